Source: an optimization exercise on an open RTL-to-GDS flow (aim: small area). Production flows keep margins and buffers that such runs may drop. RTL that was checked went through simulation tests only; none was proved equivalent to the original. Runs are listed by start time; runs that overlapped did not see each other's results, and the first one shown may already differ from the original design. The series may have gaps, and a smaller design here may also do less where the tests do not look. No functional check of the RTL was part of runs 1 and 17. In runs 13 to 17 the design's own scripts or RTL, not TritonCTS, make the clock network. The flow treats the clock pin as an ideal source. Dropping or thinning the clock tree relies on that and would not hold on a real chip.

==> flow/design.v <==
module clock_dividers(
	input clk_in,
	input rst,
	output clk_1hz,
	output clk_2hz,
	output clk_blink,
	output scan_tick,    
	output [1:0] scan_idx  
);
reg [7:0] c0;
reg scan;
reg [4:0] j;
reg [2:0] wave;
wire w0 = (c0 == 8'hec);
wire c0_zero = (c0 == 8'h00);
wire e1 = w0 & scan;
wire jw = (j == 5'd24);
always @(posedge clk_in) begin
	if (rst | w0)
		c0 <= 8'd0;
	else
		c0 <= {c0[6:0], ~(c0[7] ^ c0[5] ^ c0[4] ^ c0[3])};
end
always @(posedge clk_in) begin
	if (rst) begin
		scan <= 1'b0;
		j <= 5'd0;
		wave <= 3'd0;
	end
	else begin
		scan <= scan ^ w0;
		if (e1) begin
			j <= jw ? 5'd0 : j + 5'd1;
			if (jw)
				wave <= wave + 3'd1;
		end
	end
end
assign clk_blink = wave[0];
assign clk_2hz = wave[1];
assign clk_1hz = wave[2];
assign scan_tick = scan & c0_zero;
assign scan_idx = j[1:0] + wave[1:0] + {1'b0, scan & ~c0_zero};
endmodule
module debouncer(
	input clk,
	input btn,
	output reg btn_out,
	output btn_rise
);
reg [15:0] lfsr;
wire z = ~|lfsr[14:0];
wire fb = btn_out | (lfsr[15] ^ lfsr[14] ^ lfsr[12] ^ lfsr[3] ^ z);
always @(posedge clk) begin
	if (!btn) begin
		lfsr <= 16'd0;
		btn_out <= 1'b0;
	end
	else begin
		lfsr <= {lfsr[14:0], fb};
		if (lfsr[15] & z)
			btn_out <= 1'b1;
	end
end
assign btn_rise = btn_out & z & ~lfsr[15];
endmodule
module display(
	input [3:0] number,
	output reg [6:0] seg
);
always @* begin
	case (number)
		0: seg = 7'b1000000;
		1: seg = 7'b1111001;
		2: seg = 7'b0100100;
		3: seg = 7'b0110000;
		4: seg = 7'b0011001;
		5: seg = 7'b0010010;
		6: seg = 7'b0000010;
		7: seg = 7'b1111000;
		8: seg = 7'b0000000;
		9: seg = 7'b0010000;
		default: seg = 7'b1111111;
	endcase
end
endmodule
module counter(
	input rst,
	input pause,
	input adj,
	input sel,
	input clk_sys,
	input clk,
	input clk_adj,
	output reg [3:0] sec_1s,
	output reg [2:0] sec_10s,
	output reg [3:0] min_1s,
	output reg [2:0] min_10s
);
wire clk_sel = adj ? clk_adj : clk;
reg clk_sel_d;
always @(posedge clk_sys)
	clk_sel_d <= clk_sel;
wire tick = clk_sel & ~clk_sel_d & ~pause;
wire sec_wrap = (sec_10s == 3'd5) & (sec_1s == 4'd9);
wire inc_sec = tick & (~adj | sel);
wire inc_min = tick & (adj ? ~sel : sec_wrap);
always @(posedge clk_sys) begin
	if (rst) begin
		sec_1s <= 0;
		sec_10s <= 0;
		min_1s <= 0;
		min_10s <= 0;
	end
	else begin
		if (inc_sec) begin
			sec_1s <= (sec_1s == 4'd9) ? 4'd0 : sec_1s + 4'd1;
			if (sec_1s == 4'd9)
				sec_10s <= (sec_10s == 3'd5) ? 3'd0 : sec_10s + 3'd1;
		end
		if (inc_min) begin
			min_1s <= (min_1s == 4'd9) ? 4'd0 : min_1s + 4'd1;
			if (min_1s == 4'd9)
				min_10s <= (min_10s == 3'd5) ? 3'd0 : min_10s + 3'd1;
		end
	end
end
endmodule
module stopwatch(
	input clk,
	input rst,
	input pause,
	input sel,
	input adj,
	output [6:0] seg,
	output [3:0] an
);
wire rst_out;
wire pause_out;
wire pause_rise;
debouncer rst_btn(
	.clk(clk),
	.btn(rst),
	.btn_out(rst_out),
	.btn_rise()
);
debouncer pause_btn(
	.clk(clk),
	.btn(pause),
	.btn_out(pause_out),
	.btn_rise(pause_rise)
);
reg is_paused;
always @(posedge clk) begin
	if (rst_out)
		is_paused <= 1'b0;
	else if (pause_rise)
		is_paused <= ~is_paused;
end
wire clk_1hz, clk_2hz, clk_blink, scan_tick;
wire [1:0] scan_idx;
clock_dividers divs(
	.clk_in(clk),
	.rst(rst_out),
	.clk_1hz(clk_1hz),
	.clk_2hz(clk_2hz),
	.clk_blink(clk_blink),
	.scan_tick(scan_tick),
	.scan_idx(scan_idx)
);
wire [3:0] sec_1s, min_1s;
wire [2:0] sec_10s, min_10s;
counter count(
	.rst(rst_out),
	.pause(is_paused),
	.adj(adj),
	.sel(sel),
	.clk_sys(clk),
	.clk(clk_1hz),
	.clk_adj(clk_2hz),
	.sec_1s(sec_1s),
	.sec_10s(sec_10s),
	.min_1s(min_1s),
	.min_10s(min_10s)
);
reg [3:0] shown;
reg [3:0] digit;
always @* begin
	case (scan_idx)
		2'd0: digit = {1'b0, min_10s};
		2'd1: digit = min_1s;
		2'd2: digit = {1'b0, sec_10s};
		default: digit = sec_1s;
	endcase
end
wire blank = adj & ~clk_blink & (sel == scan_idx[1]);
always @(posedge clk) begin
	if (rst_out)
		shown <= 4'd15;
	else if (scan_tick)
		shown <= blank ? 4'd10 : digit;
end
display dec(
	.number(shown),
	.seg(seg)
);
wire on = ~&shown;
assign an[3] = ~(on & (scan_idx == 2'd1));
assign an[2] = ~(on & (scan_idx == 2'd2));
assign an[1] = ~(on & (scan_idx == 2'd3));
assign an[0] = ~(on & (scan_idx == 2'd0));
endmodule
==> flow/run.sh <==
#!/bin/bash
# synth_recipe.tcl (not shown) runs the flow's synth.tcl, then flattens the netlist and writes it again
# the make line also repeats each setting of config.mk as NAME=value (left out here)
make -C /OpenROAD-flow-scripts/flow DESIGN_CONFIG=/design/flow/config.mk WORK_HOME=/design/flow/orfs CLKGATE_MAP_FILE= SYNTH_SCRIPT=/design/flow/synth_recipe.tcl finish
==> flow/config.mk <==
export PLATFORM = sky130hd
export DESIGN_NAME = stopwatch
export DESIGN_NICKNAME = stopwatch
export VERILOG_FILES = /design/flow/design.v
export SDC_FILE = /design/flow/constraint.sdc
export NUM_CORES = 4
export LEC_CHECK = 0
export CAP_MARGIN = 20
export CORE_MARGIN = 2
export CORE_UTILIZATION = 40
export SLEW_MARGIN = 20
==> flow/constraint.sdc <==
create_clock -name core_clock -period 10.0 [get_ports {clk}]
set_input_delay 2.0000 -clock core_clock [delete_from_list [all_inputs] [get_ports {clk}]]
set_output_delay 2.0000 -clock core_clock [all_outputs]
set_load 0.01 [all_outputs]
==> results.sh, run 1 <==
export IMPL_yosysTopAreaCellShare_pct=48.4
export IMPL_viasPerCell=4.81
export IMPL_insertion_delay_ns=0.34
export IMPL_setup_ws_ns=5.33
export IMPL_yosysWarningCount=5
export IMPL_rows=32
export IMPL_avgSynthCellArea_sq_um=10.1
export IMPL_max_freq_mhz=214
export IMPL_grt_antenna_before_repair=0
export IMPL_ff2ff_setup_slack_ns=6.28
export IMPL_ys_seq_area_share_pct=48.4
export IMPL_synth_async_reset_ratio_pct=0
export IMPL_post_route_period_util_pct=46.7
export IMPL_rsz0062_at_grt="false"
export IMPL_crit_cells=7
export IMPL_r2r_end="seg[4]"
export IMPL_max_stage_delay_ns=0.54
export IMPL_ctsResizeCount=0
export IMPL_dpl_cell_area_sq_um=3470
export IMPL_hp_start="pause_btn.lfsr[13]"
export IMPL_post_route_drc_count=0
export IMPL_synth_most_common_cell="dfxtp_1"
export IMPL_grt_overflow=0
export IMPL_routed_wl_um=5360
export IMPL_synthDistinctLibCells=47
export IMPL_numCtsBuffers=9
export IMPL_min_to="pause_btn.lfsr[14]"
export IMPL_grt_pass1_vias=1992
export IMPL_fillers=742
export IMPL_crit_arrival_ns=2.67
export IMPL_grt_max_degree=30
export IMPL_r2r_cells=14
export IMPL_cp_required_ns=8.00
export IMPL_wl_per_cell_um=12.0
export IMPL_crit_fanout=11
export IMPL_regArea_sq_um=1560
export IMPL_drv_slew=0
export IMPL_start_util_pct=41.5
export IMPL_stdcell_area_sq_um=3680
export IMPL_outcome="finished clean"
export IMPL_antennaDiodeCount=0
export IMPL_die_area_sq_um=8800
export IMPL_vias=2141
export IMPL_critical_path_class="register to primary output"
export IMPL_slew_headroom_pct=61.1
export IMPL_worstMarginPinSlew_ns=0.580
export IMPL_grt_pass1_wl_um=9140
export IMPL_dr_pass1_iters=4
export IMPL_setup_tns_ns=0
export IMPL_crit_family="simple AND/OR/NAND/NOR gates"
export IMPL_layout_drive_gt1_share_pct=8.45
export IMPL_place_congestion=0.775
export IMPL_core_area_sq_um=7770
export IMPL_syn_instance_count=320
export IMPL_fin_skew_ns=0.0154
export IMPL_synth_seq_cells=78
export IMPL_grt_usage_pct=13.4
export IMPL_yosysTopAreaCell="dfxtp_1"
export IMPL_start_kind="register"
export IMPL_ctsHoldBuffers=0
export IMPL_yosys_top_cells_area="dfxtp_1, and2_1, xnor2_1, ha_1, mux2i_1"
export IMPL_multi_input_area_sq_um=1580
export IMPL_postCtsSetupRepairBufs=0
export IMPL_hold_violations=0
export IMPL_clkSinkCount=78
export IMPL_synth_common_cells="dfxtp_1, and2_1, nor2_1, a21oi_1, xnor2_1"
export IMPL_die_w_um=93.8
export IMPL_fin_nets=354
export IMPL_period_minus_slack_ns=4.67
export IMPL_clk_pin_slew_worst_paths_ns=0.08
export IMPL_io_buffers=15
export IMPL_cts_buffer_depth=2
export IMPL_pre_cts_ws_ns=5.45
export IMPL_synth_enable_flop_cells=0
export IMPL_finalSetupViolCount=0
export IMPL_die_h_um=93.8
export IMPL_path_buf_inv=1
export IMPL_slowest_stage="clkdlybuf4s50_1"
export IMPL_drv_cap=0
export IMPL_io_pins=16
export IMPL_cp_end_kind="primary output"
export IMPL_cts_tree="done"
export IMPL_clock_root_buffer="clkbuf_8"
export IMPL_hold_depth=1
export IMPL_synthesis_area_sq_um=3230
export IMPL_ant_nets=0
export IMPL_h_tree_depth=3
export IMPL_hold_class="register to register"
export IMPL_drtIter0Drc=78
export IMPL_timing_rr_start="divs.c0[4]"
export IMPL_ys_flop_type="dfxtp_1"
export IMPL_synth_nets=336
export IMPL_area_delta_synth_final_pct=14.0
export IMPL_finish_utilization_pct=47.3
export IMPL_place_hpwl_um=3690
export IMPL_critical_path_cell_chain="nor3_1, nand3_1, nand2_1, fa_1, xnor3_1, nand3b_1, clkdlybuf4s50_1"
[metrics by stage]
stage	instances	hold slack, ns
after CTS	445	0.452
after global placement	429	0.438
final	445	0.453
after detailed placement	429	0.446
after global routing	445	0.470
after floorplan	320	0.430
[layout make-up]
type,instances,area share (%)
clock buffer,11,4.12
sequential,78,42.5
tap,102,3.47
inverter,12,1.29
multi-input combinational,221,42.8
clock inverter,5,1.53
timing repair buffer,16,4.29
[sequential cells by signal, indices dropped and copies added, names as in the netlist]
signal	count
count.min_10s	3
count.clk_sel_d	1
divs.j	5
divs.c0	8
divs.scan	1
rst_btn.btn_out	1
seg	7
is_paused	1
count.sec_10s	3
pause_btn.lfsr	16
shown	4
count.min_1s	4
count.sec_1s	4
divs.wave	3
rst_btn.lfsr	16
pause_btn.btn_out	1
[cell families after synthesis]
family	share of synthesized area, %
multiplexers	4.77
adder cells (fa/ha/maj)	4.50
buffers and inverters	2.79
XOR/XNOR	7.48
AO/OA/AOI/OAI	7.83
flip-flops	48.4
AND/OR/NAND/NOR	24.2
[worst max-delay path by stage]
| stage | from | end | slack (ns) |
|---|---|---|---|
| after CTS | divs.c0[4] | an[0] | 5.32 |
| after floorplan | sel | seg[4] | 6.15 |
| after global placement | adj | seg[4] | 5.51 |
| final | divs.c0[4] | an[0] | 5.33 |
| after detailed placement | adj | seg[4] | 5.45 |
| after global routing | divs.c0[4] | an[0] | 5.16 |
[layer usage]
metal | part of all wire [%] | GRT usage (%) | routed length, um | vias to the layer above
met5 | 0 | 0 | 0 | -
met2 | 42 | 19.9 | 2270 | 25
met3 | 3.4 | 4.25 | 182 | 10
met4 | 2.5 | 7.25 | 136 | 0
li1 | - | - | - | 1131
met1 | 52 | 17.2 | 2770 | 975
[cells in the final DEF (no fill, tap or decap), types with 7 or more instances in the layout]
| cell | synthesis | layout |
|---|---|---|
| inv_1 | 9 | 9 |
| clkbuf_8 | 0 | 11 |
| clkdlybuf4s50_1 | 0 | 15 |
| ha_1 | 10 | 10 |
| a21oi_1 | 19 | 19 |
| and2_1 | 34 | 34 |
| nor3_1 | 7 | 7 |
| nor2b_1 | 14 | 14 |
| dfxtp_1 | 78 | 78 |
| xor2_1 | 8 | 8 |
| nor2_1 | 22 | 22 |
| xnor2_1 | 17 | 17 |
| mux2i_1 | 12 | 12 |
| nand2_1 | 12 | 12 |
Power of run 1 is not shown: the default activity estimate is doubtful for this run.
==> inputs of run 2 (changes only) <==
--- a/flow/design.v
+++ b/flow/design.v
@@ -66,23 +66,17 @@
 endmodule
 module display(
 	input [3:0] number,
-	output reg [6:0] seg
-);
-always @* begin
-	case (number)
-		0: seg = 7'b1000000;
-		1: seg = 7'b1111001;
-		2: seg = 7'b0100100;
-		3: seg = 7'b0110000;
-		4: seg = 7'b0011001;
-		5: seg = 7'b0010010;
-		6: seg = 7'b0000010;
-		7: seg = 7'b1111000;
-		8: seg = 7'b0000000;
-		9: seg = 7'b0010000;
-		default: seg = 7'b1111111;
-	endcase
-end
+	output [6:0] seg
+);
+localparam [15:0] SEG_A = 16'hfc12;
+localparam [15:0] SEG_B = 16'hfc60;
+localparam [15:0] SEG_C = 16'hfc04;
+localparam [15:0] SEG_D = 16'hfc92;
+localparam [15:0] SEG_E = 16'hfeba;
+localparam [15:0] SEG_F = 16'hfc8e;
+localparam [15:0] SEG_G = 16'hfc83;
+assign seg = {SEG_G[number], SEG_F[number], SEG_E[number], SEG_D[number],
+	SEG_C[number], SEG_B[number], SEG_A[number]};
 endmodule
 module counter(
 	input rst,
==> results.sh, run 2 <==
export IMPL_max_stage_delay_ns=0.57
export IMPL_reg_top3="pause_btn.lfsr (16), rst_btn.lfsr (16), divs.c0 (8)"
export IMPL_io_buffers=15
export IMPL_place_congestion=0.713
export IMPL_numCtsBuffers=9
export IMPL_outcome="finished clean"
export IMPL_wl_met3_um=149
export IMPL_setup_ws_ns=5.27
export IMPL_cts_buffer_depth=2
export IMPL_period_minus_slack_ns=4.73
export IMPL_area_delta_synth_final_pct=12.5
export IMPL_post_route_drc_count=0
export IMPL_finalSetupViolCount=0
export IMPL_wl_per_cell_um=12.6
export IMPL_instances_no_fill=433
export IMPL_grt_max_degree=29
export IMPL_ctsResizeCount=0
export IMPL_r2r_end="shown[2]"
export IMPL_drv_slew=0
export IMPL_max_freq_mhz=212
export IMPL_ys_flop_type="dfxtp_1"
export IMPL_crit_family="adder cells"
export IMPL_yosys_top_cells_area="dfxtp_1, and2_1, xnor2_1, ha_1, o21ai_0"
export IMPL_grt_pass1_vias=2082
export IMPL_syn_instance_count=316
export IMPL_crit_arrival_ns=2.73
export IMPL_die_w_um=91.0
export IMPL_yosysWarningCount=4
export IMPL_r2r_cells=7
export IMPL_synth_common_cells="dfxtp_1, and2_1, nor2_1, o21ai_0, nand2_1"
export IMPL_synth_most_common_cell="dfxtp_1"
export IMPL_synth_enable_flop_cells=0
export IMPL_crit_fanout=7
export IMPL_synth_async_reset_ratio_pct=0
export IMPL_cp_end_kind="primary output"
export IMPL_clkSinkCount=71
export IMPL_final_cell_mix="dfxtp_1, and2_1, nor2_1, o21ai_0, nand2_1"
export IMPL_rsz0062_at_grt="false"
export IMPL_routed_wl_um=5440
export IMPL_dr_pass1_iters=4
export IMPL_topRoutingLayerUsed="met4"
export IMPL_synthesis_area_sq_um=3030
export IMPL_pre_cts_ws_ns=5.65
export IMPL_wl_met1_um=2670
export IMPL_grt_pass1_wl_um=9470
export IMPL_path_buf_inv=1
export IMPL_cts_tree="done"
export IMPL_avgSynthCellArea_sq_um=9.59
export IMPL_place_hpwl_um=3880
export IMPL_start_kind="register"
export IMPL_worstMarginPinSlew_ns=0.978
export IMPL_yosysTopAreaCell="dfxtp_1"
export IMPL_post_route_period_util_pct=47.3
export IMPL_die_h_um=91.0
export IMPL_viasPerCell=4.99
export IMPL_synth_seq_cells=71
export IMPL_postCtsSetupRepairBufs=0
export IMPL_grt_antenna_before_repair=0
export IMPL_io_pins=16
export IMPL_drv_cap=0
export IMPL_hold_depth=1
export IMPL_vias=2161
export IMPL_clock_root_buffer="clkbuf_8"
export IMPL_clk_pin_slew_worst_paths_ns=0.07
export IMPL_fin_nets=346
export IMPL_ys_seq_area_share_pct=46.9
export IMPL_hold_violations=0
export IMPL_hp_start="pause_btn.lfsr[1]"
export IMPL_critical_path_cell_chain="nor4_1, nand2_1, o21ai_0, fa_1, a31oi_1, nand2_1, clkdlybuf4s50_1"
export IMPL_wl_met2_um=2530
export IMPL_h_tree_depth=3
export IMPL_die_area_sq_um=8280
export IMPL_ff2ff_setup_slack_ns=7.32
export IMPL_setup_tns_ns=0
export IMPL_critical_path_class="register to primary output"
export IMPL_grt_usage_pct=14.2
export IMPL_rows=31
export IMPL_layout_drive_gt1_share_pct=5.39
export IMPL_hold_class="register to register"
export IMPL_ctsHoldBuffers=0
export IMPL_antennaDiodeCount=0
export IMPL_cpMostUsedCell="nand2_1"
export IMPL_grt_overflow=0
export IMPL_fillers=737
export IMPL_slowest_stage="fa_1"
export IMPL_yosysTopAreaCellShare_pct=46.9
export IMPL_layout_commonest_cell="dfxtp_1"
export IMPL_slew_headroom_pct=34.7
export IMPL_ant_nets=0
export IMPL_min_to="pause_btn.lfsr[2]"
export IMPL_start_util_pct=41.5
export IMPL_cp_required_ns=8.00
export IMPL_synthDistinctLibCells=47
export IMPL_core_area_sq_um=7290
export IMPL_timing_rr_start="divs.c0[3]"
export IMPL_drtIter0Drc=103
export IMPL_synth_nets=331
export IMPL_insertion_delay_ns=0.33
export IMPL_fin_skew_ns=0.00970
export IMPL_dp_cells=419
[run 2: changes by cell type in the layout (fill, tap and decap cells not counted), sizes merged, moves of 5 or more]
cell | before | now
a21oi | 19 | 14
dfxtp | 78 | 71
mux2i | 12 | 6
nand2 | 12 | 17
o21ai | 5 | 18
[run 2: layout make-up]
| class | instances | area (sq um) | share of cell area, % |
|---|---|---|---|
| repair buffers | 15 | 150 | 4.41 |
| flip-flops and latches | 71 | 1420 | 41.7 |
| well taps | 99 | 124 | 3.64 |
| clock inverters | 4 | 25.0 | 0.734 |
| inverters | 11 | 41.3 | 1.21 |
| clock buffers | 10 | 128 | 3.75 |
| multi-input cells | 223 | 1520 | 44.5 |
[run 2: how the worst max path moves through the flow]
stage | to | depth (start not counted) | start | slack, ns
after floorplan | an[3] | 7 | divs.c0[3] | 6.21
after global placement | an[1] | 7 | divs.c0[3] | 5.65
after detailed placement | an[1] | 7 | divs.c0[3] | 5.65
after CTS | an[1] | 7 | divs.c0[3] | 5.26
after global routing | an[3] | 7 | divs.c0[3] | 5.08
final | an[1] | 7 | divs.c0[3] | 5.27
[run 2: metrics by stage]
stage | hold slack, ns | area, sq um | util [%]
2_1_floorplan | 0.430 | 3030 | -
3_3_place_gp | 0.435 | 3250 | 44.6
3_5_place_dp | 0.440 | 3250 | 44.6
4_1_cts | 0.458 | 3410 | 46.7
5_1_grt | 0.477 | 3410 | 46.7
6_report | 0.454 | 3410 | 46.7
[run 2: kinds of logic (layout without fill, tap and decap cells)]
kind of cell	Yosys count	after routing	share of synthesized area [%]
multiplexers	10	10	4.34
AND/OR/NAND/NOR	129	129	24.0
AO/OA/AOI/OAI	52	52	10.5
XOR/XNOR	22	22	6.82
adder cells (fa/ha/maj)	10	10	4.38
flip-flops	71	71	46.9
buffers and inverters	22	40	2.97
[run 2: per-layer routing]
metal,vias up,GRT usage (%)
met3,7,2.99
met1,1005,17.8
met2,24,23.0
li1,1125,-
met4,0,7.58
met5,-,0
Power of run 2 is not shown: the default activity estimate is doubtful for this run.
==> inputs of run 3 (changes only) <==
--- a/flow/config.mk
+++ b/flow/config.mk
@@ -8,4 +8,7 @@
 export CAP_MARGIN = 20
 export CORE_MARGIN = 2
 export CORE_UTILIZATION = 40
+export CTS_BUF_LIST = sky130_fd_sc_hd__clkbuf_4 sky130_fd_sc_hd__clkbuf_8
+export CTS_CLUSTER_DIAMETER = 500
+export CTS_CLUSTER_SIZE = 100
 export SLEW_MARGIN = 20
==> results.sh, run 3 <==
export IMPL_synth_async_reset_ratio_pct=0
export IMPL_yosys_top_cells_area="dfxtp_1, and2_1, xnor2_1, ha_1, o21ai_0"
export IMPL_multi_input_area_sq_um=1520
export IMPL_grt_pass1_wl_um=9470
export IMPL_crit_fanout=7
export IMPL_cp_end_kind="primary output"
export IMPL_synthDistinctLibCells=47
export IMPL_vias=2161
export IMPL_ctsResizeCount=0
export IMPL_wl_per_cell_um=12.6
export IMPL_synth_common_cells="dfxtp_1, and2_1, nor2_1, o21ai_0, nand2_1"
export IMPL_yosysTopAreaCellShare_pct=46.9
export IMPL_clock_root_buffer="clkbuf_8"
export IMPL_regArea_sq_um=1420
export IMPL_critPathLaunch="divs.c0[3]"
export IMPL_avgSynthCellArea_sq_um=9.59
export IMPL_clk_pin_slew_worst_paths_ns=0.07
export IMPL_start_util_pct=41.5
export IMPL_synth_most_common_cell="dfxtp_1"
export IMPL_yosysWarningCount=4
export IMPL_cp_required_ns=8.00
export IMPL_yosysTopAreaCell="dfxtp_1"
export IMPL_topRoutingLayerUsed="met4"
export IMPL_start_kind="register"
export IMPL_post_route_drc_count=0
export IMPL_fin_skew_ns=0.00970
export IMPL_hp_start="pause_btn.lfsr[1]"
export IMPL_post_route_period_util_pct=47.3
export IMPL_fin_nets=346
export IMPL_wl_met1_um=2670
export IMPL_timing_rr_start="divs.c0[3]"
export IMPL_wl_met3_um=149
export IMPL_synth_nets=331
export IMPL_drv_cap=0
export IMPL_final_cell_mix="dfxtp_1, and2_1, nor2_1, o21ai_0, nand2_1"
export IMPL_cts_buffer_depth=2
export IMPL_crit_family="adder cells"
export IMPL_numCtsBuffers=9
export IMPL_setup_tns_ns=0
export IMPL_grt_max_degree=29
export IMPL_dr_pass1_iters=4
export IMPL_synth_enable_flop_cells=0
export IMPL_synth_seq_cells=71
export IMPL_crit_arrival_ns=2.73
export IMPL_reg_top3="pause_btn.lfsr (16), rst_btn.lfsr (16), divs.c0 (8)"
export IMPL_h_tree_depth=3
export IMPL_postCtsSetupRepairBufs=0
export IMPL_die_area_sq_um=8280
export IMPL_ant_nets=0
export IMPL_insertion_delay_ns=0.33
export IMPL_grt_overflow=0
export IMPL_synthesis_area_sq_um=3030
export IMPL_critical_path_cell_chain="nor4_1, nand2_1, o21ai_0, fa_1, a31oi_1, nand2_1, clkdlybuf4s50_1"
export IMPL_die_w_um=91.0
export IMPL_hold_class="register to register"
export IMPL_worstMarginPinSlew_ns=0.978
export IMPL_ys_seq_area_share_pct=46.9
export IMPL_syn_instance_count=316
export IMPL_cpMostUsedCell="nand2_1"
export IMPL_period_minus_slack_ns=4.73
export IMPL_max_freq_mhz=212
export IMPL_clkSinkCount=71
export IMPL_place_congestion=0.713
export IMPL_slowest_stage="fa_1"
export IMPL_area_delta_synth_final_pct=12.6
export IMPL_max_stage_delay_ns=0.57
export IMPL_io_pins=16
export IMPL_grt_antenna_before_repair=0
export IMPL_grt_usage_pct=14.2
export IMPL_ctsHoldBuffers=0
export IMPL_routed_wl_um=5440
export IMPL_layout_commonest_cell="dfxtp_1"
export IMPL_antennaDiodeCount=0
export IMPL_die_h_um=91.0
export IMPL_rows=31
export IMPL_rsz0062_at_grt="false"
export IMPL_fillers=737
export IMPL_finalSetupViolCount=0
export IMPL_wl_met2_um=2530
export IMPL_critical_path_class="register to primary output"
export IMPL_ys_flop_type="dfxtp_1"
export IMPL_outcome="finished clean"
export IMPL_io_buffers=15
export IMPL_slew_headroom_pct=34.7
export IMPL_grt_pass1_vias=2082
export IMPL_layout_drive_gt1_share_pct=5.69
export IMPL_drv_slew=0
export IMPL_drtIter0Drc=103
export IMPL_place_hpwl_um=3880
export IMPL_path_buf_inv=1
export IMPL_core_area_sq_um=7290
export IMPL_viasPerCell=4.99
export IMPL_cts_tree="done"
export IMPL_hold_violations=0
-- run 3: changes by cell type in the layout (fill, tap and decap cells not counted) --
| cell | before | now |
|---|---|---|
| clkbuf_1 | 1 | 0 |
| clkbuf_4 | 0 | 1 |
-- run 3: final cells by class --
cell class                      instances  area share, %
Clock inverter                          4          0.734
Sequential cell                        71           41.7
Multi-Input combinational cell        223           44.5
Inverter                               11           1.21
Tap cell                               99           3.63
Clock buffer                           10           3.85
Timing Repair Buffer                   15           4.40
-- run 3: cells by family after synthesis --
| logic type | after synthesis | share of synthesized area, % |
|---|---|---|
| flops | 71 | 46.9 |
| compound gates | 52 | 10.5 |
| simple gates | 129 | 24.0 |
| buf+inv | 22 | 2.97 |
| mux | 10 | 4.34 |
| xor+xnor | 22 | 6.82 |
| fa+ha+maj | 10 | 4.38 |
-- run 3: per-layer routing --
layer	GRT usage, %	up-vias
li1	-	1125
met1	17.8	1005
met2	23.0	24
met3	2.99	7
met4	7.58	0
met5	0	-
-- run 3: through the flow --
stage               instances  util [%]  area, sq um  setup WS, ns  hold slack [ns]
floorplan                 316         -         3030          6.21            0.430
global placement          419      44.6         3250          5.65            0.435
detailed placement        419      44.6         3250          5.65            0.440
CTS                       433      46.8         3410          5.26            0.458
global route              433      46.8         3410          5.08            0.477
finish                    433      46.8         3410          5.27            0.454
-- run 3: worst paths after layout --
path | end | slack [ns] | depth (start not counted)
setup / recovery | an[1] | 5.27 | 7
setup reg to reg | shown[2] | 7.32 | 7
hold / removal | pause_btn.lfsr[2] | 0.45 | 1
hold reg to reg | pause_btn.lfsr[2] | 0.45 | 1
Power of run 3 is not shown: the default activity estimate is doubtful for this run.
==> inputs of run 4 (changes only) <==
--- a/flow/design.v
+++ b/flow/design.v
@@ -14,13 +14,15 @@
 wire w0 = (c0 == 8'hec);
 wire c0_zero = (c0 == 8'h00);
 wire e1 = w0 & scan;
-wire jw = (j == 5'd24);
+wire jw = j[4] & j[3];
 always @(posedge clk_in) begin
 	if (rst | w0)
 		c0 <= 8'd0;
 	else
 		c0 <= {c0[6:0], ~(c0[7] ^ c0[5] ^ c0[4] ^ c0[3])};
 end
+wire e2 = e1 & jw;
+wire j3c = e1 & j[2] & j[1] & j[0];
 always @(posedge clk_in) begin
 	if (rst) begin
 		scan <= 1'b0;
@@ -29,11 +31,14 @@
 	end
 	else begin
 		scan <= scan ^ w0;
-		if (e1) begin
-			j <= jw ? 5'd0 : j + 5'd1;
-			if (jw)
-				wave <= wave + 3'd1;
-		end
+		j[0] <= j[0] ^ (e1 & ~jw);
+		j[1] <= j[1] ^ (e1 & j[0]);
+		j[2] <= j[2] ^ (e1 & j[1] & j[0]);
+		j[3] <= j[3] ^ (e2 | j3c);
+		j[4] <= j[4] ^ (e2 | (j3c & j[3]));
+		wave[0] <= wave[0] ^ e2;
+		wave[1] <= wave[1] ^ (e2 & wave[0]);
+		wave[2] <= wave[2] ^ (e2 & wave[1] & wave[0]);
 	end
 end
 assign clk_blink = wave[0];
@@ -48,16 +53,18 @@
 	output reg btn_out,
 	output btn_rise
 );
-reg [15:0] lfsr;
+localparam [15:0] INV = 16'haaaa;
+reg [15:0] sr;
+wire [15:0] lfsr = sr ^ INV;
 wire z = ~|lfsr[14:0];
 wire fb = btn_out | (lfsr[15] ^ lfsr[14] ^ lfsr[12] ^ lfsr[3] ^ z);
 always @(posedge clk) begin
 	if (!btn) begin
-		lfsr <= 16'd0;
+		sr <= INV;
 		btn_out <= 1'b0;
 	end
 	else begin
-		lfsr <= {lfsr[14:0], fb};
+		sr <= {lfsr[14:0], fb} ^ INV;
 		if (lfsr[15] & z)
 			btn_out <= 1'b1;
 	end
@@ -86,37 +93,44 @@
 	input clk_sys,
 	input clk,
 	input clk_adj,
-	output reg [3:0] sec_1s,
-	output reg [2:0] sec_10s,
-	output reg [3:0] min_1s,
-	output reg [2:0] min_10s
+	output [3:0] sec_1s,
+	output [2:0] sec_10s,
+	output [3:0] min_1s,
+	output [2:0] min_10s
 );
 wire clk_sel = adj ? clk_adj : clk;
 reg clk_sel_d;
 always @(posedge clk_sys)
 	clk_sel_d <= clk_sel;
 wire tick = clk_sel & ~clk_sel_d & ~pause;
-wire sec_wrap = (sec_10s == 3'd5) & (sec_1s == 4'd9);
+wire sec_wrap = sec_10s[2] & sec_10s[0] & sec_1s[3] & sec_1s[0];
 wire inc_sec = tick & (~adj | sel);
 wire inc_min = tick & (adj ? ~sel : sec_wrap);
-always @(posedge clk_sys) begin
+bcd60 sec(.clk(clk_sys), .rst(rst), .inc(inc_sec), .ones(sec_1s), .tens(sec_10s));
+bcd60 min(.clk(clk_sys), .rst(rst), .inc(inc_min), .ones(min_1s), .tens(min_10s));
+endmodule
+module bcd60(
+	input clk,
+	input rst,
+	input inc,
+	output reg [3:0] ones,
+	output reg [2:0] tens
+);
+wire e1 = inc & ones[0];
+wire e10 = e1 & ones[3];
+always @(posedge clk) begin
 	if (rst) begin
-		sec_1s <= 0;
-		sec_10s <= 0;
-		min_1s <= 0;
-		min_10s <= 0;
+		ones <= 4'd0;
+		tens <= 3'd0;
 	end
 	else begin
-		if (inc_sec) begin
-			sec_1s <= (sec_1s == 4'd9) ? 4'd0 : sec_1s + 4'd1;
-			if (sec_1s == 4'd9)
-				sec_10s <= (sec_10s == 3'd5) ? 3'd0 : sec_10s + 3'd1;
-		end
-		if (inc_min) begin
-			min_1s <= (min_1s == 4'd9) ? 4'd0 : min_1s + 4'd1;
-			if (min_1s == 4'd9)
-				min_10s <= (min_10s == 3'd5) ? 3'd0 : min_10s + 3'd1;
-		end
+		ones[0] <= ones[0] ^ inc;
+		ones[1] <= ones[1] ^ (e1 & ~ones[3]);
+		ones[2] <= ones[2] ^ (e1 & ones[1]);
+		ones[3] <= ones[3] ^ (e1 & (ones[3] | (ones[2] & ones[1])));
+		tens[0] <= tens[0] ^ e10;
+		tens[1] <= tens[1] ^ (e10 & tens[0] & ~tens[2]);
+		tens[2] <= tens[2] ^ (e10 & tens[0] & (tens[2] | tens[1]));
 	end
 end
 endmodule
--- a/flow/config.mk
+++ b/flow/config.mk
@@ -8,7 +8,5 @@
 export CAP_MARGIN = 20
 export CORE_MARGIN = 2
 export CORE_UTILIZATION = 40
-export CTS_BUF_LIST = sky130_fd_sc_hd__clkbuf_4 sky130_fd_sc_hd__clkbuf_8
-export CTS_CLUSTER_DIAMETER = 500
-export CTS_CLUSTER_SIZE = 100
+export CTS_BUF_LIST = sky130_fd_sc_hd__clkbuf_2 sky130_fd_sc_hd__clkbuf_8
 export SLEW_MARGIN = 20
==> results.sh, run 4 <==
export IMPL_dr_pass1_iters=4
export IMPL_multi_input_area_sq_um=1470
export IMPL_wl_per_cell_um=11.2
export IMPL_io_buffers=15
export IMPL_ctsHoldBuffers=0
export IMPL_routed_wl_um=4870
export IMPL_layout_drive_gt1_share_pct=7.14
export IMPL_crit_fanout=5
export IMPL_post_route_drc_count=0
export IMPL_h_tree_depth=3
export IMPL_grt_pass1_wl_um=8460
export IMPL_numCtsBuffers=9
export IMPL_muxShareOfSynthArea_pct=4.73
export IMPL_crit_arrival_ns=2.65
export IMPL_synth_enable_flop_cells=0
export IMPL_drtIter0Drc=73
export IMPL_die_w_um=90.1
export IMPL_place_congestion=0.771
export IMPL_grt_pass1_vias=1922
export IMPL_cts_buffer_depth=2
export IMPL_period_minus_slack_ns=4.65
export IMPL_synth_nets=332
export IMPL_yosys_area_share_adder_pct=5.32
export IMPL_drv_cap=0
export IMPL_layout_commonest_cell="dfxtp_1"
export IMPL_die_h_um=90.1
export IMPL_fin_skew_ns=0.0108
export IMPL_hold_class="register to register"
export IMPL_yosysWarningCount=5
export IMPL_io_pins=16
export IMPL_synth_compound_area_share_pct=6.29
export IMPL_clk_pin_slew_worst_paths_ns=0.07
export IMPL_yosys_top_cells_area="dfxtp_1, nor2b_1, xnor2_1, nand2_1, ha_1"
export IMPL_vias=2068
export IMPL_cp_end_kind="primary output"
export IMPL_slew_headroom_pct=59.3
export IMPL_synth_async_reset_ratio_pct=0
export IMPL_ys_seq_area_share_pct=48.0
export IMPL_grtUsageMet2_pct=20.8
export IMPL_ctsResizeCount=0
export IMPL_hold_ws_ns=0.374
export IMPL_synth_seq_cells=71
export IMPL_antennaDiodeCount=0
export IMPL_cts_tree="done"
export IMPL_clkSinkCount=71
export IMPL_viasPerCell=4.75
export IMPL_postCtsSetupRepairBufs=0
export IMPL_grt_overflow=0
export IMPL_grt_usage_pct=13.0
export IMPL_start_util_pct=41.1
export IMPL_rows=31
export IMPL_yosysTopAreaCellShare_pct=48.0
export IMPL_critical_path_class="register to primary output"
export IMPL_avgSynthCellArea_sq_um=9.41
export IMPL_synth_most_common_cell="dfxtp_1"
export IMPL_synth_top_family_by_area="simple AND/OR/NAND/NOR gates"
export IMPL_area_delta_synth_final_pct=16.4
export IMPL_synthSimpleGateAreaFrac_pct=25.0
export IMPL_use_met1_pct=16.0
export IMPL_core_area_sq_um=7210
export IMPL_grt_antenna_before_repair=0
export IMPL_worstMarginPinSlew_ns=0.609
export IMPL_r2r_cells=7
export IMPL_post_route_period_util_pct=46.5
export IMPL_ys_flop_type="dfxtp_1"
export IMPL_clock_root_buffer="clkbuf_8"
export IMPL_hold_violations=0
export IMPL_finalSetupViolCount=0
export IMPL_syn_instance_count=315
export IMPL_drv_slew=0
export IMPL_synthXorXnorAreaFrac_pct=8.19
export IMPL_grt_max_degree=36
export IMPL_outcome="finished clean"
export IMPL_start_kind="register"
export IMPL_top_usage_layer="met2"
export IMPL_cp_required_ns=8.00
export IMPL_insertion_delay_ns=0.34
export IMPL_hold_depth=1
export IMPL_synth_common_cells="dfxtp_1, nand2_1, nor2b_1, nor2_1, xnor2_1"
export IMPL_regArea_sq_um=1420
export IMPL_place_hpwl_um=3540
export IMPL_final_cell_mix="dfxtp_1, nand2_1, nor2b_1, nor2_1, xnor2_1"
export IMPL_use_met3_pct=3.77
export IMPL_fillers=717
export IMPL_fin_nets=348
export IMPL_synthDistinctLibCells=38
export IMPL_rsz0062_at_grt="false"
export IMPL_ant_nets=0
export IMPL_die_area_sq_um=8110
export IMPL_setup_tns_ns=0
export IMPL_max_freq_mhz=215
export IMPL_reg_top3="pause_btn.sr (16), rst_btn.sr (16), divs.c0 (8)"
export IMPL_synthesis_area_sq_um=2960
export IMPL_yosysTopAreaCell="dfxtp_1"
## run 4: cell count changes after synthesis, sizes merged, moves of 3 or more
cell / change
xnor2: +6
nor2b: +24
nand3: +4
or4: -3
nand2b: +5
o21ai: -13
nor4: -3
nor2: +8
inv: -3
and2: -30
nand2: +21
o211ai: -3
## run 4: worst max-delay path, stage by stage (launching register included)
cell and delay, ns:
dfxtp_1 0.38, nor4_1 0.08, nand2_1 0.07, nand2_1 0.08, fa_1 0.44, xnor2_1 0.45
xnor2_1 0.16, nand3_1 0.12, clkdlybuf4s50_1 0.54
## run 4: worst paths after layout
check / from / endpoint / slack (ns)
worst min register to register: rst_btn.sr[2] / rst_btn.sr[3] / 0.37
worst max-delay path: divs.c0[4] / an[0] / 5.35
worst min-delay path: rst_btn.sr[2] / rst_btn.sr[3] / 0.37
worst max register to register: divs.c0[4] / shown[0] / 7.54
## run 4: final cells by class
type,instances,share of cell area (%)
Clock inverter,5,3.05
Tap cell,99,3.59
Inverter,8,0.871
Timing Repair Buffer,16,4.57
Sequential cell,71,41.2
Clock buffer,11,4.13
Multi-Input combinational cell,225,42.6
## run 4: logic make-up (layout without fill, tap and decap cells)
logic type	Yosys count	in the layout
muxes	10	10
AOI/OAI and AO/OA	30	30
DFF	71	71
adders and majority gates	12	12
and+or+nand+nor	147	147
xor gates and xnor gates	26	26
buffers and inverters	19	40
## run 4: per-layer routing
| layer | routed length (um) | vias up | share of wire [%] |
|---|---|---|---|
| met5 | 0 | - | 0 |
| met4 | 80 | 0 | 1.6 |
| met3 | 141 | 6 | 2.9 |
| met2 | 2210 | 16 | 45 |
| met1 | 2430 | 963 | 50 |
| li1 | - | 1083 | - |
## run 4: per-stage QoR
| step | setup slack [ns] | instances | utilization [%] | cell area (sq um) |
|---|---|---|---|---|
| 6_report | 5.35 | 435 | 47.8 | 3450 |
| 5_1_grt | 5.13 | 435 | 47.8 | 3450 |
| 4_1_cts | 5.29 | 435 | 47.8 | 3450 |
| 3_5_place_dp | 5.67 | 419 | 44.4 | 3200 |
| 3_3_place_gp | 5.74 | 419 | 44.4 | 3200 |
| 2_1_floorplan | 6.28 | 315 | - | 2960 |
Power of run 4 is not shown: the default activity estimate is doubtful for this run.
==> inputs of run 5 (changes only) <==
--- a/flow/config.mk
+++ b/flow/config.mk
@@ -8,5 +8,5 @@
 export CAP_MARGIN = 20
 export CORE_MARGIN = 2
 export CORE_UTILIZATION = 40
-export CTS_BUF_LIST = sky130_fd_sc_hd__clkbuf_2 sky130_fd_sc_hd__clkbuf_8
+export CTS_BUF_LIST = sky130_fd_sc_hd__clkbuf_4
 export SLEW_MARGIN = 20
==> results.sh, run 5 <==
export IMPL_rsz0062_at_grt="false"
export IMPL_drv_slew=0
export IMPL_synth_nets=332
export IMPL_hold_class="register to register"
export IMPL_layout_drive_gt1_share_pct=6.85
export IMPL_cts_tree="done"
export IMPL_min_to="rst_btn.sr[3]"
export IMPL_yosysTopAreaCell="dfxtp_1"
export IMPL_grt_pass1_wl_um=8540
export IMPL_slew_headroom_pct=59.9
export IMPL_final_cell_mix="dfxtp_1, nand2_1, nor2b_1, nor2_1, xnor2_1"
export IMPL_ctsHoldBuffers=0
export IMPL_dp_cells=419
export IMPL_r2r_end="shown[0]"
export IMPL_postCtsSetupRepairBufs=0
export IMPL_reg_top3="pause_btn.sr (16), rst_btn.sr (16), divs.c0 (8)"
export IMPL_numCtsBuffers=9
export IMPL_clkSinkCount=71
export IMPL_fillers=721
export IMPL_die_h_um=90.1
export IMPL_cp_end_kind="primary output"
export IMPL_io_buffers=15
export IMPL_post_route_drc_count=0
export IMPL_viasPerCell=4.80
export IMPL_synth_common_cells="dfxtp_1, nand2_1, nor2b_1, nor2_1, xnor2_1"
export IMPL_clock_root_buffer="clkbuf_4"
export IMPL_ys_flop_type="dfxtp_1"
export IMPL_crit_fanout=5
export IMPL_ys_seq_area_share_pct=48.0
export IMPL_place_hpwl_um=3540
export IMPL_synth_enable_flop_cells=0
export IMPL_finalSetupViolCount=0
export IMPL_synth_seq_cells=71
export IMPL_start_kind="register"
export IMPL_max_freq_mhz=211
export IMPL_cp_required_ns=8.00
export IMPL_synthesis_area_sq_um=2960
export IMPL_grt_antenna_before_repair=0
export IMPL_routed_wl_um=4860
export IMPL_drtIter0Drc=65
export IMPL_ctsResizeCount=0
export IMPL_wl_per_cell_um=11.2
export IMPL_die_w_um=90.1
export IMPL_grt_pass1_vias=1927
export IMPL_hp_start="rst_btn.sr[2]"
export IMPL_clk_pin_slew_worst_paths_ns=0.12
export IMPL_antennaDiodeCount=0
export IMPL_avgSynthCellArea_sq_um=9.41
export IMPL_vias=2088
export IMPL_synth_async_reset_ratio_pct=0
export IMPL_timing_rr_start="divs.c0[4]"
export IMPL_cts_buffer_depth=2
export IMPL_h_tree_depth=3
export IMPL_dr_pass1_iters=4
export IMPL_finish_utilization_pct=46.9
export IMPL_fin_nets=348
export IMPL_ant_nets=0
export IMPL_synth_most_common_cell="dfxtp_1"
export IMPL_insertion_delay_ns=0.42
export IMPL_io_pins=16
export IMPL_yosysWarningCount=5
export IMPL_rows=31
export IMPL_fin_skew_ns=0.0141
export IMPL_instances_no_fill=435
export IMPL_yosysTopAreaCellShare_pct=48.0
export IMPL_grt_overflow=0
export IMPL_grt_max_degree=36
export IMPL_worstMarginPinSlew_ns=0.601
export IMPL_core_area_sq_um=7210
export IMPL_post_route_period_util_pct=47.5
export IMPL_hold_violations=0
export IMPL_critical_path_class="register to primary output"
export IMPL_outcome="finished clean"
export IMPL_grt_usage_pct=13.2
export IMPL_period_minus_slack_ns=4.75
export IMPL_syn_instance_count=315
export IMPL_start_util_pct=41.1
export IMPL_ff2ff_setup_slack_ns=7.53
export IMPL_place_congestion=0.771
export IMPL_drv_cap=0
export IMPL_synthDistinctLibCells=38
export IMPL_layout_commonest_cell="dfxtp_1"
export IMPL_area_delta_synth_final_pct=14.2
export IMPL_r2r_cells=7
export IMPL_crit_arrival_ns=2.75
export IMPL_die_area_sq_um=8110
export IMPL_yosys_top_cells_area="dfxtp_1, nor2b_1, xnor2_1, nand2_1, ha_1"
export IMPL_setup_tns_ns=0
export IMPL_hold_depth=1
run 5: kinds of logic after synthesis:
| group | count (synthesis) | share of synthesized area [%] |
|---|---|---|
| XOR/XNOR | 26 | 8.19 |
| buffers and inverters | 19 | 2.49 |
| flip-flops | 71 | 48.0 |
| multiplexers | 10 | 4.73 |
| AND/OR/NAND/NOR | 147 | 25.0 |
| adder cells (fa/ha/maj) | 12 | 5.32 |
| AO/OA/AOI/OAI | 30 | 6.29 |
run 5: cell type report:
cell class | instances | area, sq um | share of cell area (%)
Clock inverter | 6 | 109 | 3.22
Sequential cell | 71 | 1420 | 42.0
Multi-Input combinational cell | 225 | 1470 | 43.4
Tap cell | 99 | 124 | 3.66
Clock buffer | 10 | 75.1 | 2.22
Timing Repair Buffer | 16 | 158 | 4.66
Inverter | 8 | 30.0 | 0.887
run 5: critical path, stage by stage, from the launching register on:
cell and delay [ns]:
dfxtp_1 0.40, nor4_1 0.08, nand2_1 0.07, nand2_1 0.08, fa_1 0.44, xnor2_1 0.45
xnor2_1 0.16, nand3_1 0.12, clkdlybuf4s50_1 0.54
run 5: how the worst max path moves through the flow:
stage	startpoint	to	slack, ns	cells after the start
final	divs.c0[4]	an[0]	5.25	8
after global placement	divs.c0[3]	an[0]	5.74	8
after global routing	divs.c0[4]	an[0]	5.03	8
after floorplan	divs.c0[3]	an[1]	6.28	7
after detailed placement	divs.c0[3]	an[0]	5.67	8
after CTS	divs.c0[4]	an[0]	5.18	8
run 5: per-layer routing:
| layer | up-vias | GRT usage [%] | share of wire (%) |
|---|---|---|---|
| met5 | - | 0 | 0 |
| met4 | 0 | 8.46 | 2.8 |
| met3 | 11 | 3.02 | 2.4 |
| met2 | 20 | 21.0 | 45 |
| met1 | 965 | 16.1 | 50 |
| li1 | 1092 | - | - |
run 5: through the flow:
step / hold WS [ns] / area (sq um) / setup WS [ns]
detailed placement: 0.363 / 3200 / 5.67
finish: 0.372 / 3390 / 5.25
CTS: 0.383 / 3390 / 5.18
global route: 0.393 / 3390 / 5.03
floorplan: 0.352 / 2960 / 6.28
global placement: 0.365 / 3200 / 5.74
Power of run 5 is not shown: the default activity estimate is doubtful for this run.
==> inputs of run 6 (changes only) <==
==> flow/flow/run.sh (new file) <==
#!/bin/bash
# Own layout flow: the standard synthesis, then the combinational logic
# re-mapped for area with an area-oriented ABC script (every register instance
# of the standard synthesis is kept as it is), then the standard layout
# steps with a leaner clock tree (no dummy loads, clkbuf_4 only).
# Each tool's output goes to a log file of its own in the work folder.
set -euo pipefail
WORK=$(pwd)
FLOWDIR=$WORK/flow
RES=$WORK/orfs/results/${FLOW_PLATFORM:-sky130hd}/stopwatch/base
YOSYS=${FLOW_HOME:-/OpenROAD-flow-scripts/flow}/../tools/install/yosys/bin/yosys
[ -x "$YOSYS" ] || YOSYS=yosys

bash standard.sh synth > "$WORK/run_synth.log" 2>&1
cp "$RES/1_2_yosys.v" "$WORK/standard_synth.v"
(cd "$WORK" && "$YOSYS" -c "$FLOWDIR/remap.tcl") > "$WORK/run_remap.log" 2>&1
cp "$WORK/remapped.v" "$RES/1_2_yosys.v"
rm -f "$RES/1_synth.odb" "$RES/1_synth.sdc"
bash standard.sh \
	"CTS_ARGS=-sink_clustering_enable -repair_clock_nets -dont_use_dummy_load -buf_list {sky130_fd_sc_hd__clkbuf_4 sky130_fd_sc_hd__clkbuf_8}" \
	"BUFFER_PORTS_ARGS=-buffer_cell sky130_fd_sc_hd__buf_1" \
	finish > "$WORK/run_layout.log" 2>&1
==> flow/flow/area.abc (new file) <==
strash
&get -n
&st
&syn2
&dch -f
&nf -R 1000
&put
strash
&get -n
&st
&syn2
&dch -f
&nf -R 1000
&put
==> flow/flow/remap.tcl (new file) <==
# Re-map the combinational cells of the standard synthesis for area. The
# flip-flop cells are black boxes, so they and their instance names stay.
set lib $::env(FLOW_HOME)/platforms/sky130hd/lib/sky130_fd_sc_hd__tt_025C_1v80.lib
set dont_use {}
foreach c {sky130_fd_sc_hd__lpflow_bleeder_1 sky130_fd_sc_hd__lpflow_clkbufkapwr_1 sky130_fd_sc_hd__lpflow_clkbufkapwr_16 sky130_fd_sc_hd__lpflow_clkbufkapwr_2 sky130_fd_sc_hd__lpflow_clkbufkapwr_4 sky130_fd_sc_hd__lpflow_clkbufkapwr_8 sky130_fd_sc_hd__lpflow_clkinvkapwr_1 sky130_fd_sc_hd__lpflow_clkinvkapwr_16 sky130_fd_sc_hd__lpflow_clkinvkapwr_2 sky130_fd_sc_hd__lpflow_clkinvkapwr_4 sky130_fd_sc_hd__lpflow_clkinvkapwr_8 sky130_fd_sc_hd__lpflow_decapkapwr_12 sky130_fd_sc_hd__lpflow_decapkapwr_3 sky130_fd_sc_hd__lpflow_decapkapwr_4 sky130_fd_sc_hd__lpflow_decapkapwr_6 sky130_fd_sc_hd__lpflow_decapkapwr_8 sky130_fd_sc_hd__lpflow_inputiso0n_1 sky130_fd_sc_hd__lpflow_inputiso0p_1 sky130_fd_sc_hd__lpflow_inputiso1n_1 sky130_fd_sc_hd__lpflow_inputiso1p_1 sky130_fd_sc_hd__lpflow_inputisolatch_1 sky130_fd_sc_hd__lpflow_isobufsrc_1 sky130_fd_sc_hd__lpflow_isobufsrc_16 sky130_fd_sc_hd__lpflow_isobufsrc_2 sky130_fd_sc_hd__lpflow_isobufsrc_4 sky130_fd_sc_hd__lpflow_isobufsrc_8 sky130_fd_sc_hd__lpflow_isobufsrckapwr_16 sky130_fd_sc_hd__lpflow_lsbuf_lh_hl_isowell_tap_1 sky130_fd_sc_hd__lpflow_lsbuf_lh_hl_isowell_tap_2 sky130_fd_sc_hd__lpflow_lsbuf_lh_hl_isowell_tap_4 sky130_fd_sc_hd__lpflow_lsbuf_lh_isowell_4 sky130_fd_sc_hd__lpflow_lsbuf_lh_isowell_tap_1 sky130_fd_sc_hd__lpflow_lsbuf_lh_isowell_tap_2 sky130_fd_sc_hd__lpflow_lsbuf_lh_isowell_tap_4 sky130_fd_sc_hd__probe_p_8 sky130_fd_sc_hd__probec_p_8} { lappend dont_use -dont_use $c }
yosys read_liberty -ignore_miss_func $lib
yosys read_verilog standard_synth.v
yosys blackbox sky130_fd_sc_hd__df* sky130_fd_sc_hd__edf* sky130_fd_sc_hd__sdf* sky130_fd_sc_hd__dl*
yosys hierarchy -top stopwatch
yosys flatten
yosys opt_clean -purge
yosys abc -script flow/area.abc -liberty $lib {*}$dont_use
yosys opt_clean -purge
yosys read_liberty -lib -overwrite $lib
yosys hilomap -singleton -hicell sky130_fd_sc_hd__conb_1 HI -locell sky130_fd_sc_hd__conb_1 LO
yosys insbuf -buf sky130_fd_sc_hd__buf_4 A X
yosys check -assert
yosys tee -o remap_stat.txt stat -liberty $lib
yosys write_verilog -noattr -nohex -nodec remapped.v
==> flow/standard.sh (new file) <==
#!/bin/bash
# synth_recipe.tcl (not shown) runs the flow's synth.tcl, then flattens the netlist and writes it again
# the make line also repeats each setting of config.mk as NAME=value (left out here)
make -C /OpenROAD-flow-scripts/flow DESIGN_CONFIG=/design/flow/config.mk WORK_HOME=/design/flow/orfs CLKGATE_MAP_FILE= SYNTH_SCRIPT=/design/flow/synth_recipe.tcl "${@:-finish}"
--- a/flow/config.mk
+++ b/flow/config.mk
@@ -8,5 +8,4 @@
 export CAP_MARGIN = 20
 export CORE_MARGIN = 2
 export CORE_UTILIZATION = 40
-export CTS_BUF_LIST = sky130_fd_sc_hd__clkbuf_4
 export SLEW_MARGIN = 20
removed: flow/run.sh
==> results.sh, run 6 <==
export IMPL_grt_overflow=0
export IMPL_critPathLaunch="divs.c0[4]"
export IMPL_max_freq_mhz=198
export IMPL_drtIter0Drc=70
export IMPL_ctsHoldBuffers=0
export IMPL_clk_pin_slew_worst_paths_ns=0.07
export IMPL_hold_depth=1
export IMPL_die_w_um=85.6
export IMPL_crit_fanout=12
export IMPL_fillers=619
export IMPL_setup_tns_ns=0
export IMPL_grt_pass1_wl_um=7680
export IMPL_antennaDiodeCount=0
export IMPL_start_kind="register"
export IMPL_max_stage_delay_ns=0.76
export IMPL_drv_cap=0
export IMPL_io_buffers=15
export IMPL_cp_end_kind="primary output"
export IMPL_rsz0062_at_grt="false"
export IMPL_ant_nets=0
export IMPL_final_cell_mix="dfxtp_1, nand2_1, nor2_1, xnor2_1, nor2b_1"
export IMPL_insertion_delay_ns=0.33
export IMPL_routed_wl_um=4550
export IMPL_r2r_cells=8
export IMPL_fin_nets=316
export IMPL_ctsResizeCount=0
export IMPL_period_minus_slack_ns=5.05
export IMPL_syn_instance_count=284
export IMPL_slew_headroom_pct=36.7
export IMPL_grt_usage_pct=13.5
export IMPL_hold_violations=0
export IMPL_worstMarginPinSlew_ns=0.942
export IMPL_core_area_sq_um=6390
export IMPL_fin_skew_ns=0.0215
export IMPL_die_h_um=85.6
export IMPL_hp_start="pause_btn.sr[8]"
export IMPL_place_hpwl_um=3250
export IMPL_min_to="pause_btn.sr[9]"
export IMPL_die_area_sq_um=7340
export IMPL_cp_required_ns=8.00
export IMPL_critical_path_class="register to primary output"
export IMPL_outcome="finished clean"
export IMPL_area_delta_synth_final_pct=10.7
export IMPL_io_pins=16
export IMPL_post_route_period_util_pct=50.5
export IMPL_hold_class="register to register"
export IMPL_ff2ff_setup_slack_ns=6.59
export IMPL_numCtsBuffers=9
export IMPL_synthesis_area_sq_um=2670
export IMPL_viasPerCell=5.01
export IMPL_layout_commonest_cell="dfxtp_1"
export IMPL_h_tree_depth=3
export IMPL_grt_pass1_vias=1766
export IMPL_grt_max_degree=23
export IMPL_postCtsSetupRepairBufs=0
export IMPL_yosysWarningCount=5
export IMPL_r2r_end="shown[2]"
export IMPL_dr_pass1_iters=4
export IMPL_post_route_drc_count=0
export IMPL_cts_tree="done"
export IMPL_vias=1933
export IMPL_finalSetupViolCount=0
export IMPL_cpMostUsedCell="nand2b_1"
export IMPL_clock_root_buffer="clkbuf_8"
export IMPL_avgSynthCellArea_sq_um=9.39
export IMPL_grt_antenna_before_repair=0
export IMPL_wl_per_cell_um=11.8
export IMPL_timing_rr_start="divs.c0[4]"
export IMPL_place_congestion=0.775
export IMPL_layout_drive_gt1_share_pct=3.88
export IMPL_crit_arrival_ns=3.05
export IMPL_cts_buffer_depth=2
export IMPL_drv_slew=0
export IMPL_start_util_pct=41.8
export IMPL_rows=29
export IMPL_synth_nets=289
export IMPL_critical_path_cell_chain="or3_1, or4_1, nor3_1, nand2b_1, a21oi_1, xnor2_1, nand2b_1, buf_1"
export IMPL_slowest_stage="xnor2_1"
export IMPL_reg_top3="pause_btn.sr (16), rst_btn.sr (16), divs.c0 (8)"
export IMPL_clkSinkCount=71
-- run 6: final cells by class --
type | count | area [sq um] | area share (%)
clock buffer | 9 | 124 | 4.20
inverter | 4 | 15.0 | 0.509
multi-input combinational | 209 | 1230 | 41.7
sequential | 71 | 1420 | 48.2
tap | 77 | 96.3 | 3.27
timing repair buffer | 16 | 63.8 | 2.16
-- run 6: worst max path at each step --
| stage | cells past startpoint | endpoint |
|---|---|---|
| 2_1_floorplan | 7 | an[1] |
| 5_1_grt | 8 | an[1] |
| 3_5_place_dp | 8 | an[1] |
| 6_report | 8 | an[2] |
| 4_1_cts | 8 | an[1] |
| 3_3_place_gp | 8 | an[1] |
-- run 6: per-layer routing --
metal | track usage (%) | vias up | wire length (um)
met2 | 21.8 | 32 | 2100
met5 | 0 | - | 0
met4 | 8.08 | 0 | 98
li1 | - | 1019 | -
met1 | 16.0 | 870 | 2210
met3 | 3.56 | 12 | 147
-- run 6: through the flow --
| step | cell area, sq um | setup WS, ns | hold WS, ns | instances | util [%] |
|---|---|---|---|---|---|
| after floorplan | 2670 | 5.64 | 0.365 | 284 | - |
| after global placement | 2830 | 5.33 | 0.373 | 377 | 44.3 |
| after detailed placement | 2830 | 5.29 | 0.374 | 377 | 44.3 |
| after CTS | 2950 | 4.90 | 0.383 | 386 | 46.2 |
| after global routing | 2950 | 4.72 | 0.406 | 386 | 46.2 |
| final | 2950 | 4.95 | 0.381 | 386 | 46.2 |
-- run 6: critical path, delay by kind of cell (launching register included) --
family,cells,cell delay (ns)
AOI/OAI and AO/OA,1,0.09
xor gates and xnor gates,1,0.76
buffers and inverters,1,0.15
DFF,1,0.32
and+or+nand+nor,5,1.40
Power of run 6 is not shown: the default activity estimate is doubtful for this run.
==> inputs of run 7 (changes only) <==
--- a/flow/flow/run.sh
+++ b/flow/flow/run.sh
@@ -17,6 +17,6 @@
 cp "$WORK/remapped.v" "$RES/1_2_yosys.v"
 rm -f "$RES/1_synth.odb" "$RES/1_synth.sdc"
 bash standard.sh \
-	"CTS_ARGS=-sink_clustering_enable -repair_clock_nets -dont_use_dummy_load -buf_list {sky130_fd_sc_hd__clkbuf_4 sky130_fd_sc_hd__clkbuf_8}" \
+	"CTS_ARGS=-sink_clustering_enable -sink_clustering_size 10 -sink_clustering_max_diameter 50 -repair_clock_nets -dont_use_dummy_load -buf_list sky130_fd_sc_hd__clkbuf_4" \
 	"BUFFER_PORTS_ARGS=-buffer_cell sky130_fd_sc_hd__buf_1" \
 	finish > "$WORK/run_layout.log" 2>&1
==> results.sh, run 7 <==
export IMPL_grt_overflow=0
export IMPL_place_hpwl_um=3250
export IMPL_grt_pass1_wl_um=7630
export IMPL_ctsResizeCount=0
export IMPL_grt_pass1_vias=1741
export IMPL_viasPerCell=5.00
export IMPL_die_h_um=85.6
export IMPL_grt_antenna_before_repair=0
export IMPL_start_kind="register"
export IMPL_insertion_delay_ns=0.39
export IMPL_ctsHoldBuffers=0
export IMPL_h_tree_depth=3
export IMPL_period_minus_slack_ns=5.13
export IMPL_dr_pass1_iters=4
export IMPL_io_buffers=15
export IMPL_final_cell_mix="dfxtp_1, nand2_1, nor2_1, xnor2_1, nor2b_1"
export IMPL_post_route_period_util_pct=51.3
export IMPL_avgSynthCellArea_sq_um=9.39
export IMPL_cp_end_kind="primary output"
export IMPL_slowest_stage="xnor2_1"
export IMPL_layout_commonest_cell="dfxtp_1"
export IMPL_clkSinkCount=71
export IMPL_antennaDiodeCount=0
export IMPL_drv_slew=0
export IMPL_hold_class="register to register"
export IMPL_reg_top3="pause_btn.sr (16), rst_btn.sr (16), divs.c0 (8)"
export IMPL_synthesis_area_sq_um=2670
export IMPL_synth_nets=289
export IMPL_rows=29
export IMPL_ant_nets=0
export IMPL_max_stage_delay_ns=0.77
export IMPL_area_delta_synth_final_pct=8.54
export IMPL_routed_wl_um=4530
export IMPL_grt_max_degree=23
export IMPL_vias=1929
export IMPL_die_area_sq_um=7340
export IMPL_max_freq_mhz=195
export IMPL_slew_headroom_pct=35.9
export IMPL_worstMarginPinSlew_ns=0.955
export IMPL_critical_path_class="register to primary output"
export IMPL_rsz0062_at_grt="false"
export IMPL_fillers=627
export IMPL_cpMostUsedCell="nand2b_1"
export IMPL_dp_cells=377
export IMPL_core_area_sq_um=6390
export IMPL_critical_path_cell_chain="or3_1, or4_1, nor3_1, nand2b_1, a21oi_1, xnor2_1, nand2b_1, buf_1"
export IMPL_yosysWarningCount=5
export IMPL_instances_no_fill=386
export IMPL_fin_skew_ns=0.0316
export IMPL_io_pins=16
export IMPL_setup_tns_ns=0
export IMPL_hold_violations=0
export IMPL_post_route_drc_count=0
export IMPL_fin_nets=316
export IMPL_clk_pin_slew_worst_paths_ns=0.10
export IMPL_cp_required_ns=8.00
export IMPL_cts_buffer_depth=2
export IMPL_path_buf_inv=1
export IMPL_drv_cap=0
export IMPL_crit_arrival_ns=3.13
export IMPL_clock_root_buffer="clkbuf_4"
export IMPL_crit_family="simple AND/OR/NAND/NOR gates"
export IMPL_postCtsSetupRepairBufs=0
export IMPL_numCtsBuffers=9
export IMPL_syn_instance_count=284
export IMPL_crit_fanout=12
export IMPL_start_util_pct=41.8
export IMPL_grt_usage_pct=13.2
export IMPL_cts_tree="done"
export IMPL_die_w_um=85.6
export IMPL_drtIter0Drc=49
export IMPL_layout_drive_gt1_share_pct=3.88
export IMPL_finalSetupViolCount=0
export IMPL_wl_per_cell_um=11.7
export IMPL_outcome="finished clean"
export IMPL_place_congestion=0.775
[run 7: cell types whose count changed in the layout (fill, tap and decap cells not counted)]
cell,before,now
clkbuf_4,0,9
clkbuf_8,9,0
[run 7: area by class of cell]
class                   count  area [sq um]  area share (%)
flip-flops and latches     71          1420            49.1
multi-input cells         209          1230            42.5
inverters                   4          15.0           0.519
repair buffers             16          63.8            2.20
well taps                  77          96.3            3.33
clock buffers               9          67.6            2.33
[run 7: path summary, 6_finish.rpt]
check                  start         endpoint  slack, ns  cells past startpoint
min reg2reg  pause_btn.sr[8]  pause_btn.sr[9]       0.38                      1
max reg2reg       divs.c0[4]         shown[2]       6.57                      8
max               divs.c0[4]            an[2]       4.87                      8
min          pause_btn.sr[8]  pause_btn.sr[9]       0.38                      1
[run 7: routing by layer]
layer | vias to the layer above | part of all wire [%] | track usage, %
li1 | 1023 | - | -
met1 | 871 | 49 | 16.3
met2 | 30 | 47 | 21.5
met3 | 5 | 3.3 | 2.89
met4 | 0 | 1.4 | 7.36
met5 | - | 0 | 0
[run 7: per-stage QoR]
stage          hold WS (ns)  util [%]  instance area [sq um]  worst slack (ns)
4_1_cts               0.378      45.3                   2890              4.82
2_1_floorplan         0.365         -                   2670              5.64
5_1_grt               0.399      45.3                   2890              4.64
3_3_place_gp          0.373      44.3                   2830              5.33
6_report              0.377      45.3                   2890              4.87
3_5_place_dp          0.374      44.3                   2830              5.29
Power of run 7 is not shown: the default activity estimate is doubtful for this run.
==> inputs of run 8 (changes only) <==
--- a/flow/design.v
+++ b/flow/design.v
@@ -11,7 +11,7 @@
 reg scan;
 reg [4:0] j;
 reg [2:0] wave;
-wire w0 = (c0 == 8'hec);
+wire w0 = (c0 == 8'h24);
 wire c0_zero = (c0 == 8'h00);
 wire e1 = w0 & scan;
 wire jw = j[4] & j[3];
@@ -19,7 +19,7 @@
 	if (rst | w0)
 		c0 <= 8'd0;
 	else
-		c0 <= {c0[6:0], ~(c0[7] ^ c0[5] ^ c0[4] ^ c0[3])};
+		c0 <= {c0[6:0], ~(c0[7] ^ c0[6] ^ c0[5] ^ c0[0])};
 end
 wire e2 = e1 & jw;
 wire j3c = e1 & j[2] & j[1] & j[0];
@@ -75,13 +75,13 @@
 	input [3:0] number,
 	output [6:0] seg
 );
-localparam [15:0] SEG_A = 16'hfc12;
-localparam [15:0] SEG_B = 16'hfc60;
-localparam [15:0] SEG_C = 16'hfc04;
-localparam [15:0] SEG_D = 16'hfc92;
-localparam [15:0] SEG_E = 16'hfeba;
-localparam [15:0] SEG_F = 16'hfc8e;
-localparam [15:0] SEG_G = 16'hfc83;
+localparam [15:0] SEG_A = 16'hcc12;
+localparam [15:0] SEG_B = 16'hec60;
+localparam [15:0] SEG_C = 16'hcc04;
+localparam [15:0] SEG_D = 16'h8892;
+localparam [15:0] SEG_E = 16'hbaba;
+localparam [15:0] SEG_F = 16'h888e;
+localparam [15:0] SEG_G = 16'h8883;
 assign seg = {SEG_G[number], SEG_F[number], SEG_E[number], SEG_D[number],
 	SEG_C[number], SEG_B[number], SEG_A[number]};
 endmodule
@@ -206,7 +206,7 @@
 	if (rst_out)
 		shown <= 4'd15;
 	else if (scan_tick)
-		shown <= blank ? 4'd10 : digit;
+		shown <= blank ? 4'd11 : digit;
 end
 display dec(
 	.number(shown),
==> flow/flow/run.sh (replaced) <==
#!/bin/bash
# Own layout flow: the standard synthesis, then the combinational logic
# re-mapped for area with area-oriented ABC scripts (every register instance
# of the standard synthesis is kept as it is; the smallest of the mappings is
# used), then the standard layout steps with a leaner clock tree (no dummy
# loads, clkbuf_4 leaves in small clusters) and buf_1 port buffers.
# Each tool's output goes to a log file of its own in the work folder.
set -euo pipefail
WORK=$(pwd)
FLOWDIR=$WORK/flow
RES=$WORK/orfs/results/${FLOW_PLATFORM:-sky130hd}/stopwatch/base
YOSYS=${FLOW_HOME:-/OpenROAD-flow-scripts/flow}/../tools/install/yosys/bin/yosys
[ -x "$YOSYS" ] || YOSYS=yosys

bash standard.sh synth > "$WORK/run_synth.log" 2>&1
cp "$RES/1_2_yosys.v" "$WORK/standard_synth.v"

best=""
best_area=""
for script in "$FLOWDIR"/abc*.script; do
	n=$(basename "$script" .script)
	REMAP_SCRIPT=$script REMAP_OUT=remap_$n "$YOSYS" -c "$FLOWDIR/remap.tcl" > "$WORK/run_remap_$n.log" 2>&1 || continue
	a=$(awk '/Chip area/ {print $NF}' "$WORK/remap_$n.stat")
	echo "$n $a" >> "$WORK/remap_areas.txt"
	if [ -z "$best" ] || awk -v a="$a" -v b="$best_area" 'BEGIN {exit !(a < b)}'; then
		best=$n
		best_area=$a
	fi
done
echo "using $best $best_area" >> "$WORK/remap_areas.txt"
cp "$WORK/remap_$best.v" "$RES/1_2_yosys.v"
rm -f "$RES/1_synth.odb" "$RES/1_synth.sdc"
bash standard.sh \
	"CTS_ARGS=$(cat "$FLOWDIR/cts_args.txt")" \
	"BUFFER_PORTS_ARGS=-buffer_cell sky130_fd_sc_hd__buf_1" \
	finish > "$WORK/run_layout.log" 2>&1
==> flow/flow/abc1.script (new file) <==
strash
&get -n
&st
&syn2
&dch -f
&nf -R 1000
&put
strash
&get -n
&st
&syn2
&dch -f
&nf -R 1000
&put
==> flow/flow/abc2.script (new file) <==
strash
&get -n
&st
&syn2
&dch -f
&nf -R 1000
&put
strash
&get -n
&st
&syn2
&dch -f
&nf -R 1000
&put
strash
&get -n
&st
&syn2
&dch -f
&nf -R 1000
&put
strash
&get -n
&st
&syn2
&dch -f
&nf -R 1000
&put
==> flow/flow/abc3.script (new file) <==
strash
&get -n
&st
&syn2
&syn3
&dch -f
&nf -a -R 1000
&put
strash
&get -n
&st
&syn2
&dch -f
&nf -a -R 1000
&put
==> flow/flow/abc4.script (new file) <==
strash
ifraig
dc2
dch -f
amap
strash
dc2
dch -f
amap
==> flow/flow/cts_args.txt (new file) <==
-sink_clustering_enable -sink_clustering_size 10 -sink_clustering_max_diameter 50 -repair_clock_nets -dont_use_dummy_load -buf_list sky130_fd_sc_hd__clkbuf_4
==> flow/flow/remap.tcl (replaced) <==
# Re-map the combinational cells of the standard synthesis for area. The
# flip-flop cells are black boxes, so they and their instance names stay.
# REMAP_SCRIPT names the ABC script, REMAP_OUT the output files' stem.
set lib $::env(FLOW_HOME)/platforms/sky130hd/lib/sky130_fd_sc_hd__tt_025C_1v80.lib
set dont_use {}
foreach c {sky130_fd_sc_hd__lpflow_bleeder_1 sky130_fd_sc_hd__lpflow_clkbufkapwr_1 sky130_fd_sc_hd__lpflow_clkbufkapwr_16 sky130_fd_sc_hd__lpflow_clkbufkapwr_2 sky130_fd_sc_hd__lpflow_clkbufkapwr_4 sky130_fd_sc_hd__lpflow_clkbufkapwr_8 sky130_fd_sc_hd__lpflow_clkinvkapwr_1 sky130_fd_sc_hd__lpflow_clkinvkapwr_16 sky130_fd_sc_hd__lpflow_clkinvkapwr_2 sky130_fd_sc_hd__lpflow_clkinvkapwr_4 sky130_fd_sc_hd__lpflow_clkinvkapwr_8 sky130_fd_sc_hd__lpflow_decapkapwr_12 sky130_fd_sc_hd__lpflow_decapkapwr_3 sky130_fd_sc_hd__lpflow_decapkapwr_4 sky130_fd_sc_hd__lpflow_decapkapwr_6 sky130_fd_sc_hd__lpflow_decapkapwr_8 sky130_fd_sc_hd__lpflow_inputiso0n_1 sky130_fd_sc_hd__lpflow_inputiso0p_1 sky130_fd_sc_hd__lpflow_inputiso1n_1 sky130_fd_sc_hd__lpflow_inputiso1p_1 sky130_fd_sc_hd__lpflow_inputisolatch_1 sky130_fd_sc_hd__lpflow_isobufsrc_1 sky130_fd_sc_hd__lpflow_isobufsrc_16 sky130_fd_sc_hd__lpflow_isobufsrc_2 sky130_fd_sc_hd__lpflow_isobufsrc_4 sky130_fd_sc_hd__lpflow_isobufsrc_8 sky130_fd_sc_hd__lpflow_isobufsrckapwr_16 sky130_fd_sc_hd__lpflow_lsbuf_lh_hl_isowell_tap_1 sky130_fd_sc_hd__lpflow_lsbuf_lh_hl_isowell_tap_2 sky130_fd_sc_hd__lpflow_lsbuf_lh_hl_isowell_tap_4 sky130_fd_sc_hd__lpflow_lsbuf_lh_isowell_4 sky130_fd_sc_hd__lpflow_lsbuf_lh_isowell_tap_1 sky130_fd_sc_hd__lpflow_lsbuf_lh_isowell_tap_2 sky130_fd_sc_hd__lpflow_lsbuf_lh_isowell_tap_4 sky130_fd_sc_hd__probe_p_8 sky130_fd_sc_hd__probec_p_8} { lappend dont_use -dont_use $c }
yosys read_liberty -ignore_miss_func $lib
yosys read_verilog standard_synth.v
yosys blackbox sky130_fd_sc_hd__df* sky130_fd_sc_hd__edf* sky130_fd_sc_hd__sdf* sky130_fd_sc_hd__dl*
yosys hierarchy -top stopwatch
yosys flatten
yosys opt_clean -purge
yosys abc -script $::env(REMAP_SCRIPT) -liberty $lib {*}$dont_use
yosys opt_clean -purge
yosys read_liberty -lib -overwrite $lib
yosys hilomap -singleton -hicell sky130_fd_sc_hd__conb_1 HI -locell sky130_fd_sc_hd__conb_1 LO
yosys insbuf -buf sky130_fd_sc_hd__buf_4 A X
yosys check -assert
yosys tee -o $::env(REMAP_OUT).stat stat -liberty $lib
yosys write_verilog -noattr -nohex -nodec $::env(REMAP_OUT).v
removed: flow/flow/area.abc
==> results.sh, run 8 <==
export IMPL_drv_slew=0
export IMPL_io_buffers=15
export IMPL_min_to="pause_btn.sr[10]"
export IMPL_fin_nets=352
export IMPL_reg_top3="pause_btn.sr (16), rst_btn.sr (16), divs.c0 (8)"
export IMPL_cp_required_ns=8.00
export IMPL_drv_cap=0
export IMPL_post_route_period_util_pct=48.8
export IMPL_r2r_end="shown[2]"
export IMPL_viasPerCell=5.05
export IMPL_hold_depth=1
export IMPL_r2r_cells=14
export IMPL_synth_nets=324
export IMPL_vias=2133
export IMPL_fillers=650
export IMPL_ant_nets=0
export IMPL_finalSetupViolCount=0
export IMPL_setup_tns_ns=0
export IMPL_routed_wl_um=4780
export IMPL_grt_overflow=0
export IMPL_fin_skew_ns=0.0381
export IMPL_grt_max_degree=28
export IMPL_clock_root_buffer="clkbuf_4"
export IMPL_h_tree_depth=3
export IMPL_hp_start="pause_btn.sr[9]"
export IMPL_rows=29
export IMPL_hold_class="register to register"
export IMPL_timing_rr_start="divs.c0[6]"
export IMPL_ctsHoldBuffers=0
export IMPL_outcome="finished clean"
export IMPL_layout_drive_gt1_share_pct=3.19
export IMPL_postCtsSetupRepairBufs=0
export IMPL_antennaDiodeCount=0
export IMPL_max_freq_mhz=205
export IMPL_final_cell_mix="dfxtp_1, nor2_1, nand2_1, clkinv_1, o21ai_0"
export IMPL_die_w_um=84.6
export IMPL_ff2ff_setup_slack_ns=7.36
export IMPL_cts_buffer_depth=2
export IMPL_worstMarginPinSlew_ns=0.602
export IMPL_critical_path_cell_chain="clkinv_1, nand2_1, nor3_1, nand3_1, nor3_1, nor2_1, or3_1, a22oi_1, clkinv_1, o21ai_0, or2_0, buf_1"
export IMPL_stdcell_area_sq_um=2830
export IMPL_die_area_sq_um=7160
export IMPL_period_minus_slack_ns=4.88
export IMPL_dpl_cell_area_sq_um=2770
export IMPL_clk_pin_slew_worst_paths_ns=0.12
export IMPL_io_pins=16
export IMPL_post_route_drc_count=0
export IMPL_grt_pass1_vias=1895
export IMPL_crit_fanout=8
export IMPL_ctsResizeCount=0
export IMPL_wl_per_cell_um=11.3
export IMPL_start_util_pct=41.2
export IMPL_layout_commonest_cell="dfxtp_1"
export IMPL_drtIter0Drc=81
export IMPL_synthesis_area_sq_um=2600
export IMPL_rsz0062_at_grt="false"
export IMPL_slew_headroom_pct=59.9
export IMPL_insertion_delay_ns=0.41
export IMPL_dr_pass1_iters=4
export IMPL_die_h_um=84.6
export IMPL_avgSynthCellArea_sq_um=8.15
export IMPL_place_hpwl_um=3470
export IMPL_place_congestion=0.791
export IMPL_numCtsBuffers=9
export IMPL_max_stage_delay_ns=0.49
export IMPL_cts_tree="done"
export IMPL_cp_end_kind="primary output"
export IMPL_grt_usage_pct=14.9
export IMPL_hold_ws_ns=0.384
export IMPL_syn_instance_count=319
export IMPL_crit_arrival_ns=2.88
export IMPL_slowest_stage="a22oi_1"
export IMPL_clkSinkCount=71
export IMPL_core_area_sq_um=6310
export IMPL_start_kind="register"
export IMPL_critical_path_class="register to primary output"
export IMPL_hold_violations=0
export IMPL_area_delta_synth_final_pct=9.05
export IMPL_yosysWarningCount=5
export IMPL_grt_pass1_wl_um=8510
export IMPL_grt_antenna_before_repair=0
export IMPL_finish_utilization_pct=44.9
run 8: routing by layer:
metal | up-vias | global-route usage [%] | wire length [um]
met3 | 10 | 3.24 | 160
met2 | 31 | 22.8 | 2180
met5 | - | 0 | 0
met1 | 947 | 19.5 | 2320
li1 | 1145 | - | -
met4 | 0 | 8.66 | 125
run 8: area by class of cell:
type | count | area [sq um] | area share [%]
Sequential cell | 71 | 1420 | 50.2
Multi-Input combinational cell | 212 | 1040 | 36.8
Inverter | 36 | 135 | 4.77
Tap cell | 77 | 96.3 | 3.40
Timing Repair Buffer | 17 | 71.3 | 2.52
Clock buffer | 9 | 67.6 | 2.38
run 8: metrics by stage:
step	setup WS [ns]	cells
6_report	5.12	422
5_1_grt	4.76	422
4_1_cts	5.11	422
3_5_place_dp	5.57	413
3_3_place_gp	5.64	413
2_1_floorplan	5.65	319
run 8: critical path, delay by kind of cell (launching register included):
| kind | cells | cell delay [ns] |
|---|---|---|
| simple gates | 7 | 1.20 |
| buf+inv | 3 | 0.38 |
| compound gates | 2 | 0.62 |
| flops | 1 | 0.30 |
run 8: worst max path at each step:
| stage | startpoint | to | slack [ns] | cells past startpoint |
|---|---|---|---|---|
| after floorplan | divs.c0[6] | an[0] | 5.65 | 10 |
| after global placement | divs.c0[6] | an[1] | 5.64 | 12 |
| after detailed placement | divs.c0[6] | an[3] | 5.57 | 12 |
| after CTS | divs.c0[6] | an[3] | 5.11 | 12 |
| after global routing | divs.c0[6] | an[1] | 4.76 | 12 |
| final | divs.c0[6] | an[3] | 5.12 | 12 |
Power of run 8 is not shown: the default activity estimate is doubtful for this run.
==> inputs of run 9 (changes only) <==
==> flow/flow/cts_args.txt (replaced) <==
-sink_clustering_enable -sink_clustering_size 20 -sink_clustering_max_diameter 60 -repair_clock_nets -dont_use_dummy_load -buf_list sky130_fd_sc_hd__clkbuf_8
==> results.sh, run 9 <==
export IMPL_fin_nets=352
export IMPL_dr_pass1_iters=4
export IMPL_core_area_sq_um=6310
export IMPL_h_tree_depth=3
export IMPL_pre_cts_ws_ns=5.57
export IMPL_synth_nets=324
export IMPL_dpl_cell_area_sq_um=2770
export IMPL_clkSinkCount=71
export IMPL_rsz0062_at_grt="false"
export IMPL_period_minus_slack_ns=4.80
export IMPL_ctsHoldBuffers=0
export IMPL_drv_slew=0
export IMPL_setup_tns_ns=0
export IMPL_finalSetupViolCount=0
export IMPL_drtIter0Drc=62
export IMPL_reg_top3="pause_btn.sr (16), rst_btn.sr (16), divs.c0 (8)"
export IMPL_worstMarginPinSlew_ns=0.591
export IMPL_stdcell_area_sq_um=2890
export IMPL_setup_ws_ns=5.20
export IMPL_routed_wl_um=4780
export IMPL_die_h_um=84.6
export IMPL_grt_overflow=0
export IMPL_rows=29
export IMPL_post_route_period_util_pct=48.0
export IMPL_cts_tree="done"
export IMPL_critical_path_class="register to primary output"
export IMPL_grt_pass1_vias=1898
export IMPL_crit_fanout=8
export IMPL_grt_max_degree=28
export IMPL_place_congestion=0.791
export IMPL_grt_antenna_before_repair=0
export IMPL_antennaDiodeCount=0
export IMPL_fillers=642
export IMPL_layout_commonest_cell="dfxtp_1"
export IMPL_io_buffers=15
export IMPL_io_pins=16
export IMPL_yosysWarningCount=5
export IMPL_die_w_um=84.6
export IMPL_postCtsSetupRepairBufs=0
export IMPL_crit_arrival_ns=2.80
export IMPL_ant_nets=0
export IMPL_viasPerCell=5.02
export IMPL_die_area_sq_um=7160
export IMPL_outcome="finished clean"
export IMPL_final_cell_mix="dfxtp_1, nor2_1, nand2_1, clkinv_1, o21ai_0"
export IMPL_wl_per_cell_um=11.3
export IMPL_post_route_drc_count=0
export IMPL_hold_class="register to register"
export IMPL_syn_instance_count=319
export IMPL_grt_pass1_wl_um=8540
export IMPL_max_freq_mhz=208
export IMPL_clk_pin_slew_worst_paths_ns=0.06
export IMPL_ctsResizeCount=0
export IMPL_layout_drive_gt1_share_pct=3.19
export IMPL_start_util_pct=41.2
export IMPL_place_hpwl_um=3470
export IMPL_cts_buffer_depth=2
export IMPL_slew_headroom_pct=60.6
export IMPL_hold_violations=0
export IMPL_vias=2119
export IMPL_grt_usage_pct=15.1
export IMPL_avgSynthCellArea_sq_um=8.15
export IMPL_cp_required_ns=8.00
export IMPL_cp_end_kind="primary output"
export IMPL_drv_cap=0
export IMPL_fin_skew_ns=0.0232
export IMPL_start_kind="register"
export IMPL_synthesis_area_sq_um=2600
export IMPL_numCtsBuffers=9
export IMPL_insertion_delay_ns=0.34
export IMPL_area_delta_synth_final_pct=11.2
export IMPL_clock_root_buffer="clkbuf_8"
==> run 9: cell types whose count changed in the layout (fill, tap and decap cells not counted) <==
cell      before  now
clkbuf_4       9    0
clkbuf_8       0    9
==> run 9: worst paths after layout <==
kind | endpoint | cells after the start | slack, ns | start
worst max-delay path | an[3] | 12 | 5.20 | divs.c0[6]
worst min-delay path | pause_btn.sr[7] | 1 | 0.38 | pause_btn.sr[6]
worst min register to register | pause_btn.sr[7] | 1 | 0.38 | pause_btn.sr[6]
worst max register to register | shown[2] | 14 | 7.35 | divs.c0[6]
==> run 9: area by class of cell <==
type,instances,area [sq um],share of cell area (%)
Sequential cell,71,1420,49.2
Multi-Input combinational cell,212,1040,36.1
Inverter,36,135,4.68
Clock buffer,9,124,4.29
Tap cell,77,96.3,3.33
Timing Repair Buffer,17,71.3,2.47
==> run 9: critical path: stages (launching register included) <==
cell and delay [ns]:
dfxtp_1 0.30, clkinv_1 0.05, nand2_1 0.06, nor3_1 0.14, nand3_1 0.12, nor3_1 0.30
nor2_1 0.09, or3_1 0.35, a22oi_1 0.49, clkinv_1 0.18, o21ai_0 0.13, or2_0 0.13
buf_1 0.15
==> run 9: through the flow <==
step	util, %	hold WS (ns)	instances
after global placement	43.8	0.370	413
final	45.8	0.385	422
after detailed placement	43.8	0.373	413
after global routing	45.8	0.402	422
after CTS	45.8	0.389	422
after floorplan	-	0.359	319
==> run 9: metal layers <==
metal  vias up  part of all wire, %  global-route usage [%]
met3         8                  3.6                    4.72
li1       1145                    -                       -
met1       932                   49                    19.3
met2        34                   46                    23.0
met4         0                  1.9                    7.79
met5         -                    0                       0
Power of run 9 is not shown: the default activity estimate is doubtful for this run.
==> inputs of run 10 (changes only) <==
==> flow/flow/abc5.script (new file) <==
strash
&get -n
&st
&deepsyn -T 60
&dch -f
&nf -R 1000
&put
==> flow/flow/cts_args.txt (replaced) <==
-sink_clustering_enable -sink_clustering_size 10 -sink_clustering_max_diameter 50 -repair_clock_nets -dont_use_dummy_load -buf_list sky130_fd_sc_hd__clkbuf_4
--- a/flow/config.mk
+++ b/flow/config.mk
@@ -5,7 +5,8 @@
 export SDC_FILE = /design/flow/constraint.sdc
 export NUM_CORES = 4
 export LEC_CHECK = 0
-export CAP_MARGIN = 20
+export CAP_MARGIN = 0
 export CORE_MARGIN = 2
 export CORE_UTILIZATION = 40
-export SLEW_MARGIN = 20
+export GPL_TIMING_DRIVEN = 0
+export SLEW_MARGIN = 0
==> results.sh, run 10 <==
export IMPL_max_freq_mhz=205
export IMPL_place_hpwl_um=3100
export IMPL_critPathLaunch="divs.c0[0]"
export IMPL_setup_tns_ns=0
export IMPL_ant_nets=0
export IMPL_vias=1916
export IMPL_synth_nets=288
export IMPL_hold_class="register to register"
export IMPL_crit_fanout=5
export IMPL_insertion_delay_ns=0.41
export IMPL_grt_pass1_vias=1789
export IMPL_cp_required_ns=8.00
export IMPL_outcome="finished clean"
export IMPL_drv_slew=0
export IMPL_ctsResizeCount=0
export IMPL_clock_root_buffer="clkbuf_4"
export IMPL_start_util_pct=41.0
export IMPL_grt_pass1_wl_um=7940
export IMPL_post_route_period_util_pct=48.8
export IMPL_grt_max_degree=22
export IMPL_syn_instance_count=283
export IMPL_routed_wl_um=4490
export IMPL_rsz0062_at_grt="false"
export IMPL_postCtsSetupRepairBufs=0
export IMPL_cts_tree="done"
export IMPL_wl_per_cell_um=11.7
export IMPL_ctsHoldBuffers=0
export IMPL_slew_headroom_pct=45.9
export IMPL_fillers=630
export IMPL_period_minus_slack_ns=4.88
export IMPL_grt_overflow=0
export IMPL_core_area_sq_um=6280
export IMPL_io_buffers=15
export IMPL_slowest_stage="maj3_1"
export IMPL_dr_pass1_iters=6
export IMPL_drtIter0Drc=77
export IMPL_cts_buffer_depth=2
export IMPL_final_cell_mix="dfxtp_1, nand2_1, nor2_1, nor2b_1, a21oi_1"
export IMPL_crit_arrival_ns=2.88
export IMPL_clkSinkCount=71
export IMPL_die_w_um=84.3
export IMPL_area_delta_synth_final_pct=8.55
export IMPL_grt_antenna_before_repair=0
export IMPL_critical_path_cell_chain="nor4_1, nand2_1, nor3_1, nor2b_1, maj3_1, xnor2_1, and2_0, nand2_1, buf_1"
export IMPL_yosysWarningCount=5
export IMPL_grt_usage_pct=13.8
export IMPL_synthesis_area_sq_um=2580
export IMPL_rows=29
export IMPL_place_congestion=0.764
export IMPL_critical_path_class="register to primary output"
export IMPL_pre_cts_ws_ns=5.58
export IMPL_fin_skew_ns=0.0348
export IMPL_crit_family="simple AND/OR/NAND/NOR gates"
export IMPL_layout_drive_gt1_share_pct=2.93
export IMPL_reg_top3="pause_btn.sr (16), rst_btn.sr (16), divs.c0 (8)"
export IMPL_worstMarginPinSlew_ns=0.811
export IMPL_fin_nets=314
export IMPL_drv_cap=0
export IMPL_cpMostUsedCell="nand2_1"
export IMPL_viasPerCell=4.99
export IMPL_max_stage_delay_ns=0.38
export IMPL_setup_ws_ns=5.12
export IMPL_avgSynthCellArea_sq_um=9.10
export IMPL_path_buf_inv=1
export IMPL_antennaDiodeCount=0
export IMPL_die_h_um=84.3
export IMPL_start_kind="register"
export IMPL_post_route_drc_count=0
export IMPL_die_area_sq_um=7100
export IMPL_cp_end_kind="primary output"
export IMPL_layout_commonest_cell="dfxtp_1"
export IMPL_clk_pin_slew_worst_paths_ns=0.09
export IMPL_timing_rr_start="divs.c0[0]"
export IMPL_io_pins=16
export IMPL_h_tree_depth=3
export IMPL_numCtsBuffers=9
export IMPL_hold_violations=0
export IMPL_finalSetupViolCount=0
export IMPL_hp_start="pause_btn.sr[8]"
run 10: per-stage QoR:
step	instances	hold WS (ns)	utilization [%]	area [sq um]
after floorplan	283	0.360	-	2580
after global placement	375	0.370	43.5	2730
after detailed placement	375	0.374	43.5	2730
after CTS	384	0.379	44.5	2800
after global routing	384	0.405	44.5	2800
final	384	0.372	44.5	2800
run 10: area by class of cell:
class,count,area [sq um],share of cell area [%]
tap,77,96.3,3.45
clock buffer,9,67.6,2.42
multi-input combinational,208,1140,40.8
sequential,71,1420,50.8
inverter,4,15.0,0.537
timing repair buffer,15,56.3,2.01
run 10: per-layer routing:
layer	global-route usage (%)	wire length, um	share of wire (%)
met4	8.36	116	2.6
met1	17.5	2380	53
met2	20.9	1830	41
met3	3.83	163	3.6
met5	0	0	0
run 10: worst register-to-register path, cell delays in order, from the launching register on:
cell and delay (ns):
dfxtp_1 0.34, nor4_1 0.30, nand2_1 0.12, nor3_1 0.23, nor2b_1 0.15, maj3_1 0.38
xnor2_1 0.37, nor2_1 0.18, a222oi_1 0.41, nand2_1 0.09, a221o_1 0.31
run 10: worst paths after layout:
path / endpoint / slack [ns] / cells after the start
max: an[3] / 5.12 / 9
min: pause_btn.sr[9] / 0.37 / 1
max reg2reg: shown[2] / 7.02 / 10
min reg2reg: pause_btn.sr[9] / 0.37 / 1
Power of run 10 is not shown: the default activity estimate is doubtful for this run.
==> inputs of run 11 (changes only) <==
==> flow/config.mk (replaced) <==
export PLATFORM = sky130hd
export DESIGN_NAME = stopwatch
export DESIGN_NICKNAME = stopwatch
export VERILOG_FILES = /design/flow/design.v
export SDC_FILE = /design/flow/constraint.sdc
export NUM_CORES = 4
export LEC_CHECK = 0
export CAP_MARGIN = 20
export CORE_MARGIN = 2
export CORE_UTILIZATION = 40
export SLEW_MARGIN = 20
==> results.sh, run 11 <==
export IMPL_clock_root_buffer="clkbuf_4"
export IMPL_crit_arrival_ns=2.74
export IMPL_ctsResizeCount=0
export IMPL_place_hpwl_um=3180
export IMPL_die_area_sq_um=7100
export IMPL_hp_start="pause_btn.sr[8]"
export IMPL_critical_path_class="register to primary output"
export IMPL_multi_input_area_sq_um=1140
export IMPL_ant_nets=0
export IMPL_dr_pass1_iters=4
export IMPL_insertion_delay_ns=0.39
export IMPL_start_util_pct=41.0
export IMPL_ctsHoldBuffers=0
export IMPL_viasPerCell=5.04
export IMPL_reg_top3="pause_btn.sr (16), rst_btn.sr (16), divs.c0 (8)"
export IMPL_worstMarginPinSlew_ns=0.804
export IMPL_clkSinkCount=71
export IMPL_slowest_stage="maj3_1"
export IMPL_die_w_um=84.3
export IMPL_drv_slew=0
export IMPL_syn_instance_count=283
export IMPL_rows=29
export IMPL_start_kind="register"
export IMPL_synthesis_area_sq_um=2580
export IMPL_slew_headroom_pct=46.3
export IMPL_rsz0062_at_grt="false"
export IMPL_core_area_sq_um=6280
export IMPL_grt_antenna_before_repair=0
export IMPL_critical_path_cell_chain="nor4_1, nand2_1, nor3_1, nor2b_1, maj3_1, xnor2_1, and2_0, nand2_1, buf_1"
export IMPL_drv_cap=0
export IMPL_fillers=634
export IMPL_drtIter0Drc=92
export IMPL_postCtsSetupRepairBufs=0
export IMPL_place_congestion=0.822
export IMPL_wl_per_cell_um=11.7
export IMPL_fin_nets=314
export IMPL_h_tree_depth=3
export IMPL_cp_end_kind="primary output"
export IMPL_min_to="pause_btn.sr[9]"
export IMPL_period_minus_slack_ns=4.74
export IMPL_setup_tns_ns=0
export IMPL_fin_skew_ns=0.0292
export IMPL_clk_pin_slew_worst_paths_ns=0.12
export IMPL_hold_violations=0
export IMPL_vias=1936
export IMPL_area_delta_synth_final_pct=8.55
export IMPL_yosysWarningCount=5
export IMPL_max_freq_mhz=211
export IMPL_max_stage_delay_ns=0.38
export IMPL_synth_nets=288
export IMPL_post_route_period_util_pct=47.4
export IMPL_io_buffers=15
export IMPL_grt_pass1_vias=1812
export IMPL_grt_overflow=0
export IMPL_layout_commonest_cell="dfxtp_1"
export IMPL_layout_drive_gt1_share_pct=2.93
export IMPL_grt_usage_pct=14.0
export IMPL_antennaDiodeCount=0
export IMPL_io_pins=16
export IMPL_post_route_drc_count=0
export IMPL_r2r_end="shown[2]"
export IMPL_final_cell_mix="dfxtp_1, nand2_1, nor2_1, nor2b_1, a21oi_1"
export IMPL_numCtsBuffers=9
export IMPL_hold_class="register to register"
export IMPL_hold_depth=1
export IMPL_outcome="finished clean"
export IMPL_timing_rr_start="divs.c0[0]"
export IMPL_die_h_um=84.3
export IMPL_cpMostUsedCell="nand2_1"
export IMPL_finalSetupViolCount=0
export IMPL_cts_tree="done"
export IMPL_regArea_sq_um=1420
export IMPL_grt_max_degree=22
export IMPL_crit_fanout=5
export IMPL_cp_required_ns=8.00
export IMPL_routed_wl_um=4500
export IMPL_grt_pass1_wl_um=7880
export IMPL_ff2ff_setup_slack_ns=7.11
export IMPL_cts_buffer_depth=2
export IMPL_avgSynthCellArea_sq_um=9.10
export IMPL_r2r_cells=10
-- run 11: cell counts in the layout (fill, tap and decap cells not counted) --
Identical to the previous run, type by type.
-- run 11: how the worst max path moves through the flow --
stage	from	endpoint	cells after the start
finish	divs.c0[0]	an[3]	9
global route	divs.c0[0]	an[3]	9
CTS	divs.c0[0]	an[3]	9
detailed placement	divs.c0[0]	an[3]	9
global placement	divs.c0[0]	an[3]	9
floorplan	divs.c0[0]	an[3]	8
-- run 11: per-stage QoR --
stage,std cells,hold WS (ns),cell area [sq um],worst slack (ns),utilization (%)
global placement,375,0.372,2730,5.72,43.5
CTS,384,0.387,2800,5.23,44.5
global route,384,0.402,2800,5.01,44.5
detailed placement,375,0.371,2730,5.67,43.5
finish,384,0.377,2800,5.26,44.5
floorplan,283,0.360,2580,6.00,-
-- run 11: final cells by class --
class	count	share of cell area (%)
Sequential cell	71	50.8
Multi-Input combinational cell	208	40.8
Tap cell	77	3.45
Clock buffer	9	2.42
Timing Repair Buffer	15	2.01
Inverter	4	0.537
-- run 11: critical path: cells and delay by family, from the launching register on --
family	cells	cell delay (ns)
and+or+nand+nor	6	1.19
buffers and inverters	1	0.14
xor gates and xnor gates	1	0.34
DFF	1	0.33
adders and majority gates	1	0.38
-- run 11: metal layers --
layer / global-route usage, % / share of wire [%] / routed length [um] / up-vias
li1: - / - / - / 1027
met1: 18.2 / 52 / 2320 / 879
met2: 21.0 / 44 / 1990 / 28
met3: 5.60 / 3.8 / 169 / 2
met4: 5.28 / 0.51 / 23 / 0
met5: 0 / 0 / 0 / -
Power of run 11 is not shown: the default activity estimate is doubtful for this run.
==> inputs of run 12 (changes only) <==
--- a/flow/design.v
+++ b/flow/design.v
@@ -9,33 +9,41 @@
 );
 reg [7:0] c0;
 reg scan;
-reg [4:0] j;
+reg [2:0] jh;
+reg [1:0] r;
 reg [2:0] wave;
-wire w0 = (c0 == 8'h24);
-wire c0_zero = (c0 == 8'h00);
+wire c0_low = ~(c0[6] | c0[4] | c0[3] | c0[1] | c0[0]);
+wire w0 = c0_low & c0[5] & ~c0[7];
+wire c0_zero = c0_low & ~c0[5] & ~c0[2];
 wire e1 = w0 & scan;
-wire jw = j[4] & j[3];
+wire jw = jh[2] & jh[1];
+wire j_low3 = (r[0] ^ wave[0]) & ~(r[1] ^ r[0] ^ wave[1]);
+wire e2 = e1 & jw;
+wire ejh = e1 & j_low3;
 always @(posedge clk_in) begin
 	if (rst | w0)
 		c0 <= 8'd0;
 	else
 		c0 <= {c0[6:0], ~(c0[7] ^ c0[6] ^ c0[5] ^ c0[0])};
 end
-wire e2 = e1 & jw;
-wire j3c = e1 & j[2] & j[1] & j[0];
 always @(posedge clk_in) begin
 	if (rst) begin
 		scan <= 1'b0;
-		j <= 5'd0;
+		jh <= 3'd0;
+		r <= 2'd0;
 		wave <= 3'd0;
 	end
 	else begin
 		scan <= scan ^ w0;
-		j[0] <= j[0] ^ (e1 & ~jw);
-		j[1] <= j[1] ^ (e1 & j[0]);
-		j[2] <= j[2] ^ (e1 & j[1] & j[0]);
-		j[3] <= j[3] ^ (e2 | j3c);
-		j[4] <= j[4] ^ (e2 | (j3c & j[3]));
+		r[0] <= r[0] ^ e1;
+		r[1] <= r[1] ^ (e1 & r[0]);
+		if (e2)
+			jh <= 3'd0;
+		else begin
+			jh[0] <= jh[0] ^ ejh;
+			jh[1] <= jh[1] ^ (ejh & jh[0]);
+			jh[2] <= jh[2] ^ (ejh & jh[1] & jh[0]);
+		end
 		wave[0] <= wave[0] ^ e2;
 		wave[1] <= wave[1] ^ (e2 & wave[0]);
 		wave[2] <= wave[2] ^ (e2 & wave[1] & wave[0]);
@@ -45,7 +53,7 @@
 assign clk_2hz = wave[1];
 assign clk_1hz = wave[2];
 assign scan_tick = scan & c0_zero;
-assign scan_idx = j[1:0] + wave[1:0] + {1'b0, scan & ~c0_zero};
+assign scan_idx = r + {1'b0, scan & ~c0_zero};
 endmodule
 module debouncer(
 	input clk,
@@ -212,7 +220,7 @@
 	.number(shown),
 	.seg(seg)
 );
-wire on = ~&shown;
+wire on = ~(shown[3] & shown[2]);
 assign an[3] = ~(on & (scan_idx == 2'd1));
 assign an[2] = ~(on & (scan_idx == 2'd2));
 assign an[1] = ~(on & (scan_idx == 2'd3));
--- a/flow/flow/run.sh
+++ b/flow/flow/run.sh
@@ -19,7 +19,12 @@
 best_area=""
 for script in "$FLOWDIR"/abc*.script; do
 	n=$(basename "$script" .script)
-	REMAP_SCRIPT=$script REMAP_OUT=remap_$n "$YOSYS" -c "$FLOWDIR/remap.tcl" > "$WORK/run_remap_$n.log" 2>&1 || continue
+	REMAP_SCRIPT=$script REMAP_OUT=remap_$n "$YOSYS" -c "$FLOWDIR/remap.tcl" > "$WORK/run_remap_$n.log" 2>&1 &
+done
+wait
+for script in "$FLOWDIR"/abc*.script; do
+	n=$(basename "$script" .script)
+	[ -f "$WORK/remap_$n.stat" ] && [ -f "$WORK/remap_$n.v" ] || continue
 	a=$(awk '/Chip area/ {print $NF}' "$WORK/remap_$n.stat")
 	echo "$n $a" >> "$WORK/remap_areas.txt"
 	if [ -z "$best" ] || awk -v a="$a" -v b="$best_area" 'BEGIN {exit !(a < b)}'; then
==> flow/flow/abc_ds1.script (new file) <==
strash
&get -n
&st
&deepsyn -S 1 -T 90
&dch -f
&nf -R 1000
&put
==> flow/flow/abc_ds2.script (new file) <==
strash
&get -n
&st
&deepsyn -S 2 -T 90
&dch -f
&nf -R 1000
&put
==> flow/flow/abc_ds3.script (new file) <==
strash
&get -n
&st
&deepsyn -S 3 -T 90
&dch -f
&nf -R 1000
&put
removed: flow/flow/abc5.script
==> results.sh, run 12 <==
export IMPL_worstMarginPinSlew_ns=0.783
export IMPL_dr_pass1_iters=4
export IMPL_wl_per_cell_um=11.8
export IMPL_grt_overflow=0
export IMPL_synth_nets=277
export IMPL_outcome="finished clean"
export IMPL_routed_wl_um=4380
export IMPL_path_buf_inv=1
export IMPL_vias=1865
export IMPL_max_stage_delay_ns=0.32
export IMPL_antennaDiodeCount=0
export IMPL_post_route_period_util_pct=38.9
export IMPL_grt_usage_pct=13.4
export IMPL_critical_path_cell_chain="nor3_1, nand2_1, nor3_1, nor2b_1, xor2_1, a21boi_0, nand2_1, buf_1"
export IMPL_finish_utilization_pct=44.4
export IMPL_dpl_cell_area_sq_um=2720
export IMPL_setup_tns_ns=0
export IMPL_hold_ws_ns=0.384
export IMPL_clkSinkCount=71
export IMPL_hold_class="register to register"
export IMPL_h_tree_depth=3
export IMPL_numCtsBuffers=9
export IMPL_rows=29
export IMPL_die_w_um=84.1
export IMPL_drv_cap=0
export IMPL_grt_pass1_vias=1743
export IMPL_ant_nets=0
export IMPL_rsz0062_at_grt="false"
export IMPL_layout_commonest_cell="dfxtp_1"
export IMPL_max_freq_mhz=257
export IMPL_grt_antenna_before_repair=0
export IMPL_clk_pin_slew_worst_paths_ns=0.12
export IMPL_ctsHoldBuffers=0
export IMPL_grt_max_degree=23
export IMPL_clock_root_buffer="clkbuf_4"
export IMPL_slew_headroom_pct=47.7
export IMPL_crit_fanout=2
export IMPL_postCtsSetupRepairBufs=0
export IMPL_die_h_um=84.1
export IMPL_drv_slew=0
export IMPL_fin_nets=303
export IMPL_area_delta_synth_final_pct=8.57
export IMPL_insertion_delay_ns=0.41
export IMPL_synthesis_area_sq_um=2570
export IMPL_post_route_drc_count=0
export IMPL_start_kind="register"
export IMPL_yosysWarningCount=5
export IMPL_slowest_stage="dfxtp_1"
export IMPL_period_minus_slack_ns=3.89
export IMPL_crit_arrival_ns=1.89
export IMPL_fin_skew_ns=0.0230
export IMPL_finalSetupViolCount=0
export IMPL_hold_violations=0
export IMPL_cts_buffer_depth=2
export IMPL_final_cell_mix="dfxtp_1, nand2_1, nor2b_1, a21oi_1, nor2_1"
export IMPL_drtIter0Drc=76
export IMPL_fillers=630
export IMPL_layout_drive_gt1_share_pct=3.38
export IMPL_grt_pass1_wl_um=7570
export IMPL_cts_tree="done"
export IMPL_place_hpwl_um=3080
export IMPL_start_util_pct=40.9
export IMPL_ctsResizeCount=0
export IMPL_avgSynthCellArea_sq_um=9.44
export IMPL_ff2ff_setup_slack_ns=7.77
export IMPL_place_congestion=0.799
export IMPL_die_area_sq_um=7080
export IMPL_io_pins=16
export IMPL_cp_end_kind="primary output"
export IMPL_io_buffers=15
export IMPL_critical_path_class="register to primary output"
export IMPL_core_area_sq_um=6280
export IMPL_syn_instance_count=272
export IMPL_viasPerCell=5.00
export IMPL_reg_top3="pause_btn.sr (16), rst_btn.sr (16), divs.c0 (8)"
export IMPL_crit_family="simple AND/OR/NAND/NOR gates"
export IMPL_cp_required_ns=8.00
export IMPL_stdcell_area_sq_um=2790
run 12: changes by cell type in the layout (fill, tap and decap cells not counted), moves of 4 or more:
cell | before | now
nand2b_1 | 1 | 5
nand2_1 | 45 | 35
a22oi_1 | 4 | 0
a21oi_1 | 23 | 18
o21a_1 | 2 | 6
and3_1 | 12 | 8
nor2_1 | 25 | 18
run 12: path summary, 6_finish.rpt:
path / start / endpoint / cells after the start
hold reg to reg: pause_btn.sr[8] / pause_btn.sr[9] / 1
setup reg to reg: divs.c0[1] / divs.wave[2] / 7
setup / recovery: divs.c0[1] / an[1] / 8
hold / removal: pause_btn.sr[8] / pause_btn.sr[9] / 1
run 12: final cells by class:
| cell class | instances | area, sq um | share of cell area (%) |
|---|---|---|---|
| well taps | 77 | 96.3 | 3.45 |
| clock buffers | 9 | 67.6 | 2.42 |
| flip-flops and latches | 71 | 1420 | 51.0 |
| inverters | 4 | 15.0 | 0.538 |
| multi-input cells | 197 | 1130 | 40.6 |
| repair buffers | 15 | 56.3 | 2.02 |
run 12: metrics by stage:
step | setup slack [ns] | cells
finish | 6.11 | 373
global route | 5.81 | 373
CTS | 6.08 | 373
detailed placement | 6.52 | 364
global placement | 6.53 | 364
floorplan | 6.72 | 272
run 12: per-layer routing:
layer	track usage, %	up-vias	part of all wire, %
li1	-	1002	-
met1	16.5	821	50
met2	20.9	36	43
met3	6.00	6	5.7
met4	4.40	0	1.3
met5	0	-	0
Power of run 12 is not shown: the default activity estimate is doubtful for this run.
==> inputs of run 13 (changes only) <==
--- a/flow/flow/run.sh
+++ b/flow/flow/run.sh
@@ -2,8 +2,8 @@
 # Own layout flow: the standard synthesis, then the combinational logic
 # re-mapped for area with area-oriented ABC scripts (every register instance
 # of the standard synthesis is kept as it is; the smallest of the mappings is
-# used), then the standard layout steps with a leaner clock tree (no dummy
-# loads, clkbuf_4 leaves in small clusters) and buf_1 port buffers.
+# used), then the standard layout steps with a manual clock tree (see
+# pre_cts.tcl) and buf_1 port buffers.
 # Each tool's output goes to a log file of its own in the work folder.
 set -euo pipefail
 WORK=$(pwd)
@@ -36,6 +36,6 @@
 cp "$WORK/remap_$best.v" "$RES/1_2_yosys.v"
 rm -f "$RES/1_synth.odb" "$RES/1_synth.sdc"
 bash standard.sh \
-	"CTS_ARGS=$(cat "$FLOWDIR/cts_args.txt")" \
+	"PRE_CTS_TCL=$FLOWDIR/pre_cts.tcl" \
 	"BUFFER_PORTS_ARGS=-buffer_cell sky130_fd_sc_hd__buf_1" \
 	finish > "$WORK/run_layout.log" 2>&1
==> flow/flow/manual_cts.tcl (new file) <==
# Manual clock tree, used in place of TritonCTS: the clock port drives nbuf
# clock buffers of cell bufname, each placed at the centre of a cluster of the
# flip-flops (balanced k-means on their placed positions) and driving it.
proc manual_clock_tree { nbuf bufname } {
  set block [ord::get_db_block]
  set db [ord::get_db]
  set clknet [$block findNet clk]
  set sinks {}
  foreach it [$clknet getITerms] {
    set inst [$it getInst]
    set bb [$inst getBBox]
    lappend sinks [list $it [expr {([$bb xMin] + [$bb xMax]) / 2.0}] [expr {([$bb yMin] + [$bb yMax]) / 2.0}]]
  }
  set n [llength $sinks]
  # initial centres: sinks sorted by x, picked evenly
  set sorted [lsort -real -index 1 $sinks]
  set cx {}; set cy {}
  for {set k 0} {$k < $nbuf} {incr k} {
    set s [lindex $sorted [expr {int(($k + 0.5) * $n / $nbuf)}]]
    lappend cx [lindex $s 1]; lappend cy [lindex $s 2]
  }
  set cap [expr {int(ceil(double($n) / $nbuf))}]
  for {set iter 0} {$iter < 30} {incr iter} {
    # balanced assignment: nearest centre with room, sinks taken by increasing distance
    set pairs {}
    set i 0
    foreach s $sinks {
      for {set k 0} {$k < $nbuf} {incr k} {
        set d [expr {abs([lindex $s 1] - [lindex $cx $k]) + abs([lindex $s 2] - [lindex $cy $k])}]
        lappend pairs [list $d $i $k]
      }
      incr i
    }
    set pairs [lsort -real -index 0 $pairs]
    array unset asg; array unset cnt
    for {set k 0} {$k < $nbuf} {incr k} { set cnt($k) 0 }
    foreach p $pairs {
      lassign $p d i k
      if {[info exists asg($i)] || $cnt($k) >= $cap} continue
      set asg($i) $k; incr cnt($k)
    }
    set ncx {}; set ncy {}
    for {set k 0} {$k < $nbuf} {incr k} {
      set sx 0.0; set sy 0.0; set m 0
      for {set i 0} {$i < $n} {incr i} {
        if {$asg($i) == $k} { set s [lindex $sinks $i]; set sx [expr {$sx + [lindex $s 1]}]; set sy [expr {$sy + [lindex $s 2]}]; incr m }
      }
      if {$m > 0} { lappend ncx [expr {$sx / $m}]; lappend ncy [expr {$sy / $m}] } else { lappend ncx [lindex $cx $k]; lappend ncy [lindex $cy $k] }
    }
    set cx $ncx; set cy $ncy
  }
  set master [$db findMaster $bufname]
  for {set k 0} {$k < $nbuf} {incr k} {
    set inst [odb::dbInst_create $block $master "clkbuf_m_$k"]
    set net [odb::dbNet_create $block "clknet_m_$k"]
    $net setSigType CLOCK
    [$inst findITerm A] connect $clknet
    [$inst findITerm X] connect $net
    $inst setLocation [expr {int([lindex $cx $k] - [$master getWidth] / 2)}] [expr {int([lindex $cy $k])}]
    $inst setPlacementStatus PLACED
    for {set i 0} {$i < $n} {incr i} {
      if {$asg($i) == $k} {
        set it [lindex [lindex $sinks $i] 0]
        $it disconnect
        $it connect $net
      }
    }
    puts "manual clock tree: $bufname clkbuf_m_$k drives $cnt($k) flip-flops"
  }
  global_connect
  set_propagated_clock [all_clocks]
}
==> flow/flow/pre_cts.tcl (new file) <==
# Sourced by ORFS's cts.tcl before it runs clock_tree_synthesis: replaces
# TritonCTS with the manual clock tree of manual_cts.tcl (the clock port
# drives four clkbuf_8, each placed at the centre of a cluster of about 18
# flip-flops and driving it). The rest of the CTS step (legalisation, timing
# repair) runs as usual.
source [file join [file dirname [info script]] manual_cts.tcl]
rename clock_tree_synthesis triton_clock_tree_synthesis
proc clock_tree_synthesis { args } {
  manual_clock_tree 4 sky130_fd_sc_hd__clkbuf_8
}
removed: flow/flow/cts_args.txt
==> results.sh, run 13 <==
export IMPL_drtIter0Drc=109
export IMPL_grt_usage_pct=12.0
export IMPL_start_kind="register"
export IMPL_io_buffers=15
export IMPL_syn_instance_count=272
export IMPL_layout_commonest_cell="dfxtp_1"
export IMPL_place_hpwl_um=3080
export IMPL_hold_class="register to register"
export IMPL_ctsHoldBuffers=0
export IMPL_die_area_sq_um=7080
export IMPL_reg_top3="pause_btn.sr (16), rst_btn.sr (16), divs.c0 (8)"
export IMPL_vias=1846
export IMPL_final_cell_mix="dfxtp_1, nand2_1, nor2b_1, a21oi_1, nor2_1"
export IMPL_ctsResizeCount=0
export IMPL_post_route_period_util_pct=36.8
export IMPL_grt_pass1_vias=1678
export IMPL_avgSynthCellArea_sq_um=9.44
export IMPL_routed_wl_um=4330
export IMPL_cp_required_ns=8.00
export IMPL_cp_end_kind="primary output"
export IMPL_insertion_delay_ns=0.16
export IMPL_rsz0062_at_grt="false"
export IMPL_grt_max_degree=23
export IMPL_clk_pin_slew_worst_paths_ns=0.11
export IMPL_rows=29
export IMPL_core_area_sq_um=6280
export IMPL_wl_per_cell_um=11.8
export IMPL_outcome="finished clean"
export IMPL_grt_pass1_wl_um=7410
export IMPL_worstMarginPinSlew_ns=0.778
export IMPL_place_congestion=0.799
export IMPL_area_delta_synth_final_pct=8.09
export IMPL_finalSetupViolCount=0
export IMPL_io_pins=16
export IMPL_max_freq_mhz=272
export IMPL_drv_slew=0
export IMPL_fillers=629
export IMPL_dr_pass1_iters=4
export IMPL_crit_fanout=2
export IMPL_start_util_pct=40.9
export IMPL_synth_nets=277
export IMPL_fin_skew_ns=0.0107
export IMPL_die_w_um=84.1
export IMPL_layout_drive_gt1_share_pct=1.72
export IMPL_yosysWarningCount=5
export IMPL_viasPerCell=5.02
export IMPL_synthesis_area_sq_um=2570
export IMPL_ant_nets=0
export IMPL_post_route_drc_count=0
export IMPL_grt_antenna_before_repair=0
export IMPL_setup_tns_ns=0
export IMPL_period_minus_slack_ns=3.68
export IMPL_critical_path_class="register to primary output"
export IMPL_hold_violations=0
export IMPL_drv_cap=0
export IMPL_postCtsSetupRepairBufs=0
export IMPL_grt_overflow=0
export IMPL_fin_nets=298
export IMPL_slew_headroom_pct=48.1
export IMPL_die_h_um=84.1
export IMPL_crit_arrival_ns=1.68
export IMPL_antennaDiodeCount=0
-- run 13: critical path, stage by stage (launching register included) --
cell      delay, ns
dfxtp_1        0.33
nor3_1         0.17
nand2_1        0.09
nor3_1         0.21
nor2b_1        0.09
xor2_1         0.16
a21boi_0       0.25
nand2_1        0.08
buf_1          0.14
-- run 13: through the flow --
step	utilization [%]	worst slack, ns	area (sq um)	hold slack (ns)	cells
after floorplan	-	6.72	2570	0.360	272
after global placement	43.4	6.53	2720	0.371	364
after detailed placement	43.4	6.52	2720	0.372	364
after CTS	44.2	6.32	2780	0.398	368
after global routing	44.2	6.05	2780	0.407	368
final	44.2	6.32	2780	0.394	368
-- run 13: worst paths after layout --
kind	start	end	slack, ns	depth (start not counted)
max	divs.c0[1]	an[1]	6.32	8
min	pause_btn.sr[4]	pause_btn.sr[5]	0.39	1
max reg2reg	divs.c0[1]	divs.wave[2]	7.76	7
min reg2reg	pause_btn.sr[4]	pause_btn.sr[5]	0.39	1
-- run 13: cell type report --
class,instances,area (sq um),share of cell area [%]
multi-input combinational,197,1130,40.8
timing repair buffer,15,56.3,2.03
inverter,4,15.0,0.541
tap,77,96.3,3.47
sequential,71,1420,51.2
buffer,4,55.1,1.98
-- run 13: per-layer routing --
layer	up-vias	GRT usage (%)	wire length (um)
li1	994	-	-
met1	817	17.5	2240
met2	30	20.0	1860
met3	5	0.787	143
met4	0	1.91	92
met5	-	0	0
Power of run 13 is not shown: the default activity estimate is doubtful for this run.
==> inputs of run 14 (changes only) <==
--- a/flow/design.v
+++ b/flow/design.v
@@ -77,7 +77,7 @@
 			btn_out <= 1'b1;
 	end
 end
-assign btn_rise = btn_out & z & ~lfsr[15];
+assign btn_rise = btn_out & ~lfsr[0];
 endmodule
 module display(
 	input [3:0] number,
--- a/flow/flow/run.sh
+++ b/flow/flow/run.sh
@@ -2,7 +2,8 @@
 # Own layout flow: the standard synthesis, then the combinational logic
 # re-mapped for area with area-oriented ABC scripts (every register instance
 # of the standard synthesis is kept as it is; the smallest of the mappings is
-# used), then the standard layout steps with a manual clock tree (see
+# used, after share_inv.py gives inverted-input gates shared inverters), then
+# the standard layout steps with a manual clock tree (see
 # pre_cts.tcl) and buf_1 port buffers.
 # Each tool's output goes to a log file of its own in the work folder.
 set -euo pipefail
@@ -15,18 +16,30 @@
 bash standard.sh synth > "$WORK/run_synth.log" 2>&1
 cp "$RES/1_2_yosys.v" "$WORK/standard_synth.v"
 
-best=""
-best_area=""
+LIB=${FLOW_HOME:-/OpenROAD-flow-scripts/flow}/platforms/sky130hd/lib/sky130_fd_sc_hd__tt_025C_1v80.lib
 for script in "$FLOWDIR"/abc*.script; do
 	n=$(basename "$script" .script)
 	REMAP_SCRIPT=$script REMAP_OUT=remap_$n "$YOSYS" -c "$FLOWDIR/remap.tcl" > "$WORK/run_remap_$n.log" 2>&1 &
 done
 wait
+best=""
+best_area=""
 for script in "$FLOWDIR"/abc*.script; do
 	n=$(basename "$script" .script)
 	[ -f "$WORK/remap_$n.stat" ] && [ -f "$WORK/remap_$n.v" ] || continue
 	a=$(awk '/Chip area/ {print $NF}' "$WORK/remap_$n.stat")
-	echo "$n $a" >> "$WORK/remap_areas.txt"
+	# share the inverters of inverted-input gates, if that still proves equivalent
+	s=0
+	if saved=$(python3 "$FLOWDIR/share_inv.py" "$LIB" "$WORK/remap_$n.v" "$WORK/remap_${n}_inv.v" 2> "$WORK/run_share_inv_$n.log"); then
+		cp "$WORK/remap_$n.v" "$WORK/equiv_a.v"
+		cp "$WORK/remap_${n}_inv.v" "$WORK/equiv_b.v"
+		if LIB=$LIB "$YOSYS" -c "$FLOWDIR/equiv.tcl" > "$WORK/run_equiv_$n.log" 2>&1; then
+			cp "$WORK/remap_${n}_inv.v" "$WORK/remap_$n.v"
+			s=$saved
+		fi
+	fi
+	a=$(awk -v a="$a" -v s="$s" 'BEGIN {printf "%.4f", a - s}')
+	echo "$n $a (inverter sharing saved $s)" >> "$WORK/remap_areas.txt"
 	if [ -z "$best" ] || awk -v a="$a" -v b="$best_area" 'BEGIN {exit !(a < b)}'; then
 		best=$n
 		best_area=$a
==> flow/flow/equiv.tcl (new file) <==
# Combinational equivalence of two netlists with the same flip-flop
# instances (flip-flops are black boxes): equiv_a.v and equiv_b.v.
yosys read_liberty -ignore_miss_func $::env(LIB)
yosys blackbox sky130_fd_sc_hd__df*
yosys read_verilog equiv_a.v
yosys rename stopwatch gold
yosys read_verilog equiv_b.v
yosys rename stopwatch gate
yosys hierarchy -check
yosys flatten gold gate
yosys opt_clean
yosys equiv_make gold gate equiv
yosys hierarchy -top equiv
yosys equiv_simple -undef
yosys equiv_status -assert
==> flow/flow/share_inv.py (new file) <==
#!/usr/bin/env python3
"""Inverter sharing for a mapped sky130hd netlist (Yosys write_verilog form).

ABC maps a gate whose input is inverted to a cell with a built-in input
inverter (nor2b, nand2b, ...) even when many such gates invert the same net.
This pass gives each such net one shared inverter (or reuses an inverter that
already drives its complement) and swaps the gates for their plain versions,
where that saves area. Usage: share_inv.py LIB IN.v OUT.v; prints the area
saved in um2."""
import re, sys

lib_path, src, dst = sys.argv[1:4]
lib = open(lib_path).read()
area = {}
for m in re.finditer(r'\n\s*cell\s*\(\s*"?(sky130_fd_sc_hd__\w+)"?\s*\)', lib):
    a = re.search(r'area\s*:\s*([\d.]+)', lib[m.end():m.end() + 400000])
    if a:
        area[m.group(1)] = float(a.group(1))

P = 'sky130_fd_sc_hd__'
# cell with one inverted input -> (inverted pin, plain cell, plain pin)
SWAP = {
    'nor2b_1': ('B_N', 'nor2_1', 'B'), 'nand2b_1': ('A_N', 'nand2_1', 'A'),
    'nor3b_1': ('C_N', 'nor3_1', 'C'), 'nand3b_1': ('A_N', 'nand3_1', 'A'),
    'nor4b_1': ('D_N', 'nor4_1', 'D'), 'nand4b_1': ('A_N', 'nand4_1', 'A'),
    'and2b_1': ('A_N', 'and2_1', 'A'), 'or2b_1': ('B_N', 'or2_1', 'B'),
    'and3b_1': ('A_N', 'and3_1', 'A'), 'or3b_1': ('C_N', 'or3_1', 'C'),
    'and4b_1': ('A_N', 'and4_1', 'A'), 'or4b_1': ('D_N', 'or4_1', 'D'),
    'a21boi_0': ('B1_N', 'a21oi_1', 'B1'), 'o21bai_1': ('B1_N', 'o21ai_1', 'B1'),
    'a21bo_1': ('B1_N', 'a21o_1', 'B1'), 'o21ba_1': ('B1_N', 'o21a_1', 'B1'),
}
SWAP = {P + k: (v[0], P + v[1], v[2]) for k, v in SWAP.items()
        if P + k in area and P + v[1] in area and area[P + k] > area[P + v[1]]}
INV = P + 'inv_1'

text = open(src).read()
inst_re = re.compile(r'^(\s*)(sky130_fd_sc_hd__\w+)(\s+)(\S+)(\s*\()(.*?)(\);)', re.M | re.S)
pin_re = re.compile(r'\.(\w+)\(((?:\\\S+\s)|[^()]*?)\s*\)')

insts = []
for m in inst_re.finditer(text):
    pins = {p.group(1): p.group(2).strip() for p in pin_re.finditer(m.group(6))}
    insts.append((m, pins))

# nets whose complement an existing inverter already drives
inv_of = {}
for m, pins in insts:
    if m.group(2) in (P + 'inv_1', P + 'clkinv_1', P + 'inv_2') and 'A' in pins and 'Y' in pins:
        inv_of.setdefault(pins['A'], pins['Y'])

groups = {}
for idx, (m, pins) in enumerate(insts):
    t = m.group(2)
    if t in SWAP:
        n = pins.get(SWAP[t][0])
        if n and not n.startswith("1'b"):
            groups.setdefault(n, []).append(idx)

def esc(n):
    return n if n.startswith('\\') else n

saved = 0.0
new_cells = []
rewrite = {}
k = 0
for n, idxs in groups.items():
    gain = sum(area[insts[i][0].group(2)] - area[SWAP[insts[i][0].group(2)][1]] for i in idxs)
    if n in inv_of:
        y = inv_of[n]
    elif gain > area[INV] + 1e-9:
        y = '_shinv_%d_' % k
        new_cells.append((n, y, 'shinv_%d' % k))
        k += 1
        gain -= area[INV]
    else:
        continue
    saved += gain
    for i in idxs:
        rewrite[i] = y

out = []
last = 0
for idx, (m, pins) in enumerate(insts):
    if idx not in rewrite:
        continue
    t = m.group(2)
    pin, plain, ppin = SWAP[t]
    body = m.group(6)
    y = rewrite[idx]
    yref = y if y.startswith('\\') else y
    body = re.sub(r'\.' + pin + r'\(((?:\\\S+\s)|[^()]*?)\s*\)', '.' + ppin + '(' + (yref + ' ' if yref.startswith('\\') else yref) + ')', body, count=1)
    out.append(text[last:m.start()])
    out.append(m.group(1) + plain + m.group(3) + m.group(4) + m.group(5) + body + m.group(7))
    last = m.end()
out.append(text[last:])
text = ''.join(out)

if new_cells:
    decl = ''.join('  wire %s;\n' % y for _, y, _ in new_cells)
    cells = ''.join('  %s %s (\n    .A(%s),\n    .Y(%s)\n  );\n' % (INV, name, n + ' ' if n.startswith('\\') else n, y)
                    for n, y, name in new_cells)
    mod = text.index('module ')
    semi = text.index(');', mod) + 2
    text = text[:semi] + '\n' + decl + text[semi:]
    end = text.rindex('endmodule')
    text = text[:end] + cells + text[end:]

open(dst, 'w').write(text)
print('%.4f' % saved)
==> results.sh, run 14 <==
export IMPL_fillers=595
export IMPL_critical_path_cell_chain="nor3_1, nand2_1, nor3_1, nor2b_1, xor2_1, a21boi_0, nand2_1, buf_1"
export IMPL_grt_pass1_vias=1719
export IMPL_rows=28
export IMPL_io_pins=16
export IMPL_die_w_um=83.4
export IMPL_start_kind="register"
export IMPL_antennaDiodeCount=0
export IMPL_core_area_sq_um=5990
export IMPL_ctsResizeCount=0
export IMPL_max_stage_delay_ns=0.32
export IMPL_critical_path_class="register to primary output"
export IMPL_timing_rr_start="divs.c0[1]"
export IMPL_hold_depth=1
export IMPL_ctsHoldBuffers=0
export IMPL_post_route_period_util_pct=38.1
export IMPL_pre_cts_ws_ns=6.39
export IMPL_setup_tns_ns=0
export IMPL_io_buffers=15
export IMPL_setup_ws_ns=6.19
export IMPL_dr_pass1_iters=4
export IMPL_start_util_pct=42.1
export IMPL_outcome="finished clean"
export IMPL_syn_instance_count=276
export IMPL_place_congestion=0.788
export IMPL_layout_commonest_cell="dfxtp_1"
export IMPL_cp_end_kind="primary output"
export IMPL_die_h_um=83.4
export IMPL_r2r_cells=8
export IMPL_worstMarginPinSlew_ns=0.756
export IMPL_max_freq_mhz=263
export IMPL_grt_usage_pct=12.9
export IMPL_cp_required_ns=8.00
export IMPL_crit_family="simple AND/OR/NAND/NOR gates"
export IMPL_die_area_sq_um=6950
export IMPL_place_hpwl_um=3210
export IMPL_finalSetupViolCount=0
export IMPL_grt_overflow=0
export IMPL_yosysWarningCount=5
export IMPL_r2r_end="divs.wave[2]"
export IMPL_fin_nets=302
export IMPL_routed_wl_um=4470
export IMPL_postCtsSetupRepairBufs=0
export IMPL_layout_drive_gt1_share_pct=1.36
export IMPL_crit_fanout=3
export IMPL_vias=1857
export IMPL_post_route_drc_count=0
export IMPL_viasPerCell=5.02
export IMPL_drv_slew=0
export IMPL_min_to="rst_btn.sr[3]"
export IMPL_hold_class="register to register"
export IMPL_period_minus_slack_ns=3.81
export IMPL_hold_violations=0
export IMPL_insertion_delay_ns=0.16
export IMPL_ff2ff_setup_slack_ns=7.83
export IMPL_slew_headroom_pct=49.6
export IMPL_grt_antenna_before_repair=0
export IMPL_grt_max_degree=22
export IMPL_drv_cap=0
export IMPL_drtIter0Drc=93
export IMPL_slowest_stage="dfxtp_1"
export IMPL_reg_top3="pause_btn.sr (16), rst_btn.sr (16), divs.c0 (8)"
export IMPL_crit_arrival_ns=1.81
export IMPL_rsz0062_at_grt="false"
export IMPL_area_delta_synth_final_pct=8.14
export IMPL_synthesis_area_sq_um=2520
export IMPL_final_cell_mix="dfxtp_1, nor2_1, nand2_1, a21oi_1, o21ai_0"
export IMPL_avgSynthCellArea_sq_um=9.13
export IMPL_regArea_sq_um=1420
export IMPL_path_buf_inv=1
export IMPL_ant_nets=0
export IMPL_fin_skew_ns=0.0114
export IMPL_wl_per_cell_um=12.1
export IMPL_hp_start="rst_btn.sr[2]"
export IMPL_synth_nets=281
export IMPL_grt_pass1_wl_um=7860
export IMPL_multi_input_area_sq_um=1070
export IMPL_clk_pin_slew_worst_paths_ns=0.11
run 14: how the worst max path moves through the flow:
stage	start	to	slack (ns)	cells after the start
6_report	divs.c0[1]	an[1]	6.19	8
2_1_floorplan	divs.c0[1]	an[1]	6.67	7
3_5_place_dp	divs.c0[1]	an[1]	6.39	8
5_1_grt	divs.c0[3]	an[3]	6.00	8
3_3_place_gp	divs.c0[1]	an[1]	6.44	8
4_1_cts	divs.c0[1]	an[1]	6.18	8
run 14: area by class of cell:
cell class	count	area share, %
Inverter	7	0.964
Buffer	4	2.02
Tap cell	75	3.44
Multi-Input combinational cell	198	39.3
Timing Repair Buffer	15	2.07
Sequential cell	71	52.2
run 14: metrics by stage:
stage	hold WS (ns)	instance area, sq um	util, %	instances
2_1_floorplan	0.360	2520	-	276
3_3_place_gp	0.371	2670	44.6	366
3_5_place_dp	0.375	2670	44.6	366
4_1_cts	0.403	2730	45.5	370
5_1_grt	0.421	2730	45.5	370
6_report	0.400	2730	45.5	370
run 14: layer usage:
metal	up-vias	part of all wire (%)	GRT usage, %
met5	-	0	0
met4	0	1.3	1.34
met3	5	2.8	0.795
met2	22	43	22.1
met1	845	53	18.6
li1	985	-	-
Power of run 14 is not shown: the default activity estimate is doubtful for this run.
==> inputs of run 15 (changes only) <==
--- a/flow/flow/run.sh
+++ b/flow/flow/run.sh
@@ -17,9 +17,15 @@
 cp "$RES/1_2_yosys.v" "$WORK/standard_synth.v"
 
 LIB=${FLOW_HOME:-/OpenROAD-flow-scripts/flow}/platforms/sky130hd/lib/sky130_fd_sc_hd__tt_025C_1v80.lib
+running=0
 for script in "$FLOWDIR"/abc*.script; do
 	n=$(basename "$script" .script)
 	REMAP_SCRIPT=$script REMAP_OUT=remap_$n "$YOSYS" -c "$FLOWDIR/remap.tcl" > "$WORK/run_remap_$n.log" 2>&1 &
+	running=$((running + 1))
+	if [ $running -ge 4 ]; then
+		wait -n || true
+		running=$((running - 1))
+	fi
 done
 wait
 best=""
==> flow/flow/abc_ds1.script (replaced) <==
strash
&get -n
&st
&deepsyn -S 1 -T 120
&dch -f
&nf -R 1000
&put
==> flow/flow/abc_ds2.script (replaced) <==
strash
&get -n
&st
&deepsyn -S 2 -T 120
&dch -f
&nf -R 1000
&put
==> flow/flow/abc_ds3.script (replaced) <==
strash
&get -n
&st
&deepsyn -S 3 -T 120
&dch -f
&nf -R 1000
&put
==> flow/flow/abc_ds4.script (new file) <==
strash
&get -n
&st
&deepsyn -S 4 -T 120
&dch -f
&nf -R 1000
&put
==> flow/flow/abc_ds5.script (new file) <==
strash
&get -n
&st
&deepsyn -S 5 -T 120
&dch -f
&nf -R 1000
&put
==> flow/flow/abc_ds6.script (new file) <==
strash
&get -n
&st
&deepsyn -S 6 -T 120
&dch -f
&nf -R 1000
&put
==> results.sh, run 15 <==
export IMPL_outcome="finished clean"
export IMPL_vias=1857
export IMPL_crit_arrival_ns=1.81
export IMPL_r2r_cells=8
export IMPL_layout_drive_gt1_share_pct=1.36
export IMPL_worstMarginPinSlew_ns=0.756
export IMPL_io_pins=16
export IMPL_core_area_sq_um=5990
export IMPL_area_delta_synth_final_pct=8.14
export IMPL_crit_fanout=3
export IMPL_hold_violations=0
export IMPL_postCtsSetupRepairBufs=0
export IMPL_rsz0062_at_grt="false"
export IMPL_die_w_um=83.4
export IMPL_die_h_um=83.4
export IMPL_grt_antenna_before_repair=0
export IMPL_grt_max_degree=22
export IMPL_hold_depth=1
export IMPL_synth_nets=281
export IMPL_slowest_stage="dfxtp_1"
export IMPL_min_to="rst_btn.sr[3]"
export IMPL_wl_per_cell_um=12.1
export IMPL_final_cell_mix="dfxtp_1, nor2_1, nand2_1, a21oi_1, o21ai_0"
export IMPL_instances_no_fill=370
export IMPL_dr_pass1_iters=4
export IMPL_reg_top3="pause_btn.sr (16), rst_btn.sr (16), divs.c0 (8)"
export IMPL_grt_pass1_vias=1719
export IMPL_cp_required_ns=8.00
export IMPL_slew_headroom_pct=49.6
export IMPL_finalSetupViolCount=0
export IMPL_start_util_pct=42.1
export IMPL_clk_pin_slew_worst_paths_ns=0.11
export IMPL_insertion_delay_ns=0.16
export IMPL_fin_nets=302
export IMPL_critical_path_class="register to primary output"
export IMPL_setup_tns_ns=0
export IMPL_place_congestion=0.788
export IMPL_viasPerCell=5.02
export IMPL_drv_cap=0
export IMPL_syn_instance_count=276
export IMPL_period_minus_slack_ns=3.81
export IMPL_synthesis_area_sq_um=2520
export IMPL_routed_wl_um=4470
export IMPL_antennaDiodeCount=0
export IMPL_post_route_period_util_pct=38.1
export IMPL_ff2ff_setup_slack_ns=7.83
export IMPL_place_hpwl_um=3210
export IMPL_die_area_sq_um=6950
export IMPL_fin_skew_ns=0.0114
export IMPL_max_freq_mhz=263
export IMPL_timing_rr_start="divs.c0[1]"
export IMPL_drtIter0Drc=93
export IMPL_dp_cells=366
export IMPL_yosysWarningCount=5
export IMPL_hp_start="rst_btn.sr[2]"
export IMPL_rows=28
export IMPL_ctsHoldBuffers=0
export IMPL_io_buffers=15
export IMPL_grt_pass1_wl_um=7860
export IMPL_hold_class="register to register"
export IMPL_grt_overflow=0
export IMPL_ant_nets=0
export IMPL_grt_usage_pct=12.9
export IMPL_max_stage_delay_ns=0.32
export IMPL_avgSynthCellArea_sq_um=9.13
export IMPL_cp_end_kind="primary output"
export IMPL_layout_commonest_cell="dfxtp_1"
export IMPL_ctsResizeCount=0
export IMPL_critical_path_cell_chain="nor3_1, nand2_1, nor3_1, nor2b_1, xor2_1, a21boi_0, nand2_1, buf_1"
export IMPL_post_route_drc_count=0
export IMPL_r2r_end="divs.wave[2]"
export IMPL_drv_slew=0
export IMPL_start_kind="register"
[run 15: cell counts in the layout (fill, tap and decap cells not counted)]
No cell type changed its count.
[run 15: final cells by class]
cell class	count	area (sq um)
Buffer	4	55.1
Fill cell	595	3270
Inverter	7	26.3
Multi-Input combinational cell	198	1070
Sequential cell	71	1420
Tap cell	75	93.8
Timing Repair Buffer	15	56.3
[run 15: how the worst max path moves through the flow]
stage	from	to	slack [ns]	depth (start not counted)
3_3_place_gp	divs.c0[1]	an[1]	6.44	8
3_5_place_dp	divs.c0[1]	an[1]	6.39	8
5_1_grt	divs.c0[3]	an[3]	6.00	8
6_report	divs.c0[1]	an[1]	6.19	8
4_1_cts	divs.c0[1]	an[1]	6.18	8
2_1_floorplan	divs.c0[1]	an[1]	6.67	7
[run 15: worst max-delay path: cells and delay by family (launching register included)]
kind,cells,cell delay (ns)
compound gates,1,0.28
buf+inv,1,0.13
flops,1,0.32
simple gates,5,0.74
xor+xnor,1,0.17
[run 15: per-layer routing]
metal	vias up	part of all wire [%]	track usage (%)
li1	985	-	-
met1	845	53	18.6
met2	22	43	22.1
met3	5	2.8	0.795
met4	0	1.3	1.34
met5	-	0	0
[run 15: through the flow]
stage	util (%)	area, sq um	worst slack (ns)	hold WS [ns]
after global placement	44.6	2670	6.44	0.371
final	45.5	2730	6.19	0.400
after CTS	45.5	2730	6.18	0.403
after detailed placement	44.6	2670	6.39	0.375
after global routing	45.5	2730	6.00	0.421
after floorplan	-	2520	6.67	0.360
Power of run 15 is not shown: the default activity estimate is doubtful for this run.
==> inputs of run 16 (changes only) <==
--- a/flow/design.v
+++ b/flow/design.v
@@ -17,7 +17,7 @@
 wire c0_zero = c0_low & ~c0[5] & ~c0[2];
 wire e1 = w0 & scan;
 wire jw = jh[2] & jh[1];
-wire j_low3 = (r[0] ^ wave[0]) & ~(r[1] ^ r[0] ^ wave[1]);
+wire j_low3 = (r == wave[1:0]);
 wire e2 = e1 & jw;
 wire ejh = e1 & j_low3;
 always @(posedge clk_in) begin
@@ -35,8 +35,8 @@
 	end
 	else begin
 		scan <= scan ^ w0;
-		r[0] <= r[0] ^ e1;
-		r[1] <= r[1] ^ (e1 & r[0]);
+		if (scan_tick)
+			r <= r + 2'd1;
 		if (e2)
 			jh <= 3'd0;
 		else begin
@@ -53,7 +53,7 @@
 assign clk_2hz = wave[1];
 assign clk_1hz = wave[2];
 assign scan_tick = scan & c0_zero;
-assign scan_idx = r + {1'b0, scan & ~c0_zero};
+assign scan_idx = r;
 endmodule
 module debouncer(
 	input clk,
--- a/flow/flow/run.sh
+++ b/flow/flow/run.sh
@@ -17,15 +17,9 @@
 cp "$RES/1_2_yosys.v" "$WORK/standard_synth.v"
 
 LIB=${FLOW_HOME:-/OpenROAD-flow-scripts/flow}/platforms/sky130hd/lib/sky130_fd_sc_hd__tt_025C_1v80.lib
-running=0
 for script in "$FLOWDIR"/abc*.script; do
 	n=$(basename "$script" .script)
 	REMAP_SCRIPT=$script REMAP_OUT=remap_$n "$YOSYS" -c "$FLOWDIR/remap.tcl" > "$WORK/run_remap_$n.log" 2>&1 &
-	running=$((running + 1))
-	if [ $running -ge 4 ]; then
-		wait -n || true
-		running=$((running - 1))
-	fi
 done
 wait
 best=""
==> flow/flow/abc_ds1.script (replaced) <==
strash
&get -n
&st
&deepsyn -S 1 -T 90
&dch -f
&nf -R 1000
&put
==> flow/flow/abc_ds2.script (replaced) <==
strash
&get -n
&st
&deepsyn -S 2 -T 90
&dch -f
&nf -R 1000
&put
==> flow/flow/abc_ds3.script (replaced) <==
strash
&get -n
&st
&deepsyn -S 3 -T 90
&dch -f
&nf -R 1000
&put
removed: flow/flow/abc_ds4.script
removed: flow/flow/abc_ds5.script
removed: flow/flow/abc_ds6.script
==> results.sh, run 16 <==
export IMPL_grt_pass1_wl_um=7680
export IMPL_crit_family="flip-flops"
export IMPL_cp_end_kind="primary output"
export IMPL_timing_rr_start="divs.c0[6]"
export IMPL_area_delta_synth_final_pct=8.16
export IMPL_period_minus_slack_ns=3.42
export IMPL_final_cell_mix="dfxtp_1, nor2_1, nand2_1, a21oi_1, buf_1"
export IMPL_synthesis_area_sq_um=2510
export IMPL_grt_usage_pct=12.6
export IMPL_grt_antenna_before_repair=0
export IMPL_critical_path_cell_chain="clkinv_1, nor2_1, nand2_1, buf_1"
export IMPL_stdcell_area_sq_um=2720
export IMPL_core_area_sq_um=5990
export IMPL_hold_violations=0
export IMPL_critical_path_class="register to primary output"
export IMPL_die_h_um=83.3
export IMPL_grt_overflow=0
export IMPL_layout_commonest_cell="dfxtp_1"
export IMPL_max_freq_mhz=293
export IMPL_postCtsSetupRepairBufs=0
export IMPL_pre_cts_ws_ns=6.61
export IMPL_post_route_period_util_pct=34.2
export IMPL_slowest_stage="dfxtp_1"
export IMPL_grt_max_degree=24
export IMPL_vias=1810
export IMPL_layout_drive_gt1_share_pct=1.71
export IMPL_r2r_cells=8
export IMPL_post_route_drc_count=0
export IMPL_crit_cells=4
export IMPL_drv_cap=0
export IMPL_ctsHoldBuffers=0
export IMPL_drv_slew=0
export IMPL_crit_fanout=10
export IMPL_fillers=585
export IMPL_crit_arrival_ns=1.42
export IMPL_cp_required_ns=8.00
export IMPL_io_buffers=15
export IMPL_worstMarginPinSlew_ns=0.830
export IMPL_place_hpwl_um=3180
export IMPL_die_area_sq_um=6930
export IMPL_dr_pass1_iters=4
export IMPL_finalSetupViolCount=0
export IMPL_endpoint="an[3]"
export IMPL_clk_pin_slew_worst_paths_ns=0.11
export IMPL_max_stage_delay_ns=0.57
export IMPL_dpl_cell_area_sq_um=2660
export IMPL_setup_ws_ns=6.58
export IMPL_rows=28
export IMPL_routed_wl_um=4440
export IMPL_slew_headroom_pct=44.6
export IMPL_outcome="finished clean"
export IMPL_ant_nets=0
export IMPL_antennaDiodeCount=0
export IMPL_yosysWarningCount=5
export IMPL_reg_top3="pause_btn.sr (16), rst_btn.sr (16), divs.c0 (8)"
export IMPL_die_w_um=83.3
export IMPL_fin_skew_ns=0.00908
export IMPL_path_buf_inv=2
export IMPL_ff2ff_setup_slack_ns=7.70
export IMPL_ctsResizeCount=0
export IMPL_start_util_pct=42.0
export IMPL_hold_ws_ns=0.398
export IMPL_avgSynthCellArea_sq_um=9.21
export IMPL_wl_per_cell_um=12.1
export IMPL_rsz0062_at_grt="false"
export IMPL_syn_instance_count=273
export IMPL_synth_nets=278
export IMPL_insertion_delay_ns=0.16
export IMPL_grt_pass1_vias=1697
export IMPL_place_congestion=0.769
export IMPL_hold_depth=1
export IMPL_critPathLaunch="divs.r[0]"
export IMPL_start_kind="register"
export IMPL_viasPerCell=4.93
export IMPL_hold_class="register to register"
export IMPL_setup_tns_ns=0
export IMPL_io_pins=16
export IMPL_fin_nets=299
export IMPL_r2r_end="divs.wave[2]"
export IMPL_drtIter0Drc=95
run 16: stage by stage:
stage               std cells  utilization (%)
floorplan                 273                -
global placement          363             44.5
detailed placement        363             44.5
CTS                       367             45.4
global route              367             45.4
finish                    367             45.4
run 16: how the worst min path moves through the flow:
stage / start / end / slack [ns]
floorplan: rst_btn.sr[0] / rst_btn.sr[1] / 0.36
global placement: pause_btn.sr[8] / pause_btn.sr[9] / 0.37
detailed placement: pause_btn.sr[8] / pause_btn.sr[9] / 0.38
CTS: pause_btn.sr[8] / pause_btn.sr[9] / 0.40
global route: rst_btn.sr[4] / rst_btn.sr[5] / 0.42
finish: pause_btn.sr[2] / pause_btn.sr[3] / 0.40
run 16: per-layer routing:
| metal | global-route usage (%) | part of all wire, % | up-vias |
|---|---|---|---|
| met5 | 0 | 0 | - |
| met4 | 1.49 | 0.92 | 0 |
| met3 | 1.49 | 3.9 | 4 |
| met2 | 20.1 | 41 | 23 |
| met1 | 18.9 | 54 | 813 |
| li1 | - | - | 970 |
run 16: area by class of cell:
cell class / count / area (sq um) / area share, %
timing repair buffer: 15 / 56.3 / 2.07
tap: 75 / 93.8 / 3.45
inverter: 6 / 22.5 / 0.828
buffer: 4 / 55.1 / 2.02
sequential: 71 / 1420 / 52.3
multi-input combinational: 196 / 1070 / 39.3
Power of run 16 is not shown: the default activity estimate is doubtful for this run.
==> inputs of run 17 (changes only) <==
--- a/flow/design.v
+++ b/flow/design.v
@@ -55,7 +55,9 @@
 assign scan_tick = scan & c0_zero;
 assign scan_idx = r;
 endmodule
-module debouncer(
+module debouncer #(
+	parameter RISE = 1   
+) (
 	input clk,
 	input btn,
 	output reg btn_out,
@@ -65,7 +67,7 @@
 reg [15:0] sr;
 wire [15:0] lfsr = sr ^ INV;
 wire z = ~|lfsr[14:0];
-wire fb = btn_out | (lfsr[15] ^ lfsr[14] ^ lfsr[12] ^ lfsr[3] ^ z);
+wire fb = (RISE & btn_out) | (lfsr[15] ^ lfsr[14] ^ lfsr[12] ^ lfsr[3] ^ z);
 always @(posedge clk) begin
 	if (!btn) begin
 		sr <= INV;
@@ -154,7 +156,7 @@
 wire rst_out;
 wire pause_out;
 wire pause_rise;
-debouncer rst_btn(
+debouncer #(.RISE(0)) rst_btn(
 	.clk(clk),
 	.btn(rst),
 	.btn_out(rst_out),
==> results.sh, run 17 <==
export IMPL_syn_instance_count=279
export IMPL_clk_pin_slew_worst_paths_ns=0.11
export IMPL_rsz0062_at_grt="false"
export IMPL_dr_pass1_iters=5
export IMPL_critical_path_cell_chain="clkinv_1, nor2_1, nand2_1, buf_1"
export IMPL_place_hpwl_um=3110
export IMPL_drtIter0Drc=75
export IMPL_r2r_cells=7
export IMPL_crit_arrival_ns=1.40
export IMPL_period_minus_slack_ns=3.40
export IMPL_outcome="finished clean"
export IMPL_start_util_pct=42.0
export IMPL_grt_max_degree=29
export IMPL_path_buf_inv=2
export IMPL_grt_usage_pct=12.5
export IMPL_crit_cells=4
export IMPL_fillers=601
export IMPL_max_stage_delay_ns=0.57
export IMPL_core_area_sq_um=5990
export IMPL_yosysWarningCount=6
export IMPL_grt_pass1_vias=1688
export IMPL_antennaDiodeCount=0
export IMPL_ctsResizeCount=0
export IMPL_crit_family="flip-flops"
export IMPL_area_delta_synth_final_pct=8.46
export IMPL_place_congestion=0.807
export IMPL_layout_commonest_cell="dfxtp_1"
export IMPL_cp_end_kind="primary output"
export IMPL_drv_slew=0
export IMPL_timing_rr_start="divs.c0[1]"
export IMPL_critical_path_class="register to primary output"
export IMPL_worstMarginPinSlew_ns=0.502
export IMPL_post_route_period_util_pct=34.0
export IMPL_ant_nets=0
export IMPL_r2r_end="divs.wave[2]"
export IMPL_io_buffers=15
export IMPL_layout_drive_gt1_share_pct=1.67
export IMPL_synth_nets=284
export IMPL_drv_cap=0
export IMPL_grt_antenna_before_repair=0
export IMPL_grt_overflow=0
export IMPL_grt_pass1_wl_um=7690
export IMPL_io_pins=16
export IMPL_fin_nets=306
export IMPL_slew_headroom_pct=66.5
export IMPL_die_h_um=83.3
export IMPL_slowest_stage="dfxtp_1"
export IMPL_die_area_sq_um=6930
export IMPL_setup_tns_ns=0
export IMPL_wl_met1_um=2230
export IMPL_post_route_drc_count=0
export IMPL_rows=28
export IMPL_max_freq_mhz=294
export IMPL_wl_met2_um=1870
export IMPL_die_w_um=83.3
export IMPL_ctsHoldBuffers=0
export IMPL_hold_violations=0
export IMPL_hold_class="register to register"
export IMPL_finalSetupViolCount=0
export IMPL_final_cell_mix="dfxtp_1, nor2_1, nand2_1, a21oi_1, nor3_1"
export IMPL_wl_met3_um=160
export IMPL_multi_input_area_sq_um=1060
export IMPL_synthesis_area_sq_um=2510
export IMPL_ff2ff_setup_slack_ns=8.22
export IMPL_start_kind="register"
export IMPL_endpoint="an[3]"
export IMPL_postCtsSetupRepairBufs=0
export IMPL_routed_wl_um=4320
export IMPL_crit_fanout=11
export IMPL_cp_required_ns=8.00
export IMPL_reg_top3="pause_btn.sr (16), rst_btn.sr (16), divs.c0 (8)"
export IMPL_vias=1875
export IMPL_wl_per_cell_um=11.5
export IMPL_viasPerCell=5.01
export IMPL_insertion_delay_ns=0.16
export IMPL_regArea_sq_um=1420
export IMPL_avgSynthCellArea_sq_um=9.01
export IMPL_fin_skew_ns=0.00675
export IMPL_critPathLaunch="divs.r[0]"
export IMPL_topRoutingLayerUsed="met4"
run 17: area by class of cell:
cell class / instances / area share [%]
timing repair buffer: 16 / 2.34
sequential: 71 / 52.1
tap: 75 / 3.44
buffer: 4 / 2.02
multi-input combinational: 199 / 38.8
inverter: 9 / 1.24
run 17: worst min path at each step:
stage                               start              end  slack (ns)  cells after the start
after detailed placement    rst_btn.sr[2]    rst_btn.sr[3]        0.37                      1
after global routing       rst_btn.sr[10]   rst_btn.sr[11]        0.42                      1
after CTS                   rst_btn.sr[2]    rst_btn.sr[3]        0.40                      1
after global placement      rst_btn.sr[2]    rst_btn.sr[3]        0.37                      1
final                       rst_btn.sr[2]    rst_btn.sr[3]        0.40                      1
after floorplan           pause_btn.sr[4]  pause_btn.sr[5]        0.36                      1
run 17: layer usage:
layer	track usage (%)	vias to the layer above
met5	0	-
met4	1.79	0
met2	21.8	33
met1	17.5	836
li1	-	1001
met3	0.895	5
run 17: per-stage QoR:
step	cell area (sq um)	setup slack, ns	util [%]	std cells	hold slack, ns
after floorplan	2510	6.85	-	279	0.360
after detailed placement	2670	6.58	44.6	370	0.372
after global placement	2670	6.63	44.6	370	0.370
after global routing	2730	6.40	45.5	374	0.417
after CTS	2730	6.59	45.5	374	0.399
final	2730	6.60	45.5	374	0.397
run 17: worst register-to-register path: stages, from the launching register on:
cell and delay, ns:
dfxtp_1 0.32, nor3_1 0.23, and4b_1 0.31, and2_0 0.21, and3_1 0.25, and3_1 0.22
o21ai_1 0.07, a21oi_1 0.11
Power of run 17 is not shown: the default activity estimate is doubtful for this run.

==> static timing again, ports no longer ideal <==
In the flow no input, the clock included, has a driving cell. The finished layouts below were timed again as built, in two steps. Step 1, drivers: a clkbuf_16 drives clk and a buf_2 each remaining input, both assumed. Step 2, shift: input delay + t, output delay - t, t = (earliest + latest rising clock arrival at the registers) / 2. This alone moves slack from input paths to output paths. Slacks: no drivers / after step 1 / after step 2; pairs: no drivers / after step 1.
| run | shift t [ns] | setup WS [ns] | worst setup path after step 2 | clock arrival spread, ns | slew at the worst register clock pin (ns) |
|---|---|---|---|---|---|
| run 1 | 0.370 | 5.333 / 5.299 / 5.425 | input to register | 0.015 / 0.015 | 0.08 / 0.08 |
| run 2 | 0.361 | 5.273 / 5.242 / 5.603 | register to output | 0.010 / 0.010 | 0.07 / 0.07 |
| run 3 | 0.361 | 5.273 / 5.241 / 5.602 | register to output | 0.009 / 0.010 | 0.07 / 0.07 |
| run 4 | 0.363 | 5.348 / 5.319 / 5.682 | register to output | 0.011 / 0.011 | 0.08 / 0.08 |
| run 5 | 0.437 | 5.254 / 5.227 / 5.664 | register to output | 0.014 / 0.014 | 0.12 / 0.12 |
| run 6 | 0.350 | 4.949 / 4.922 / 5.271 | register to output | 0.027 / 0.027 | 0.07 / 0.07 |
| run 7 | 0.399 | 4.870 / 4.846 / 5.245 | register to output | 0.038 / 0.038 | 0.11 / 0.11 |
| run 8 | 0.414 | 5.124 / 5.097 / 5.511 | register to output | 0.040 / 0.040 | 0.12 / 0.12 |
| run 9 | 0.354 | 5.202 / 5.172 / 5.526 | register to output | 0.024 / 0.024 | 0.08 / 0.08 |
| run 10 | 0.417 | 5.123 / 5.098 / 5.515 | register to output | 0.035 / 0.035 | 0.11 / 0.11 |
| run 11 | 0.400 | 5.265 / 5.239 / 5.639 | register to output | 0.033 / 0.034 | 0.12 / 0.12 |
| run 12 | 0.417 | 6.107 / 6.081 / 6.498 | register to output | 0.034 / 0.034 | 0.12 / 0.12 |
| run 13 | 0.215 | 6.323 / 6.265 / 6.480 | register to output | 0.011 / 0.010 | 0.11 / 0.11 |
| run 14 | 0.214 | 6.193 / 6.138 / 6.353 | register to output | 0.013 / 0.013 | 0.11 / 0.11 |
| run 15 | 0.214 | 6.193 / 6.138 / 6.353 | register to output | 0.013 / 0.013 | 0.11 / 0.11 |
| run 16 | 0.211 | 6.582 / 6.530 / 6.603 | input to register | 0.009 / 0.009 | 0.11 / 0.11 |
| run 17 | 0.213 | 6.599 / 6.543 / 6.585 | input to register | 0.010 / 0.010 | 0.11 / 0.11 |
After both steps every run listed still meets setup and hold. For run 17, which loses most, drivers alone change the setup slack by -0.056 ns; drivers and shift together by -0.014 ns.
